Context: an optimization exercise on an open-source flow, tuned for a short achievable clock period and few clock cycles. The choices shown serve that exercise and are no tape-out recipe. RTL that was checked went through simulation tests only; none was proved equivalent to the original. Order is by start time. A run may have started before the one above it ended, and the first run may already hold edits. The series may have gaps, and a smaller design here may also do less where the tests do not look. For runs 3 and 6 to 9, only the layout was checked, not whether the RTL still works.

### design/flow/config.mk
export PLATFORM = sky130hd
export DESIGN_NAME = top
export DESIGN_NICKNAME = top
export VERILOG_FILES = /design/flow/design.v
export SDC_FILE = /design/flow/constraint.sdc
export NUM_CORES = 4
export LEC_CHECK = 0
export CAP_MARGIN = 20
export CELL_PAD_IN_SITES_DETAIL_PLACEMENT = 2
export CELL_PAD_IN_SITES_GLOBAL_PLACEMENT = 2
export CORE_MARGIN = 2
export CORE_UTILIZATION = 30
export SLEW_MARGIN = 20
### design/flow/constraint.sdc
create_clock -name core_clock -period 8.0 [get_ports {clk}]
set_input_delay 1.6000 -clock core_clock [delete_from_list [all_inputs] [get_ports {clk}]]
set_output_delay 1.6000 -clock core_clock [all_outputs]
set_load 0.01 [all_outputs]
### design/flow/run.sh
#!/bin/bash
# synth_recipe.tcl (not shown) runs the flow's synth.tcl, then flattens the netlist and writes it again
# the make line also repeats each setting of config.mk as NAME=value (left out here)
make -C /OpenROAD-flow-scripts/flow DESIGN_CONFIG=/design/flow/config.mk WORK_HOME=/design/flow/orfs CLKGATE_MAP_FILE= SYNTH_SCRIPT=/design/flow/synth_recipe.tcl finish
### design/flow/design.v
`timescale 1ns / 1ps
module Mux (a,b,s,c);
    input [31:0]a,b;
    input s;
    output [31:0]c;
    assign c = (~s) ? a : b ;
endmodule
module Mux3 (a,b,c,s,d);
    input [31:0] a,b,c;
    input [1:0] s;
    output [31:0] d;
    assign d = (s == 2'b00) ? a : (s == 2'b01) ? b : (s == 2'b10) ? c : 32'h00000000;
endmodule
`timescale 1ns / 1ps
module mux2 #(parameter WIDTH = 8) 
(input [WIDTH-1:0] d0, d1,  
input s,  
output [WIDTH-1:0] y); 
assign y = s ? d1 : d0;  
endmodule 
`timescale 1ns / 1ps
module adder(input  [31:0] a, b,
             output [31:0] y); 
assign y = a + b; 
endmodule 
`timescale 1ns / 1ps
module flopr #(parameter WIDTH = 8) 
(input clk, reset, 
input [WIDTH-1:0] d,  
output reg [WIDTH-1:0] q); 
always @(posedge clk, posedge reset) 
if (reset)
 q <= 0; 
else       q <= d; 
endmodule
`timescale 1ns / 1ps
module flopenr #(parameter WIDTH = 8) 
(input clk, reset, en, 
input [WIDTH-1:0] d,  
output reg [WIDTH-1:0] q); 
always @(posedge clk, posedge reset) 
if (reset)   q <= 0; 
else if (en) q <= d; 
endmodule
`timescale 1ns / 1ps
module extend(instr,immsrc,immext);
input [31:0] instr;
input [1:0] immsrc;
output reg [31:0] immext;
always @(*)
begin
    case(immsrc)
      2'b00:     immext = {{20{instr[31]}}, instr[31:20]};   
      2'b01:     immext = {{20{instr[31]}}, instr[31:25],  instr[11:7]};
      2'b10:      immext = {{20{instr[31]}}, instr[7],  instr[30:25], instr[11:8], 1'b0};                                        
      2'b11:      immext = {{12{instr[31]}}, instr[19:12],  instr[20], instr[30:21], 1'b0};
           default: immext = 32'bx;  
        endcase
end
endmodule
`timescale 1ns / 1ps
module ALU(
    input [31:0] SrcAE, SrcBE,       
    input [2:0] ALUControlE,   
    output reg ZeroE,          
    output reg [31:0] ALUResult  
);
    wire [31:0] Sum;          
    wire [31:0] SubResult;    
    assign Sum = SrcAE + SrcBE; 
    assign SubResult = SrcAE - SrcBE;
    always @(*) begin
        case (ALUControlE)
            3'b000: ALUResult = Sum;                 
            3'b001: ALUResult = SubResult;           
            3'b010: ALUResult = SrcAE & SrcBE;       
            3'b011: ALUResult = SrcAE | SrcBE;       
            3'b100: ALUResult = SrcAE ^ SrcBE;      
            3'b101: ALUResult = ($signed(SrcAE) < $signed(SrcBE)) ? 32'b1 : 32'b0; 
            3'b110: ALUResult = SrcAE << 1;          
            3'b111: ALUResult = SrcAE >>> 1;         
            default: ALUResult = 32'b0;             
        endcase
        ZeroE = (ALUResult == 32'b0);
    end
endmodule
`timescale 1ns / 1ps
module register_File(CLK,rst,WE3,WD3,A1,A2,A3,RD1,RD2);
    input CLK,rst,WE3;
    input [4:0] A1,A2,A3;
    input [31:0]WD3;
    output reg [31:0]RD1,RD2;
    integer i;
    reg [31:0] register [31:0];
    always @ (posedge rst or negedge CLK) begin
        if (rst) begin
            for (i = 0; i < 32; i = i + 1) 
                register[i] <= 32'b0;  
        end 
        else if (WE3 && A3 != 5'b0) 
            register[A3] <= WD3;  
    end
    always @(*) begin
        RD1 = (A1 == 5'h0) ? 32'b0 : register[A1];  
        RD2 = (A2 == 5'h0) ? 32'b0 : register[A2];
    end
endmodule
 `timescale 1ns/1ps
 module maindec(input [6:0] op,
                           output [1:0] ResultSrc,
                           output           MemWrite,
                           output           Branch, ALUSrc,
                           output          RegWrite, Jump,
                           output [1:0] ImmSrc,
                           output [1:0] ALUOp);
    reg[11:0] controls;
    assign {RegWrite, ImmSrc, ALUSrc, MemWrite,
                  ResultSrc, Branch, ALUOp, Jump} = controls;
    always @(*)
    begin
       case(op)
            7'b0000011: controls = 11'b1_00_1_0_01_0_00_0;  
          7'b0100011: controls = 11'b0_01_1_1_00_0_00_0;  
          7'b0110011: controls = 11'b1_xx_0_0_00_0_10_0;  
          7'b1100011: controls = 11'b0_10_0_0_00_1_01_0;  
          7'b0010011: controls = 11'b1_00_1_0_00_0_10_0;  
          7'b1101111: controls = 11'b1_11_0_0_10_0_00_1;  
          7'b0000000: controls = 11'b0_00_0_0_00_0_00_0;
           default:      controls = 11'bx_xx_x_x_xx_x_xx_x;  
        endcase
        end
 endmodule
  module aludec(input           opb5,
                        input    [2:0] funct3,
                        input            funct7b5,
                        input  [1:0] ALUOp,
                        output reg [2:0] ALUControl);
    wire RtypeSub;
    assign RtypeSub = funct7b5 & opb5;   
    always @(*)
    begin
       case(ALUOp)
           2'b00: ALUControl = 3'b000;  
           2'b01: ALUControl = 3'b001;  
           default: case(funct3)  
                            3'b000:    if (RtypeSub)
                                                 ALUControl = 3'b001;  
                                            else
                                                ALUControl = 3'b000;  
                         3'b010:       ALUControl = 3'b101;  
                         3'b100:       ALUControl = 3'b100; 
                         3'b110:       ALUControl = 3'b011;  
                         3'b111:       ALUControl = 3'b010;  
                         default:      ALUControl = 3'bxxx;  
                         endcase
         endcase
         end
 endmodule
`timescale 1ns / 1ps
module control_d(clk, reset,clr, op,funct3,funct7, RegWriteE, ResultSrcE, MemWriteE, JumpE, BranchE, 
ALUControlE, ALUSrcE,ImmSrcD);
input clk,clr, reset ,funct7;
input [2:0] funct3;
input [6:0] op;
output [1:0] ImmSrcD;
output reg RegWriteE, MemWriteE, JumpE, BranchE, ALUSrcE;
output reg [1:0]  ResultSrcE;
output reg [2:0] ALUControlE;
wire [1:0] ALUOp;
wire RegWriteD, MemWriteD, JumpD, BranchD, ALUSrcD;
wire [1:0] ResultSrcD;
wire [2:0] ALUControlD;
maindec dec1(op,ResultSrcD,MemWriteD,BranchD, ALUSrcD,RegWriteD, JumpD,
   ImmSrcD,ALUOp);
   aludec dec2(op[5], funct3, funct7, ALUOp,ALUControlD);
always @(posedge clk, posedge reset)
begin
if(reset)
begin
   ResultSrcE <= 0;
   MemWriteE <= 0;
   BranchE <= 0;
   ALUSrcE <= 0;
   RegWriteE <= 0;
   JumpE <= 0;
   ALUControlE <= 0;
end
else if(clr)
begin
   ResultSrcE <= 0;
   MemWriteE <= 0;
   BranchE <= 0;
   ALUSrcE <= 0;
   RegWriteE <= 0;
   JumpE <= 0;
   ALUControlE <= 0;
end
else
begin
   ResultSrcE <= ResultSrcD;
   MemWriteE <= MemWriteD;
   BranchE <= BranchD;
   ALUSrcE <= ALUSrcD;
   RegWriteE <= RegWriteD;
   JumpE <= JumpD;
   ALUControlE <= ALUControlD;
end
end
endmodule
`timescale 1ns/1ps
module control_e(clk, reset, RegWriteE, ResultSrcE, MemWriteE, JumpE, BranchE, RegWriteM,
     ResultSrcM, MemWriteM, ZeroE, PCSrcE );
input clk, reset, RegWriteE, MemWriteE, JumpE, BranchE, ZeroE;
input [1:0] ResultSrcE;
output reg RegWriteM, MemWriteM; 
output PCSrcE;
output reg [1:0]  ResultSrcM;
wire andr;
and (andr, ZeroE, BranchE);
or (PCSrcE, andr, JumpE);
always @(posedge clk, posedge reset)
begin
if(reset)
begin
   ResultSrcM <= 0;
   MemWriteM <= 0;
   RegWriteM <= 0;
end
else
begin  ResultSrcM <= ResultSrcE;
   MemWriteM <= MemWriteE;
   RegWriteM <= RegWriteE;
end
end
endmodule
`timescale 1ns / 1ps
module control_m(clk, reset, RegWriteM, ResultSrcM, RegWriteW, 
ResultSrcW);
input clk, reset, RegWriteM;
input [1:0] ResultSrcM;
output reg  RegWriteW;
output reg [1:0] ResultSrcW;
always @(posedge clk, posedge reset)
begin   
    if(reset)
    begin
        RegWriteW <= 0;
        ResultSrcW <= 0;
    end
    else
    begin
        RegWriteW <= RegWriteM;
        ResultSrcW <= ResultSrcM;
    end
end
endmodule
`timescale 1ns / 1ps
module Controller(clk, reset, FlushE,ZeroE, InstrD, ImmSrcD, ALUSrcE,
PCSrcE, ResultSrcE, ALUControlE,MemWriteM,RegWriteM, RegWriteW, ResultSrcW);
input clk, reset, FlushE, ZeroE;
input [31:0] InstrD;
output MemWriteM, ALUSrcE, PCSrcE, RegWriteM, RegWriteW;
output [1:0] ImmSrcD, ResultSrcE, ResultSrcW;
output [2:0] ALUControlE;
wire RegWriteE, MemWriteE, JumpE, BranchE;
wire [1:0]ResultSrcM;
control_d control1(clk, reset,FlushE, InstrD[6:0], InstrD[14:12],
InstrD[30],RegWriteE, ResultSrcE, MemWriteE, JumpE, BranchE, 
ALUControlE, ALUSrcE,ImmSrcD);
control_e control2(clk, reset, RegWriteE, ResultSrcE, MemWriteE, JumpE, BranchE, RegWriteM,
     ResultSrcM, MemWriteM, ZeroE, PCSrcE );
control_m control3(clk, reset, RegWriteM, ResultSrcM, RegWriteW, 
ResultSrcW);
endmodule
`timescale 1ns / 1ps
module Hazard(regWriteW, rdW, regWriteM, rdM, resultSrcE, forwardBE, forwardAE, pcSrcE,
rs1E, rs2E, rdE, flushE, rs1D, rs2D, stallD, flushD, stallF );
input regWriteW, regWriteM, pcSrcE;
input [1:0] resultSrcE;
input [4:0] rdM, rdW, rs1E, rs2E, rdE, rs1D, rs2D;
output flushE, stallD, flushD, stallF;
output reg [1:0] forwardBE, forwardAE;
wire lwStallD;
always @(*)
    begin
        if (((rs1E == rdM)& regWriteM)&(rs1E != 0)) forwardAE = 2'b10;
        else if (((rs1E == rdW)& regWriteW)&(rs1E != 0)) forwardAE = 2'b01;
        else forwardAE = 2'b00;
        if (((rs2E == rdM)& regWriteM)&(rs2E != 0)) forwardBE = 2'b10;
        else if (((rs2E == rdW)& regWriteW)&(rs2E != 0)) forwardBE = 2'b01;
        else forwardBE = 2'b00;
    end
        assign lwStallD = resultSrcE[0] & ((rs1D == rdE) | (rs2D == rdE));   
        assign stallD = lwStallD; 
        assign stallF = lwStallD; 
        assign flushD = pcSrcE; 
        assign flushE = lwStallD | pcSrcE; 
endmodule 
`timescale 1ns / 1ps
module Fetch_reg(clk, reset, FlushD, StallD,RD, PCF, PCPlus4F, InstrD, PCD, PCPlus4D);
input clk, reset, FlushD,StallD;
input[31:0] RD, PCF, PCPlus4F;
output reg [31:0] InstrD, PCD, PCPlus4D;
    always @(posedge clk or posedge reset)
     begin
        if (reset) begin
            InstrD <= 0;
            PCD <= 0;
            PCPlus4D <= 0;
        end else if (FlushD) begin
            InstrD <= 0;
            PCD <= 0;
            PCPlus4D <= 0;
        end else if (!StallD) begin
            InstrD <= RD;
            PCD <= PCF;
            PCPlus4D <= PCPlus4F;
        end
    end
endmodule
`timescale 1ns / 1ps
module fetch(clk, reset,PCSrcE, StallF,StallD, FlushD, InstrF, PCF,PCTargetE,
 InstrD, PCPlus4D, PCD);
input clk, reset,PCSrcE, StallF, StallD, FlushD;
input [31:0] InstrF, PCTargetE;
output [31:0] PCF, InstrD,PCPlus4D, PCD;
wire [31:0] PCPlus4F, PCNextF;
mux2 #(32) m1(PCPlus4F, PCTargetE, PCSrcE, PCNextF);
flopenr #(32) pcflop(clk, reset, ~StallF, PCNextF, PCF);
adder pcadd(PCF, 32'h4, PCPlus4F);
Fetch_reg fetch_reg(clk, reset, FlushD, StallD,
InstrF, PCF, PCPlus4F, InstrD, PCD, PCPlus4D);
endmodule
`timescale 1ns / 1ps
module data_Path (CLK,rst,InstrD,ImmSrcD,PCD,PCPlus4D,RS1_E,ResultSrcW,RD,
RS2_E, RD_E,RegWriteW,flushE,ForwardA_E,ForwardB_E,
ALUControlE,ALUSrcE, RD_M,PCPlus4M, WriteDataM, ALU_ResultM,RDW,
PCTargetE,ZeroE);
    input CLK, rst, RegWriteW,ALUSrcE, flushE;
    input [31:0] InstrD, PCD, PCPlus4D,RD;
    input [1:0] ForwardA_E, ForwardB_E,ImmSrcD,ResultSrcW;
    input [2:0] ALUControlE;
    output ZeroE;
    output [4:0] RD_M,RS1_E, RS2_E, RD_E; 
    output [31:0] PCTargetE;
    output [4:0] RDW;
    output [31:0] PCPlus4M, WriteDataM, ALU_ResultM;
    wire [31:0] ResultW;
    wire [31:0] RD1_D, RD2_D, Imm_Ext_D;
    wire [31:0] RD1_E, RD2_E, Imm_Ext_E;
    wire [31:0] PCE, PCPlus4E;
    wire [31:0] Src_A, Src_B_inter, Src_B;
    wire [31:0] ResultE;
    wire ZeroE1;
    wire [31:0] PCPlus4W, WriteDataW, ALUResultW,ReadDataW;
    reg [31:0] RD1_D_r, RD2_D_r, Imm_Ext_D_r;
    reg [4:0] RD_D_r, RS1_D_r, RS2_D_r;
    reg [31:0] PCD_r, PCPlus4D_r;
    reg RegWriteE_r, MemWriteE_r, ResultSrcE_r;
    reg [4:0] RD_E_r;
    reg [31:0] PCPlus4E_r, RD2_E_r, ResultE_r;
    register_File reg1(
        .CLK(CLK),.rst(rst),.WE3(RegWriteW),.WD3(ResultW),.A1(InstrD[19:15]),.A2(InstrD[24:20]),.A3(RDW),.RD1(RD1_D),.RD2(RD2_D)
    );
    extend ext(
        .instr(InstrD), .immsrc(ImmSrcD) , .immext(Imm_Ext_D)
    );
    always @(posedge CLK or posedge rst) begin
        if(rst) begin
            RD1_D_r <= 32'h00000000; 
            RD2_D_r <= 32'h00000000; 
            Imm_Ext_D_r <= 32'h00000000;
            RD_D_r <= 5'h00;
            PCD_r <= 32'h00000000; 
            PCPlus4D_r <= 32'h00000000;
            RS1_D_r <= 5'h00;
            RS2_D_r <= 5'h00;
        end
        else if(flushE) begin
            RD1_D_r <= 32'h00000000; 
            RD2_D_r <= 32'h00000000; 
            Imm_Ext_D_r <= 32'h00000000;
            RD_D_r <= 5'h00;
            PCD_r <= 32'h00000000; 
            PCPlus4D_r <= 32'h00000000;
            RS1_D_r <= 5'h00;
            RS2_D_r <= 5'h00;
        end
        else begin
            RD1_D_r <= RD1_D; 
            RD2_D_r <= RD2_D; 
            Imm_Ext_D_r <= Imm_Ext_D;
            RD_D_r <= InstrD[11:7];
            PCD_r <= PCD; 
            PCPlus4D_r <= PCPlus4D;
            RS1_D_r <= InstrD[19:15];
            RS2_D_r <= InstrD[24:20];
        end
    end
    assign RD1_E = RD1_D_r;
    assign RD2_E = RD2_D_r;
    assign Imm_Ext_E = Imm_Ext_D_r;
    assign RD_E = RD_D_r;
    assign PCE = PCD_r;
    assign PCPlus4E = PCPlus4D_r;
    assign RS1_E = RS1_D_r;
    assign RS2_E = RS2_D_r;
    Mux3 srca (
                        .a(RD1_E),
                        .b(ResultW),
                        .c(ALU_ResultM),
                        .s(ForwardA_E),
                        .d(Src_A)
                        );
    Mux3 srcb (
                        .a(RD2_E),
                        .b(ResultW),
                        .c(ALU_ResultM),
                        .s(ForwardB_E),
                        .d(Src_B_inter)
                        );
    Mux alu_src_mux (
            .a(Src_B_inter),
            .b(Imm_Ext_E),
            .s(ALUSrcE),
            .c(Src_B)
            );
    ALU alu (
            .SrcAE(Src_A),
            .SrcBE(Src_B),
            .ALUResult(ResultE),
            .ALUControlE(ALUControlE),
            .ZeroE(ZeroE1)
            );
    adder branch_adder (
            .a(PCE),
            .b(Imm_Ext_E),
            .y(PCTargetE)
            );
    always @(posedge CLK or posedge rst) begin
        if(rst) begin
            RD_E_r <= 5'h00;
            PCPlus4E_r <= 32'h00000000; 
            RD2_E_r <= 32'h00000000; 
            ResultE_r <= 32'h00000000;
        end
        else begin
            RD_E_r <= RD_E;
            PCPlus4E_r <= PCPlus4E; 
            RD2_E_r <= Src_B_inter; 
            ResultE_r <= ResultE;
        end
    end
    assign ZeroE = ZeroE1;
    assign RD_M = RD_E_r;
    assign PCPlus4M = PCPlus4E_r;
    assign WriteDataM = RD2_E_r;
    assign ALU_ResultM = ResultE_r;
    flopr  #(101) regW(CLK, rst,{ALU_ResultM, RD ,RD_M, PCPlus4M}, {ALUResultW, ReadDataW, RDW, PCPlus4W});
    Mux3 resulta(
                        .a(ALUResultW),
                        .b(ReadDataW),
                        .c(PCPlus4W),
                        .s(ResultSrcW),
                        .d(ResultW)
                        );
endmodule
`timescale 1ns / 1ps
module top(input clk, reset, input [31:0] InstrF, readDataM, output memWriteM, output [31:0] ALUResultM, writeDataM, pcF);
wire FlushE,StallD,FlushD,StallF, ZeroE, ALUSrcE, PCSrcE, RegWriteM, RegWriteW ;
wire [1:0] ImmSrcD, ResultSrcE,ResultSrcW, ForwardAE, ForwardBE;
wire [2:0] ALUControlE;
wire [31:0] InstrD, PCD, PCPlus4D, PCTargetE, PCPlus4M; 
wire [4:0] RS1E, RS2E,RDE, RDW, RDM ;
Controller controller1(clk, reset, FlushE,ZeroE, InstrD, ImmSrcD, ALUSrcE,
PCSrcE, ResultSrcE, ALUControlE,memWriteM,RegWriteM, RegWriteW, ResultSrcW);
data_Path dataPath(clk,reset,InstrD,ImmSrcD,PCD,PCPlus4D,RS1E,ResultSrcW,readDataM,
RS2E, RDE,RegWriteW,FlushE,ForwardAE,ForwardBE,
ALUControlE,ALUSrcE, RDM,PCPlus4M, writeDataM, ALUResultM,RDW,
PCTargetE,ZeroE);
Hazard hazard_unit(RegWriteW, RDW, RegWriteM, RDM, ResultSrcE, ForwardBE, ForwardAE, PCSrcE,
RS1E, RS2E, RDE, FlushE, InstrD[19:15], InstrD[24:20] , StallD, FlushD, StallF );
fetch Fetch(clk, reset,PCSrcE, StallF,StallD, FlushD, InstrF, pcF,PCTargetE,
 InstrD, PCPlus4D, PCD);
endmodule
==> results of run 1 <==
## sequential cells by signal, indices dropped and copies added, names as in the netlist, 21 cells and up
register	flops
dataPath.Imm_Ext_D_r	21
Fetch.fetch_reg.PCPlus4D	30
dataPath.RD1_D_r	32
dataPath.PCPlus4E_r	32
Fetch.fetch_reg.InstrD	32
dataPath.regW.q	101
dataPath.RD2_D_r	32
dataPath.ResultE_r	32
dataPath.RD2_E_r	32
dataPath.PCPlus4D_r	30
Fetch.fetch_reg.PCD	32
Fetch.pcflop.q	32
dataPath.PCD_r	32
dataPath.reg1.register	992
## per-layer routing
metal  global-route usage  wire [µm]  part of all wire
met5                    0         22          0.000052
met4                0.162      24500             0.058
met3               0.0701      35000             0.083
met2                0.508     184000              0.43
met1                0.465     181000              0.43
## cell usage after synthesis, types with 84 or more instances
master	instances	area (µm²)
dfrtn_1	992	24800
a21oi_1	894	4470
nor2_1	799	3000
nand2_1	768	2880
clkbuf_1	629	2360
o21ai_0	622	3110
dfrtp_1	506	12700
a22oi_1	366	2750
a22o_1	256	2240
a221oi_1	250	2190
nor3_1	178	891
nand4_1	142	888
nand3_1	135	676
ha_1	128	1600
inv_1	119	447
and2_1	92	576
mux2i_1	88	881
a222oi_1	84	841
## worst max-delay path: cells and delay by family (launching register included)
kind	cells	cell delay (ps)
muxes	1	400
buffers and inverters	4	710
xor gates and xnor gates	2	450
and+or+nand+nor	7	3000
AOI/OAI and AO/OA	7	1790
DFF	1	450
adders and majority gates	2	710
## layout by cell type (no fill, tap or decap), types with 46 or more instances in the layout
| cell type | instances |
|---|---|
| dfrtn_1 | 992 |
| nand2_1 | 758 |
| and2_1 | 91 |
| mux2i_1 | 87 |
| nand4_1 | 142 |
| dfrtp_1 | 500 |
| a22o_1 | 256 |
| a211oi_1 | 54 |
| clkbuf_1 | 46 |
| buf_4 | 287 |
| a221oi_1 | 250 |
| ha_1 | 128 |
| clkbuf_16 | 183 |
| nor3_1 | 167 |
| clkdlybuf4s50_1 | 162 |
| inv_1 | 118 |
| xnor2_1 | 72 |
| nand3_1 | 135 |
| nor2_4 | 74 |
| a21oi_1 | 868 |
| o21ai_0 | 620 |
| buf_12 | 56 |
| nor2_1 | 724 |
| a222oi_1 | 84 |
| a22oi_1 | 366 |
## cell families (layout without fill, tap and decap cells)
logic type,Yosys count,after routing,synth area share
AOI/OAI and AO/OA,2799,2800,0.251
and+or+nand+nor,2320,2320,0.142
DFF,1498,1498,0.517
buffers and inverters,810,966,0.0423
adders and majority gates,131,131,0.0229
xor gates and xnor gates,98,98,0.0118
muxes,92,92,0.0128
other,0,15,0
## per-stage QoR
stage | instances | worst slack [ps] | instance area (µm²) | hold slack [ps] | utilization
floorplan | 7748 | -17820 | 72500 | 331 | -
global placement | 10700 | 232 | 79800 | 333 | 0.332
detailed placement | 10800 | 88.3 | 79800 | 336 | 0.332
CTS | 11100 | 47.3 | 85800 | 348 | 0.357
global route | 11100 | 14.8 | 85900 | 347 | 0.357
finish | 11100 | 324 | 86000 | 343 | 0.357
## worst paths after layout
path | slack (ps) | from | end | depth (start not counted)
max reg2reg | 320 | dataPath.RS1_D_r[0] | Fetch.pcflop.q[25] | 23
max | 320 | dataPath.RS1_D_r[0] | Fetch.pcflop.q[25] | 23
min in group asynchronous | 1820 | reset | dataPath.RD2_D_r[17] | 3
min reg2reg | 340 | dataPath.PCPlus4D_r[14] | dataPath.PCPlus4E_r[14] | 0
min | 340 | dataPath.PCPlus4D_r[14] | dataPath.PCPlus4E_r[14] | 0
max in group asynchronous | 1640 | reset | dataPath.reg1.register[29][27] | 4
## final cells by class
class,instances,area share
inverters,120,0.00528
well taps,3185,0.0464
clock buffers,269,0.0617
flip-flops and latches,1498,0.436
repair buffers,510,0.0582
clock inverters,67,0.00802
multi-input cells,5441,0.384
diodes,15,0.000437
==> results.yml, run 1 <==
placement:
  hpwlAfterDp_um: 266000
  place.gp.congestion: 0.910
  io_buffers: 162
worst_setup_path:
  cpMaxStageDelayCell: "nor3_2"
  crit_type: "register to register"
  cp_common_cell: "buf_12"
  cp.arrival_ps: 8400
  cp_cell_sequence: "xnor2_1, nand4_1, nor3_2, mux2i_1, ha_1, inv_1, fa_1, xor2_1, o22ai_1, a22oi_1, o31ai_1, o32a_1, or3b_1, or4_1, or4_1, nor4_2, nand4b_1, o41ai_4, buf_12, buf_12, buf_12, o21ai_0, a221o_1"
  worst_setup_path_start_kind: "register"
  end_kind: "register"
  crit_path_max_fanout: 54
  crit_required_ps: 8720
  cpPeakStageDelay_ps: 690
detailed_routing:
  drc: 0
  vias: 70500
  routedWlPerCell_um: 38.1
  routed_via_density: 6.35
  wl_um: 424000
  drt-initial-drc-count: 8610
  ant_nets: 0
  first_pass_iters: 9
logic_synthesis:
  synth-main-ff-cell: "dfrtn_1"
  synth.distinct_cells: 77
  synth.avg_cell_area_um2: 9.36
  netlist_area_um2: 72500
  ys_seq_elements: 1498
  synth_edf_count: 0
  synth_cells: 7748
  yosysWarningCount: 14
  async_reset_ff_frac: 1.00
  seq_area_frac_synth: 0.517
global_route:
  grt_pass1_vias: 72900
  grtUsageTotal: 0.339
  antenna_found_initial: 20
  grt_overflow_total: 0
  grt_start_max_net_pins: 106
  grt_pass1_wl_um: 590000
sta:
  hold_viol_final: 0
  setup_viol: 0
  slew_headroom: 0.151
  fin_tns_setup_ps: 0
  rsz0062_at_grt: "false"
  fmax_ghz: 0.130
  fin_worst_skew_ps: 119
  slew_violations: 0
  layout_min_cycle_time_ps: 7680
  tightest_slew_ps: 1270
  period_share: 0.959
floorplanning:
  rows: 180
  core_um2: 241000
  dieArea_um2: 246000
  die_h_um: 496
  die_w_um: 496
  start_util: 0.301
  num_io_pins: 163
finish:
  seqCellArea_um2: 37500
  multi_input_area_um2: 33000
  drive_gt1_frac: 0.106
  syn_to_final_growth_pct: 18.6
  fillCellCount: 25800
  final_nets: 7949
clock_tree:
  numClockSinks: 1498
  post_cts_resized: 0
  cts_max_level: 4
  cts_buffer_depth: 3
  cts_tree: "yes"
  clock_latency_ps: 870
  clockRootBuffer: "clkbuf_16"
  cts_setup_buffers: 0
  cts.clk_slew.worst_paths_ps: 60
  postCtsHoldBufs: 0
  cts_buffers: 181
job:
  maxCapViolations: 0
min_path:
  hold_path_class: "register to register"
status:
  status: "complete, no violations"
Testbench counts, summed over its fixed seeds: cycles 22,409.
Power of run 1 is not shown: the default activity estimate is doubtful for this run.
==> inputs of run 2 (changes only) <==
==> design/flow/design.v (replaced) <==
`timescale 1ns / 1ps
module top(input clk, reset, input [31:0] InstrF, readDataM,
           output memWriteM, output [31:0] ALUResultM, writeDataM, pcF);
  reg  [31:0] pcF_r;
  reg         validD, predTakenD;
  reg  [31:0] InstrD, PCPlus4D, altPC_D;
  reg  [31:0] A_E, B_E, SD_E, altPC_E;
  reg         fA_L, fA_M, fA_W, fB_L, fB_M, fB_W, fS_L, fS_M, fS_W;
  reg         addE, subE, sltE, xorE, orE, andE;
  reg         branchE, predTakenE, loadE, storeE, regWriteE;
  reg  [4:0]  rdE;
  reg  [31:0] ALUResultM_r, WD_M;
  reg         memWriteM_r, loadM, regWriteM;
  reg  [4:0]  rdM;
  reg  [31:0] resW;
  reg         regWriteW;
  reg  [4:0]  rdW;
  reg  [31:0] rf [1:31];
  assign pcF        = pcF_r;
  assign ALUResultM = ALUResultM_r;
  assign memWriteM  = memWriteM_r;
  assign writeDataM = WD_M;
  wire mispE;
  wire [6:0]  opF   = InstrF[6:0];
  wire        isJF  = (opF == 7'b1101111);
  wire        isBF  = (opF == 7'b1100011);
  wire        predF = isJF | (isBF & ((InstrF[19:15] == InstrF[24:20]) | InstrF[31]));
  wire [31:0] immBF = {{20{InstrF[31]}}, InstrF[7], InstrF[30:25], InstrF[11:8], 1'b0};
  wire [31:0] immJF = {{12{InstrF[31]}}, InstrF[19:12], InstrF[20], InstrF[30:21], 1'b0};
  wire [31:0] targetJF = pcF_r + immJF;
  wire [31:0] targetBF = pcF_r + immBF;
  wire [31:0] targetF  = isJF ? targetJF : targetBF;
  wire [31:0] PCPlus4F = pcF_r + 32'd4;
  wire [31:0] pcNext   = mispE ? altPC_E : predF ? targetF : PCPlus4F;
  always @(posedge clk or posedge reset) begin
    if (reset) begin
      pcF_r      <= 32'd0;
      validD     <= 1'b0;
      predTakenD <= 1'b0;
      InstrD     <= 32'd0;
      PCPlus4D   <= 32'd0;
      altPC_D    <= 32'd0;
    end else begin
      pcF_r      <= pcNext;
      validD     <= ~mispE;
      predTakenD <= predF;
      InstrD     <= InstrF;
      PCPlus4D   <= PCPlus4F;
      altPC_D    <= predF ? PCPlus4F : targetF;
    end
  end
  wire [6:0] op  = InstrD[6:0];
  wire [2:0] f3  = InstrD[14:12];
  wire [4:0] rs1 = InstrD[19:15];
  wire [4:0] rs2 = InstrD[24:20];
  wire [4:0] rd  = InstrD[11:7];
  wire isR = (op == 7'b0110011);
  wire isI = (op == 7'b0010011);
  wire isL = (op == 7'b0000011);
  wire isS = (op == 7'b0100011);
  wire isB = (op == 7'b1100011);
  wire isJ = (op == 7'b1101111);
  wire [31:0] immI = {{20{InstrD[31]}}, InstrD[31:20]};
  wire [31:0] immS = {{20{InstrD[31]}}, InstrD[31:25], InstrD[11:7]};
  wire useA  = isR | isI | isL | isS | isB;
  wire useB  = isR | isB;
  wire useSD = isS;
  wire wrD   = (isR | isI | isL | isJ) & (rd != 5'd0);
  wire [31:0] rf1 = (rs1 == 5'd0) ? 32'd0 : rf[rs1];
  wire [31:0] rf2 = (rs2 == 5'd0) ? 32'd0 : rf[rs2];
  wire [31:0] rv1 = (regWriteW && rdW == rs1) ? resW : rf1;
  wire [31:0] rv2 = (regWriteW && rdW == rs2) ? resW : rf2;
  wire e1 = regWriteE && rdE == rs1;
  wire e2 = regWriteE && rdE == rs2;
  wire m1 = regWriteM && rdM == rs1;
  wire m2 = regWriteM && rdM == rs2;
  wire goE = validD & ~mispE;
  always @(posedge clk or posedge reset) begin
    if (reset) begin
      A_E <= 32'd0; B_E <= 32'd0; SD_E <= 32'd0; altPC_E <= 32'd0;
      fA_L <= 1'b0; fA_M <= 1'b0; fA_W <= 1'b0;
      fB_L <= 1'b0; fB_M <= 1'b0; fB_W <= 1'b0;
      fS_L <= 1'b0; fS_M <= 1'b0; fS_W <= 1'b0;
      addE <= 1'b0; subE <= 1'b0; sltE <= 1'b0; xorE <= 1'b0; orE <= 1'b0; andE <= 1'b0;
      branchE <= 1'b0; predTakenE <= 1'b0; loadE <= 1'b0; storeE <= 1'b0;
      regWriteE <= 1'b0; rdE <= 5'd0;
    end else begin
      A_E  <= isJ ? PCPlus4D : rv1;
      B_E  <= useB ? rv2 : isJ ? 32'd0 : isS ? immS : immI;
      SD_E <= rv2;
      altPC_E <= altPC_D;
      fA_L <= useA & e1 & loadE;
      fA_M <= useA & e1 & ~loadE;
      fA_W <= useA & ~e1 & m1;
      fB_L <= useB & e2 & loadE;
      fB_M <= useB & e2 & ~loadE;
      fB_W <= useB & ~e2 & m2;
      fS_L <= useSD & e2 & loadE;
      fS_M <= useSD & e2 & ~loadE;
      fS_W <= useSD & ~e2 & m2;
      addE <= isL | isS | isJ | ((isR | isI) & f3 == 3'b000 & ~(isR & InstrD[30]));
      subE <= isR & f3 == 3'b000 & InstrD[30];
      sltE <= (isR | isI) & f3 == 3'b010;
      xorE <= (isR | isI) & f3 == 3'b100;
      orE  <= (isR | isI) & f3 == 3'b110;
      andE <= (isR | isI) & f3 == 3'b111;
      predTakenE <= predTakenD;
      rdE  <= rd;
      branchE   <= goE & isB;
      loadE     <= goE & isL;
      storeE    <= goE & isS;
      regWriteE <= goE & wrD;
    end
  end
  wire [31:0] srcA = ({32{fA_L}} & readDataM) | ({32{fA_M}} & ALUResultM_r) |
                     ({32{fA_W}} & resW) | ({32{~(fA_L | fA_M | fA_W)}} & A_E);
  wire [31:0] srcB = ({32{fB_L}} & readDataM) | ({32{fB_M}} & ALUResultM_r) |
                     ({32{fB_W}} & resW) | ({32{~(fB_L | fB_M | fB_W)}} & B_E);
  wire [31:0] sdE  = ({32{fS_L}} & readDataM) | ({32{fS_M}} & ALUResultM_r) |
                     ({32{fS_W}} & resW) | ({32{~(fS_L | fS_M | fS_W)}} & SD_E);
  wire [31:0] sum  = srcA + srcB;
  wire [31:0] diff = srcA - srcB;
  wire        lt   = $signed(srcA) < $signed(srcB);
  wire [31:0] aluE = ({32{addE}} & sum) | ({32{subE}} & diff) |
                     ({32{andE}} & (srcA & srcB)) | ({32{orE}} & (srcA | srcB)) |
                     ({32{xorE}} & (srcA ^ srcB)) | {31'd0, sltE & lt};
  wire        eqE  = (srcA == srcB);
  assign mispE = branchE & (eqE ^ predTakenE);
  always @(posedge clk or posedge reset) begin
    if (reset) begin
      ALUResultM_r <= 32'd0; WD_M <= 32'd0;
      memWriteM_r <= 1'b0; loadM <= 1'b0; regWriteM <= 1'b0; rdM <= 5'd0;
    end else begin
      ALUResultM_r <= aluE;
      WD_M         <= sdE;
      memWriteM_r  <= storeE;
      loadM        <= loadE;
      regWriteM    <= regWriteE;
      rdM          <= rdE;
    end
  end
  integer i;
  always @(posedge clk or posedge reset) begin
    if (reset) begin
      resW <= 32'd0; regWriteW <= 1'b0; rdW <= 5'd0;
      for (i = 1; i < 32; i = i + 1) rf[i] <= 32'd0;
    end else begin
      resW      <= loadM ? readDataM : ALUResultM_r;
      regWriteW <= regWriteM;
      rdW       <= rdM;
      if (regWriteW) rf[rdW] <= resW;
    end
  end
endmodule
--- a/design/flow/config.mk
+++ b/design/flow/config.mk
@@ -7,2 +7,3 @@
 export LEC_CHECK = 0
+export ABC_CLOCK_PERIOD_IN_PS = 2500
 export CAP_MARGIN = 20
@@ -12,2 +13,4 @@
 export CORE_UTILIZATION = 30
+export SETUP_SLACK_MARGIN = 5
 export SLEW_MARGIN = 20
+export TNS_END_PERCENT = 100
==> results.yml, run 2 <==
status:
  status: "complete, no violations"
sta:
  slew_headroom: 0.154
  slew_violations: 0
  rsz0062_at_grt: "true"
  final.setup.worst_slack_ps: 3660
  hold_viol_final: 0
  fin_worst_skew_ps: 84.2
  fin_tns_setup_ps: 0
  setup_viol: 0
  fmax_ghz: 0.230
  tightest_slew_ps: 1270
  layout_min_cycle_time_ps: 4340
  period_share: 0.543
clock_tree:
  cts_tree: "yes"
  cts_buffers: 164
  clockRootBuffer: "clkbuf_16"
  cts_max_level: 4
  cts_buffer_depth: 3
  cts.clk_slew.worst_paths_ps: 70
  clock_latency_ps: 930
  numClockSinks: 1384
finish:
  fillCellCount: 23400
  final_common_cell: "dfrtp_1"
  largest_reg_flops: 992
  final_cell_mix: "dfrtp_1 (1322), mux2_2 (1030), buf_4 (555), nand2_1 (515), a22oi_1 (456)"
  final_nets: 7251
  top_register: "rf"
  drive_gt1_frac: 0.438
  syn_to_final_growth_pct: 34.4
worst_setup_path:
  reg2reg_depth: 18
  end_kind: "register"
  timing.rr.start: "fB_L"
  crit_type: "input port to register"
  crit_path_max_fanout: 6
  crit_required_ps: 8740
  rrSetupSlack_ps: 3850
  cp.arrival_ps: 5080
  reg2reg_to: "ALUResultM_r[24]"
  worst_setup_path_start_kind: "input port"
logic_synthesis:
  yosysWarningCount: 2
  async_reset_ff_frac: 1.00
  ys_seq_elements: 1384
  synth.distinct_cells: 81
  seq_area_frac_synth: 0.491
  synth.avg_cell_area_um2: 11.1
  synth-main-ff-cell: "dfrtp_1"
  synth_top_cell_by_area: "dfrtp_1"
  yosysTopAreaCellShare: 0.491
  netlist_area_um2: 70500
  yosys-top-cells-count: "dfrtp_1 (1384), mux2_2 (1033), nand2_1 (552)"
  synth_area_leaders: "dfrtp_1 (49%), mux2_2 (17%), a22oi_1 (5.6%)"
  synth_cells: 6377
  synth_edf_count: 0
  synth_most_common_cell: "dfrtp_1"
detailed_routing:
  wl_um: 447000
  ant_nets: 0
  drt-initial-drc-count: 10200
  first_pass_iters: 9
  routedWlPerCell_um: 43.3
  vias: 68000
  routed_via_density: 6.59
  drc: 0
min_path:
  whs_endpoint: "altPC_E[26]"
  min_delay_path_depth: 0
  hold_path_class: "register to register"
  hp-start: "altPC_D[26]"
placement:
  io_buffers: 162
  place.gp.congestion: 0.909
  hpwlAfterDp_um: 242000
  place_ws_ps: 1530
job:
  maxCapViolations: 0
global_route:
  grt_pass1_wl_um: 589000
  grtUsageTotal: 0.353
  grt_start_max_net_pins: 154
  antenna_found_initial: 33
  grt_pass1_vias: 68900
  grt_overflow_total: 0
floorplanning:
  die_h_um: 489
  start_util: 0.302
  core_um2: 233000
  num_io_pins: 163
  dieArea_um2: 239000
  die_w_um: 489
  rows: 177
[run 2: cell types whose count changed in the layout (fill, tap and decap cells not counted), moves of 90 or more]
cell / change
dfrtn_1: -992
dfrtp_1: +822
nand2_1: -243
mux2_2: +1026
buf_6: +223
a22o_1: -95
o21ai_0: -511
a22oi_1: +90
nor3_1: -148
nor2_1: -602
a21oi_1: -718
buf_4: +268
clkdlybuf4s50_1: -146
a221oi_1: -153
[run 2: routing by layer]
metal	GRT usage	share of wire	wire, µm
met1	0.475	0.40	177000
met2	0.511	0.42	186000
met3	0.0904	0.11	49900
met4	0.206	0.075	33500
met5	0	0.00099	443
[run 2: cell families (layout without fill, tap and decap cells)]
logic type               count (synthesis)  count (layout)  share of synthesized area
other                                    0               9                          0
flip-flops                            1384            1384                      0.491
AND/OR/NAND/NOR                       1265            1265                     0.0825
multiplexers                          1038            1038                      0.166
XOR/XNOR                               121             121                     0.0150
buffers and inverters                  731            1533                     0.0401
adder cells (fa/ha/maj)                130             130                     0.0234
AO/OA/AOI/OAI                         1708            1708                      0.182
[run 2: through the flow]
stage / std cells / hold WS (ps) / util / area [µm²]
floorplan: 6377 / 331 / - / 70500
global placement: 9316 / 331 / 0.328 / 76400
detailed placement: 9318 / 336 / 0.328 / 76400
CTS: 10100 / 348 / 0.390 / 90900
global route: 10300 / 353 / 0.406 / 94700
finish: 10300 / 342 / 0.406 / 94700
[run 2: critical path, stage by stage]
cell and delay (ps):
buf_8 100, nor2b_4 80, nand4_1 130, nor2_2 160, buf_6 140, mux2_4 310, ha_4 170, fa_2 400
a211oi_4 300, nor3_2 100, o2111ai_2 240, a21boi_2 110, o31ai_2 240, buf_4 190, o21ai_4 70, a21o_1 230
a31o_2 270, xnor2_2 150, mux2i_1 100
[run 2: area by class of cell]
cell class                      count  area [µm²]  share of cell area
Timing Repair inverter              2        13.8            0.000145
Multi-Input combinational cell   4262       37900               0.400
Inverter                          140         586             0.00618
Clock buffer                      234        4750              0.0501
Tap cell                         3132        3920              0.0414
Clock inverter                     56         875             0.00923
Timing Repair Buffer             1101       12000               0.126
Antenna cell                        9        22.5            0.000238
Sequential cell                  1384       34700               0.367
[run 2: what timing repair did]
item	CTS	global route
gates resized for setup	1597	441
gates cloned	27	17
buffers inserted	497	162
hold buffers	0	0
pin swaps	446	401
endpoints found under the setup margin	662	621
[run 2: how the worst max path moves through the flow]
stage | from | end | slack (ps) | depth (start not counted)
after CTS | InstrF[4] | altPC_D[29] | 3830 | 19
after global placement | readDataM[18] | loadE | 1670 | 13
after floorplan | reset | ALUResultM_r[0] | -12750 | 1
after detailed placement | readDataM[18] | loadE | 1530 | 13
after global routing | InstrF[4] | altPC_D[29] | 3470 | 19
final | InstrF[4] | altPC_D[29] | 3660 | 19
Testbench counts for the RTL of run 2, summed over its fixed seeds: cycles 18,568.
Power of run 2 is not shown: the default activity estimate is doubtful for this run.
==> inputs of run 3 (changes only) <==
--- a/design/flow/design.v
+++ b/design/flow/design.v
@@ -7,3 +7,3 @@
   reg  [31:0] A_E, B_E, SD_E, altPC_E;
-  reg         fA_L, fA_M, fA_W, fB_L, fB_M, fB_W, fS_L, fS_M, fS_W;
+  reg         fA_M, fB_M, fS_L, fS_M;
   reg         addE, subE, sltE, xorE, orE, andE;
@@ -31,5 +31,6 @@
   wire [31:0] targetBF = pcF_r + immBF;
-  wire [31:0] targetF  = isJF ? targetJF : targetBF;
+  wire [31:0] targetF  = ({32{isJF}} & targetJF) | ({32{~isJF}} & targetBF);
   wire [31:0] PCPlus4F = pcF_r + 32'd4;
-  wire [31:0] pcNext   = mispE ? altPC_E : predF ? targetF : PCPlus4F;
+  wire        stallD;
+  wire [31:0] pcNext   = mispE ? altPC_E : stallD ? pcF_r : predF ? targetF : PCPlus4F;
   always @(posedge clk or posedge reset) begin
@@ -44,7 +45,12 @@
       pcF_r      <= pcNext;
-      validD     <= ~mispE;
-      predTakenD <= predF;
-      InstrD     <= InstrF;
-      PCPlus4D   <= PCPlus4F;
-      altPC_D    <= predF ? PCPlus4F : targetF;
+      if (mispE)
+        validD <= 1'b0;
+      else if (!stallD)
+        validD <= 1'b1;
+      if (!stallD) begin
+        predTakenD <= predF;
+        InstrD     <= InstrF;
+        PCPlus4D   <= PCPlus4F;
+        altPC_D    <= predF ? PCPlus4F : targetF;
+      end
     end
@@ -70,4 +76,4 @@
   wire [31:0] rf2 = (rs2 == 5'd0) ? 32'd0 : rf[rs2];
-  wire [31:0] rv1 = (regWriteW && rdW == rs1) ? resW : rf1;
-  wire [31:0] rv2 = (regWriteW && rdW == rs2) ? resW : rf2;
+  wire [31:0] rw1 = (regWriteW && rdW == rs1) ? resW : rf1;
+  wire [31:0] rw2 = (regWriteW && rdW == rs2) ? resW : rf2;
   wire e1 = regWriteE && rdE == rs1;
@@ -76,3 +82,7 @@
   wire m2 = regWriteM && rdM == rs2;
-  wire goE = validD & ~mispE;
+  wire [31:0] valM = loadM ? readDataM : ALUResultM_r;
+  wire [31:0] rv1 = m1 ? valM : rw1;
+  wire [31:0] rv2 = m2 ? valM : rw2;
+  assign stallD = validD & loadE & ((useA & e1) | (useB & e2));
+  wire goE = validD & ~mispE & ~stallD;
   always @(posedge clk or posedge reset) begin
@@ -80,5 +90,5 @@
       A_E <= 32'd0; B_E <= 32'd0; SD_E <= 32'd0; altPC_E <= 32'd0;
-      fA_L <= 1'b0; fA_M <= 1'b0; fA_W <= 1'b0;
-      fB_L <= 1'b0; fB_M <= 1'b0; fB_W <= 1'b0;
-      fS_L <= 1'b0; fS_M <= 1'b0; fS_W <= 1'b0;
+      fA_M <= 1'b0;
+      fB_M <= 1'b0;
+      fS_L <= 1'b0; fS_M <= 1'b0;
       addE <= 1'b0; subE <= 1'b0; sltE <= 1'b0; xorE <= 1'b0; orE <= 1'b0; andE <= 1'b0;
@@ -91,11 +101,6 @@
       altPC_E <= altPC_D;
-      fA_L <= useA & e1 & loadE;
-      fA_M <= useA & e1 & ~loadE;
-      fA_W <= useA & ~e1 & m1;
-      fB_L <= useB & e2 & loadE;
-      fB_M <= useB & e2 & ~loadE;
-      fB_W <= useB & ~e2 & m2;
+      fA_M <= useA & e1;
+      fB_M <= useB & e2;
       fS_L <= useSD & e2 & loadE;
       fS_M <= useSD & e2 & ~loadE;
-      fS_W <= useSD & ~e2 & m2;
       addE <= isL | isS | isJ | ((isR | isI) & f3 == 3'b000 & ~(isR & InstrD[30]));
@@ -114,8 +119,6 @@
   end
-  wire [31:0] srcA = ({32{fA_L}} & readDataM) | ({32{fA_M}} & ALUResultM_r) |
-                     ({32{fA_W}} & resW) | ({32{~(fA_L | fA_M | fA_W)}} & A_E);
-  wire [31:0] srcB = ({32{fB_L}} & readDataM) | ({32{fB_M}} & ALUResultM_r) |
-                     ({32{fB_W}} & resW) | ({32{~(fB_L | fB_M | fB_W)}} & B_E);
+  wire [31:0] srcA = fA_M ? ALUResultM_r : A_E;
+  wire [31:0] srcB = fB_M ? ALUResultM_r : B_E;
   wire [31:0] sdE  = ({32{fS_L}} & readDataM) | ({32{fS_M}} & ALUResultM_r) |
-                     ({32{fS_W}} & resW) | ({32{~(fS_L | fS_M | fS_W)}} & SD_E);
+                     ({32{~(fS_L | fS_M)}} & SD_E);
   wire [31:0] sum  = srcA + srcB;
==> results.yml, run 3 <==
floorplanning:
  dieArea_um2: 246000
  die_w_um: 496
  num_io_pins: 163
  rows: 180
  start_util: 0.302
  core_um2: 241000
  die_h_um: 496
sta:
  rsz0062_at_grt: "true"
  hold_viol_final: 0
  setup_viol: 0
  fin_worst_skew_ps: 67.0
  fin_tns_setup_ps: 0
  slew_violations: 0
  slew_headroom: 0.0589
  period_share: 0.524
  tightest_slew_ps: 1400
  fmax_ghz: 0.239
  whs_ps: 374
  layout_min_cycle_time_ps: 4190
placement:
  io_buffers: 162
  hpwlAfterDp_um: 250000
  placed_cell_area_um2: 78400
  dp_cells: 9707
  place.gp.congestion: 0.890
worst_setup_path:
  cpPeakStageDelay_ps: 970
  crit_path_max_fanout: 5
  worst_setup_path_start_kind: "register"
  cp_cell_sequence: "buf_12, nand3b_1, buf_6, nor2_4, buf_6, buf_8, buf_6, buf_6, buf_4, a21oi_1, nand4_1, nor4_4, buf_4, nor3_2, a211oi_2, a21oi_2, o2bb2ai_2"
  crit_buf_inv: 8
  path_depth: 17
  cp.arrival_ps: 4940
  crit_type: "register to register"
  crit_required_ps: 8750
  reg2reg_depth: 17
  crit_family: "simple AND/OR/NAND/NOR gates"
  end_kind: "register"
  cp_common_cell: "buf_6"
  cpMaxStageDelayCell: "nor4_4"
detailed_routing:
  drc: 0
  ant_nets: 0
  first_pass_iters: 8
  vias: 73300
  drt-initial-drc-count: 10700
  routedWlPerCell_um: 44.8
  wl_um: 491000
  routed_via_density: 6.68
global_route:
  grt_pass1_wl_um: 627000
  antenna_found_initial: 38
  grtUsageTotal: 0.367
  grt_overflow_total: 0
  grt_start_max_net_pins: 156
  grt_pass1_vias: 72500
logic_synthesis:
  async_reset_ff_frac: 1.00
  synth_area_leaders: "dfrtp_1 (48%), mux2_2 (15%), a22oi_1 (6.8%)"
  yosysTopAreaCellShare: 0.476
  synth_cells: 6717
  synth_top_cell_by_area: "dfrtp_1"
  seq_area_frac_synth: 0.476
  synth.distinct_cells: 91
  yosys-top-cells-count: "dfrtp_1 (1380), mux2_2 (995), a22oi_1 (661)"
  synth-main-ff-cell: "dfrtp_1"
  synth_edf_count: 0
  netlist_area_um2: 72600
  synth.avg_cell_area_um2: 10.8
  synth_most_common_cell: "dfrtp_1"
  yosysWarningCount: 2
  ys_seq_elements: 1380
job:
  maxCapViolations: 0
min_path:
  hold_path_class: "register to register"
  min_delay_path_depth: 0
clock_tree:
  cts_buffers: 161
  cts_buffer_depth: 3
  clockRootBuffer: "clkbuf_16"
  clock_latency_ps: 930
  cts_max_level: 4
  numClockSinks: 1380
  cts.clk_slew.worst_paths_ps: 60
  cts_tree: "yes"
finish:
  largest_reg_flops: 992
  design_area_um2: 103000
  instances_no_fill: 11000
  syn_to_final_growth_pct: 41.2
  drive_gt1_frac: 0.472
  final_common_cell: "dfrtp_1"
  top_register: "rf"
  final_nets: 7850
  final_cell_mix: "dfrtp_1 (1292), mux2_2 (995), buf_4 (669), a22oi_1 (561), nand2_1 (445)"
status:
  status: "complete, no violations"
[run 3: changes by cell type after synthesis, sizes merged, moves of 63 or more]
cell,previous run,this run
a22oi,522,661
a21oi,214,343
clkbuf,439,330
buf,152,258
mux2i,5,108
a222oi,145,56
nand2,552,476
nor3,72,135
[run 3: layout make-up]
type | instances | area [µm²]
fill | 23900 | 138000
multi-input combinational | 4599 | 42400
sequential | 1380 | 34700
timing repair buffer | 1342 | 15400
clock buffer | 230 | 4700
tap | 3185 | 3990
clock inverter | 56 | 723
inverter | 154 | 598
antenna | 28 | 70.1
timing repair inverter | 2 | 15.0
[run 3: worst register-to-register path, delay by kind of cell (launching register included)]
kind                   cells  cell delay [ps]
flip-flops                 1              500
AO/OA/AOI/OAI              4              760
AND/OR/NAND/NOR            5             1480
buffers and inverters      8             1310
[run 3: path summary, 6_finish.rpt]
check | slack, ps | to | from
max in group asynchronous | 5010 | rf[24][12] | reset
min reg2reg | 370 | altPC_E[17] | altPC_D[17]
min | 370 | altPC_E[17] | altPC_D[17]
max reg2reg | 3810 | B_E[4] | InstrD[22]
max | 3810 | B_E[4] | InstrD[22]
min in group asynchronous | 1660 | rf[29][0] | reset
[run 3: per-stage QoR]
| stage | setup WS (ps) | utilization |
|---|---|---|
| after global placement | 2300 | 0.326 |
| after detailed placement | 2290 | 0.326 |
| after floorplan | -12690 | - |
| final | 3810 | 0.426 |
| after global routing | 3960 | 0.426 |
| after CTS | 4290 | 0.397 |
[run 3: logic make-up (layout without fill, tap and decap cells)]
logic type | after synthesis | count (layout) | synth area share
multiplexers | 1103 | 1103 | 0.169
adder cells (fa/ha/maj) | 144 | 144 | 0.0252
flip-flops | 1380 | 1380 | 0.476
other | 0 | 28 | 0
XOR/XNOR | 118 | 118 | 0.0142
buffers and inverters | 742 | 1784 | 0.0423
AND/OR/NAND/NOR | 1380 | 1383 | 0.0912
AO/OA/AOI/OAI | 1850 | 1851 | 0.182
[run 3: timing repair]
action / in CTS / in global routing
hold buffers: 0 / 0
gates cloned: 48 / 25
pin swaps: 388 / 486
resized for setup: 1718 / 860
buffers inserted: 555 / 327
setup endpoints to repair: 1374 / 972
[run 3: routing by layer]
metal,vias up,routed length (µm),GRT usage
met3,2031,59200,0.127
met4,30,39400,0.225
li1,27100,-,-
met1,38500,188000,0.473
met5,-,396,0
met2,5616,204000,0.526
Power of run 3 is not shown: the default activity estimate is doubtful for this run.
==> inputs of run 4 (changes only) <==
--- a/design/flow/design.v
+++ b/design/flow/design.v
@@ -6,2 +6,3 @@
   reg  [31:0] InstrD, PCPlus4D, altPC_D;
+  reg  [31:1] rs1oh, rs2oh;
   reg  [31:0] A_E, B_E, SD_E, altPC_E;
@@ -29,4 +30,13 @@
   wire [31:0] immJF = {{12{InstrF[31]}}, InstrF[19:12], InstrF[20], InstrF[30:21], 1'b0};
-  wire [31:0] targetJF = pcF_r + immJF;
-  wire [31:0] targetBF = pcF_r + immBF;
+  wire [31:1] rs1ohF, rs2ohF;
+  genvar gi;
+  generate
+    for (gi = 1; gi < 32; gi = gi + 1) begin : g_oh
+      assign rs1ohF[gi] = (InstrF[19:15] == gi);
+      assign rs2ohF[gi] = (InstrF[24:20] == gi);
+    end
+  endgenerate
+  wire [31:0] targetJF, targetBF;
+  add32 u_tJ (.a(pcF_r), .b(immJF), .s(targetJF));
+  add32 u_tB (.a(pcF_r), .b(immBF), .s(targetBF));
   wire [31:0] targetF  = ({32{isJF}} & targetJF) | ({32{~isJF}} & targetBF);
@@ -39,6 +49,2 @@
       validD     <= 1'b0;
-      predTakenD <= 1'b0;
-      InstrD     <= 32'd0;
-      PCPlus4D   <= 32'd0;
-      altPC_D    <= 32'd0;
     end else begin
@@ -49,2 +55,5 @@
         validD <= 1'b1;
+    end
+  end
+  always @(posedge clk) begin
       if (!stallD) begin
@@ -54,4 +63,5 @@
         altPC_D    <= predF ? PCPlus4F : targetF;
+        rs1oh      <= rs1ohF;
+        rs2oh      <= rs2ohF;
       end
-    end
   end
@@ -74,4 +84,12 @@
   wire wrD   = (isR | isI | isL | isJ) & (rd != 5'd0);
-  wire [31:0] rf1 = (rs1 == 5'd0) ? 32'd0 : rf[rs1];
-  wire [31:0] rf2 = (rs2 == 5'd0) ? 32'd0 : rf[rs2];
+  reg  [31:0] rf1, rf2;
+  integer k;
+  always @(*) begin
+    rf1 = 32'd0;
+    rf2 = 32'd0;
+    for (k = 1; k < 32; k = k + 1) begin
+      rf1 = rf1 | ({32{rs1oh[k]}} & rf[k]);
+      rf2 = rf2 | ({32{rs2oh[k]}} & rf[k]);
+    end
+  end
   wire [31:0] rw1 = (regWriteW && rdW == rs1) ? resW : rf1;
@@ -89,10 +107,11 @@
     if (reset) begin
-      A_E <= 32'd0; B_E <= 32'd0; SD_E <= 32'd0; altPC_E <= 32'd0;
-      fA_M <= 1'b0;
-      fB_M <= 1'b0;
-      fS_L <= 1'b0; fS_M <= 1'b0;
-      addE <= 1'b0; subE <= 1'b0; sltE <= 1'b0; xorE <= 1'b0; orE <= 1'b0; andE <= 1'b0;
-      branchE <= 1'b0; predTakenE <= 1'b0; loadE <= 1'b0; storeE <= 1'b0;
-      regWriteE <= 1'b0; rdE <= 5'd0;
+      branchE <= 1'b0; loadE <= 1'b0; storeE <= 1'b0; regWriteE <= 1'b0;
     end else begin
+      branchE   <= goE & isB;
+      loadE     <= goE & isL;
+      storeE    <= goE & isS;
+      regWriteE <= goE & wrD;
+    end
+  end
+  always @(posedge clk) begin
       A_E  <= isJ ? PCPlus4D : rv1;
@@ -113,7 +132,2 @@
       rdE  <= rd;
-      branchE   <= goE & isB;
-      loadE     <= goE & isL;
-      storeE    <= goE & isS;
-      regWriteE <= goE & wrD;
-    end
   end
@@ -123,5 +137,6 @@
                      ({32{~(fS_L | fS_M)}} & SD_E);
-  wire [31:0] sum  = srcA + srcB;
-  wire [31:0] diff = srcA - srcB;
-  wire        lt   = $signed(srcA) < $signed(srcB);
+  wire [31:0] sum, diff;
+  add32 u_sum (.a(srcA), .b(srcB), .s(sum));
+  sub32 u_diff (.a(srcA), .b(srcB), .d(diff));
+  wire        lt   = (srcA[31] ^ srcB[31]) ? srcA[31] : diff[31];
   wire [31:0] aluE = ({32{addE}} & sum) | ({32{subE}} & diff) |
@@ -129,3 +144,7 @@
                      ({32{xorE}} & (srcA ^ srcB)) | {31'd0, sltE & lt};
-  wire        eqE  = (srcA == srcB);
+  wire        eqMB, eqAM, eqAB;
+  eq32 u_eqMB (.a(ALUResultM_r), .b(B_E), .eq(eqMB));
+  eq32 u_eqAM (.a(A_E), .b(ALUResultM_r), .eq(eqAM));
+  eq32 u_eqAB (.a(A_E), .b(B_E), .eq(eqAB));
+  wire        eqE  = fA_M ? (fB_M | eqMB) : fB_M ? eqAM : eqAB;
   assign mispE = branchE & (eqE ^ predTakenE);
@@ -133,7 +152,4 @@
     if (reset) begin
-      ALUResultM_r <= 32'd0; WD_M <= 32'd0;
-      memWriteM_r <= 1'b0; loadM <= 1'b0; regWriteM <= 1'b0; rdM <= 5'd0;
+      memWriteM_r <= 1'b0; loadM <= 1'b0; regWriteM <= 1'b0;
     end else begin
-      ALUResultM_r <= aluE;
-      WD_M         <= sdE;
       memWriteM_r  <= storeE;
@@ -141,4 +157,8 @@
       regWriteM    <= regWriteE;
+    end
+  end
+  always @(posedge clk) begin
+      ALUResultM_r <= aluE;
+      WD_M         <= sdE;
       rdM          <= rdE;
-    end
   end
@@ -147,8 +167,6 @@
     if (reset) begin
-      resW <= 32'd0; regWriteW <= 1'b0; rdW <= 5'd0;
+      regWriteW <= 1'b0;
       for (i = 1; i < 32; i = i + 1) rf[i] <= 32'd0;
     end else begin
-      resW      <= loadM ? readDataM : ALUResultM_r;
       regWriteW <= regWriteM;
-      rdW       <= rdM;
       if (regWriteW) rf[rdW] <= resW;
@@ -156,2 +174,15 @@
   end
+  always @(posedge clk) begin
+      resW      <= loadM ? readDataM : ALUResultM_r;
+      rdW       <= rdM;
+  end
 endmodule
+module add32(input [31:0] a, b, output [31:0] s);
+  assign s = a + b;
+endmodule
+module sub32(input [31:0] a, b, output [31:0] d);
+  assign d = a - b;
+endmodule
+module eq32(input [31:0] a, b, output eq);
+  assign eq = (a == b);
+endmodule
--- a/design/flow/config.mk
+++ b/design/flow/config.mk
@@ -7,3 +7,2 @@
 export LEC_CHECK = 0
-export ABC_CLOCK_PERIOD_IN_PS = 2500
 export CAP_MARGIN = 20
@@ -12,5 +11,8 @@
 export CORE_MARGIN = 2
-export CORE_UTILIZATION = 30
+export CORE_UTILIZATION = 50
+export PLACE_DENSITY = 0.7
 export SETUP_SLACK_MARGIN = 5
 export SLEW_MARGIN = 20
+export SYNTH_HIERARCHICAL = 1
+export SYNTH_MINIMUM_KEEP_SIZE = 0
 export TNS_END_PERCENT = 100
==> results.yml, run 4 <==
clock_tree:
  numClockSinks: 1442
  cts_setup_buffers: 243
  cts_buffer_depth: 3
  post_cts_resized: 1372
  cts_max_level: 4
  cts_buffers: 161
  clockRootBuffer: "clkbuf_16"
  postCtsHoldBufs: 0
logic_synthesis:
  synth.avg_cell_area_um2: 11.2
  synth_top_cell_by_area: "dfrtp_1"
  synth-main-ff-cell: "dfrtp_1"
  synth_cells: 6667
  ys_seq_elements: 1442
  synth_most_common_cell: "mux2_2"
  yosysTopAreaCellShare: 0.345
  netlist_area_um2: 75000
  synth_edf_count: 159
  yosysWarningCount: 8
  synth_area_leaders: "dfrtp_1 (34%), mux2_2 (16%), a22oi_1 (7.0%)"
  synth.distinct_cells: 95
  seq_area_frac_synth: 0.475
  yosys-top-cells-count: "mux2_2 (1038), dfrtp_1 (1033), a22oi_1 (698)"
  async_reset_ff_frac: 0.716
floorplanning:
  rows: 142
  num_io_pins: 163
  start_util: 0.502
  die_w_um: 391
  die_h_um: 391
placement:
  hpwlAfterDp_um: 234000
  place_ws_ps: 2100
  place.gp.congestion: 0.931
  io_buffers: 162
  dp_cells: 8481
status:
  stop_stage: "clock tree synthesis"
  status: "stopped before the end"
  toolErrorMsg: "[ERROR DPL-0033] detailed placement checks failed during check placement."
==> run 4: worst max-delay path by stage <==
stage,start,endpoint,slack (ps),depth (start not counted)
floorplan,reset,branchE,-7840,1
global placement,InstrF[31],pcF_r[31],2270,13
detailed placement,InstrF[31],altPC_D[31],2100,11
==> run 4: logic make-up after synthesis <==
kind of cell             after synthesis  share of synthesized area
AO/OA/AOI/OAI                       1746                      0.178
flip-flops                          1442                      0.475
AND/OR/NAND/NOR                     1189                     0.0791
multiplexers                        1131                      0.168
buffers and inverters                698                     0.0357
XOR/XNOR                             267                     0.0312
adder cells (fa/ha/maj)              193                     0.0326
other                                  1                  0.0000500
==> run 4: stage by stage <==
| stage | util | hold WS (ps) | area (µm²) |
|---|---|---|---|
| 2_1_floorplan | - | 323 | 75000 |
| 3_3_place_gp | 0.527 | 324 | 78700 |
| 3_5_place_dp | 0.527 | 330 | 78800 |
==> run 4: per-module statistics from Yosys (local to each module, per instance) <==
module / cell area (µm²) / cells / flops+latches
add32: 1740 / 241 / 0
eq32: 347 / 43 / 0
sub32: 1840 / 279 / 0
top: 66900 / 5536 / 1442
Testbench counts for the RTL of run 4, summed over its fixed seeds: cycles 19,318.
==> inputs of run 5 (changes only) <==
--- a/design/flow/config.mk
+++ b/design/flow/config.mk
@@ -11,4 +11,3 @@
 export CORE_MARGIN = 2
-export CORE_UTILIZATION = 50
-export PLACE_DENSITY = 0.7
+export CORE_UTILIZATION = 30
 export SETUP_SLACK_MARGIN = 5
==> results.yml, run 5 <==
logic_synthesis:
  async_reset_ff_frac: 0.716
  synth_cells: 6667
  ys_seq_elements: 1442
  yosys-top-cells-count: "mux2_2 (1038), dfrtp_1 (1033), a22oi_1 (698)"
  synth_area_leaders: "dfrtp_1 (34%), mux2_2 (16%), a22oi_1 (7.0%)"
  yosysWarningCount: 8
  synth.distinct_cells: 95
  seq_area_frac_synth: 0.475
  synth_most_common_cell: "mux2_2"
  yosysTopAreaCellShare: 0.345
  synth-main-ff-cell: "dfrtp_1"
  synth.avg_cell_area_um2: 11.2
  synth_edf_count: 159
  synth_top_cell_by_area: "dfrtp_1"
  netlist_area_um2: 75000
min_path:
  hold_path_class: "register to register"
finish:
  top_register: "rf"
  final_cell_mix: "mux2_2 (1035), dfrtp_1 (998), a22oi_1 (686), buf_4 (445), nor2_1 (248)"
  finalCoreUtilization: 0.382
  syn_to_final_growth_pct: 26.8
  instances_no_fill: 10500
  drive_gt1_frac: 0.385
  largest_reg_flops: 992
  final_common_cell: "mux2_2"
  fillCellCount: 25500
  final_nets: 7314
floorplanning:
  rows: 183
  die_h_um: 504
  num_io_pins: 163
  start_util: 0.302
  core_um2: 249000
  dieArea_um2: 254000
  die_w_um: 504
clock_tree:
  postCtsHoldBufs: 0
  clockRootBuffer: "clkbuf_16"
  cts_buffers: 169
  cts_buffer_depth: 3
  cts_tree: "yes"
  numClockSinks: 1442
  cts.clk_slew.worst_paths_ps: 60
  cts_max_level: 4
  clock_latency_ps: 870
global_route:
  antenna_found_initial: 19
  grt_overflow_total: 0
  grt_pass1_vias: 69900
  grt_start_max_net_pins: 155
  grt_pass1_wl_um: 581000
  grtUsageTotal: 0.323
worst_setup_path:
  crit_type: "register to register"
  crit_path_max_fanout: 5
  crit_required_ps: 8720
  end_kind: "register"
  worst_setup_path_start_kind: "register"
  cp.arrival_ps: 4360
detailed_routing:
  drc: 0
  wl_um: 430000
  first_pass_iters: 8
  ant_nets: 0
  routed_via_density: 6.41
  vias: 67600
  routedWlPerCell_um: 40.8
  drt-initial-drc-count: 9338
status:
  status: "complete, no violations"
job:
  maxCapViolations: 0
sta:
  slew_headroom: 0.188
  setup_viol: 0
  fmax_ghz: 0.274
  fin_tns_setup_ps: 0
  whs_ps: 341
  rsz0062_at_grt: "true"
  slew_violations: 0
  hold_viol_final: 0
  fin_worst_skew_ps: 45.1
  period_share: 0.456
  tightest_slew_ps: 1220
  layout_min_cycle_time_ps: 3650
placement:
  place.gp.congestion: 0.924
  dp_cells: 9823
  io_buffers: 162
  hpwlAfterDp_um: 248000
[run 5: cell counts after synthesis]
Identical to the previous run, type by type.
[run 5: layout make-up]
| class | instances | area [µm²] | share of cell area |
|---|---|---|---|
| Multi-Input combinational cell | 4532 | 41100 | 0.433 |
| Sequential cell | 1442 | 35900 | 0.377 |
| Timing Repair Buffer | 759 | 7380 | 0.0776 |
| Clock buffer | 247 | 4960 | 0.0522 |
| Tap cell | 3330 | 4170 | 0.0438 |
| Clock inverter | 68 | 935 | 0.00983 |
| Inverter | 150 | 581 | 0.00611 |
| Antenna cell | 9 | 22.5 | 0.000237 |
| Timing Repair inverter | 1 | 5.00 | 0.0000527 |
[run 5: repair_timing]
action,in CTS,in global routing
setup buffers,236,128
setup endpoints to repair,851,538
resized for setup,1284,371
cloned,24,3
pin swaps,138,222
[run 5: through the flow]
step                      area, µm²  worst slack (ps)
after floorplan               75000             -7840
after global placement        80600              2610
after detailed placement      80600              2600
after CTS                     92200              4440
after global routing          95000              4250
final                         95000              4350
[run 5: critical path, stage by stage (launching register included)]
cell and delay (ps):
dfxtp_4 350, buf_4 140, buf_12 140, buf_12 120, mux2i_4 180, inv_2 110
inv_2 50, ha_4 170, fa_2 450, nor2b_4 180, o2111ai_4 170, nand2_2 140
a31o_4 230, buf_6 120, a21oi_4 70, o311ai_4 360, xor2_2 140, a22oi_2 220
o2111ai_2 150
[run 5: cell families (layout without fill, tap and decap cells)]
family,count (synthesis),after routing,synth area share
compound gates,1746,1746,0.178
flops,1442,1442,0.475
simple gates,1189,1193,0.0791
mux,1131,1131,0.168
buf+inv,698,1225,0.0357
xor+xnor,267,267,0.0312
fa+ha+maj,193,193,0.0326
other cells,1,11,0.0000500
[run 5: Yosys stat by module (local to each module, per instance)]
module | cell area [µm²] | flops+latches | cells | times used
eq32 | 347 | 0 | 43 | 3
top | 66900 | 1442 | 5536 | 1
add32 | 1740 | 0 | 241 | 3
sub32 | 1840 | 0 | 279 | 1
[run 5: per-layer routing]
| layer | vias up | part of all wire | global-route usage |
|---|---|---|---|
| met5 | - | 0.00013 | 0 |
| met4 | 6 | 0.055 | 0.152 |
| met1 | 36300 | 0.42 | 0.443 |
| met2 | 3995 | 0.43 | 0.474 |
| met3 | 1026 | 0.10 | 0.0808 |
| li1 | 26300 | - | - |
[run 5: path summary, 6_finish.rpt]
kind,slack [ps],cells after the start,from,endpoint
max in group asynchronous,5410,4,reset,rf[22][29]
setup reg to reg,4350,18,fA_M,ALUResultM_r[30]
min in group asynchronous,1350,3,reset,rf[30][1]
hold reg to reg,340,0,altPC_D[3],altPC_E[3]
hold / removal,340,0,altPC_D[3],altPC_E[3]
setup / recovery,4350,18,fA_M,ALUResultM_r[30]
Power of run 5 is not shown: the default activity estimate is doubtful for this run.
==> inputs of run 6 (changes only) <==
--- a/design/flow/design.v
+++ b/design/flow/design.v
@@ -8,3 +8,4 @@
   reg  [31:0] A_E, B_E, SD_E, altPC_E;
-  reg         fA_M, fB_M, fS_L, fS_M;
+  reg         fS_L, fS_M;
+  reg  [31:0] fwdA_r, fwdB_r;
   reg         addE, subE, sltE, xorE, orE, andE;
@@ -19,4 +20,6 @@
   reg  [31:0] rf [1:31];
+  reg  [31:1] weW;     
   assign pcF        = pcF_r;
-  assign ALUResultM = ALUResultM_r;
+  reg  [31:0] addrM;
+  assign ALUResultM = addrM;
   assign memWriteM  = memWriteM_r;
@@ -41,6 +44,8 @@
   add32 u_tB (.a(pcF_r), .b(immBF), .s(targetBF));
-  wire [31:0] targetF  = ({32{isJF}} & targetJF) | ({32{~isJF}} & targetBF);
   wire [31:0] PCPlus4F = pcF_r + 32'd4;
   wire        stallD;
-  wire [31:0] pcNext   = mispE ? altPC_E : stallD ? pcF_r : predF ? targetF : PCPlus4F;
+  wire        takeF    = ~mispE & ~stallD & predF;
+  wire [31:0] pcOther  = mispE ? altPC_E : stallD ? pcF_r : PCPlus4F;
+  wire [31:0] pcNext   = ({32{takeF & isJF}} & targetJF) | ({32{takeF & ~isJF}} & targetBF) |
+                         ({32{~takeF}} & pcOther);
   always @(posedge clk or posedge reset) begin
@@ -62,3 +67,4 @@
         PCPlus4D   <= PCPlus4F;
-        altPC_D    <= predF ? PCPlus4F : targetF;
+        altPC_D    <= ({32{predF}} & PCPlus4F) | ({32{~predF & isJF}} & targetJF) |
+                      ({32{~predF & ~isJF}} & targetBF);
         rs1oh      <= rs1ohF;
@@ -105,2 +111,4 @@
   wire goE = validD & ~mispE & ~stallD;
+  wire fAn = useA & e1;
+  wire fBn = useB & e2;
   always @(posedge clk or posedge reset) begin
@@ -116,8 +124,6 @@
   always @(posedge clk) begin
-      A_E  <= isJ ? PCPlus4D : rv1;
-      B_E  <= useB ? rv2 : isJ ? 32'd0 : isS ? immS : immI;
+      A_E  <= fAn ? 32'd0 : isJ ? PCPlus4D : rv1;
+      B_E  <= fBn ? 32'd0 : useB ? rv2 : isJ ? 32'd0 : isS ? immS : immI;
       SD_E <= rv2;
       altPC_E <= altPC_D;
-      fA_M <= useA & e1;
-      fB_M <= useB & e2;
       fS_L <= useSD & e2 & loadE;
@@ -133,4 +139,4 @@
   end
-  wire [31:0] srcA = fA_M ? ALUResultM_r : A_E;
-  wire [31:0] srcB = fB_M ? ALUResultM_r : B_E;
+  wire [31:0] srcA = fwdA_r | A_E;
+  wire [31:0] srcB = fwdB_r | B_E;
   wire [31:0] sdE  = ({32{fS_L}} & readDataM) | ({32{fS_M}} & ALUResultM_r) |
@@ -138,5 +144,6 @@
   wire [31:0] sum, diff;
-  add32 u_sum (.a(srcA), .b(srcB), .s(sum));
-  sub32 u_diff (.a(srcA), .b(srcB), .d(diff));
-  wire        lt   = (srcA[31] ^ srcB[31]) ? srcA[31] : diff[31];
+  fwd_add32 u_sum (.xa(fwdA_r), .a(A_E), .xb(fwdB_r), .b(B_E), .s(sum));
+  fwd_sub32 u_diff (.xa(fwdA_r), .a(A_E), .xb(fwdB_r), .b(B_E), .d(diff));
+  wire        lt;
+  fwd_lt32 u_lt (.xa(fwdA_r), .a(A_E), .xb(fwdB_r), .b(B_E), .lt(lt));
   wire [31:0] aluE = ({32{addE}} & sum) | ({32{subE}} & diff) |
@@ -144,7 +151,4 @@
                      ({32{xorE}} & (srcA ^ srcB)) | {31'd0, sltE & lt};
-  wire        eqMB, eqAM, eqAB;
-  eq32 u_eqMB (.a(ALUResultM_r), .b(B_E), .eq(eqMB));
-  eq32 u_eqAM (.a(A_E), .b(ALUResultM_r), .eq(eqAM));
-  eq32 u_eqAB (.a(A_E), .b(B_E), .eq(eqAB));
-  wire        eqE  = fA_M ? (fB_M | eqMB) : fB_M ? eqAM : eqAB;
+  wire        eqE;
+  fwd_eq32 u_eq (.xa(fwdA_r), .a(A_E), .xb(fwdB_r), .b(B_E), .eq(eqE));
   assign mispE = branchE & (eqE ^ predTakenE);
@@ -161,2 +165,5 @@
       ALUResultM_r <= aluE;
+      fwdA_r       <= aluE & {32{fAn}};
+      fwdB_r       <= aluE & {32{fBn}};
+      addrM        <= sum;
       WD_M         <= sdE;
@@ -168,2 +175,3 @@
       regWriteW <= 1'b0;
+      weW <= 31'd0;
       for (i = 1; i < 32; i = i + 1) rf[i] <= 32'd0;
@@ -171,3 +179,6 @@
       regWriteW <= regWriteM;
-      if (regWriteW) rf[rdW] <= resW;
+      for (i = 1; i < 32; i = i + 1) begin
+        weW[i] <= regWriteM && rdM == i;
+        if (weW[i]) rf[i] <= resW;
+      end
     end
@@ -188 +199,13 @@
 endmodule
+module fwd_add32(input [31:0] xa, a, xb, b, output [31:0] s);
+  assign s = (xa | a) + (xb | b);
+endmodule
+module fwd_sub32(input [31:0] xa, a, xb, b, output [31:0] d);
+  assign d = (xa | a) - (xb | b);
+endmodule
+module fwd_lt32(input [31:0] xa, a, xb, b, output lt);
+  assign lt = $signed(xa | a) < $signed(xb | b);
+endmodule
+module fwd_eq32(input [31:0] xa, a, xb, b, output eq);
+  assign eq = ((xa | a) == (xb | b));
+endmodule
==> results.yml, run 6 <==
status:
  status: "complete, no violations"
global_route:
  grt_pass1_wl_um: 599000
  grt_start_max_net_pins: 160
  antenna_found_initial: 25
  grt_overflow_total: 0
  grtUsageTotal: 0.314
  grt_pass1_vias: 72500
worst_setup_path:
  worst_setup_path_start_kind: "register"
  cp.arrival_ps: 4490
  crit_type: "register to register"
  crit_required_ps: 8740
  crit_path_max_fanout: 6
  end_kind: "register"
  crit_start: "fwdA_r[8]"
  timing.rr.start: "fwdA_r[8]"
detailed_routing:
  routedWlPerCell_um: 39.3
  routed_via_density: 6.26
  first_pass_iters: 9
  drc: 0
  vias: 69900
  drt-initial-drc-count: 8812
  ant_nets: 0
  wl_um: 439000
finish:
  drive_gt1_frac: 0.360
  top_register: "rf"
  final_common_cell: "mux2_2"
  final_nets: 7779
  fillCellCount: 27300
  design_area_um2: 97700
  largest_reg_flops: 992
  final_cell_mix: "mux2_2 (1026), dfrtp_1 (999), a22oi_1 (697), nor2_1 (450), buf_4 (367)"
  syn_to_final_growth_pct: 22.9
sta:
  fmax_ghz: 0.266
  rsz0062_at_grt: "true"
  period_share: 0.469
  layout_min_cycle_time_ps: 3750
  slew_violations: 0
  hold_viol_final: 0
  slew_headroom: 0.137
  tightest_slew_ps: 1290
  fin_worst_skew_ps: 48.9
  setup_viol: 0
floorplanning:
  rows: 188
  dieArea_um2: 269000
  num_io_pins: 163
  die_w_um: 519
  core_um2: 263000
  start_util: 0.302
  die_h_um: 519
placement:
  placed_cell_area_um2: 85300
  place.gp.congestion: 0.885
  io_buffers: 162
  hpwlAfterDp_um: 263000
logic_synthesis:
  synth_edf_count: 159
  synth_most_common_cell: "dfrtp_1"
  synth_top_cell_by_area: "dfrtp_1"
  yosysWarningCount: 8
  seq_area_frac_synth: 0.482
  synth.distinct_cells: 113
  async_reset_ff_frac: 0.679
  synth_area_leaders: "dfrtp_1 (34%), mux2_2 (15%), dfxtp_1 (8.7%)"
  synth-main-ff-cell: "dfrtp_1"
  ys_seq_elements: 1567
  yosysTopAreaCellShare: 0.335
  synth_cells: 7241
  yosys-top-cells-count: "dfrtp_1 (1064), mux2_2 (1027), a22oi_1 (699)"
  synth.avg_cell_area_um2: 11.0
  netlist_area_um2: 79400
clock_tree:
  clock_latency_ps: 860
  cts_buffers: 183
  cts_max_level: 4
  cts_tree: "yes"
  clockRootBuffer: "clkbuf_16"
  cts.clk_slew.worst_paths_ps: 60
  numClockSinks: 1567
  cts_buffer_depth: 3
min_path:
  hp-start: "altPC_D[28]"
  hold_path_class: "register to register"
job:
  maxCapViolations: 0
==> run 6: changes by cell type in the layout (fill, tap and decap cells not counted), moves of 52 or more <==
cell	change
xor2_1	-72
or2_2	+162
nand2_1	+79
dfxtp_1	+103
o21ai_0	+60
buf_4	-78
nor2_1	+202
inv_1	+52
ha_1	+54
==> run 6: worst max-delay path, cell delays in order (launching register included) <==
cell and delay, ps:
dfxtp_4 370, or4_4 550, a21oi_4 200, nand4_1 310
nor4_4 560, xor2_2 170, and2_4 180, buf_12 130
clkinvlp_4 90, buf_12 130, nand4_1 160, buf_6 200
o31ai_4 280, o22ai_1 110, a2bb2oi_1 190
==> run 6: worst paths after layout <==
kind	slack, ps	depth (start not counted)	endpoint
min in group asynchronous	1190	2	rf[25][9]
hold reg to reg	330	0	altPC_E[28]
setup / recovery	4250	14	pcF_r[18]
setup reg to reg	4250	14	pcF_r[18]
max in group asynchronous	5060	3	pcF_r[12]
hold / removal	330	0	altPC_E[28]
==> run 6: what timing repair did <==
item,in CTS,in global routing
resized for setup,1062,341
endpoints found under the setup margin,732,558
hold buffers,0,0
pin swaps,146,185
hold endpoints to repair,0,0
buffers inserted,171,84
cloned,10,6
==> run 6: cell type report <==
class | instances | area (µm²) | share of cell area
multi-input combinational | 4927 | 42100 | 0.431
sequential | 1567 | 38500 | 0.394
timing repair buffer | 641 | 5710 | 0.0585
clock buffer | 271 | 5350 | 0.0548
tap | 3515 | 4400 | 0.0450
clock inverter | 71 | 888 | 0.00910
inverter | 168 | 667 | 0.00683
antenna | 14 | 35.0 | 0.000359
timing repair inverter | 1 | 8.76 | 0.0000897
==> run 6: routing by layer <==
layer | vias to the layer above | GRT usage | routed length (µm)
li1 | 27600 | - | -
met1 | 37400 | 0.434 | 188000
met2 | 3705 | 0.461 | 188000
met3 | 1118 | 0.0619 | 36900
met5 | - | 0 | 52
met4 | 10 | 0.162 | 26600
==> run 6: per-module statistics from Yosys, one instance, submodules excluded <==
module | cells inside | times used | flip-flops and latches | cell area [µm²]
fwd_sub32 | 315 | 1 | 0 | 2150
fwd_add32 | 290 | 1 | 0 | 2130
fwd_lt32 | 142 | 1 | 0 | 991
add32 | 241 | 2 | 0 | 1740
top | 5906 | 1 | 1567 | 70100
fwd_eq32 | 106 | 1 | 0 | 592
==> run 6: per-stage QoR <==
step	worst slack (ps)	hold slack, ps	std cells	util	TNS (ps)
after detailed placement	2680	328	10500	0.325	0
after global placement	2770	324	10500	0.324	0
after CTS	4240	316	11100	0.362	0
after global routing	4220	333	11200	0.371	0
final	4250	326	11200	0.371	0
after floorplan	-8270	323	7242	-	-8802940
==> run 6: cells by family (layout without fill, tap and decap cells) <==
logic type,count (synthesis),count (layout),synth area share
other cells,1,16,0.0000472
flops,1567,1567,0.482
simple gates,1605,1607,0.100
compound gates,1845,1845,0.175
mux,1041,1041,0.147
xor+xnor,208,208,0.0230
buf+inv,750,1152,0.0363
fa+ha+maj,224,224,0.0357
Power of run 6 is not shown: the default activity estimate is doubtful for this run.
==> inputs of run 7 (changes only) <==
--- a/design/flow/design.v
+++ b/design/flow/design.v
@@ -42,10 +42,21 @@
   wire [31:0] targetJF, targetBF;
-  add32 u_tJ (.a(pcF_r), .b(immJF), .s(targetJF));
-  add32 u_tB (.a(pcF_r), .b(immBF), .s(targetBF));
+  wire        cJ, cB;
+  wire [11:0] hiJp, hiJm;
+  wire [19:0] hiBp, hiBm;
+  addc20 u_tJlo (.a(pcF_r[19:0]), .b(immJF[19:0]), .s(targetJF[19:0]), .c(cJ));
+  addc12 u_tBlo (.a(pcF_r[11:0]), .b(immBF[11:0]), .s(targetBF[11:0]), .c(cB));
+  incdec12 u_tJhi (.a(pcF_r[31:20]), .p(hiJp), .m(hiJm));
+  incdec20 u_tBhi (.a(pcF_r[31:12]), .p(hiBp), .m(hiBm));
+  wire        sF = InstrF[31];
+  assign targetJF[31:20] = ({12{~sF &  cJ}} & hiJp) | ({12{sF & ~cJ}} & hiJm) |
+                           ({12{sF == cJ}} & pcF_r[31:20]);
+  assign targetBF[31:12] = ({20{~sF &  cB}} & hiBp) | ({20{sF & ~cB}} & hiBm) |
+                           ({20{sF == cB}} & pcF_r[31:12]);
   wire [31:0] PCPlus4F = pcF_r + 32'd4;
   wire        stallD;
-  wire        takeF    = ~mispE & ~stallD & predF;
-  wire [31:0] pcOther  = mispE ? altPC_E : stallD ? pcF_r : PCPlus4F;
-  wire [31:0] pcNext   = ({32{takeF & isJF}} & targetJF) | ({32{takeF & ~isJF}} & targetBF) |
+  wire        takeF    = ~stallD & predF;
+  wire [31:0] pcOther  = stallD ? pcF_r : PCPlus4F;
+  wire [31:0] pcNorm   = ({32{takeF & isJF}} & targetJF) | ({32{takeF & ~isJF}} & targetBF) |
                          ({32{~takeF}} & pcOther);
+  wire [31:0] pcNext   = mispE ? altPC_E : pcNorm;
   always @(posedge clk or posedge reset) begin
@@ -211 +222,15 @@
 endmodule
+module addc20(input [19:0] a, b, output [19:0] s, output c);
+  assign {c, s} = {1'b0, a} + {1'b0, b};
+endmodule
+module addc12(input [11:0] a, b, output [11:0] s, output c);
+  assign {c, s} = {1'b0, a} + {1'b0, b};
+endmodule
+module incdec12(input [11:0] a, output [11:0] p, m);
+  assign p = a + 12'd1;
+  assign m = a - 12'd1;
+endmodule
+module incdec20(input [19:0] a, output [19:0] p, m);
+  assign p = a + 20'd1;
+  assign m = a - 20'd1;
+endmodule
==> results.yml, run 7 <==
sta:
  rsz0062_at_grt: "true"
  tightest_slew_ps: 1200
  slew_violations: 0
  period_share: 0.488
  layout_min_cycle_time_ps: 3910
  fin_tns_setup_ps: 0
  fmax_ghz: 0.256
  fin_worst_skew_ps: 62.3
  setup_viol: 0
  slew_headroom: 0.199
  hold_viol_final: 0
clock_tree:
  cts_tree: "yes"
  numClockSinks: 1567
  cts_buffer_depth: 3
  cts_max_level: 4
  clock_latency_ps: 890
  cts_buffers: 187
  postCtsHoldBufs: 0
  clockRootBuffer: "clkbuf_16"
  cts.clk_slew.worst_paths_ps: 70
floorplanning:
  dieArea_um2: 267000
  num_io_pins: 163
  rows: 188
  core_um2: 262000
  die_w_um: 517
  die_h_um: 517
  start_util: 0.301
logic_synthesis:
  async_reset_ff_frac: 0.679
  yosys-top-cells-count: "dfrtp_1 (1064), mux2_2 (1034), nor2_1 (491)"
  synth.avg_cell_area_um2: 11.0
  synth-main-ff-cell: "dfrtp_1"
  seq_area_frac_synth: 0.485
  synth_top_cell_by_area: "dfrtp_1"
  yosysWarningCount: 8
  netlist_area_um2: 79000
  ys_seq_elements: 1567
  synth_edf_count: 159
  synth_most_common_cell: "dfrtp_1"
  synth_area_leaders: "dfrtp_1 (34%), mux2_2 (15%), dfxtp_1 (8.7%)"
  yosysTopAreaCellShare: 0.337
  synth.distinct_cells: 109
  synth_cells: 7171
detailed_routing:
  wl_um: 442000
  ant_nets: 0
  first_pass_iters: 9
  drc: 0
  routed_via_density: 6.29
  drt-initial-drc-count: 9014
  vias: 69900
  routedWlPerCell_um: 39.7
finish:
  final_nets: 7690
  final_cell_mix: "mux2_2 (1034), dfrtp_1 (1005), nor2_1 (472), a22oi_1 (450), nand2_1 (385)"
  top_register: "rf"
  syn_to_final_growth_pct: 21.5
  instances_no_fill: 11100
  final_common_cell: "mux2_2"
  drive_gt1_frac: 0.338
  largest_reg_flops: 992
min_path:
  min_delay_path_depth: 0
  hold_path_class: "register to register"
worst_setup_path:
  reg2reg_depth: 19
  cp.arrival_ps: 4620
  worst_setup_path_start_kind: "register"
  crit_path_max_fanout: 3
  end_kind: "register"
  crit_type: "register to register"
  crit_required_ps: 8720
placement:
  hpwlAfterDp_um: 264000
  place.gp.congestion: 0.870
  io_buffers: 162
  dp_cells: 10500
global_route:
  antenna_found_initial: 27
  grt_overflow_total: 0
  grt_pass1_wl_um: 603000
  grt_pass1_vias: 72500
  grt_start_max_net_pins: 151
  grtUsageTotal: 0.322
status:
  status: "complete, no violations"
job:
  maxCapViolations: 0
-- run 7: cell count changes in the layout (fill, tap and decap cells not counted), moves of 64 or more --
cell,change
a22oi_1,-247
a22o_1,+139
a221oi_1,+128
nor3_1,+91
nand2_1,+66
o21ai_0,-64
-- run 7: worst max-delay path, stage by stage (launching register included) --
cell,delay [ps]
dfxtp_4,350
or2_4,260
ha_4,170
fa_2,350
a211o_1,360
a2111oi_4,480
nor4b_4,110
nor3_2,110
buf_4,160
buf_6,100
buf_6,90
o21ai_4,70
buf_6,150
buf_4,140
a41oi_4,150
xnor2_2,100
nand2_1,90
o21ai_2,80
a211oi_4,320
nor2_1,80
-- run 7: per-module statistics from Yosys, one instance, submodules excluded --
module	cells	area, µm²
fwd_lt32	142	991
addc12	82	628
fwd_add32	290	2130
incdec12	60	447
fwd_sub32	299	1980
top	5947	70500
incdec20	103	703
fwd_eq32	106	592
addc20	142	1010
-- run 7: cell type report --
type,count,area [µm²]
fill,27300,166000
multi-input combinational,4870,40000
sequential,1567,38500
timing repair buffer,641,6010
clock buffer,268,5300
tap,3515,4400
clock inverter,86,1170
inverter,154,602
antenna,9,22.5
timing repair inverter,1,5.00
-- run 7: layer usage --
metal,routed length (µm),GRT usage
met5,133,0
met4,25600,0.165
met3,39500,0.0738
met2,192000,0.484
met1,184000,0.430
-- run 7: logic make-up (layout without fill, tap and decap cells) --
kind of cell	after synthesis	count (layout)	synth area share
compound gates	1682	1682	0.166
simple gates	1714	1716	0.107
other cells	1	11	0.0000475
fa+ha+maj	202	202	0.0324
flops	1567	1567	0.485
buf+inv	737	1150	0.0361
xor+xnor	219	219	0.0244
mux	1049	1049	0.149
-- run 7: stage by stage --
stage	worst slack (ps)	util	instance area (µm²)	hold WS, ps
floorplan	-8270	-	79000	323
global placement	2300	0.323	84500	324
detailed placement	2210	0.323	84500	328
CTS	4030	0.360	94400	328
global route	3930	0.366	96000	324
finish	4090	0.366	96000	326
-- run 7: repair_timing --
item / in CTS / in global routing
gates resized for setup: 982 / 193
cloned: 9 / 5
endpoints found under the setup margin: 828 / 604
pin swaps: 129 / 126
buffers inserted: 173 / 80
-- run 7: worst paths after layout --
| path | from | end | slack (ps) |
|---|---|---|---|
| worst max-delay path | A_E[0] | fwdB_r[24] | 4090 |
| worst min-delay path | altPC_D[6] | altPC_E[6] | 330 |
| worst max register to register | A_E[0] | fwdB_r[24] | 4090 |
| worst min register to register | altPC_D[6] | altPC_E[6] | 330 |
| max in group asynchronous | reset | rf[11][20] | 5370 |
| min in group asynchronous | reset | rf[20][6] | 1190 |
Power of run 7 is not shown: the default activity estimate is doubtful for this run.
==> inputs of run 8 (changes only) <==
--- a/design/flow/design.v
+++ b/design/flow/design.v
@@ -159,4 +159,3 @@
   fwd_lt32 u_lt (.xa(fwdA_r), .a(A_E), .xb(fwdB_r), .b(B_E), .lt(lt));
-  wire [31:0] aluE = ({32{addE}} & sum) | ({32{subE}} & diff) |
-                     ({32{andE}} & (srcA & srcB)) | ({32{orE}} & (srcA | srcB)) |
+  wire [31:0] logE = ({32{andE}} & (srcA & srcB)) | ({32{orE}} & (srcA | srcB)) |
                      ({32{xorE}} & (srcA ^ srcB)) | {31'd0, sltE & lt};
@@ -175,5 +174,5 @@
   always @(posedge clk) begin
-      ALUResultM_r <= aluE;
-      fwdA_r       <= aluE & {32{fAn}};
-      fwdB_r       <= aluE & {32{fBn}};
+      ALUResultM_r <= ({32{addE}} & sum) | ({32{subE}} & diff) | logE;
+      fwdA_r       <= ({32{addE & fAn}} & sum) | ({32{subE & fAn}} & diff) | ({32{fAn}} & logE);
+      fwdB_r       <= ({32{addE & fBn}} & sum) | ({32{subE & fBn}} & diff) | ({32{fBn}} & logE);
       addrM        <= sum;
==> results.yml, run 8 <==
status:
  status: "complete, no violations"
logic_synthesis:
  synth.distinct_cells: 104
  seq_area_frac_synth: 0.489
  ys_seq_elements: 1567
  yosys-top-cells-count: "dfrtp_1 (1064), mux2_2 (1030), a22oi_1 (606)"
  yosysTopAreaCellShare: 0.340
  yosysWarningCount: 8
  synth_cells: 7025
  synth.avg_cell_area_um2: 11.1
  synth-main-ff-cell: "dfrtp_1"
  synth_edf_count: 159
  synth_area_leaders: "dfrtp_1 (34%), mux2_2 (15%), dfxtp_1 (8.8%)"
  synth_top_cell_by_area: "dfrtp_1"
  async_reset_ff_frac: 0.679
  synth_most_common_cell: "dfrtp_1"
  netlist_area_um2: 78300
clock_tree:
  cts_buffers: 184
  cts_tree: "yes"
  postCtsHoldBufs: 0
  cts.clk_slew.worst_paths_ps: 70
  cts_buffer_depth: 3
  clock_latency_ps: 860
  numClockSinks: 1567
  cts_max_level: 4
  clockRootBuffer: "clkbuf_16"
placement:
  hpwlAfterDp_um: 252000
  placed_cell_area_um2: 84000
  io_buffers: 162
  place.gp.congestion: 0.878
job:
  maxCapViolations: 0
worst_setup_path:
  cpPeakStageDelay_ps: 480
  timing.rr.start: "fwdA_r[0]"
  reg2reg_depth: 14
  worst_setup_path_start_kind: "register"
  crit_path_max_fanout: 5
  reg2reg_to: "fwdA_r[30]"
  cpMaxStageDelayCell: "a2111oi_4"
  crit_required_ps: 8730
  rrSetupSlack_ps: 4240
  endpoint: "fwdA_r[30]"
  cp_cell_sequence: "or2_4, ha_4, fa_2, a211o_1, a2111oi_4, nor4b_4, nor3_2, buf_4, o211ai_1, a211oi_2, xnor2_2, a222oi_1, o211a_1, nor2_1"
  crit_type: "register to register"
  crit_start: "fwdA_r[0]"
  end_kind: "register"
  cp.arrival_ps: 4490
detailed_routing:
  first_pass_iters: 9
  ant_nets: 0
  vias: 68700
  drc: 0
  routedWlPerCell_um: 39.5
  wl_um: 427000
  routed_via_density: 6.35
  drt-initial-drc-count: 9330
finish:
  final_cell_mix: "mux2_2 (1030), dfrtp_1 (1002), a22oi_1 (602), nor2_1 (433), buf_4 (310)"
  fillCellCount: 26800
  syn_to_final_growth_pct: 21.5
  seqCellArea_um2: 38500
  design_area_um2: 95100
  largest_reg_flops: 992
  final_nets: 7517
  top_register: "rf"
  multi_input_area_um2: 39600
  final_common_cell: "mux2_2"
  drive_gt1_frac: 0.344
sta:
  tightest_slew_ps: 1290
  layout_min_cycle_time_ps: 3760
  rsz0062_at_grt: "true"
  fin_worst_skew_ps: 43.6
  setup_viol: 0
  fin_tns_setup_ps: 0
  slew_violations: 0
  period_share: 0.470
  fmax_ghz: 0.266
  hold_viol_final: 0
  slew_headroom: 0.140
global_route:
  grt_pass1_wl_um: 586000
  antenna_found_initial: 22
  gr-usage-met1: 0.431
  grt_pass1_vias: 71400
  met2_usage: 0.461
  busiest_layer: "met2"
  grt_start_max_net_pins: 157
  grtUsageMet3: 0.0664
  grtUsageTotal: 0.313
  grt_overflow_total: 0
floorplanning:
  rows: 187
  core_um2: 259000
  die_w_um: 515
  num_io_pins: 163
  start_util: 0.302
  dieArea_um2: 265000
  die_h_um: 515
min_path:
  hold_path_class: "register to register"
==> run 8: cell count changes after synthesis, moves of 30 or more <==
cell      previous run  this run
a211oi_1            48        10
a21oi_1            125       213
a222oi_1            85       115
nor3_1             136        96
a22o_1             289       198
or3_1               47        14
nor2_1             491       459
nand4_1            176       225
a22oi_1            451       606
a311oi_1            35         3
a31oi_1             66        25
nand2_1            394       289
a221oi_1           253       194
o211a_1              1        31
==> run 8: through the flow <==
stage               utilization  setup slack [ps]  cells  hold WS [ps]
finish                    0.366              4240  10800           340
global route              0.366              4080  10800           349
CTS                       0.361              4080  10800           342
detailed placement        0.324              2370  10200           329
global placement          0.324              2320  10200           324
floorplan                     -             -8270   7026           323
==> run 8: what timing repair did <==
item                                     CTS  global route
endpoints found under the hold margin      0             0
resized for setup                       1000           204
buffers inserted                         168            43
gates cloned                              13             5
endpoints found under the setup margin   560           521
pin swaps                                182           156
==> run 8: per-layer routing <==
| metal | part of all wire | up-vias |
|---|---|---|
| met3 | 0.090 | 1064 |
| li1 | - | 27000 |
| met4 | 0.059 | 8 |
| met1 | 0.42 | 36800 |
| met5 | 0.00022 | - |
| met2 | 0.43 | 3922 |
==> run 8: cell type report <==
type | count | share of cell area
multi-input combinational | 4727 | 0.417
clock inverter | 83 | 0.0113
clock buffer | 264 | 0.0561
timing repair buffer | 596 | 0.0581
tap | 3402 | 0.0448
timing repair inverter | 2 | 0.000145
antenna | 15 | 0.000395
inverter | 171 | 0.00724
sequential | 1567 | 0.405
==> run 8: kinds of logic after synthesis <==
kind of cell	synth area share
AOI/OAI and AO/OA	0.168
xor gates and xnor gates	0.0252
adders and majority gates	0.0327
buffers and inverters	0.0363
DFF	0.489
muxes	0.151
other	0.0000479
and+or+nand+nor	0.0976
==> run 8: worst min path at each step <==
stage | start | end | slack [ps] | depth (start not counted)
6_report | altPC_D[26] | altPC_E[26] | 340 | 0
5_1_grt | altPC_D[17] | altPC_E[17] | 350 | 0
4_1_cts | altPC_D[26] | altPC_E[26] | 340 | 0
3_5_place_dp | altPC_D[6] | altPC_E[6] | 330 | 0
3_3_place_gp | altPC_D[29] | altPC_E[29] | 320 | 0
2_1_floorplan | altPC_D[0] | altPC_E[0] | 320 | 0
==> run 8: worst max-delay path, delay by kind of cell (launching register included) <==
family,cells,cell delay (ps)
adder cells (fa/ha/maj),2,520
AND/OR/NAND/NOR,4,540
XOR/XNOR,1,140
buffers and inverters,1,160
AO/OA/AOI/OAI,6,1910
flip-flops,1,350
==> run 8: Yosys stat by module, one instance, submodules excluded, a selection <==
module     cells inside  times used  flops+latches
incdec12             60           1              0
addc20              142           1              0
top                5801           1           1567
fwd_sub32           299           1              0
addc12               82           1              0
fwd_eq32            106           1              0
fwd_lt32            142           1              0
fwd_add32           290           1              0
Power of run 8 is not shown: the default activity estimate is doubtful for this run.
==> inputs of run 9 (changes only) <==
--- a/design/flow/design.v
+++ b/design/flow/design.v
@@ -7,5 +7,5 @@
   reg  [31:1] rs1oh, rs2oh;
-  reg  [31:0] A_E, B_E, SD_E, altPC_E;
+  reg  [31:0] A_En, B_En, SD_E, altPC_E;    
   reg         fS_L, fS_M;
-  reg  [31:0] fwdA_r, fwdB_r;
+  reg  [31:0] fwdA_n, fwdB_n;
   reg         addE, subE, sltE, xorE, orE, andE;
@@ -135,4 +135,4 @@
   always @(posedge clk) begin
-      A_E  <= fAn ? 32'd0 : isJ ? PCPlus4D : rv1;
-      B_E  <= fBn ? 32'd0 : useB ? rv2 : isJ ? 32'd0 : isS ? immS : immI;
+      A_En <= ~(fAn ? 32'd0 : isJ ? PCPlus4D : rv1);
+      B_En <= ~(fBn ? 32'd0 : useB ? rv2 : isJ ? 32'd0 : isS ? immS : immI);
       SD_E <= rv2;
@@ -150,4 +150,4 @@
   end
-  wire [31:0] srcA = fwdA_r | A_E;
-  wire [31:0] srcB = fwdB_r | B_E;
+  wire [31:0] srcA = ~(fwdA_n & A_En);
+  wire [31:0] srcB = ~(fwdB_n & B_En);
   wire [31:0] sdE  = ({32{fS_L}} & readDataM) | ({32{fS_M}} & ALUResultM_r) |
@@ -155,6 +155,6 @@
   wire [31:0] sum, diff;
-  fwd_add32 u_sum (.xa(fwdA_r), .a(A_E), .xb(fwdB_r), .b(B_E), .s(sum));
-  fwd_sub32 u_diff (.xa(fwdA_r), .a(A_E), .xb(fwdB_r), .b(B_E), .d(diff));
+  add32 u_sum (.a(srcA), .b(srcB), .s(sum));
+  sub32 u_diff (.a(srcA), .b(srcB), .d(diff));
   wire        lt;
-  fwd_lt32 u_lt (.xa(fwdA_r), .a(A_E), .xb(fwdB_r), .b(B_E), .lt(lt));
+  lt32 u_lt (.a(srcA), .b(srcB), .lt(lt));
   wire [31:0] logE = ({32{andE}} & (srcA & srcB)) | ({32{orE}} & (srcA | srcB)) |
@@ -162,3 +162,3 @@
   wire        eqE;
-  fwd_eq32 u_eq (.xa(fwdA_r), .a(A_E), .xb(fwdB_r), .b(B_E), .eq(eqE));
+  eq32 u_eq (.a(srcA), .b(srcB), .eq(eqE));
   assign mispE = branchE & (eqE ^ predTakenE);
@@ -175,4 +175,4 @@
       ALUResultM_r <= ({32{addE}} & sum) | ({32{subE}} & diff) | logE;
-      fwdA_r       <= ({32{addE & fAn}} & sum) | ({32{subE & fAn}} & diff) | ({32{fAn}} & logE);
-      fwdB_r       <= ({32{addE & fBn}} & sum) | ({32{subE & fBn}} & diff) | ({32{fBn}} & logE);
+      fwdA_n       <= ~(({32{addE & fAn}} & sum) | ({32{subE & fAn}} & diff) | ({32{fAn}} & logE));
+      fwdB_n       <= ~(({32{addE & fBn}} & sum) | ({32{subE & fBn}} & diff) | ({32{fBn}} & logE));
       addrM        <= sum;
@@ -209,13 +209,4 @@
 endmodule
-module fwd_add32(input [31:0] xa, a, xb, b, output [31:0] s);
-  assign s = (xa | a) + (xb | b);
-endmodule
-module fwd_sub32(input [31:0] xa, a, xb, b, output [31:0] d);
-  assign d = (xa | a) - (xb | b);
-endmodule
-module fwd_lt32(input [31:0] xa, a, xb, b, output lt);
-  assign lt = $signed(xa | a) < $signed(xb | b);
-endmodule
-module fwd_eq32(input [31:0] xa, a, xb, b, output eq);
-  assign eq = ((xa | a) == (xb | b));
+module lt32(input [31:0] a, b, output lt);
+  assign lt = $signed(a) < $signed(b);
 endmodule
==> results.yml, run 9 <==
min_path:
  hold_path_class: "register to register"
  hp-start: "altPC_D[31]"
worst_setup_path:
  crit_path_max_fanout: 7
  cpPeakStageDelay_ps: 480
  crit_family: "compound AO/OA/AOI/OAI gates"
  cp.arrival_ps: 4660
  worst_setup_path_start_kind: "input port"
  crit_required_ps: 8730
  crit_start: "InstrF[21]"
  cp_cell_sequence: "buf_12, fa_2, a211oi_2, o21a_2, a221o_1, o221ai_2, a221o_2, ha_4, a222oi_1, and2_1, a2111oi_4, a221oi_2, a21oi_1"
  end_kind: "register"
  cpMaxStageDelayCell: "a221o_2"
  timing.rr.start: "pcF_r[1]"
  crit_type: "input port to register"
  crit_buf_inv: 1
placement:
  place_ws_ps: 2010
  place.gp.congestion: 0.897
  placed_cell_area_um2: 82800
  hpwlAfterDp_um: 251000
  io_buffers: 162
floorplanning:
  core_um2: 256000
  dieArea_um2: 262000
  die_w_um: 511
  rows: 186
  num_io_pins: 163
  start_util: 0.301
  die_h_um: 511
finish:
  final_common_cell: "dfrtp_1"
  final_cell_mix: "dfrtp_1 (1007), mux2_2 (1000), a22oi_1 (780), buf_4 (392), nand2_1 (348)"
  drive_gt1_frac: 0.332
  design_area_um2: 95000
  final_nets: 7456
  top_register: "rf"
  largest_reg_flops: 992
  syn_to_final_growth_pct: 22.9
sta:
  whs_ps: 340
  tightest_slew_ps: 1250
  slew_violations: 0
  rsz0062_at_grt: "true"
  setup_viol: 0
  layout_min_cycle_time_ps: 3930
  fin_worst_skew_ps: 44.1
  period_share: 0.491
  slew_headroom: 0.164
  fmax_ghz: 0.255
  hold_viol_final: 0
  final.setup.worst_slack_ps: 4070
logic_synthesis:
  synth.avg_cell_area_um2: 11.2
  synth.distinct_cells: 105
  yosys-top-cells-count: "dfrtp_1 (1064), mux2_2 (1000), a22oi_1 (784)"
  yosysTopAreaCellShare: 0.345
  synth_top_cell_by_area: "dfrtp_1"
  synth-main-ff-cell: "dfrtp_1"
  yosysWarningCount: 8
  synth_most_common_cell: "dfrtp_1"
  synth_edf_count: 159
  synth_area_leaders: "dfrtp_1 (34%), mux2_2 (15%), dfxtp_1 (8.9%)"
  ys_seq_elements: 1567
  synth_cells: 6904
  netlist_area_um2: 77300
  async_reset_ff_frac: 0.679
  seq_area_frac_synth: 0.496
global_route:
  antenna_found_initial: 29
  grt_pass1_vias: 70100
  grtUsageTotal: 0.319
  grt_start_max_net_pins: 155
  grt_pass1_wl_um: 589000
  grt_overflow_total: 0
clock_tree:
  clockRootBuffer: "clkbuf_16"
  postCtsHoldBufs: 0
  numClockSinks: 1567
  cts_tree: "yes"
  cts.clk_slew.worst_paths_ps: 60
  cts_max_level: 4
  cts_buffers: 184
  cts_buffer_depth: 3
  clock_latency_ps: 870
status:
  status: "complete, no violations"
detailed_routing:
  vias: 68300
  wl_um: 434000
  drc: 0
  ant_nets: 0
  routedWlPerCell_um: 40.4
  drt-initial-drc-count: 9214
  first_pass_iters: 9
  routed_via_density: 6.35
job:
  maxCapViolations: 0
run 9: cell count changes after synthesis, moves of 36 or more:
cell      delta
a22oi_1    +178
nor2_1     -159
nand2_1    +128
clkbuf_1    +46
a21oi_1     -74
nand3_1    +113
mux2i_1     +36
o211ai_1    +76
nor3_1      -52
a22o_1     -113
a221oi_1    -97
inv_1       +36
or2_2      -183
run 9: logic make-up (layout without fill, tap and decap cells):
logic type | Yosys count | count (layout) | synth area share
compound gates | 1670 | 1671 | 0.165
flops | 1567 | 1567 | 0.496
simple gates | 1388 | 1391 | 0.0879
mux | 1057 | 1057 | 0.153
buf+inv | 792 | 1233 | 0.0397
xor+xnor | 227 | 227 | 0.0257
fa+ha+maj | 202 | 202 | 0.0331
other cells | 1 | 16 | 0.0000485
run 9: path summary, 6_finish.rpt:
| check | depth (start not counted) | to | slack [ps] |
|---|---|---|---|
| setup / recovery | 13 | pcF_r[25] | 4070 |
| hold / removal | 0 | altPC_E[31] | 340 |
| setup reg to reg | 12 | pcF_r[25] | 4460 |
| hold reg to reg | 0 | altPC_E[31] | 340 |
| max in group asynchronous | 4 | rf[25][31] | 5200 |
| min in group asynchronous | 2 | rf[18][1] | 1330 |
run 9: area by class of cell:
cell class	instances	area [µm²]
inverters	206	797
fillers	26400	161000
repair inverters	1	5.00
repair buffers	678	6460
well taps	3384	4230
diodes	14	35.0
clock buffers	271	5460
flip-flops and latches	1567	38400
multi-input cells	4550	38500
clock inverters	77	1020
run 9: metal layers:
layer / vias up / track usage / share of wire
met4: 13 / 0.176 / 0.063
met1: 36500 / 0.428 / 0.42
met3: 1149 / 0.0771 / 0.094
met2: 3970 / 0.470 / 0.43
li1: 26600 / - / -
met5: - / 0.00329 / 0.00042
run 9: what timing repair did:
item                       4_1_cts  5_1_grt
pin swaps                      186      151
gates cloned                    14        7
resized for setup             1034      165
setup buffers                  210       80
setup endpoints to repair      586      615
run 9: modules after synthesis (local to each module, per instance):
module / flip-flops and latches / cells / copies in the design / cell area, µm²
top: 1567 / 5846 / 1 / 69700
sub32: 0 / 279 / 1 / 1840
add32: 0 / 241 / 1 / 1740
addc20: 0 / 142 / 1 / 1010
lt32: 0 / 108 / 1 / 790
incdec20: 0 / 103 / 1 / 703
addc12: 0 / 82 / 1 / 628
incdec12: 0 / 60 / 1 / 447
eq32: 0 / 43 / 1 / 347
run 9: through the flow:
stage	cells	TNS [ps]	util
2_1_floorplan	6905	-8802940	-
3_3_place_gp	10100	0	0.323
3_5_place_dp	10100	0	0.323
4_1_cts	10600	0	0.364
5_1_grt	10700	0	0.370
6_report	10700	0	0.370
Power of run 9 is not shown: the default activity estimate is doubtful for this run.
==> inputs of run 10 (changes only) <==
--- a/design/flow/design.v
+++ b/design/flow/design.v
@@ -7,5 +7,4 @@
   reg  [31:1] rs1oh, rs2oh;
-  reg  [31:0] A_En, B_En, SD_E, altPC_E;    
-  reg         fS_L, fS_M;
-  reg  [31:0] fwdA_n, fwdB_n;
+  reg  [31:0] A_E, B_E, SD_E, altPC_E;
+  reg         fA_M, fB_M, fS_L, fS_M;
   reg         addE, subE, sltE, xorE, orE, andE;
@@ -42,21 +41,10 @@
   wire [31:0] targetJF, targetBF;
-  wire        cJ, cB;
-  wire [11:0] hiJp, hiJm;
-  wire [19:0] hiBp, hiBm;
-  addc20 u_tJlo (.a(pcF_r[19:0]), .b(immJF[19:0]), .s(targetJF[19:0]), .c(cJ));
-  addc12 u_tBlo (.a(pcF_r[11:0]), .b(immBF[11:0]), .s(targetBF[11:0]), .c(cB));
-  incdec12 u_tJhi (.a(pcF_r[31:20]), .p(hiJp), .m(hiJm));
-  incdec20 u_tBhi (.a(pcF_r[31:12]), .p(hiBp), .m(hiBm));
-  wire        sF = InstrF[31];
-  assign targetJF[31:20] = ({12{~sF &  cJ}} & hiJp) | ({12{sF & ~cJ}} & hiJm) |
-                           ({12{sF == cJ}} & pcF_r[31:20]);
-  assign targetBF[31:12] = ({20{~sF &  cB}} & hiBp) | ({20{sF & ~cB}} & hiBm) |
-                           ({20{sF == cB}} & pcF_r[31:12]);
+  add32 u_tJ (.a(pcF_r), .b(immJF), .s(targetJF));
+  add32 u_tB (.a(pcF_r), .b(immBF), .s(targetBF));
   wire [31:0] PCPlus4F = pcF_r + 32'd4;
   wire        stallD;
-  wire        takeF    = ~stallD & predF;
-  wire [31:0] pcOther  = stallD ? pcF_r : PCPlus4F;
-  wire [31:0] pcNorm   = ({32{takeF & isJF}} & targetJF) | ({32{takeF & ~isJF}} & targetBF) |
+  wire        takeF    = ~mispE & ~stallD & predF;
+  wire [31:0] pcOther  = mispE ? altPC_E : stallD ? pcF_r : PCPlus4F;
+  wire [31:0] pcNext   = ({32{takeF & isJF}} & targetJF) | ({32{takeF & ~isJF}} & targetBF) |
                          ({32{~takeF}} & pcOther);
-  wire [31:0] pcNext   = mispE ? altPC_E : pcNorm;
   always @(posedge clk or posedge reset) begin
@@ -122,4 +110,2 @@
   wire goE = validD & ~mispE & ~stallD;
-  wire fAn = useA & e1;
-  wire fBn = useB & e2;
   always @(posedge clk or posedge reset) begin
@@ -135,6 +121,8 @@
   always @(posedge clk) begin
-      A_En <= ~(fAn ? 32'd0 : isJ ? PCPlus4D : rv1);
-      B_En <= ~(fBn ? 32'd0 : useB ? rv2 : isJ ? 32'd0 : isS ? immS : immI);
+      A_E  <= isJ ? PCPlus4D : rv1;
+      B_E  <= useB ? rv2 : isJ ? 32'd0 : isS ? immS : immI;
       SD_E <= rv2;
       altPC_E <= altPC_D;
+      fA_M <= useA & e1;
+      fB_M <= useB & e2;
       fS_L <= useSD & e2 & loadE;
@@ -150,4 +138,4 @@
   end
-  wire [31:0] srcA = ~(fwdA_n & A_En);
-  wire [31:0] srcB = ~(fwdB_n & B_En);
+  wire [31:0] srcA = fA_M ? ALUResultM_r : A_E;
+  wire [31:0] srcB = fB_M ? ALUResultM_r : B_E;
   wire [31:0] sdE  = ({32{fS_L}} & readDataM) | ({32{fS_M}} & ALUResultM_r) |
@@ -155,10 +143,14 @@
   wire [31:0] sum, diff;
-  add32 u_sum (.a(srcA), .b(srcB), .s(sum));
-  sub32 u_diff (.a(srcA), .b(srcB), .d(diff));
+  fwd_add32 u_sum (.fa(fA_M), .fb(fB_M), .m(ALUResultM_r), .a(A_E), .b(B_E), .s(sum));
+  fwd_sub32 u_diff (.fa(fA_M), .fb(fB_M), .m(ALUResultM_r), .a(A_E), .b(B_E), .d(diff));
   wire        lt;
-  lt32 u_lt (.a(srcA), .b(srcB), .lt(lt));
-  wire [31:0] logE = ({32{andE}} & (srcA & srcB)) | ({32{orE}} & (srcA | srcB)) |
+  fwd_lt32 u_lt (.fa(fA_M), .fb(fB_M), .m(ALUResultM_r), .a(A_E), .b(B_E), .lt(lt));
+  wire [31:0] aluE = ({32{addE}} & sum) | ({32{subE}} & diff) |
+                     ({32{andE}} & (srcA & srcB)) | ({32{orE}} & (srcA | srcB)) |
                      ({32{xorE}} & (srcA ^ srcB)) | {31'd0, sltE & lt};
-  wire        eqE;
-  eq32 u_eq (.a(srcA), .b(srcB), .eq(eqE));
+  wire        eqMB, eqAM, eqAB;
+  eq32 u_eqMB (.a(ALUResultM_r), .b(B_E), .eq(eqMB));
+  eq32 u_eqAM (.a(A_E), .b(ALUResultM_r), .eq(eqAM));
+  eq32 u_eqAB (.a(A_E), .b(B_E), .eq(eqAB));
+  wire        eqE  = fA_M ? (fB_M | eqMB) : fB_M ? eqAM : eqAB;
   assign mispE = branchE & (eqE ^ predTakenE);
@@ -174,5 +166,3 @@
   always @(posedge clk) begin
-      ALUResultM_r <= ({32{addE}} & sum) | ({32{subE}} & diff) | logE;
-      fwdA_n       <= ~(({32{addE & fAn}} & sum) | ({32{subE & fAn}} & diff) | ({32{fAn}} & logE));
-      fwdB_n       <= ~(({32{addE & fBn}} & sum) | ({32{subE & fBn}} & diff) | ({32{fBn}} & logE));
+      ALUResultM_r <= aluE;
       addrM        <= sum;
@@ -209,18 +199,16 @@
 endmodule
-module lt32(input [31:0] a, b, output lt);
-  assign lt = $signed(a) < $signed(b);
-endmodule
-module addc20(input [19:0] a, b, output [19:0] s, output c);
-  assign {c, s} = {1'b0, a} + {1'b0, b};
-endmodule
-module addc12(input [11:0] a, b, output [11:0] s, output c);
-  assign {c, s} = {1'b0, a} + {1'b0, b};
-endmodule
-module incdec12(input [11:0] a, output [11:0] p, m);
-  assign p = a + 12'd1;
-  assign m = a - 12'd1;
-endmodule
-module incdec20(input [19:0] a, output [19:0] p, m);
-  assign p = a + 20'd1;
-  assign m = a - 20'd1;
-endmodule
+module fwd_add32(input fa, fb, input [31:0] m, a, b, output [31:0] s);
+  wire [31:0] x = fa ? m : a;
+  wire [31:0] y = fb ? m : b;
+  assign s = x + y;
+endmodule
+module fwd_sub32(input fa, fb, input [31:0] m, a, b, output [31:0] d);
+  wire [31:0] x = fa ? m : a;
+  wire [31:0] y = fb ? m : b;
+  assign d = x - y;
+endmodule
+module fwd_lt32(input fa, fb, input [31:0] m, a, b, output lt);
+  wire [31:0] x = fa ? m : a;
+  wire [31:0] y = fb ? m : b;
+  assign lt = $signed(x) < $signed(y);
+endmodule
==> results.yml, run 10 <==
sta:
  final.setup.worst_slack_ps: 4390
  rsz0062_at_grt: "true"
  fin_worst_skew_ps: 42.8
  layout_min_cycle_time_ps: 3610
  hold_viol_final: 0
  fmax_ghz: 0.277
  slew_violations: 0
  tightest_slew_ps: 1260
  slew_headroom: 0.157
  period_share: 0.451
  fin_tns_setup_ps: 0
  setup_viol: 0
detailed_routing:
  drc: 0
  drt-initial-drc-count: 9751
  ant_nets: 0
  first_pass_iters: 9
  wl_um: 444000
  routed_via_density: 6.39
  routedWlPerCell_um: 40.3
  vias: 70400
finish:
  finalCoreUtilization: 0.371
  drive_gt1_frac: 0.366
  top_register: "rf"
  final_common_cell: "mux2_2"
  largest_reg_flops: 992
  syn_to_final_growth_pct: 23.2
  final_nets: 7623
  final_cell_mix: "mux2_2 (1140), dfrtp_1 (999), a22oi_1 (669), buf_4 (396), nor2_1 (301)"
worst_setup_path:
  crit_path_max_fanout: 8
  cpMaxStageDelayCell: "or4_4"
  cp.arrival_ps: 4320
  crit_buf_inv: 3
  crit_family: "simple AND/OR/NAND/NOR gates"
  end_kind: "register"
  crit_required_ps: 8710
  crit_type: "register to register"
  cp_cell_sequence: "buf_12, buf_8, mux2_4, ha_4, nand2_2, or4_4, o21ai_4, a311oi_4, or2_1, buf_6, xnor2_4, a222oi_1, nand2_1"
  cpPeakStageDelay_ps: 590
  worst_setup_path_start_kind: "register"
logic_synthesis:
  synth-main-ff-cell: "dfrtp_1"
  synth_area_leaders: "dfrtp_1 (33%), mux2_2 (16%), dfxtp_1 (7.1%)"
  ys_seq_elements: 1505
  synth-compound-area-share: 0.171
  synth_top_cell_by_area: "dfrtp_1"
  synth-simple-area-share: 0.0795
  synth_top_family_by_area: "multiplexers"
  netlist_area_um2: 79600
  synth_most_common_cell: "mux2_2"
  synth_xor_area_frac: 0.0297
  synth_edf_count: 159
  yosys-top-cells-count: "mux2_2 (1160), dfrtp_1 (1064), a22oi_1 (677)"
  seq_area_frac_synth: 0.466
  muxShareOfSynthArea: 0.182
  synth.distinct_cells: 122
  yosysWarningCount: 8
  async_reset_ff_frac: 0.707
  synth_cells: 7069
  yosysTopAreaCellShare: 0.335
  synthAdderAreaFrac: 0.0356
  synth.avg_cell_area_um2: 11.3
status:
  status: "complete, no violations"
clock_tree:
  cts.clk_slew.worst_paths_ps: 60
  cts_buffers: 177
  numClockSinks: 1505
  clock_latency_ps: 870
  postCtsHoldBufs: 0
  clockRootBuffer: "clkbuf_16"
  cts_tree: "yes"
  cts_max_level: 4
  cts_buffer_depth: 3
global_route:
  grt_pass1_wl_um: 604000
  grt_overflow_total: 0
  grtUsageTotal: 0.316
  grt_start_max_net_pins: 175
  grt_pass1_vias: 72800
  antenna_found_initial: 37
floorplanning:
  rows: 189
  start_util: 0.301
  core_um2: 264000
  num_io_pins: 163
  dieArea_um2: 269000
  die_h_um: 519
  die_w_um: 519
min_path:
  hold_path_class: "register to register"
placement:
  place_ws_ps: 2680
  place.gp.congestion: 0.881
  io_buffers: 162
  hpwlAfterDp_um: 259000
job:
  maxCapViolations: 0
run 10: cell count changes after synthesis, sizes merged, moves of 81 or more:
| cell | delta |
|---|---|
| o211ai | -86 |
| a22o | +88 |
| mux2 | +160 |
| a22oi | -106 |
| mux2i | +81 |
| nand2 | -134 |
run 10: layer usage:
metal  global-route usage  share of wire  vias up
met5                    0        0.00031        -
met4                0.144          0.052       16
met3               0.0715          0.098     1035
met2                0.474           0.43     4044
met1                0.431           0.42    37800
li1                     -              -    27500
run 10: cell families after synthesis:
logic type	Yosys count
AO/OA/AOI/OAI	1760
XOR/XNOR	270
adder cells (fa/ha/maj)	224
buffers and inverters	760
flip-flops	1505
multiplexers	1298
other	1
AND/OR/NAND/NOR	1251
run 10: worst reg2reg max path: stages, from the launching register on:
cell and delay [ps]:
dfxtp_4 470, buf_12 180, buf_8 140, mux2_4 340, ha_4 280, nand2_2 40
or4_4 590, o21ai_4 300, a311oi_4 170, or2_1 280, buf_6 140, xnor2_4 140
a222oi_1 300, nand2_1 120
run 10: area by class of cell:
cell class	instances	area [µm²]
antenna	8	20.0
clock buffer	264	5270
clock inverter	66	922
fill	27400	166000
inverter	169	667
multi-input combinational	4811	43100
sequential	1505	37400
tap	3533	4420
timing repair buffer	668	6300
timing repair inverter	1	5.00
run 10: metrics by stage:
| step | hold WS (ps) | cell area (µm²) | std cells |
|---|---|---|---|
| 4_1_cts | 337 | 95700 | 10900 |
| 2_1_floorplan | 323 | 79600 | 7070 |
| 3_3_place_gp | 325 | 85100 | 10400 |
| 5_1_grt | 349 | 98000 | 11000 |
| 3_5_place_dp | 328 | 85100 | 10400 |
| 6_report | 331 | 98000 | 11000 |
run 10: what timing repair did:
| item | CTS | global route |
|---|---|---|
| gates resized for setup | 1148 | 293 |
| hold endpoints to repair | 0 | 0 |
| setup endpoints to repair | 743 | 556 |
| cloned | 19 | 6 |
| pin swaps | 166 | 178 |
| buffers inserted | 183 | 102 |
run 10: modules after synthesis (local to each module, per instance):
module | cells | flops+latches
top | 5641 | 1505
fwd_add32 | 338 | 0
fwd_sub32 | 326 | 0
add32 | 241 | 0
fwd_lt32 | 153 | 0
eq32 | 43 | 0
run 10: worst paths after layout:
kind	slack, ps	cells after the start	startpoint	to
max	4390	13	fA_M	ALUResultM_r[25]
min	330	0	altPC_D[1]	altPC_E[1]
max reg2reg	4390	13	fA_M	ALUResultM_r[25]
min reg2reg	330	0	altPC_D[1]	altPC_E[1]
max in group asynchronous	5330	5	reset	pcF_r[27]
min in group asynchronous	1320	3	reset	rf[13][2]
Testbench counts for the RTL of run 10, summed over its fixed seeds: cycles 19,318.
Power of run 10 is not shown: the default activity estimate is doubtful for this run.
==> inputs of run 11 (changes only) <==
--- a/design/flow/config.mk
+++ b/design/flow/config.mk
@@ -8,6 +8,6 @@
 export CAP_MARGIN = 20
-export CELL_PAD_IN_SITES_DETAIL_PLACEMENT = 2
-export CELL_PAD_IN_SITES_GLOBAL_PLACEMENT = 2
+export CELL_PAD_IN_SITES_DETAIL_PLACEMENT = 1
+export CELL_PAD_IN_SITES_GLOBAL_PLACEMENT = 1
 export CORE_MARGIN = 2
-export CORE_UTILIZATION = 30
+export CORE_UTILIZATION = 40
 export SETUP_SLACK_MARGIN = 5
==> results.yml, run 11 <==
status:
  status: "complete, no violations"
clock_tree:
  cts_tree: "yes"
  clockRootBuffer: "clkbuf_16"
  numClockSinks: 1505
  cts_buffer_depth: 3
  cts_buffers: 169
  cts.clk_slew.worst_paths_ps: 60
  cts_max_level: 4
  clock_latency_ps: 860
detailed_routing:
  wl_met3_um: 45000
  wl_met2_um: 171000
  routed_via_density: 6.94
  wl_met1_um: 159000
  first_pass_iters: 7
  drt-initial-drc-count: 10500
  top_layer_used: "met5"
  drc: 0
  routedWlPerCell_um: 39.9
  vias: 70200
  wl_um: 404000
  ant_nets: 0
floorplanning:
  die_h_um: 450
  core_um2: 197000
  num_io_pins: 163
  die_w_um: 450
  rows: 163
  start_util: 0.403
  dieArea_um2: 203000
finish:
  design_area_um2: 97200
  top_register: "rf"
  drive_gt1_frac: 0.367
  largest_reg_flops: 992
  final_nets: 7612
  finalCoreUtilization: 0.492
  final_common_cell: "mux2_2"
  syn_to_final_growth_pct: 22.1
  final_cell_mix: "mux2_2 (1125), dfrtp_1 (1001), a22oi_1 (668), buf_4 (386), nor2_1 (298)"
sta:
  rsz0062_at_grt: "true"
  final.setup.worst_slack_ps: 4500
  fmax_ghz: 0.286
  setup_viol: 0
  layout_min_cycle_time_ps: 3500
  fin_worst_skew_ps: 33.0
  tightest_slew_ps: 1210
  slew_headroom: 0.195
  slew_violations: 0
  whs_ps: 331
  hold_viol_final: 0
  period_share: 0.437
logic_synthesis:
  seq_area_frac_synth: 0.466
  ys_seq_elements: 1505
  synth-main-ff-cell: "dfrtp_1"
  synth_most_common_cell: "mux2_2"
  synth.distinct_cells: 122
  netlist_area_um2: 79600
  synth_cells: 7069
  synth.avg_cell_area_um2: 11.3
  yosysWarningCount: 8
  async_reset_ff_frac: 0.707
  synth_area_leaders: "dfrtp_1 (33%), mux2_2 (16%), dfxtp_1 (7.1%)"
  synth_edf_count: 159
  yosysTopAreaCellShare: 0.335
  yosys-top-cells-count: "mux2_2 (1160), dfrtp_1 (1064), a22oi_1 (677)"
  synth_top_cell_by_area: "dfrtp_1"
global_route:
  antenna_found_initial: 17
  grt_pass1_vias: 70200
  grt_overflow_total: 0
  grt_pass1_wl_um: 557000
  grtUsageTotal: 0.385
  grt_start_max_net_pins: 149
placement:
  placed_cell_area_um2: 83800
  hpwlAfterDp_um: 228000
  io_buffers: 162
  place_ws_ps: 2700
  place.gp.congestion: 0.940
worst_setup_path:
  worst_setup_path_start_kind: "register"
  cpMaxStageDelayCell: "or4_4"
  end_kind: "register"
  crit_path_max_fanout: 6
  cp_common_cell: "buf_12"
  cpPeakStageDelay_ps: 580
  crit_required_ps: 8700
  crit_family: "simple AND/OR/NAND/NOR gates"
  crit_buf_inv: 3
  cp_cell_sequence: "buf_12, buf_16, mux2_4, ha_4, nand2_2, or4_4, o21ai_4, buf_12, a311oi_4, or2_4, xnor2_2, a222oi_1, nand2_1"
  rrSetupSlack_ps: 4500
  crit_type: "register to register"
  cp.arrival_ps: 4200
job:
  maxCapViolations: 0
min_path:
  hold_path_class: "register to register"
[run 11: final timing paths]
path,cells after the start,endpoint,startpoint
setup / recovery,13,ALUResultM_r[25],fB_M
hold reg to reg,0,altPC_E[14],altPC_D[14]
max in group asynchronous,4,rf[28][24],reset
setup reg to reg,13,ALUResultM_r[25],fB_M
hold / removal,0,altPC_E[14],altPC_D[14]
min in group asynchronous,2,rf[29][3],reset
[run 11: logic make-up after synthesis]
| logic type | count (synthesis) | synth area share |
|---|---|---|
| AO/OA/AOI/OAI | 1760 | 0.171 |
| AND/OR/NAND/NOR | 1251 | 0.0795 |
| flip-flops | 1505 | 0.466 |
| buffers and inverters | 760 | 0.0373 |
| multiplexers | 1298 | 0.182 |
| adder cells (fa/ha/maj) | 224 | 0.0356 |
| XOR/XNOR | 270 | 0.0297 |
| other | 1 | 0.0000471 |
[run 11: metrics by stage]
stage / std cells / TNS, ps
4_1_cts: 10000 / 0
2_1_floorplan: 7070 / -8802940
3_5_place_dp: 9464 / 0
5_1_grt: 10100 / 0
3_3_place_gp: 9463 / 0
6_report: 10100 / 0
[run 11: layout make-up]
cell class | instances | area [µm²]
multi-input cells | 4809 | 43400
clock buffers | 261 | 5120
clock inverters | 55 | 706
flip-flops and latches | 1505 | 37400
inverters | 169 | 662
repair buffers | 668 | 6550
diodes | 14 | 35.0
well taps | 2640 | 3300
fillers | 20300 | 100000
[run 11: modules after synthesis (local to each module, per instance)]
module	area, µm²	cells inside
eq32	347	43
fwd_sub32	2560	326
add32	1740	241
fwd_lt32	1410	153
fwd_add32	2660	338
top	68400	5641
[run 11: worst reg2reg max path: stages, from the launching register on]
cell,delay [ps]
dfxtp_4,490
buf_12,170
buf_16,140
mux2_4,320
ha_4,290
nand2_2,50
or4_4,580
o21ai_4,240
buf_12,150
a311oi_4,100
or2_4,290
xnor2_2,170
a222oi_1,280
nand2_1,100
[run 11: what timing repair did]
| action | 4_1_cts | 5_1_grt |
|---|---|---|
| setup buffers | 210 | 88 |
| gates cloned | 25 | 4 |
| gates resized for setup | 1245 | 240 |
| setup endpoints to repair | 430 | 416 |
| pin swaps | 208 | 163 |
| hold buffers | 0 | 0 |
[run 11: routing by layer]
| layer | up-vias | GRT usage |
|---|---|---|
| met5 | - | 0.00166 |
| met4 | 10 | 0.238 |
| met1 | 36500 | 0.510 |
| li1 | 27500 | - |
| met3 | 1316 | 0.107 |
| met2 | 4798 | 0.556 |
Power of run 11 is not shown: the default activity estimate is doubtful for this run.
==> inputs of run 12 (changes only) <==
--- a/design/flow/design.v
+++ b/design/flow/design.v
@@ -5,6 +5,7 @@
   reg         validD, predTakenD;
-  reg  [31:0] InstrD, PCPlus4D, altPC_D;
+  reg  [31:0] InstrD, PCD, PCPlus4D, immB_D;
   reg  [31:1] rs1oh, rs2oh;
-  reg  [31:0] A_E, B_E, SD_E, altPC_E;
-  reg         fA_M, fB_M, fS_L, fS_M;
+  reg  [31:0] A_En, B_En, SD_E, altPC_E;    
+  reg         fS_L, fS_M;
+  reg  [31:0] fwdA_n, fwdB_n;
   reg         addE, subE, sltE, xorE, orE, andE;
@@ -45,6 +46,7 @@
   wire        stallD;
-  wire        takeF    = ~mispE & ~stallD & predF;
-  wire [31:0] pcOther  = mispE ? altPC_E : stallD ? pcF_r : PCPlus4F;
-  wire [31:0] pcNext   = ({32{takeF & isJF}} & targetJF) | ({32{takeF & ~isJF}} & targetBF) |
+  wire        takeF    = ~stallD & predF;
+  wire [31:0] pcOther  = stallD ? pcF_r : PCPlus4F;
+  wire [31:0] pcNorm   = ({32{takeF & isJF}} & targetJF) | ({32{takeF & ~isJF}} & targetBF) |
                          ({32{~takeF}} & pcOther);
+  wire [31:0] pcNext   = mispE ? altPC_E : pcNorm;
   always @(posedge clk or posedge reset) begin
@@ -66,4 +68,4 @@
         PCPlus4D   <= PCPlus4F;
-        altPC_D    <= ({32{predF}} & PCPlus4F) | ({32{~predF & isJF}} & targetJF) |
-                      ({32{~predF & ~isJF}} & targetBF);
+        PCD        <= pcF_r;
+        immB_D     <= immBF;
         rs1oh      <= rs1ohF;
@@ -110,2 +112,6 @@
   wire goE = validD & ~mispE & ~stallD;
+  wire [31:0] targetD;
+  add32 u_tD (.a(PCD), .b(immB_D), .s(targetD));
+  wire fAn = useA & e1;
+  wire fBn = useB & e2;
   always @(posedge clk or posedge reset) begin
@@ -121,8 +127,6 @@
   always @(posedge clk) begin
-      A_E  <= isJ ? PCPlus4D : rv1;
-      B_E  <= useB ? rv2 : isJ ? 32'd0 : isS ? immS : immI;
+      A_En <= ~(fAn ? 32'd0 : isJ ? PCPlus4D : rv1);
+      B_En <= ~(fBn ? 32'd0 : useB ? rv2 : isJ ? 32'd0 : isS ? immS : immI);
       SD_E <= rv2;
-      altPC_E <= altPC_D;
-      fA_M <= useA & e1;
-      fB_M <= useB & e2;
+      altPC_E <= predTakenD ? PCPlus4D : targetD;
       fS_L <= useSD & e2 & loadE;
@@ -138,4 +142,4 @@
   end
-  wire [31:0] srcA = fA_M ? ALUResultM_r : A_E;
-  wire [31:0] srcB = fB_M ? ALUResultM_r : B_E;
+  wire [31:0] srcA = ~(fwdA_n & A_En);
+  wire [31:0] srcB = ~(fwdB_n & B_En);
   wire [31:0] sdE  = ({32{fS_L}} & readDataM) | ({32{fS_M}} & ALUResultM_r) |
@@ -143,14 +147,10 @@
   wire [31:0] sum, diff;
-  fwd_add32 u_sum (.fa(fA_M), .fb(fB_M), .m(ALUResultM_r), .a(A_E), .b(B_E), .s(sum));
-  fwd_sub32 u_diff (.fa(fA_M), .fb(fB_M), .m(ALUResultM_r), .a(A_E), .b(B_E), .d(diff));
+  add32 u_sum (.a(srcA), .b(srcB), .s(sum));
+  sub32 u_diff (.a(srcA), .b(srcB), .d(diff));
   wire        lt;
-  fwd_lt32 u_lt (.fa(fA_M), .fb(fB_M), .m(ALUResultM_r), .a(A_E), .b(B_E), .lt(lt));
-  wire [31:0] aluE = ({32{addE}} & sum) | ({32{subE}} & diff) |
-                     ({32{andE}} & (srcA & srcB)) | ({32{orE}} & (srcA | srcB)) |
+  lt32 u_lt (.a(srcA), .b(srcB), .lt(lt));
+  wire [31:0] logE = ({32{andE}} & (srcA & srcB)) | ({32{orE}} & (srcA | srcB)) |
                      ({32{xorE}} & (srcA ^ srcB)) | {31'd0, sltE & lt};
-  wire        eqMB, eqAM, eqAB;
-  eq32 u_eqMB (.a(ALUResultM_r), .b(B_E), .eq(eqMB));
-  eq32 u_eqAM (.a(A_E), .b(ALUResultM_r), .eq(eqAM));
-  eq32 u_eqAB (.a(A_E), .b(B_E), .eq(eqAB));
-  wire        eqE  = fA_M ? (fB_M | eqMB) : fB_M ? eqAM : eqAB;
+  wire        eqE;
+  eq32 u_eq (.a(srcA), .b(srcB), .eq(eqE));
   assign mispE = branchE & (eqE ^ predTakenE);
@@ -166,3 +166,5 @@
   always @(posedge clk) begin
-      ALUResultM_r <= aluE;
+      ALUResultM_r <= ({32{addE}} & sum) | ({32{subE}} & diff) | logE;
+      fwdA_n       <= ~(({32{addE & fAn}} & sum) | ({32{subE & fAn}} & diff) | ({32{fAn}} & logE));
+      fwdB_n       <= ~(({32{addE & fBn}} & sum) | ({32{subE & fBn}} & diff) | ({32{fBn}} & logE));
       addrM        <= sum;
@@ -199,16 +201,4 @@
 endmodule
-module fwd_add32(input fa, fb, input [31:0] m, a, b, output [31:0] s);
-  wire [31:0] x = fa ? m : a;
-  wire [31:0] y = fb ? m : b;
-  assign s = x + y;
-endmodule
-module fwd_sub32(input fa, fb, input [31:0] m, a, b, output [31:0] d);
-  wire [31:0] x = fa ? m : a;
-  wire [31:0] y = fb ? m : b;
-  assign d = x - y;
-endmodule
-module fwd_lt32(input fa, fb, input [31:0] m, a, b, output lt);
-  wire [31:0] x = fa ? m : a;
-  wire [31:0] y = fb ? m : b;
-  assign lt = $signed(x) < $signed(y);
-endmodule
+module lt32(input [31:0] a, b, output lt);
+  assign lt = $signed(a) < $signed(b);
+endmodule
==> results.yml, run 12 <==
sta:
  period_share: 0.402
  fmax_ghz: 0.311
  slew_violations: 0
  rsz0062_at_grt: "true"
  fin_tns_setup_ps: 0
  tightest_slew_ps: 1290
  layout_min_cycle_time_ps: 3210
  fin_worst_skew_ps: 33.5
  setup_viol: 0
  whs_ps: 393
  slew_headroom: 0.141
  hold_viol_final: 0
finish:
  design_area_um2: 96400
  largest_reg_flops: 992
  final_cell_mix: "mux2_2 (1029), dfrtp_1 (1000), a22oi_1 (472), buf_4 (407), nand2_1 (326)"
  top_register: "rf"
  drive_gt1_frac: 0.341
  final_common_cell: "mux2_2"
  finalCoreUtilization: 0.488
  syn_to_final_growth_pct: 21.2
  final_nets: 7744
logic_synthesis:
  netlist_area_um2: 79500
  synth_cells: 7186
  yosysWarningCount: 8
  async_reset_ff_frac: 0.680
  synth_top_cell_by_area: "dfrtp_1"
  synth.distinct_cells: 88
  yosysTopAreaCellShare: 0.335
  synth-main-ff-cell: "dfrtp_1"
  synth.avg_cell_area_um2: 11.1
  ys_seq_elements: 1565
  synth_edf_count: 157
  seq_area_frac_synth: 0.481
  synth_area_leaders: "dfrtp_1 (33%), mux2_2 (15%), dfxtp_1 (8.7%)"
  synth_most_common_cell: "dfrtp_1"
  yosys-top-cells-count: "dfrtp_1 (1064), mux2_2 (1029), a22oi_1 (473)"
worst_setup_path:
  cp_common_cell: "a31oi_1"
  rrSetupSlack_ps: 4820
  worst_setup_path_start_kind: "input port"
  crit_type: "input port to register"
  cp.arrival_ps: 3950
  cpMaxStageDelayCell: "xor2_1"
  timing.rr.start: "B_En[10]"
  reg2reg_depth: 11
  cp_cell_sequence: "buf_6, ha_4, a21o_1, a31o_4, nand4_1, a21oi_2, buf_4, nand3_2, a311oi_2, xor2_1, a31oi_1, a31oi_1"
  cpPeakStageDelay_ps: 300
  end_kind: "register"
  crit_required_ps: 8740
  crit_path_max_fanout: 4
  reg2reg_to: "ALUResultM_r[31]"
global_route:
  antenna_found_initial: 22
  busiest_layer: "met2"
  grtUsageTotal: 0.384
  grt_overflow_total: 0
  gr-usage-met1: 0.519
  met2_usage: 0.542
  grtUsageMet3: 0.115
  grt_pass1_wl_um: 554000
  grt_pass1_vias: 69800
  grt_start_max_net_pins: 155
placement:
  io_buffers: 162
  placed_cell_area_um2: 83800
  hpwlAfterDp_um: 228000
  place.gp.congestion: 0.898
min_path:
  hold_path_class: "register to register"
  min_delay_path_depth: 0
  whs_endpoint: "rdM[4]"
  hp-start: "rdE[4]"
floorplanning:
  rows: 163
  core_um2: 197000
  die_h_um: 450
  die_w_um: 450
  start_util: 0.403
  dieArea_um2: 202000
  num_io_pins: 163
job:
  maxCapViolations: 0
clock_tree:
  cts.clk_slew.worst_paths_ps: 60
  clock_latency_ps: 860
  cts_buffers: 175
  numClockSinks: 1565
  cts_tree: "yes"
  cts_buffer_depth: 3
  clockRootBuffer: "clkbuf_16"
  cts_max_level: 4
detailed_routing:
  wl_um: 405000
  drc: 0
  vias: 70300
  ant_nets: 0
  drt-initial-drc-count: 10900
  routed_via_density: 6.88
  routedWlPerCell_um: 39.6
  first_pass_iters: 8
status:
  status: "complete, no violations"
## run 12: cell types whose count changed after synthesis, moves of 67 or more
cell	previous run	this run
mux2_2	1160	1029
a22oi_1	677	473
nand2_1	281	403
clkbuf_1	391	462
mux2i_1	137	42
a22o_1	173	247
a221oi_1	175	242
## run 12: modules after synthesis (local to each module, per instance)
module,flops+latches,copies in the design,cell area [µm²]
lt32,0,1,790
add32,0,4,1740
sub32,0,1,1840
eq32,0,1,347
top,1565,1,69600
## run 12: layout make-up
class | instances | area, µm²
Antenna cell | 9 | 22.5
Inverter | 202 | 791
Timing Repair inverter | 3 | 21.3
Tap cell | 2640 | 3300
Clock buffer | 261 | 5160
Clock inverter | 67 | 807
Fill cell | 20600 | 101000
Sequential cell | 1565 | 38400
Multi-Input combinational cell | 4827 | 42200
Timing Repair Buffer | 648 | 5740
## run 12: kinds of logic after synthesis
kind of cell	synth area share
fa+ha+maj	0.0407
buf+inv	0.0382
xor+xnor	0.0257
flops	0.481
other cells	0.0000471
compound gates	0.178
simple gates	0.0857
mux	0.151
## run 12: through the flow
stage / worst slack (ps) / std cells
after floorplan: -8270 / 7188
after global placement: 2850 / 9567
after detailed placement: 2850 / 9568
after CTS: 4860 / 10100
after global routing: 4630 / 10200
final: 4790 / 10200
## run 12: repair_timing
action / CTS / global route
resized for setup: 1158 / 278
endpoints found under the setup margin: 613 / 408
gates cloned: 11 / 8
setup buffers: 204 / 94
pin swaps: 196 / 221
hold buffers: 0 / 0
## run 12: worst max-delay path by stage
stage,slack [ps],startpoint,to
after global placement,2850,InstrF[24],pcF_r[31]
after detailed placement,2850,InstrF[24],pcF_r[31]
final,4790,InstrF[9],pcF_r[18]
after CTS,4860,A_En[4],ALUResultM_r[31]
after floorplan,-8270,reset,branchE
after global routing,4630,InstrF[31],pcF_r[31]
## run 12: critical path: cells and delay by family
family	cells	cell delay [ps]
buf+inv	2	240
fa+ha+maj	1	280
compound gates	6	1250
xor+xnor	1	300
simple gates	2	270
## run 12: metal layers
| metal | part of all wire | wire length, µm |
|---|---|---|
| met5 | 0.00038 | 153 |
| met4 | 0.069 | 28000 |
| met3 | 0.11 | 45500 |
| met2 | 0.41 | 167000 |
| met1 | 0.41 | 164000 |
Testbench counts for the RTL of run 12, summed over its fixed seeds: cycles 19,318.
Power of run 12 is not shown: the default activity estimate is doubtful for this run.
==> inputs of run 13 (changes only) <==
--- a/design/flow/design.v
+++ b/design/flow/design.v
@@ -33,3 +33,3 @@
   wire [31:0] immJF = {{12{InstrF[31]}}, InstrF[19:12], InstrF[20], InstrF[30:21], 1'b0};
-  wire [31:1] rs1ohF, rs2ohF;
+  wire [31:1] rs1ohF, rs2ohF, rs1ohD, rs2ohD;
   genvar gi;
@@ -39,2 +39,4 @@
       assign rs2ohF[gi] = (InstrF[24:20] == gi);
+      assign rs1ohD[gi] = (InstrD[19:15] == gi);
+      assign rs2ohD[gi] = (InstrD[24:20] == gi);
     end
@@ -70,5 +72,5 @@
         immB_D     <= immBF;
-        rs1oh      <= rs1ohF;
-        rs2oh      <= rs2ohF;
       end
+      rs1oh <= stallD ? rs1ohD : rs1ohF;
+      rs2oh <= stallD ? rs2ohD : rs2ohF;
   end
==> results.yml, run 13 <==
sta:
  final.setup.worst_slack_ps: 4680
  slew_headroom: 0.160
  setup_viol: 0
  layout_min_cycle_time_ps: 3320
  slew_violations: 0
  rsz0062_at_grt: "true"
  tightest_slew_ps: 1260
  period_share: 0.414
  hold_viol_final: 0
  fmax_ghz: 0.302
  fin_worst_skew_ps: 46.4
logic_synthesis:
  seq_area_frac_synth: 0.472
  yosysWarningCount: 8
  async_reset_ff_frac: 0.680
  synth.avg_cell_area_um2: 10.8
  synth_top_cell_by_area: "dfrtp_1"
  yosysTopAreaCellShare: 0.334
  synth_edf_count: 95
  netlist_area_um2: 79600
  ys_seq_elements: 1565
  yosys-top-cells-count: "dfrtp_1 (1064), mux2_2 (1064), a22oi_1 (841)"
  synth.distinct_cells: 100
  synth_cells: 7358
  synth-main-ff-cell: "dfrtp_1"
  synth_area_leaders: "dfrtp_1 (33%), mux2_2 (15%), dfxtp_1 (10%)"
placement:
  place.gp.congestion: 0.892
  io_buffers: 162
  hpwlAfterDp_um: 232000
  place_ws_ps: 2930
global_route:
  antenna_found_initial: 16
  grt_pass1_vias: 70300
  grt_pass1_wl_um: 552000
  grt_overflow_total: 0
  grt_start_max_net_pins: 156
  grtUsageTotal: 0.382
floorplanning:
  rows: 163
  die_h_um: 450
  die_w_um: 450
  dieArea_um2: 203000
  core_um2: 198000
  start_util: 0.403
  num_io_pins: 163
clock_tree:
  cts.clk_slew.worst_paths_ps: 70
  numClockSinks: 1565
  cts_max_level: 4
  cts_buffer_depth: 3
  postCtsHoldBufs: 0
  cts_buffers: 178
  cts_tree: "yes"
  clock_latency_ps: 880
  clockRootBuffer: "clkbuf_16"
detailed_routing:
  routedWlPerCell_um: 38.8
  vias: 70600
  routed_via_density: 6.82
  drc: 0
  wl_um: 402000
  ant_nets: 0
  first_pass_iters: 9
  drt-initial-drc-count: 9930
finish:
  top_register: "rf"
  largest_reg_flops: 992
  final_nets: 7879
  final_common_cell: "mux2_2"
  fillCellCount: 20700
  drive_gt1_frac: 0.341
  syn_to_final_growth_pct: 20.2
  final_cell_mix: "mux2_2 (1064), dfrtp_1 (1000), a22oi_1 (841), nor2_1 (370), buf_4 (369)"
worst_setup_path:
  crit_path_max_fanout: 5
  worst_setup_path_start_kind: "input port"
  crit_type: "input port to register"
  crit_required_ps: 8740
  end_kind: "register"
  cp.arrival_ps: 4060
status:
  status: "complete, no violations"
job:
  maxCapViolations: 0
min_path:
  hold_path_class: "register to register"
run 13: critical path, stage by stage:
cell	delay [ps]
buf_8	110
ha_4	290
and3_4	190
o211ai_1	80
o21bai_4	210
a22oi_4	280
a311oi_4	160
o311a_1	310
or3_1	390
a22o_1	280
nand2_1	80
a31oi_1	70
run 13: repair_timing:
item | 4_1_cts | 5_1_grt
setup buffers | 156 | 131
pin swaps | 159 | 204
resized for setup | 1022 | 298
gates cloned | 5 | 8
endpoints found under the setup margin | 572 | 593
run 13: area by class of cell:
class | count | area, µm² | share of cell area
timing repair buffer | 616 | 5450 | 0.0570
clock buffer | 258 | 5150 | 0.0538
clock inverter | 69 | 872 | 0.00912
sequential | 1565 | 37900 | 0.396
antenna | 10 | 25.0 | 0.000262
timing repair inverter | 2 | 16.3 | 0.000170
tap | 2640 | 3300 | 0.0345
multi-input combinational | 4990 | 42100 | 0.441
inverter | 204 | 808 | 0.00845
run 13: routing by layer:
metal  global-route usage  vias to the layer above  routed length (µm)
li1                     -                    28000                   -
met1                0.515                    36500              162000
met2                0.545                     4732              167000
met3                0.113                     1389               45500
met4                0.211                       12               27500
met5              0.00118                        -                 132
run 13: metrics by stage:
step | instance area (µm²) | hold WS [ps] | TNS, ps | instances | utilization
6_report | 95700 | 372 | 0 | 10400 | 0.484
5_1_grt | 95600 | 394 | 0 | 10300 | 0.484
4_1_cts | 93200 | 392 | 0 | 10200 | 0.471
3_5_place_dp | 84000 | 386 | 0 | 9716 | 0.425
3_3_place_gp | 84000 | 383 | 0 | 9716 | 0.425
2_1_floorplan | 80000 | 329 | -8802940 | 7360 | -
run 13: kinds of logic after synthesis:
group | count (synthesis) | share of synthesized area
buffers and inverters | 806 | 0.0393
and+or+nand+nor | 1561 | 0.0937
DFF | 1565 | 0.472
xor gates and xnor gates | 235 | 0.0260
adders and majority gates | 256 | 0.0407
other | 1 | 0.0000471
muxes | 1108 | 0.156
AOI/OAI and AO/OA | 1826 | 0.172
run 13: final timing paths:
path,from,end,slack [ps],cells past startpoint
min in group asynchronous,reset,rf[23][2],1470,4
hold reg to reg,rdE[1],rdM[1],370,0
setup reg to reg,A_En[10],fwdA_n[31],4770,12
hold / removal,rdE[1],rdM[1],370,0
setup / recovery,InstrF[29],pcF_r[31],4680,12
max in group asynchronous,reset,rf[8][30],5370,5
run 13: Yosys stat by module (local to each module, per instance):
| module | cells inside | copies in the design | area [µm²] |
|---|---|---|---|
| add32 | 241 | 4 | 1740 |
| eq32 | 43 | 1 | 347 |
| lt32 | 108 | 1 | 790 |
| sub32 | 279 | 1 | 1840 |
| top | 5964 | 1 | 69700 |
Testbench counts for the RTL of run 13, summed over its fixed seeds: cycles 19,318.
Power of run 13 is not shown: the default activity estimate is doubtful for this run.
==> inputs of run 14 (changes only) <==
--- a/design/flow/design.v
+++ b/design/flow/design.v
@@ -33,3 +33,3 @@
   wire [31:0] immJF = {{12{InstrF[31]}}, InstrF[19:12], InstrF[20], InstrF[30:21], 1'b0};
-  wire [31:1] rs1ohF, rs2ohF, rs1ohD, rs2ohD;
+  wire [31:1] rs1ohF, rs2ohF;
   genvar gi;
@@ -39,4 +39,2 @@
       assign rs2ohF[gi] = (InstrF[24:20] == gi);
-      assign rs1ohD[gi] = (InstrD[19:15] == gi);
-      assign rs2ohD[gi] = (InstrD[24:20] == gi);
     end
@@ -72,5 +70,5 @@
         immB_D     <= immBF;
+        rs1oh      <= rs1ohF;
+        rs2oh      <= rs2ohF;
       end
-      rs1oh <= stallD ? rs1ohD : rs1ohF;
-      rs2oh <= stallD ? rs2ohD : rs2ohF;
   end
--- a/design/flow/config.mk
+++ b/design/flow/config.mk
@@ -8,6 +8,6 @@
 export CAP_MARGIN = 20
-export CELL_PAD_IN_SITES_DETAIL_PLACEMENT = 1
-export CELL_PAD_IN_SITES_GLOBAL_PLACEMENT = 1
+export CELL_PAD_IN_SITES_DETAIL_PLACEMENT = 0
+export CELL_PAD_IN_SITES_GLOBAL_PLACEMENT = 0
 export CORE_MARGIN = 2
-export CORE_UTILIZATION = 40
+export CORE_UTILIZATION = 50
 export SETUP_SLACK_MARGIN = 5
==> results.yml, run 14 <==
status:
  status: "complete, no violations"
sta:
  final.setup.worst_slack_ps: 4790
  fin_tns_setup_ps: 0
  fmax_ghz: 0.311
  slew_violations: 0
  slew_headroom: 0.190
  tightest_slew_ps: 1220
  period_share: 0.402
  hold_viol_final: 0
  whs_ps: 394
  layout_min_cycle_time_ps: 3210
  fin_worst_skew_ps: 55.4
  rsz0062_at_grt: "true"
  setup_viol: 0
clock_tree:
  cts_buffers: 169
  clockRootBuffer: "clkbuf_16"
  cts.clk_slew.worst_paths_ps: 70
  postCtsHoldBufs: 0
  numClockSinks: 1565
  cts_max_level: 4
  cts_buffer_depth: 3
  clock_latency_ps: 860
  cts_tree: "yes"
global_route:
  antenna_found_initial: 15
  gr-usage-met1: 0.578
  met2_usage: 0.598
  grt_pass1_wl_um: 506000
  grt_overflow_total: 0
  grt_start_max_net_pins: 160
  grtUsageMet3: 0.177
  grtUsageTotal: 0.437
  grt_pass1_vias: 66600
  busiest_layer: "met2"
floorplanning:
  dieArea_um2: 162000
  core_um2: 158000
  die_w_um: 403
  num_io_pins: 163
  start_util: 0.503
  rows: 146
  die_h_um: 403
logic_synthesis:
  ys_seq_elements: 1565
  seq_area_frac_synth: 0.481
  synth.distinct_cells: 88
  synth_edf_count: 157
  synth_cells: 7186
  synth.avg_cell_area_um2: 11.1
  synth_most_common_cell: "dfrtp_1"
  yosys-top-cells-count: "dfrtp_1 (1064), mux2_2 (1029), a22oi_1 (473)"
  yosysTopAreaCellShare: 0.335
  yosysWarningCount: 8
  async_reset_ff_frac: 0.680
  synth-main-ff-cell: "dfrtp_1"
  synth_area_leaders: "dfrtp_1 (33%), mux2_2 (15%), dfxtp_1 (8.7%)"
  netlist_area_um2: 79500
  synth_top_cell_by_area: "dfrtp_1"
detailed_routing:
  drt-initial-drc-count: 13000
  ant_nets: 0
  wl_um: 366000
  first_pass_iters: 12
  routed_via_density: 7.35
  drc: 0
  vias: 70300
  routedWlPerCell_um: 38.2
finish:
  final_nets: 7653
  top_register: "rf"
  final_cell_mix: "mux2_2 (1029), dfrtp_1 (1001), a22oi_1 (472), buf_4 (347), nand2_1 (328)"
  largest_reg_flops: 992
  finalCoreUtilization: 0.596
  final_common_cell: "mux2_2"
  fillCellCount: 13000
  syn_to_final_growth_pct: 18.6
  drive_gt1_frac: 0.323
worst_setup_path:
  timing.rr.start: "A_En[9]"
  worst_setup_path_start_kind: "input port"
  path_depth: 12
  cp.arrival_ps: 3930
  end_kind: "register"
  cp_cell_sequence: "dlygate4sd2_1, ha_4, nand2_1, a21o_1, a22oi_4, a311oi_4, o311a_1, or3_4, nand2_2, o31ai_2, nand2_1, a31oi_1"
  crit_type: "input port to register"
  crit_buf_inv: 1
  crit_required_ps: 8710
  reg2reg_depth: 11
  crit_path_max_fanout: 5
  crit_start: "InstrF[13]"
  crit_family: "compound AO/OA/AOI/OAI gates"
  cpMaxStageDelayCell: "or3_4"
  reg2reg_to: "ALUResultM_r[31]"
  rrSetupSlack_ps: 4870
  cpPeakStageDelay_ps: 390
  endpoint: "pcF_r[31]"
  cp_common_cell: "nand2_1"
placement:
  place.gp.congestion: 0.934
  place_ws_ps: 2660
  io_buffers: 162
  hpwlAfterDp_um: 207000
job:
  maxCapViolations: 0
min_path:
  hold_path_class: "register to register"
run 14: cell count changes in the layout (fill, tap and decap cells not counted), sizes merged, moves of 62 or more:
| cell | change |
|---|---|
| a221oi | +186 |
| a22o | +172 |
| a22oi | -368 |
| buf | -90 |
| dfxtp | -62 |
| edfxtp | +62 |
| nor2 | -66 |
run 14: routing by layer:
layer / part of all wire / routed length [µm] / up-vias
li1: - / - / 27500
met1: 0.38 / 137000 / 35200
met2: 0.40 / 146000 / 6028
met3: 0.15 / 54200 / 1586
met4: 0.076 / 27600 / 14
met5: 0.00091 / 333 / -
run 14: worst reg2reg max path, cell delays in order, from the launching register on:
cell and delay (ps):
dfxtp_4 390, nand2_8 90, ha_4 310, and3_4 180
o211ai_1 90, o21bai_4 220, a22oi_4 270, a311oi_4 170
o311a_1 320, or3_4 400, a222oi_1 340, nand3_1 200
run 14: through the flow:
step                cells  instance area [µm²]
global route         9547                94300
CTS                  9477                92600
detailed placement   9005                83100
global placement     9004                83100
floorplan            7188                79600
finish               9565                94300
run 14: logic make-up after synthesis:
| kind of cell | Yosys count | synth area share |
|---|---|---|
| AO/OA/AOI/OAI | 1853 | 0.178 |
| XOR/XNOR | 233 | 0.0257 |
| adder cells (fa/ha/maj) | 256 | 0.0407 |
| buffers and inverters | 801 | 0.0382 |
| flip-flops | 1565 | 0.481 |
| multiplexers | 1071 | 0.151 |
| other | 1 | 0.0000471 |
| AND/OR/NAND/NOR | 1406 | 0.0857 |
run 14: what timing repair did:
item                                    in CTS  in global routing
gates resized for setup                    962                253
pin swaps                                  172                177
buffers inserted                           149                 66
cloned                                       8                  4
endpoints found under the setup margin     722                555
run 14: worst min path at each step:
stage          startpoint  endpoint  slack [ps]  depth (start not counted)
6_report           rdE[4]    rdM[4]         390                          0
5_1_grt            rdE[4]    rdM[4]         400                          0
3_5_place_dp       rdE[4]    rdM[4]         380                          0
2_1_floorplan      rdM[2]    rdW[2]         330                          0
3_3_place_gp       rdE[1]    rdM[1]         380                          0
4_1_cts            rdE[1]    rdM[1]         390                          0
run 14: final cells by class:
cell class	instances	area, µm²	share of cell area
inverter	202	782	0.00829
tap	2072	2590	0.0275
multi-input combinational	4826	41500	0.440
timing repair inverter	1	5.00	0.0000531
timing repair buffer	566	5120	0.0542
sequential	1565	38400	0.407
clock buffer	258	5190	0.0550
clock inverter	57	712	0.00755
antenna	18	45.0	0.000478
run 14: modules after synthesis, one instance, submodules excluded:
module / area [µm²] / flip-flops and latches / cells / copies in the design
top: 69600 / 1565 / 5792 / 1
lt32: 790 / 0 / 108 / 1
sub32: 1840 / 0 / 279 / 1
add32: 1740 / 0 / 241 / 4
eq32: 347 / 0 / 43 / 1
Testbench counts for the RTL of run 14, summed over its fixed seeds: cycles 19,318.
Power of run 14 is not shown: the default activity estimate is doubtful for this run.
==> inputs of run 15 (changes only) <==
--- a/design/flow/design.v
+++ b/design/flow/design.v
@@ -47,6 +47,8 @@
   wire        takeF    = ~stallD & predF;
-  wire [31:0] pcOther  = stallD ? pcF_r : PCPlus4F;
-  wire [31:0] pcNorm   = ({32{takeF & isJF}} & targetJF) | ({32{takeF & ~isJF}} & targetBF) |
-                         ({32{~takeF}} & pcOther);
-  wire [31:0] pcNext   = mispE ? altPC_E : pcNorm;
+  wire        selJ     = ~mispE & takeF & isJF;
+  wire        selB     = ~mispE & takeF & ~isJF;
+  wire [31:0] pcOther  = mispE ? altPC_E : stallD ? pcF_r : PCPlus4F;
+  wire [31:0] pcNext;
+  ao222 u_pcsel (.a(targetJF), .sa(selJ), .b(targetBF), .sb(selB), .c(pcOther), .sc(~(selJ | selB)),
+                 .y(pcNext));
   always @(posedge clk or posedge reset) begin
@@ -151,2 +153,6 @@
   lt32 u_lt (.a(srcA), .b(srcB), .lt(lt));
+  wire [31:0] resE, fwdA_d, fwdB_d;
+  ao222 u_res (.a(sum), .sa(addE), .b(diff), .sb(subE), .c(logE), .sc(1'b1), .y(resE));
+  ao222n u_fwdA (.a(sum), .sa(addE & fAn), .b(diff), .sb(subE & fAn), .c(logE), .sc(fAn), .y(fwdA_d));
+  ao222n u_fwdB (.a(sum), .sa(addE & fBn), .b(diff), .sb(subE & fBn), .c(logE), .sc(fBn), .y(fwdB_d));
   wire [31:0] logE = ({32{andE}} & (srcA & srcB)) | ({32{orE}} & (srcA | srcB)) |
@@ -166,5 +172,5 @@
   always @(posedge clk) begin
-      ALUResultM_r <= ({32{addE}} & sum) | ({32{subE}} & diff) | logE;
-      fwdA_n       <= ~(({32{addE & fAn}} & sum) | ({32{subE & fAn}} & diff) | ({32{fAn}} & logE));
-      fwdB_n       <= ~(({32{addE & fBn}} & sum) | ({32{subE & fBn}} & diff) | ({32{fBn}} & logE));
+      ALUResultM_r <= resE;
+      fwdA_n       <= fwdA_d;
+      fwdB_n       <= fwdB_d;
       addrM        <= sum;
@@ -204 +210,7 @@
 endmodule
+module ao222(input [31:0] a, b, c, input sa, sb, sc, output [31:0] y);
+  assign y = ({32{sa}} & a) | ({32{sb}} & b) | ({32{sc}} & c);
+endmodule
+module ao222n(input [31:0] a, b, c, input sa, sb, sc, output [31:0] y);
+  assign y = ~(({32{sa}} & a) | ({32{sb}} & b) | ({32{sc}} & c));
+endmodule
--- a/design/flow/config.mk
+++ b/design/flow/config.mk
@@ -8,6 +8,6 @@
 export CAP_MARGIN = 20
-export CELL_PAD_IN_SITES_DETAIL_PLACEMENT = 0
-export CELL_PAD_IN_SITES_GLOBAL_PLACEMENT = 0
+export CELL_PAD_IN_SITES_DETAIL_PLACEMENT = 1
+export CELL_PAD_IN_SITES_GLOBAL_PLACEMENT = 1
 export CORE_MARGIN = 2
-export CORE_UTILIZATION = 50
+export CORE_UTILIZATION = 40
 export SETUP_SLACK_MARGIN = 5
==> results.yml, run 15 <==
status:
  status: "complete, no violations"
logic_synthesis:
  synth_xor_area_frac: 0.0259
  synth_top_cell_by_area: "dfrtp_1"
  yosys-top-cells-count: "mux2_2 (1076), dfrtp_1 (1064), a22oi_1 (613)"
  synth-compound-area-share: 0.184
  muxShareOfSynthArea: 0.154
  seq_area_frac_synth: 0.476
  synth_most_common_cell: "mux2_2"
  synth-simple-area-share: 0.0772
  synth-main-ff-cell: "dfrtp_1"
  yosysTopAreaCellShare: 0.332
  netlist_area_um2: 80200
  synthAdderAreaFrac: 0.0404
  synth_edf_count: 157
  synth.avg_cell_area_um2: 11.2
  synth_area_leaders: "dfrtp_1 (33%), mux2_2 (15%), dfxtp_1 (8.6%)"
  async_reset_ff_frac: 0.680
  synth.distinct_cells: 95
  synth_top_family_by_area: "compound AO/OA/AOI/OAI gates"
  ys_seq_elements: 1565
  synth_cells: 7150
  yosysWarningCount: 8
detailed_routing:
  first_pass_iters: 10
  wl_um: 401000
  vias: 70900
  routedWlPerCell_um: 39.3
  drt-initial-drc-count: 11200
  routed_via_density: 6.95
  ant_nets: 0
  drc: 0
placement:
  hpwlAfterDp_um: 235000
  place.gp.congestion: 0.906
  io_buffers: 162
sta:
  fin_worst_skew_ps: 50.9
  hold_viol_final: 0
  tightest_slew_ps: 1230
  slew_violations: 0
  setup_viol: 0
  layout_min_cycle_time_ps: 3400
  fin_tns_setup_ps: 0
  whs_ps: 397
  rsz0062_at_grt: "true"
  fmax_ghz: 0.294
  period_share: 0.425
  slew_headroom: 0.182
worst_setup_path:
  cp.arrival_ps: 4110
  crit_start: "B_En[4]"
  cpMaxStageDelayCell: "a222oi_1"
  timing.rr.start: "B_En[4]"
  cp_cell_sequence: "nand2_4, ha_4, buf_4, a21oi_4, o21ai_4, o21bai_4, a22oi_4, a311oi_4, buf_4, nor4_1, or3_4, a222oi_1, inv_1"
  cpPeakStageDelay_ps: 680
  cp_common_cell: "buf_4"
  end_kind: "register"
  crit_required_ps: 8710
  crit_path_max_fanout: 5
  worst_setup_path_start_kind: "register"
  crit_type: "register to register"
finish:
  drive_gt1_frac: 0.351
  final_common_cell: "mux2_2"
  largest_reg_flops: 992
  fillCellCount: 20600
  final_nets: 7707
  syn_to_final_growth_pct: 20.6
  top_register: "rf"
  final_cell_mix: "mux2_2 (1076), dfrtp_1 (1000), a22oi_1 (611), buf_4 (409), dfxtp_1 (285)"
floorplanning:
  start_util: 0.402
  die_w_um: 452
  dieArea_um2: 204000
  core_um2: 199000
  die_h_um: 452
  num_io_pins: 163
  rows: 164
min_path:
  hold_path_class: "register to register"
  hp-start: "rdE[4]"
clock_tree:
  cts_buffer_depth: 3
  cts.clk_slew.worst_paths_ps: 60
  clock_latency_ps: 860
  cts_buffers: 180
  postCtsHoldBufs: 0
  clockRootBuffer: "clkbuf_16"
  numClockSinks: 1565
  cts_max_level: 4
  cts_tree: "yes"
global_route:
  grt_pass1_vias: 70700
  grt_start_max_net_pins: 148
  grtUsageTotal: 0.379
  grt_overflow_total: 0
  grt_pass1_wl_um: 552000
  antenna_found_initial: 17
job:
  maxCapViolations: 0
## run 15: worst paths after layout
kind / end / slack, ps / depth (start not counted)
max reg2reg: ALUResultM_r[31] / 4600 / 13
max in group asynchronous: pcF_r[15] / 5110 / 4
max: ALUResultM_r[31] / 4600 / 13
min: rdM[4] / 400 / 0
min in group asynchronous: rf[14][24] / 1140 / 2
min reg2reg: rdM[4] / 400 / 0
## run 15: critical path, delay by kind of cell (launching register included)
kind / cells / cell delay, ps
AO/OA/AOI/OAI: 6 / 1650
AND/OR/NAND/NOR: 3 / 580
flip-flops: 1 / 340
buffers and inverters: 3 / 420
adder cells (fa/ha/maj): 1 / 260
## run 15: logic make-up after synthesis
| logic type | count (synthesis) |
|---|---|
| muxes | 1099 |
| AOI/OAI and AO/OA | 1912 |
| xor gates and xnor gates | 237 |
| adders and majority gates | 256 |
| and+or+nand+nor | 1233 |
| other | 2 |
| buffers and inverters | 846 |
| DFF | 1565 |
## run 15: routing by layer
metal | global-route usage | vias up | wire [µm] | share of wire
met5 | 0.00163 | - | 92 | 0.00023
met4 | 0.205 | 14 | 25400 | 0.063
met3 | 0.107 | 1261 | 45500 | 0.11
met2 | 0.546 | 4772 | 169000 | 0.42
met1 | 0.513 | 37000 | 161000 | 0.40
li1 | - | 27900 | - | -
## run 15: modules after synthesis, one instance, submodules excluded
| module | area (µm²) | flops+latches | cells inside | copies in the design |
|---|---|---|---|---|
| eq32 | 347 | 0 | 43 | 1 |
| ao222n | 403 | 0 | 41 | 2 |
| ao222 | 504 | 0 | 73 | 2 |
| add32 | 1740 | 0 | 241 | 4 |
| lt32 | 790 | 0 | 108 | 1 |
| top | 68500 | 1565 | 5528 | 1 |
| sub32 | 1840 | 0 | 279 | 1 |
## run 15: final cells by class
cell class              instances  area [µm²]  area share
repair buffers                647        5730      0.0592
multi-input cells            4749       42400       0.438
well taps                    2656        3320      0.0343
clock inverters                59         673     0.00695
flip-flops and latches       1565       38400       0.397
clock buffers                 271        5340      0.0552
inverters                     242         932     0.00963
diodes                         12        30.0    0.000310
## run 15: timing repair
item | CTS | global route
pin swaps | 145 | 205
setup endpoints to repair | 405 | 334
buffers inserted | 156 | 109
gates cloned | 11 | 7
resized for setup | 1051 | 283
## run 15: per-stage QoR
step	util	cell area (µm²)	std cells	setup slack [ps]
floorplan	-	80800	7156	-8270
global placement	0.426	84900	9576	2640
detailed placement	0.426	84900	9576	2870
CTS	0.473	94400	10100	4650
global route	0.485	96800	10200	4540
finish	0.485	96800	10200	4600
Testbench counts for the RTL of run 15, summed over its fixed seeds: cycles 19,318.
Power of run 15 is not shown: the default activity estimate is doubtful for this run.
==> inputs of run 16 (changes only) <==
--- a/design/flow/config.mk
+++ b/design/flow/config.mk
@@ -8,6 +8,6 @@
 export CAP_MARGIN = 20
-export CELL_PAD_IN_SITES_DETAIL_PLACEMENT = 1
-export CELL_PAD_IN_SITES_GLOBAL_PLACEMENT = 1
+export CELL_PAD_IN_SITES_DETAIL_PLACEMENT = 0
+export CELL_PAD_IN_SITES_GLOBAL_PLACEMENT = 0
 export CORE_MARGIN = 2
-export CORE_UTILIZATION = 40
+export CORE_UTILIZATION = 50
 export SETUP_SLACK_MARGIN = 5
==> results.yml, run 16 <==
sta:
  period_share: 0.415
  fin_tns_setup_ps: 0
  setup_viol: 0
  final.setup.worst_slack_ps: 4680
  whs_ps: 351
  slew_violations: 0
  tightest_slew_ps: 1220
  hold_viol_final: 0
  fmax_ghz: 0.301
  fin_worst_skew_ps: 35.2
  rsz0062_at_grt: "true"
  layout_min_cycle_time_ps: 3320
  slew_headroom: 0.188
finish:
  final_cell_mix: "mux2_2 (1076), dfrtp_1 (1001), a22oi_1 (612), buf_4 (357), nand2_1 (273)"
  drive_gt1_frac: 0.335
  final_nets: 7632
  seqCellArea_um2: 38400
  fillCellCount: 13100
  final_common_cell: "mux2_2"
  multi_input_area_um2: 42200
  largest_reg_flops: 992
  syn_to_final_growth_pct: 18.7
  top_register: "rf"
logic_synthesis:
  synth_cells: 7150
  yosys-top-cells-count: "mux2_2 (1076), dfrtp_1 (1064), a22oi_1 (613)"
  synth_most_common_cell: "mux2_2"
  synth_area_leaders: "dfrtp_1 (33%), mux2_2 (15%), dfxtp_1 (8.6%)"
  yosysTopAreaCellShare: 0.332
  async_reset_ff_frac: 0.680
  synth_top_cell_by_area: "dfrtp_1"
  yosysWarningCount: 8
  synth_edf_count: 157
  synth.avg_cell_area_um2: 11.2
  ys_seq_elements: 1565
  netlist_area_um2: 80200
  seq_area_frac_synth: 0.476
  synth.distinct_cells: 95
  synth-main-ff-cell: "dfrtp_1"
min_path:
  hold_path_class: "register to register"
placement:
  hpwlAfterDp_um: 210000
  io_buffers: 162
  place_ws_ps: 2920
  place.gp.congestion: 0.948
detailed_routing:
  wl_um: 366000
  routedWlPerCell_um: 38.3
  drc: 0
  ant_nets: 0
  first_pass_iters: 14
  vias: 70800
  drt-initial-drc-count: 14700
  routed_via_density: 7.42
worst_setup_path:
  crit_type: "input port to register"
  end_kind: "register"
  cpMaxStageDelayCell: "or3_1"
  crit_buf_inv: 2
  cp.arrival_ps: 4020
  crit_path_max_fanout: 5
  crit_family: "compound AO/OA/AOI/OAI gates"
  cpPeakStageDelay_ps: 370
  cp_cell_sequence: "clkdlybuf4s15_2, ha_4, nand2_1, a21o_1, a22oi_4, a311oi_4, o311a_1, or3_1, a222oi_1, inv_1"
  worst_setup_path_start_kind: "input port"
  crit_required_ps: 8700
clock_tree:
  cts.clk_slew.worst_paths_ps: 60
  cts_buffers: 169
  clockRootBuffer: "clkbuf_16"
  cts_buffer_depth: 3
  numClockSinks: 1565
  clock_latency_ps: 830
  cts_tree: "yes"
  cts_max_level: 4
floorplanning:
  start_util: 0.501
  die_w_um: 405
  num_io_pins: 163
  core_um2: 160000
  dieArea_um2: 164000
  rows: 147
  die_h_um: 405
status:
  status: "complete, no violations"
job:
  maxCapViolations: 0
global_route:
  grtUsageTotal: 0.431
  antenna_found_initial: 19
  grt_pass1_vias: 66900
  grt_overflow_total: 0
  grt_pass1_wl_um: 503000
  grt_start_max_net_pins: 164
==> run 16: worst register-to-register path: cells and delay by family, from the launching register on <==
kind | cells | cell delay (ps)
buffers and inverters | 1 | 470
AOI/OAI and AO/OA | 2 | 840
muxes | 1 | 310
DFF | 1 | 660
and+or+nand+nor | 2 | 750
==> run 16: area by class of cell <==
| class | count | area share |
|---|---|---|
| repair buffers | 584 | 0.0575 |
| clock inverters | 57 | 0.00694 |
| multi-input cells | 4748 | 0.444 |
| clock buffers | 252 | 0.0516 |
| flip-flops and latches | 1565 | 0.403 |
| inverters | 242 | 0.00976 |
| well taps | 2086 | 0.0274 |
| diodes | 7 | 0.000184 |
==> run 16: cell families after synthesis <==
logic type / Yosys count / synth area share
simple gates: 1233 / 0.0772
xor+xnor: 237 / 0.0259
buf+inv: 846 / 0.0421
flops: 1565 / 0.476
fa+ha+maj: 256 / 0.0404
compound gates: 1912 / 0.184
mux: 1099 / 0.154
other cells: 2 / 0.0000936
==> run 16: modules after synthesis (local to each module, per instance) <==
module / area, µm² / flip-flops and latches
ao222: 504 / 0
ao222n: 403 / 0
sub32: 1840 / 0
lt32: 790 / 0
top: 68500 / 1565
eq32: 347 / 0
add32: 1740 / 0
==> run 16: path summary, 6_finish.rpt <==
path,slack [ps],from,depth (start not counted),end
max,4680,InstrF[13],10,pcF_r[31]
min,350,storeE,0,memWriteM_r
max reg2reg,4840,rs2oh[9],6,SD_E[24]
min reg2reg,350,storeE,0,memWriteM_r
max in group asynchronous,5060,reset,4,pcF_r[28]
min in group asynchronous,1180,reset,2,rf[30][26]
==> run 16: timing repair <==
item                       4_1_cts  5_1_grt
setup buffers                  120       93
hold buffers                     0        0
cloned                          11        7
pin swaps                      102      174
gates resized for setup        833      371
setup endpoints to repair      451      501
==> run 16: metrics by stage <==
step	std cells	cell area, µm²	utilization
after floorplan	7156	80800	-
after global placement	8994	84100	0.526
after detailed placement	8994	84100	0.526
after CTS	9434	92700	0.579
after global routing	9535	95200	0.595
final	9541	95300	0.595
==> run 16: per-layer routing <==
metal | vias to the layer above | global-route usage | wire length [µm]
li1 | 27700 | - | -
met1 | 35400 | 0.570 | 137000
met2 | 5975 | 0.587 | 145000
met3 | 1720 | 0.166 | 54100
met4 | 26 | 0.269 | 29200
met5 | - | 0.00446 | 275
Power of run 16 is not shown: the default activity estimate is doubtful for this run.
==> inputs of run 17 (changes only) <==
--- a/design/flow/design.v
+++ b/design/flow/design.v
@@ -47,8 +47,6 @@
   wire        takeF    = ~stallD & predF;
-  wire        selJ     = ~mispE & takeF & isJF;
-  wire        selB     = ~mispE & takeF & ~isJF;
-  wire [31:0] pcOther  = mispE ? altPC_E : stallD ? pcF_r : PCPlus4F;
-  wire [31:0] pcNext;
-  ao222 u_pcsel (.a(targetJF), .sa(selJ), .b(targetBF), .sb(selB), .c(pcOther), .sc(~(selJ | selB)),
-                 .y(pcNext));
+  wire [31:0] pcOther  = stallD ? pcF_r : PCPlus4F;
+  wire [31:0] pcNorm   = ({32{takeF & isJF}} & targetJF) | ({32{takeF & ~isJF}} & targetBF) |
+                         ({32{~takeF}} & pcOther);
+  wire [31:0] pcNext   = mispE ? altPC_E : pcNorm;
   always @(posedge clk or posedge reset) begin
@@ -153,6 +151,2 @@
   lt32 u_lt (.a(srcA), .b(srcB), .lt(lt));
-  wire [31:0] resE, fwdA_d, fwdB_d;
-  ao222 u_res (.a(sum), .sa(addE), .b(diff), .sb(subE), .c(logE), .sc(1'b1), .y(resE));
-  ao222n u_fwdA (.a(sum), .sa(addE & fAn), .b(diff), .sb(subE & fAn), .c(logE), .sc(fAn), .y(fwdA_d));
-  ao222n u_fwdB (.a(sum), .sa(addE & fBn), .b(diff), .sb(subE & fBn), .c(logE), .sc(fBn), .y(fwdB_d));
   wire [31:0] logE = ({32{andE}} & (srcA & srcB)) | ({32{orE}} & (srcA | srcB)) |
@@ -172,5 +166,5 @@
   always @(posedge clk) begin
-      ALUResultM_r <= resE;
-      fwdA_n       <= fwdA_d;
-      fwdB_n       <= fwdB_d;
+      ALUResultM_r <= ({32{addE}} & sum) | ({32{subE}} & diff) | logE;
+      fwdA_n       <= ~(({32{addE & fAn}} & sum) | ({32{subE & fAn}} & diff) | ({32{fAn}} & logE));
+      fwdB_n       <= ~(({32{addE & fBn}} & sum) | ({32{subE & fBn}} & diff) | ({32{fBn}} & logE));
       addrM        <= sum;
@@ -210,7 +204 @@
 endmodule
-module ao222(input [31:0] a, b, c, input sa, sb, sc, output [31:0] y);
-  assign y = ({32{sa}} & a) | ({32{sb}} & b) | ({32{sc}} & c);
-endmodule
-module ao222n(input [31:0] a, b, c, input sa, sb, sc, output [31:0] y);
-  assign y = ~(({32{sa}} & a) | ({32{sb}} & b) | ({32{sc}} & c));
-endmodule
--- a/design/flow/config.mk
+++ b/design/flow/config.mk
@@ -11,3 +11,3 @@
 export CORE_MARGIN = 2
-export CORE_UTILIZATION = 50
+export CORE_UTILIZATION = 60
 export SETUP_SLACK_MARGIN = 5
==> results.yml, run 17 <==
status:
  status: "complete, no violations"
logic_synthesis:
  muxShareOfSynthArea: 0.151
  async_reset_ff_frac: 0.680
  synth_area_leaders: "dfrtp_1 (33%), mux2_2 (15%), dfxtp_1 (8.7%)"
  synth-compound-area-share: 0.178
  synth_top_cell_by_area: "dfrtp_1"
  synth-simple-area-share: 0.0857
  synthAdderAreaFrac: 0.0407
  ys_seq_elements: 1565
  netlist_area_um2: 79500
  synth_top_family_by_area: "compound AO/OA/AOI/OAI gates"
  synth_edf_count: 157
  synth-main-ff-cell: "dfrtp_1"
  yosysWarningCount: 8
  synth_xor_area_frac: 0.0257
  synth.avg_cell_area_um2: 11.1
  yosys-top-cells-count: "dfrtp_1 (1064), mux2_2 (1029), a22oi_1 (473)"
  yosysTopAreaCellShare: 0.335
  synth_cells: 7186
  synth.distinct_cells: 88
  synth_most_common_cell: "dfrtp_1"
  seq_area_frac_synth: 0.481
detailed_routing:
  drt-initial-drc-count: 14200
  wl_um: 355000
  vias: 71100
  ant_nets: 0
  first_pass_iters: 13
  routed_via_density: 7.68
  drc: 0
  routedWlPerCell_um: 38.4
floorplanning:
  core_um2: 131000
  dieArea_um2: 136000
  start_util: 0.605
  num_io_pins: 163
  die_w_um: 368
  rows: 133
  die_h_um: 368
placement:
  io_buffers: 162
  hpwlAfterDp_um: 202000
  dp_cells: 8693
  place.gp.congestion: 0.984
clock_tree:
  numClockSinks: 1565
  cts_max_level: 4
  cts_buffers: 161
  cts_tree: "yes"
  postCtsHoldBufs: 0
  clockRootBuffer: "clkbuf_16"
  cts_buffer_depth: 3
  cts.clk_slew.worst_paths_ps: 70
  clock_latency_ps: 840
finish:
  syn_to_final_growth_pct: 17.8
  final_common_cell: "mux2_2"
  multi_input_area_um2: 41700
  final_nets: 7675
  fillCellCount: 9451
  seqCellArea_um2: 38400
  instances_no_fill: 9258
  drive_gt1_frac: 0.319
  top_register: "rf"
  largest_reg_flops: 992
  final_cell_mix: "mux2_2 (1029), dfrtp_1 (1000), a22oi_1 (473), buf_4 (387), nand2_1 (335)"
global_route:
  antenna_found_initial: 17
  grt_pass1_vias: 66800
  grtUsageMet3: 0.242
  busiest_layer: "met2"
  grt_overflow_total: 0
  grt_start_max_net_pins: 145
  grt_pass1_wl_um: 492000
  gr-usage-met1: 0.658
  met2_usage: 0.668
  grtUsageTotal: 0.507
sta:
  slew_violations: 0
  hold_viol_final: 0
  slew_headroom: 0.180
  fmax_ghz: 0.305
  layout_min_cycle_time_ps: 3280
  whs_ps: 392
  tightest_slew_ps: 1200
  fin_worst_skew_ps: 40.4
  period_share: 0.410
  setup_viol: 0
  rsz0062_at_grt: "true"
job:
  maxCapViolations: 0
worst_setup_path:
  end_kind: "register"
  crit_required_ps: 8720
  cp.arrival_ps: 4000
  crit_type: "input port to register"
  crit_path_max_fanout: 8
  worst_setup_path_start_kind: "input port"
min_path:
  hold_path_class: "register to register"
-- run 17: cell types whose count changed after synthesis, moves of 30 or more --
cell / change
a22o_1: +68
clkbuf_1: +53
a22oi_1: -140
nor3b_1: +32
nand2_1: +55
a221oi_1: +31
a31oi_1: +61
o22ai_1: +32
a222oi_1: -97
inv_1: -41
mux2_2: -47
o221ai_1: -32
nor2_1: +102
nand2b_1: +30
-- run 17: worst max-delay path: stages --
cell,delay [ps]
buf_12,130
buf_16,130
buf_12,120
ha_4,280
a21oi_4,200
buf_4,150
nand2b_1,50
a31oi_1,210
o21ai_1,120
a21o_1,180
a21oi_2,180
xnor2_2,160
a32o_2,210
nand2_1,60
a31oi_1,220
-- run 17: layout make-up --
class                      count  area share
antenna                       13    0.000347
clock buffer                 254      0.0519
clock inverter                46     0.00552
inverter                     202     0.00840
multi-input combinational   4828       0.445
sequential                  1565       0.410
tap                         1755      0.0234
timing repair buffer         593      0.0558
timing repair inverter         2    0.000134
-- run 17: cells by family (layout without fill, tap and decap cells) --
group	count (synthesis)	in the layout
other	1	16
and+or+nand+nor	1406	1411
xor gates and xnor gates	233	233
buffers and inverters	801	1097
adders and majority gates	256	256
AOI/OAI and AO/OA	1853	1854
DFF	1565	1565
muxes	1071	1071
-- run 17: repair_timing --
item | 4_1_cts | 5_1_grt
pin swaps | 191 | 167
buffers inserted | 154 | 85
gates cloned | 10 | 3
endpoints found under the setup margin | 730 | 439
gates resized for setup | 911 | 267
-- run 17: per-layer routing --
layer	share of wire	wire length, µm
met1	0.35	126000
met5	0.00043	153
met4	0.089	31600
met2	0.39	137000
met3	0.17	60700
-- run 17: path summary, 6_finish.rpt --
check                                start          endpoint  slack, ps  depth (start not counted)
worst max-delay path            InstrF[31]         pcF_r[25]       4720                         15
worst min-delay path                rdE[0]            rdM[0]        390                          0
worst max register to register     A_En[0]  ALUResultM_r[31]       4820                         12
worst min register to register      rdE[0]            rdM[0]        390                          0
max in group asynchronous            reset         rf[7][20]       5340                          5
min in group asynchronous            reset          rf[2][6]       1250                          3
-- run 17: Yosys stat by module (local to each module, per instance) --
module / copies in the design / cells inside / cell area, µm² / flops+latches
add32: 4 / 241 / 1740 / 0
eq32: 1 / 43 / 347 / 0
lt32: 1 / 108 / 790 / 0
sub32: 1 / 279 / 1840 / 0
top: 1 / 5792 / 69600 / 1565
-- run 17: metrics by stage --
step | cell area (µm²) | worst slack [ps] | util | setup TNS (ps)
floorplan | 79600 | -8270 | - | -8802940
global placement | 82700 | 2730 | 0.629 | 0
detailed placement | 82700 | 2590 | 0.629 | 0
CTS | 91700 | 4770 | 0.697 | 0
global route | 93700 | 4620 | 0.712 | 0
finish | 93700 | 4720 | 0.713 | 0
Testbench counts for the RTL of run 17, summed over its fixed seeds: cycles 19,318.
Power of run 17 is not shown: the default activity estimate is doubtful for this run.
==> inputs of run 18 (changes only) <==
--- a/design/flow/config.mk
+++ b/design/flow/config.mk
@@ -7,3 +7,3 @@
 export LEC_CHECK = 0
-export CAP_MARGIN = 20
+export CAP_MARGIN = 5
 export CELL_PAD_IN_SITES_DETAIL_PLACEMENT = 0
@@ -11,5 +11,5 @@
 export CORE_MARGIN = 2
-export CORE_UTILIZATION = 60
+export CORE_UTILIZATION = 50
 export SETUP_SLACK_MARGIN = 5
-export SLEW_MARGIN = 20
+export SLEW_MARGIN = 5
 export SYNTH_HIERARCHICAL = 1
==> results.yml, run 18 <==
status:
  status: "complete, no violations"
finish:
  final_nets: 7679
  top_register: "rf"
  largest_reg_flops: 992
  drive_gt1_frac: 0.323
  final_common_cell: "mux2_2"
  final_cell_mix: "mux2_2 (1029), dfrtp_1 (1001), a22oi_1 (472), buf_4 (378), nand2_1 (332)"
  design_area_um2: 94400
  syn_to_final_growth_pct: 18.7
  fillCellCount: 13100
logic_synthesis:
  ys_seq_elements: 1565
  synth_most_common_cell: "dfrtp_1"
  synth_edf_count: 157
  synth-main-ff-cell: "dfrtp_1"
  seq_area_frac_synth: 0.481
  synth.avg_cell_area_um2: 11.1
  yosys-top-cells-count: "dfrtp_1 (1064), mux2_2 (1029), a22oi_1 (473)"
  yosysTopAreaCellShare: 0.335
  yosysWarningCount: 8
  synth_area_leaders: "dfrtp_1 (33%), mux2_2 (15%), dfxtp_1 (8.7%)"
  synth.distinct_cells: 88
  synth_top_cell_by_area: "dfrtp_1"
  synth_cells: 7186
  netlist_area_um2: 79500
  async_reset_ff_frac: 0.680
global_route:
  gr-usage-met1: 0.574
  met2_usage: 0.597
  antenna_found_initial: 11
  grtUsageMet3: 0.170
  grt_start_max_net_pins: 160
  grtUsageTotal: 0.435
  grt_pass1_vias: 66600
  grt_overflow_total: 0
  busiest_layer: "met2"
  grt_pass1_wl_um: 503000
sta:
  period_share: 0.405
  rsz0062_at_grt: "true"
  setup_viol: 0
  layout_min_cycle_time_ps: 3240
  slew_violations: 0
  hold_viol_final: 0
  slew_headroom: 0.0908
  fmax_ghz: 0.309
  fin_worst_skew_ps: 48.1
  tightest_slew_ps: 1350
worst_setup_path:
  cpMaxStageDelayCell: "ha_4"
  cp.arrival_ps: 3990
  end_kind: "register"
  crit_path_max_fanout: 6
  cpPeakStageDelay_ps: 330
  cp_cell_sequence: "buf_16, buf_12, buf_4, ha_4, nand2_4, a21o_1, a22oi_4, buf_4, buf_6, buf_6, a21o_1, a31oi_1, xnor2_1, nand3_1, a31oi_1"
  crit_required_ps: 8750
  worst_setup_path_start_kind: "input port"
  crit_type: "input port to register"
placement:
  place.gp.congestion: 0.934
  io_buffers: 162
  hpwlAfterDp_um: 207000
  placed_cell_area_um2: 83100
floorplanning:
  core_um2: 158000
  die_w_um: 403
  rows: 146
  dieArea_um2: 162000
  num_io_pins: 163
  start_util: 0.503
  die_h_um: 403
clock_tree:
  cts_buffer_depth: 3
  clockRootBuffer: "clkbuf_16"
  cts_buffers: 166
  cts.clk_slew.worst_paths_ps: 60
  cts_tree: "yes"
  postCtsHoldBufs: 0
  numClockSinks: 1565
  clock_latency_ps: 840
  cts_max_level: 4
detailed_routing:
  vias: 70500
  ant_nets: 0
  wl_um: 366000
  first_pass_iters: 10
  routed_via_density: 7.35
  drc: 0
  drt-initial-drc-count: 12200
  routedWlPerCell_um: 38.2
min_path:
  hold_path_class: "register to register"
job:
  maxCapViolations: 0
run 18: cell counts after synthesis:
Identical to the previous run, type by type.
run 18: path summary, 6_finish.rpt:
| kind | startpoint | to | slack (ps) | depth (start not counted) |
|---|---|---|---|---|
| min in group asynchronous | reset | rf[24][25] | 1280 | 2 |
| max | InstrF[31] | pcF_r[21] | 4760 | 15 |
| min | rdE[4] | rdM[4] | 390 | 0 |
| max in group asynchronous | reset | rf[20][15] | 5110 | 4 |
| min reg2reg | rdE[4] | rdM[4] | 390 | 0 |
| max reg2reg | B_En[4] | ALUResultM_r[28] | 4840 | 14 |
run 18: kinds of logic after synthesis:
logic type,synth area share
multiplexers,0.151
XOR/XNOR,0.0257
AO/OA/AOI/OAI,0.178
adder cells (fa/ha/maj),0.0407
AND/OR/NAND/NOR,0.0857
buffers and inverters,0.0382
flip-flops,0.481
other,0.0000471
run 18: layer usage:
| layer | routed length, µm | share of wire |
|---|---|---|
| met1 | 139000 | 0.38 |
| met2 | 147000 | 0.40 |
| met3 | 52500 | 0.14 |
| met4 | 27600 | 0.075 |
| met5 | 84 | 0.00023 |
run 18: worst max-delay path, delay by kind of cell:
| family | cells | cell delay, ps |
|---|---|---|
| AOI/OAI and AO/OA | 5 | 790 |
| buffers and inverters | 6 | 720 |
| xor gates and xnor gates | 1 | 320 |
| and+or+nand+nor | 2 | 240 |
| adders and majority gates | 1 | 330 |
run 18: modules after synthesis (local to each module, per instance):
module  area (µm²)  times used  cells
sub32         1840           1    279
add32         1740           4    241
lt32           790           1    108
eq32           347           1     43
top          69600           1   5792
run 18: layout make-up:
cell class | count | area (µm²) | share of cell area
Clock buffer | 252 | 5020 | 0.0531
Clock inverter | 61 | 761 | 0.00806
Multi-Input combinational cell | 4827 | 41500 | 0.439
Timing Repair inverter | 1 | 5.00 | 0.0000530
Inverter | 202 | 779 | 0.00825
Timing Repair Buffer | 594 | 5390 | 0.0570
Sequential cell | 1565 | 38400 | 0.406
Antenna cell | 21 | 52.6 | 0.000556
Tap cell | 2072 | 2590 | 0.0275
run 18: metrics by stage:
step                      setup slack [ps]   util  hold WS [ps]  TNS (ps)  cells
after floorplan                      -8270      -           329  -8802940   7188
after CTS                             4870  0.584           393         0   9476
after global placement                2600  0.525           383         0   9004
after detailed placement              2570  0.525           384         0   9004
after global routing                  4710  0.597           400         0   9574
final                                 4760  0.597           394         0   9595
run 18: what timing repair did:
item | 4_1_cts | 5_1_grt
setup endpoints to repair | 731 | 598
cloned | 6 | 6
pin swaps | 148 | 200
buffers inserted | 153 | 92
hold endpoints to repair | 0 | 0
resized for setup | 932 | 251
Power of run 18 is not shown: the default activity estimate is doubtful for this run.

[static timing again, ports no longer ideal]
How much do the figures lean on ideal ports? The routed layouts below were timed once more, with nothing changed but the port constraints. Step 1 assumes that a clkbuf_16 drives the clock port and a buf_2 every other input. Step 2 also shifts input and output timing later by t, the mid clock arrival at the registers, as if the neighbouring blocks saw the same clock. Three values: no drivers, after step 1, after step 2; two values: the first two.
run | t, ns | slack for setup (ns) | clock arrival spread, ns | worst slew at a driven data input, ns | pins driven straight from the clock port
run 2 | 0.978 | 3.657 / 3.711 / 2.732 | 0.093 / 0.093 | 0.20 | 1
run 3 | 1.003 | 3.811 / 3.811 / 3.628 | 0.075 / 0.076 | 0.13 | 1
run 5 | 0.936 | 4.353 / 4.353 / 3.570 | 0.049 / 0.049 | 0.22 | 1
run 6 | 0.932 | 4.248 / 4.248 / 3.556 | 0.060 / 0.060 | 0.20 | 1
run 7 | 0.966 | 4.093 / 4.093 / 3.361 | 0.068 / 0.068 | 0.14 | 1
run 8 | 0.933 | 4.240 / 4.240 / 3.517 | 0.060 / 0.059 | 0.16 | 1
run 9 | 0.945 | 4.074 / 4.122 / 3.177 | 0.044 / 0.045 | 0.07 | 1
run 10 | 0.950 | 4.392 / 4.392 / 3.629 | 0.045 / 0.045 | 0.08 | 1
run 11 | 0.927 | 4.502 / 4.502 / 3.672 | 0.048 / 0.047 | 0.11 | 1
run 12 | 0.947 | 4.787 / 4.819 / 3.880 | 0.046 / 0.046 | 0.09 | 1
run 13 | 0.933 | 4.685 / 4.718 / 3.785 | 0.048 / 0.047 | 0.06 | 1
run 14 | 0.910 | 4.788 / 4.790 / 3.880 | 0.060 / 0.059 | 0.18 | 1
run 15 | 0.923 | 4.604 / 4.604 / 3.686 | 0.059 / 0.060 | 0.25 | 1
run 16 | 0.907 | 4.680 / 4.725 / 3.818 | 0.040 / 0.039 | 0.12 | 1
run 17 | 0.901 | 4.720 / 4.760 / 3.860 | 0.042 / 0.043 | 0.08 | 1
run 18 | 0.897 | 4.764 / 4.751 / 3.854 | 0.057 / 0.057 | 0.14 | 1
After both steps every run listed still meets setup and hold. For run 2, which loses most, drivers alone change the setup slack by +0.054 ns; drivers and shift together by -0.925 ns.
